This design comes from an exercise in tuning for small area and a short achievable clock period on the open sky130 flow, not from production work. At most, simulation tests tie the RTL to the original design; equivalence was not proved. Order is by start time. A run may have started before the one above it ended, and the first run may already hold edits. The series may have gaps, and a smaller design here may also do less where the tests do not look. No functional check of the RTL was part of runs 2, 5, 6 and 14. Power figures rest on the tool's default switching activity, not on a simulated workload.

==> design/flow/design.v <==
module final_top (clk,reset,data1,data2,data3,data4,data5,data6,data7,data8,data9,data10,data11,data12,data13,data14,data15,data16,wr1,wr2,wr3,wr4,wr5,wr6,wr7,wr8,wr9,wr10,wr11,wr12,wr13,wr14,wr15,wr16,datao1,datao2,datao3,datao4,datao5,datao6,datao7,datao8,datao9,datao10,datao11,datao12,datao13,datao14,datao15,datao16);
input clk,reset;
input [7:0] data1,data2,data3,data4,data5,data6,data7,data8,data9,data10,data11,data12,data13,data14,data15,data16;
input wr1,wr2,wr3,wr4,wr5,wr6,wr7,wr8,wr9,wr10,wr11,wr12,wr13,wr14,wr15,wr16;
output [7:0] datao1,datao2,datao3,datao4,datao5,datao6,datao7,datao8,datao9,datao10,datao11,datao12,datao13,datao14,datao15,datao16;
wire [7:0] datao1,datao2,datao3,datao4,datao5,datao6,datao7,datao8,datao9,datao10,datao11,datao12,datao13,datao14,datao15,datao16;
wire rr1,rr2,rr3,rr4,rr5,rr6,rr7,rr8,rr9,rr10,rr11,rr12,rr13,rr14,rr15,rr16;
wire [7:0] data_fifo1_out,data_fifo2_out,data_fifo3_out,data_fifo4_out,data_fifo5_out,data_fifo6_out,data_fifo7_out,data_fifo8_out,data_fifo9_out,data_fifo10_out,data_fifo11_out,data_fifo12_out,data_fifo13_out,data_fifo14_out,data_fifo15_out,data_fifo16_out;
wire output_avail1,output_avail2,output_avail3,output_avail4,output_avail5,output_avail6,output_avail7,output_avail8,output_avail9,output_avail10,output_avail11,output_avail12,output_avail13,output_avail14,output_avail15,output_avail16;
wire schedulerenable;
wire rd_en1,rd_en2,rd_en3,rd_en4,rd_en5,rd_en6,rd_en7,rd_en8,rd_en9,rd_en10,rd_en11,rd_en12,rd_en13,rd_en14,rd_en15,rd_en16;
fifo i_fifo1 (
.clk (clk),
.reset (reset),
.iput_data (data1),
.rd_en (rd_en1),
.wr_en (wr1),
.output_avail (output_avail1),
.output_data (data_fifo1_out)
);
fifo i_fifo2 (
.clk (clk),
.reset (reset),
.iput_data (data2),
.rd_en (rd_en2),
.wr_en (wr2),
.output_avail (output_avail2),
.output_data (data_fifo2_out)
);
fifo i_fifo3 (
.clk (clk),
.reset (reset),
.iput_data (data3),
.rd_en (rd_en3),
.wr_en (wr3),
.output_avail (output_avail3),
.output_data (data_fifo3_out)
);
fifo i_fifo4 (
.clk (clk),
.reset (reset),
.iput_data (data4),
.rd_en (rd_en4),
.wr_en (wr4),
.output_avail (output_avail4),
.output_data (data_fifo4_out)
);
fifo i_fifo5 (
.clk (clk),
.reset (reset),
.iput_data (data5),
.rd_en (rd_en5),
.wr_en (wr5),
.output_avail (output_avail5),
.output_data (data_fifo5_out)
);
fifo i_fifo6 (
.clk (clk),
.reset (reset),
.iput_data (data6),
.rd_en (rd_en6),
.wr_en (wr6),
.output_avail (output_avail6),
.output_data (data_fifo6_out)
);
fifo i_fifo7 (
.clk (clk),
.reset (reset),
.iput_data (data7),
.rd_en (rd_en7),
.wr_en (wr7),
.output_avail (output_avail7),
.output_data (data_fifo7_out)
);
fifo i_fifo8 (
.clk (clk),
.reset (reset),
.iput_data (data8),
.rd_en (rd_en8),
.wr_en (wr8),
.output_avail (output_avail8),
.output_data (data_fifo8_out)
);
fifo i_fifo9 (
.clk (clk),
.reset (reset),
.iput_data (data9),
.rd_en (rd_en9),
.wr_en (wr9),
.output_avail (output_avail9),
.output_data (data_fifo9_out)
);
fifo i_fifo10 (
.clk (clk),
.reset (reset),
.iput_data (data10),
.rd_en (rd_en10),
.wr_en (wr10),
.output_avail (output_avail10),
.output_data (data_fifo10_out)
);
fifo i_fifo11 (
.clk (clk),
.reset (reset),
.iput_data (data11),
.rd_en (rd_en11),
.wr_en (wr11),
.output_avail (output_avail11),
.output_data (data_fifo11_out)
);
fifo i_fifo12 (
.clk (clk),
.reset (reset),
.iput_data (data12),
.rd_en (rd_en12),
.wr_en (wr12),
.output_avail (output_avail12),
.output_data (data_fifo12_out)
);
fifo i_fifo13 (
.clk (clk),
.reset (reset),
.iput_data (data13),
.rd_en (rd_en13),
.wr_en (wr13),
.output_avail (output_avail13),
.output_data (data_fifo13_out)
);
fifo i_fifo14 (
.clk (clk),
.reset (reset),
.iput_data (data14),
.rd_en (rd_en14),
.wr_en (wr14),
.output_avail (output_avail14),
.output_data (data_fifo14_out)
);
fifo i_fifo15 (
.clk (clk),
.reset (reset),
.iput_data (data15),
.rd_en (rd_en15),
.wr_en (wr15),
.output_avail (output_avail15),
.output_data (data_fifo15_out)
);
fifo i_fifo16 (
.clk (clk),
.reset (reset),
.iput_data (data16),
.rd_en (rd_en16),
.wr_en (wr16),
.output_avail (output_avail16),
.output_data (data_fifo16_out)
);
scheduler i_scheduler1 (
	.clk (clk),
	.reset (reset),
	.enable (1) ,
	.in_en1 (output_avail1) ,
	.in_en2 (output_avail2) ,
	.in_en3 (output_avail3) ,
	.in_en4 (output_avail4) ,
	.in_en5 (output_avail5) ,
	.in_en6 (output_avail6) ,
	.in_en7 (output_avail7) ,
	.in_en8 (output_avail8) ,
	.in_en9 (output_avail9) ,
	.in_en10 (output_avail10) ,
	.in_en11 (output_avail11) ,
	.in_en12 (output_avail12) ,
	.in_en13 (output_avail13) ,
	.in_en14 (output_avail14) ,
	.in_en15 (output_avail15) ,
	.in_en16 (output_avail16) ,
	.rr1    (rr1) ,
	.rr2    (rr2) ,
	.rr3    (rr3) ,
	.rr4    (rr4) ,
	.rr5    (rr5) ,
	.rr6    (rr6) ,
	.rr7    (rr7) ,
	.rr8    (rr8) ,
	.rr9    (rr9) ,
	.rr10    (rr10),
	.rr11    (rr11),
	.rr12    (rr12),
	.rr13    (rr13),
	.rr14    (rr14),
	.rr15    (rr15),
	.rr16    (rr16)
);
crossbar i_crossbar (
	.clk (clk),
	.reset (reset),
	.rr1(rr1),
	.rr2(rr2),
	.rr3(rr3),
	.rr4(rr4),
	.rr5(rr5),
	.rr6(rr6),
	.rr7(rr7),
	.rr8(rr8),
	.rr9(rr9),
	.rr10(rr10),
	.rr11    (rr11),
	.rr12    (rr12),
	.rr13    (rr13),
	.rr14    (rr14),
	.rr15    (rr15),
	.rr16    (rr16),
	.iput_data1(data_fifo1_out),
	.iput_data2(data_fifo2_out),
	.iput_data3(data_fifo3_out),
	.iput_data4(data_fifo4_out),
	.iput_data5(data_fifo5_out),
        .iput_data6(data_fifo6_out),
	.iput_data7(data_fifo7_out),
	.iput_data8(data_fifo8_out),
	.iput_data9(data_fifo9_out),
	.iput_data10(data_fifo10_out),
	.iput_data11(data_fifo11_out),
	.iput_data12(data_fifo12_out),
	.iput_data13(data_fifo13_out),
	.iput_data14(data_fifo14_out),
	.iput_data15(data_fifo15_out),
	.iput_data16(data_fifo16_out),
	.datao1(datao1),
	.datao2(datao2),
	.datao3(datao3),
	.datao4(datao4),
	.datao5(datao5),
	.datao6(datao6),
	.datao7(datao7),
	.datao8(datao8),
	.datao9(datao9),
	.datao10(datao10),
	.datao11(datao11),
	.datao12(datao12),
	.datao13(datao13),
	.datao14(datao14),
	.datao15(datao15),
	.datao16(datao16),
	.rd_en1(rd_en1),
	.rd_en2(rd_en2),
	.rd_en3(rd_en3),
	.rd_en4(rd_en4),
	.rd_en5(rd_en5),
	.rd_en6(rd_en6),
	.rd_en7(rd_en7),
	.rd_en8(rd_en8),
	.rd_en9(rd_en9),
	.rd_en10(rd_en10),
	.rd_en11(rd_en11),
	.rd_en12(rd_en12),
	.rd_en13(rd_en13),
	.rd_en14(rd_en14),
	.rd_en15(rd_en15),
	.rd_en16(rd_en16),
	.in_en1 (output_avail1) ,
	.in_en2 (output_avail2) ,
	.in_en3 (output_avail3) ,
	.in_en4 (output_avail4) ,
	.in_en5 (output_avail5) ,
	.in_en6 (output_avail6) ,
	.in_en7 (output_avail7) ,
	.in_en8 (output_avail8) ,
	.in_en9 (output_avail9) ,
	.in_en10 (output_avail10), 
	.in_en11 (output_avail11), 
	.in_en12 (output_avail12), 
	.in_en13 (output_avail13), 
	.in_en14 (output_avail14), 
	.in_en15 (output_avail15), 
	.in_en16 (output_avail16) 
   );
endmodule
module fifo (clk,reset,iput_data,rd_en,wr_en,wr_addr,rd_addr,output_data,output_avail);
input clk;
input reset;
input  [7:0] iput_data;
output [7:0] output_data; 
input [2:0]  wr_addr;
input [2:0]  rd_addr;
input   rd_en;
input  wr_en;
output output_avail;
wire cs_0;
wire we_0;
wire oe_0;
wire [2:0] address_0;
wire [2:0] address_0rd;
wire [7:0] data_0;
reg [7:0] data_0_out;
reg [7:0] mem [7:0];
reg  [2:0] wr_addr_int;
reg  [2:0] rd_addr_int;
wire  [7:0] iput_data_int;
integer             i;
always @ (posedge clk or negedge reset)
begin
  if(!reset)
   begin
     wr_addr_int <= 3'd0;
    end
   else if  (wr_en)
   begin
     wr_addr_int  <= wr_addr_int+1;
   end
end
always @ (posedge clk or negedge reset)
begin
  if(!reset)
   begin
     rd_addr_int <= 3'd0;
    end
   else if  (rd_en)
   begin
     rd_addr_int  <= rd_addr_int+1;
   end
end
	assign iput_data_int = iput_data;
assign output_avail = (wr_addr_int != rd_addr_int);
assign cs_0 =1'b1;
assign we_0 = |wr_en;
assign oe_0 = |rd_en;
assign address_0 = wr_addr_int;
assign address_0rd = rd_addr_int;
assign data_0 = iput_data_int;
always @ (posedge clk or negedge reset)
begin : MEM_WRITE
 if(!reset)
   begin
    for (i =0; i< 8;i= i+1 )
     mem[i] <= 8'd0;
  end
 else  if ( cs_0 && we_0 ) begin
     mem[address_0] <= data_0;
  end
end
assign output_data = mem[address_0rd];
endmodule
module scheduler (clk,reset,enable,in_en1,in_en2,in_en3,in_en4,in_en5,in_en6,in_en7,in_en8,in_en9,in_en10,in_en11,in_en12,in_en13,in_en14,in_en15,in_en16, rr1,rr2,rr3,rr4,rr5,rr6,rr7,rr8,rr9,rr10,rr11,rr12,rr13,rr14,rr15,rr16);
input clk;
input reset;
input  in_en1,in_en2,in_en3,in_en4,in_en5,in_en6,in_en7,in_en8,in_en9,in_en10,in_en11,in_en12,in_en13,in_en14,in_en15,in_en16;
output rr1,rr2,rr3,rr4,rr5,rr6,rr7,rr8,rr9,rr10,rr11,rr12,rr13,rr14,rr15,rr16;
input        enable;
reg  rr1,rr2,rr3,rr4,rr5,rr6,rr7,rr8,rr9,rr10,rr11,rr12,rr13,rr14,rr15,rr16;
reg  [3:0] count;
reg   enableff;
always @ (posedge clk or negedge reset)
begin
  if(!reset)
   begin
    count  <= 4'd0;
    end
   else if  (count==15)
   begin
     count   <= 0;
   end
   else if (enable)
   begin
     count   <= count+1;
   end
end
always @ (posedge clk or negedge reset)
begin
  if(!reset)
   begin
    enableff  <= 1'd0;
    end
   else if (enable)
   begin
     enableff  <= 1'd1;
   end
   else
   begin
     enableff  <= 1'd0;
   end
end
always @ (*)
begin
     rr1         = 1'd0;
     rr2         = 1'd0;
     rr3         = 1'd0;
     rr4         = 1'd0;
     rr5         = 1'd0;
     rr6         = 1'd0;
     rr7         = 1'd0;
     rr8         = 1'd0;
     rr9         = 1'd0;
     rr10        = 1'd0;
     rr11        = 1'd0;
     rr12        = 1'd0;
     rr13        = 1'd0;
     rr14        = 1'd0;
     rr15        = 1'd0;
     rr16        = 1'd0;
    if ( (enable) & (count==0))
   begin
     rr1         = 1'd1;    
   end
   else if ( (enable) & (count==1))
   begin
     rr2         = 1'd1;    
   end
   else if ( (enable) & (count==2))
   begin
     rr3         = 1'd1;    
   end
   else if ( (enable) & (count==3))
   begin
     rr4         = 1'd1;    
   end
   else if ( (enable) & (count==4))
   begin
     rr5         = 1'd1;    
   end
     else if ( (enable) & (count==5))
   begin
     rr6         = 1'd1;    
   end
    else if ( (enable) & (count==6))
   begin
     rr7         = 1'd1;    
   end
    else if ( (enable) & (count==7))
   begin
     rr8         = 1'd1;    
   end
    else if ( (enable) & (count==8))
   begin
     rr9         = 1'd1;    
   end
    else if ( (enable) & (count==9))
   begin
     rr10         = 1'd1;    
   end
    else if ( (enable) & (count==10))
   begin
     rr11         = 1'd1;    
   end
    else if ( (enable) & (count==11))
   begin
     rr12         = 1'd1;    
   end
    else if ( (enable) & (count==12))
   begin
     rr13         = 1'd1;    
   end
    else if ( (enable) & (count==13))
   begin
     rr14         = 1'd1;    
   end
    else if ( (enable) & (count==14))
   begin
     rr15         = 1'd1;    
   end
    else if ( (enable) & (count==15))
   begin
     rr16         = 1'd1;    
   end
   else
   begin
     rr1         = 1'd0;
     rr2         = 1'd0;
     rr3         = 1'd0;
     rr4         = 1'd0;
     rr5         = 1'd0;
     rr6         = 1'd0;
     rr7         = 1'd0;
     rr8         = 1'd0;
     rr9         = 1'd0;
     rr10        = 1'd0;
     rr11        = 1'd0;
     rr12        = 1'd0;
     rr13        = 1'd0;
     rr14        = 1'd0;
     rr15        = 1'd0;
    end
end
endmodule
module crossbar (clk,reset,rr1,rr2,rr3,rr4,rr5,rr6,rr7,rr8,rr9,rr10,rr11,rr12,rr13,rr14,rr15,rr16,iput_data1,iput_data2,iput_data3,iput_data4,iput_data5,iput_data6,iput_data7,iput_data8,iput_data9,iput_data10,iput_data11,iput_data12,iput_data13,iput_data14,iput_data15,iput_data16,datao1,datao2,datao3,datao4,datao5,datao6,datao7,datao8,datao9,datao10,datao11,datao12,datao13,datao14,datao15,datao16,
	        rd_en1,rd_en2,rd_en3,rd_en4,rd_en5,rd_en6,rd_en7,rd_en8,rd_en9,rd_en10,rd_en11,rd_en12,rd_en13,rd_en14,rd_en15,rd_en16,in_en1,in_en2,in_en3,in_en4,in_en5,in_en6,in_en7,in_en8,in_en9,in_en10,in_en11,in_en12,in_en13,in_en14,in_en15,in_en16);
input clk;
input reset;
input[7:0]  iput_data1,iput_data2,iput_data3,iput_data4,iput_data5, iput_data6,iput_data7,iput_data8,iput_data9,iput_data10,iput_data11,iput_data12,iput_data13,iput_data14,iput_data15,iput_data16;
input rr1,rr2,rr3,rr4,rr5,rr6,rr7,rr8,rr9,rr10,rr11,rr12,rr13,rr14,rr15,rr16;
input in_en1,in_en2,in_en3,in_en4,in_en5,in_en6,in_en7,in_en8,in_en9,in_en10,in_en11,in_en12,in_en13,in_en14,in_en15,in_en16;
output [7:0] datao1,datao2,datao3,datao4,datao5,datao6,datao7,datao8,datao9,datao10,datao11,datao12,datao13,datao14,datao15,datao16;
output  rd_en1,rd_en2,rd_en3,rd_en4,rd_en5,rd_en6,rd_en7,rd_en8,rd_en9,rd_en10,rd_en11,rd_en12,rd_en13,rd_en14,rd_en15,rd_en16;
wire [3:0] port1_addr,port2_addr,port3_addr,port4_addr,port5_addr,port6_addr,port7_addr,port8_addr,port9_addr,port10_addr,port11_addr,port12_addr,port13_addr,port14_addr,port15_addr,port16_addr;
assign port1_addr = iput_data1[3:0];
assign port2_addr = iput_data2[3:0];
assign port3_addr = iput_data3[3:0];
assign port4_addr = iput_data4[3:0];
assign port5_addr = iput_data5[3:0];
assign port6_addr = iput_data6[3:0];
assign port7_addr = iput_data7[3:0];
assign port8_addr = iput_data8[3:0];
assign port9_addr = iput_data9[3:0];
assign port10_addr = iput_data10[3:0];
assign port11_addr = iput_data11[3:0];
assign port12_addr = iput_data12[3:0];
assign port13_addr = iput_data13[3:0];
assign port14_addr = iput_data14[3:0];
assign port15_addr = iput_data15[3:0];
assign port16_addr = iput_data16[3:0];
assign   datao1 = (rr1 & in_en1 & (port1_addr ==0 ) ) ? iput_data1 :
	          (rr2 & in_en2 & (port2_addr ==0 )) ? iput_data2 :
		   (rr3 & in_en3  & (port3_addr ==0 )) ? iput_data3 :
		    (rr4 & in_en4 & (port4_addr ==0 )) ? iput_data4 :
		   (rr5 & in_en5 &  (port5_addr ==0 )) ? iput_data5 :
		  (rr6 & in_en6 & (port6_addr ==0 )) ? iput_data6 :
		 (rr7 & in_en7 & (port7_addr ==0 )) ? iput_data7 :
	          (rr8 & in_en8 & (port8_addr ==0 )) ? iput_data8 :
	          (rr9 & in_en9 & (port9_addr ==0 )) ? iput_data9 :
	          (rr10 & in_en10 & (port10_addr ==0 )) ? iput_data10 : 
	          (rr11 & in_en11 & (port11_addr ==0 )) ? iput_data11 : 
	          (rr12 & in_en12 & (port12_addr ==0 )) ? iput_data12 : 
	          (rr13 & in_en13 & (port13_addr ==0 )) ? iput_data13 : 
	          (rr14 & in_en14 & (port14_addr ==0 )) ? iput_data14 : 
	          (rr15 & in_en15 & (port15_addr ==0 )) ? iput_data15 : 
	          (rr16 & in_en16 & (port16_addr ==0 )) ? iput_data16 : 
		  '0;
assign   datao2 = (rr2 & in_en1 & (port1_addr ==1 ) ) ? iput_data1 :
	          (rr3 & in_en2 & (port2_addr ==1 )) ? iput_data2 :
		   (rr4 & in_en3  & (port3_addr ==1 )) ? iput_data3 :
		    (rr5 & in_en4 & (port4_addr ==1 )) ? iput_data4 :
		   (rr6 & in_en5 &  (port5_addr ==1 )) ? iput_data5 :
		  (rr7 & in_en6 & (port6_addr ==1 )) ? iput_data6 :
		 (rr8 & in_en7 & (port7_addr ==1 )) ? iput_data7 :
	          (rr9 & in_en8 & (port8_addr ==1 )) ? iput_data8 :
	          (rr10 & in_en9 & (port9_addr ==1 )) ? iput_data9 :
	          (rr11 & in_en10 & (port10_addr ==1 )) ? iput_data10 :
	          (rr12 & in_en11 & (port11_addr ==1 )) ? iput_data11 :
	          (rr13 & in_en12 & (port12_addr ==1 )) ? iput_data12 :
	          (rr14 & in_en13 & (port13_addr ==1 )) ? iput_data13 :
	          (rr15 & in_en14 & (port14_addr ==1 )) ? iput_data14 :
	          (rr16 & in_en15 & (port15_addr ==1 )) ? iput_data15 : 
	          (rr1 & in_en16 & (port16_addr ==1 )) ? iput_data16 : 
		  '0;
assign   datao3 = (rr3 & in_en1 & (port1_addr ==2 ) ) ? iput_data1 :
	          (rr4 & in_en2 & (port2_addr ==2 )) ? iput_data2 :
		   (rr5 & in_en3  & (port3_addr ==2 )) ? iput_data3 :
		    (rr6 & in_en4 & (port4_addr ==2 )) ? iput_data4 :
		   (rr7 & in_en5 &  (port5_addr ==2 )) ? iput_data5 :
		  (rr8 & in_en6 & (port6_addr ==2 )) ? iput_data6 :
		 (rr9 & in_en7 & (port7_addr ==2 )) ? iput_data7 :
	          (rr10 & in_en8 & (port8_addr ==2 )) ? iput_data8 :
	          (rr11 & in_en9 & (port9_addr ==2 )) ? iput_data9 :
	          (rr12 & in_en10 & (port10_addr ==2 )) ? iput_data10 :
	          (rr13 & in_en11 & (port11_addr ==2 )) ? iput_data11 :
	          (rr14 & in_en12 & (port12_addr ==2 )) ? iput_data12 :
	          (rr15 & in_en13 & (port13_addr ==2 )) ? iput_data13 :
	          (rr16 & in_en14 & (port14_addr ==2 )) ? iput_data14 :
	          (rr1 & in_en15 & (port15_addr ==2 )) ? iput_data15 :
	          (rr2 & in_en16 & (port16_addr ==2 )) ? iput_data16 : '0;
assign   datao4 = (rr4 & in_en1 & (port1_addr ==3 ) ) ? iput_data1 :
	          (rr5 & in_en2 & (port2_addr ==3 )) ? iput_data2 :
		   (rr6 & in_en3  & (port3_addr ==3 )) ? iput_data3 :
		    (rr7 & in_en4 & (port4_addr ==3 )) ? iput_data4 :
		   (rr8 & in_en5 &  (port5_addr ==3 )) ? iput_data5 :
		  (rr9 & in_en6 & (port6_addr ==3 )) ? iput_data6 :
		 (rr10 & in_en7 & (port7_addr ==3 )) ? iput_data7 :
		 (rr11 & in_en8 & (port8_addr ==3 )) ? iput_data8 :
		 (rr12 & in_en9 & (port9_addr ==3 )) ? iput_data9 :
		 (rr13 & in_en10 & (port10_addr ==3 )) ? iput_data10 :
		 (rr14 & in_en11 & (port11_addr ==3 )) ? iput_data11 :
		 (rr15 & in_en12 & (port12_addr ==3 )) ? iput_data12 :
	         (rr16 & in_en13 & (port13_addr ==3 )) ? iput_data13 :
	          (rr1 & in_en14 & (port14_addr ==3 )) ? iput_data14 :
	          (rr2 & in_en15 & (port15_addr ==3 )) ? iput_data15 :
	          (rr3 & in_en16 & (port16_addr ==3)) ? iput_data16 : '0;
assign   datao5 = (rr5 & in_en1 & (port1_addr ==4 ) ) ? iput_data1 :
	          (rr6 & in_en2 & (port2_addr ==4 )) ? iput_data2 :
		   (rr7 & in_en3  & (port3_addr ==4 )) ? iput_data3 :
		    (rr8 & in_en4 & (port4_addr ==4 )) ? iput_data4 :
		   (rr9 & in_en5 &  (port5_addr ==4 )) ? iput_data5 :
		  (rr10 & in_en6 & (port6_addr ==4 )) ? iput_data6 :
		  (rr11 & in_en7 & (port7_addr ==4 )) ? iput_data7 :
		  (rr12 & in_en8 & (port8_addr ==4 )) ? iput_data8 :
		  (rr13 & in_en9 & (port9_addr ==4 )) ? iput_data9 :
		  (rr14 & in_en10 & (port10_addr ==4 )) ? iput_data10 :
		  (rr15 & in_en11 & (port11_addr ==4 )) ? iput_data11 :
		 (rr16 & in_en12 & (port12_addr ==4 )) ? iput_data12 :
		 (rr1 & in_en13 & (port13_addr ==4 )) ? iput_data13 :
	          (rr2 & in_en14 & (port14_addr ==4 )) ? iput_data14 :
	          (rr3 & in_en15 & (port15_addr ==4 )) ? iput_data15 :
	          (rr4 & in_en16 & (port16_addr ==4 )) ? iput_data16 : '0;
assign   datao6 = (rr6 & in_en1 & (port1_addr ==5 ) ) ? iput_data1 :
	          (rr7 & in_en2 & (port2_addr ==5 )) ? iput_data2 :
		   (rr8 & in_en3  & (port3_addr ==5 )) ? iput_data3 :
		    (rr9 & in_en4 & (port4_addr ==5 )) ? iput_data4 :
		   (rr10 & in_en5 &  (port5_addr ==5 )) ? iput_data5 :
		  (rr11 & in_en6 & (port6_addr ==5 )) ? iput_data6 :
		  (rr12 & in_en7 & (port7_addr ==5 )) ? iput_data7 :
		  (rr13 & in_en8 & (port8_addr ==5 )) ? iput_data8 :
		  (rr14 & in_en9 & (port9_addr ==5 )) ? iput_data9 :
		  (rr15 & in_en10 & (port10_addr ==5 )) ? iput_data10 :
		  (rr16 & in_en11 & (port11_addr ==5 )) ? iput_data11 :
		 (rr1 & in_en12 & (port12_addr ==5 )) ? iput_data12 :
		 (rr2 & in_en13 & (port13_addr ==5 )) ? iput_data13 :
	          (rr3 & in_en14 & (port14_addr ==5 )) ? iput_data14 :
	          (rr4 & in_en15 & (port15_addr ==5 )) ? iput_data15 :
	          (rr5 & in_en16 & (port16_addr ==5 )) ? iput_data16 : '0;
assign   datao7 = (rr7 & in_en1 & (port1_addr ==6 ) ) ? iput_data1 :
	          (rr8 & in_en2 & (port2_addr ==6 )) ? iput_data2 :
		   (rr9 & in_en3  & (port3_addr ==6 )) ? iput_data3 :
		    (rr10 & in_en4 & (port4_addr ==6 )) ? iput_data4 :
		    (rr11 & in_en5 & (port5_addr ==6 )) ? iput_data5 :
		    (rr12 & in_en6 & (port6_addr ==6 )) ? iput_data6 :
		    (rr13 & in_en7 & (port7_addr ==6 )) ? iput_data7 :
		    (rr14 & in_en8 & (port8_addr ==6 )) ? iput_data8 :
		    (rr15 & in_en9 & (port9_addr ==6 )) ? iput_data9 :
		   (rr16 & in_en10 &  (port10_addr ==6 )) ? iput_data10 :
		   (rr1 & in_en11 &  (port11_addr ==6 )) ? iput_data11 :
		  (rr2 & in_en12 & (port12_addr ==6 )) ? iput_data12 :
		 (rr3 & in_en13 & (port13_addr ==6 )) ? iput_data13 :
	          (rr4 & in_en14 & (port14_addr ==6 )) ? iput_data14 :
	          (rr5 & in_en15 & (port15_addr ==6 )) ? iput_data15 :
	          (rr6 & in_en16 & (port16_addr ==6 )) ? iput_data16 : '0;
assign   datao8 = (rr8 & in_en1 & (port1_addr ==7 ) ) ? iput_data1 :
	          (rr9 & in_en2 & (port2_addr ==7 )) ? iput_data2 :
		   (rr10 & in_en3  & (port3_addr ==7 )) ? iput_data3 :
		   (rr11 & in_en4  & (port4_addr ==7 )) ? iput_data4 :
		   (rr12 & in_en5  & (port5_addr ==7 )) ? iput_data5 :
		   (rr13 & in_en6  & (port6_addr ==7 )) ? iput_data6 :
		   (rr14 & in_en7  & (port7_addr ==7 )) ? iput_data7 :
		   (rr15 & in_en8  & (port8_addr ==7 )) ? iput_data8 :
		    (rr16 & in_en9 & (port9_addr ==7 )) ? iput_data9 :
		    (rr1 & in_en10 & (port10_addr ==7 )) ? iput_data10 :
		   (rr2 & in_en11 &  (port11_addr ==7 )) ? iput_data11 :
		  (rr3 & in_en12 & (port12_addr ==7 )) ? iput_data12 :
		 (rr4 & in_en13 & (port13_addr ==7 )) ? iput_data13 :
	          (rr5 & in_en14 & (port14_addr ==7 )) ? iput_data14 :
	          (rr6 & in_en15 & (port15_addr ==7 )) ? iput_data15 :
	          (rr7 & in_en16 & (port16_addr ==7 )) ? iput_data16 : '0;
assign   datao9 = (rr9 & in_en1 & (port1_addr ==8 ) ) ? iput_data1 :
	          (rr10 & in_en2 & (port2_addr ==8 )) ? iput_data2 :
	          (rr11 & in_en3 & (port3_addr ==8 )) ? iput_data3 :
	          (rr12 & in_en4 & (port4_addr ==8 )) ? iput_data4 :
	          (rr13 & in_en5 & (port5_addr ==8 )) ? iput_data5 :
	          (rr14 & in_en6 & (port6_addr ==8 )) ? iput_data6 :
	          (rr15 & in_en7 & (port7_addr ==8 )) ? iput_data7 :
		   (rr16 & in_en8  & (port8_addr ==8 )) ? iput_data8 :
		   (rr1 & in_en9  & (port9_addr ==8 )) ? iput_data9 :
		    (rr2 & in_en10 & (port10_addr ==8 )) ? iput_data10 :
		   (rr3 & in_en11 &  (port11_addr ==8 )) ? iput_data11 :
		  (rr4 & in_en12 & (port12_addr ==8 )) ? iput_data12 :
		 (rr5 & in_en13 & (port13_addr ==8 )) ? iput_data13 :
	          (rr6 & in_en14 & (port14_addr ==8 )) ? iput_data14 :
	          (rr7 & in_en15 & (port15_addr ==8 )) ? iput_data15 :
	          (rr8 & in_en16 & (port16_addr ==8 )) ? iput_data16 : '0;
assign   datao10 = (rr10 & in_en1 &  (port1_addr ==9 )) ? iput_data1 :
                   (rr11 & in_en2 &  (port2_addr ==9 )) ? iput_data2 :
                   (rr12 & in_en3 &  (port3_addr ==9 )) ? iput_data3 :
                   (rr13 & in_en4 &  (port4_addr ==9 )) ? iput_data4 :
                   (rr14 & in_en5 &  (port5_addr ==9 )) ? iput_data5 :
                   (rr15 & in_en6 &  (port6_addr ==9 )) ? iput_data6 :
	          (rr16 & in_en7 &  (port7_addr ==9 )   ) ? iput_data7 :
	          (rr1 & in_en8 &  (port8_addr ==9 )   ) ? iput_data8 :
		   (rr2 & in_en9  &  (port9_addr ==9 )   ) ? iput_data9 :
		    (rr3 & in_en10 &   (port10_addr ==9 )  ) ? iput_data10 :
		   (rr4 & in_en11 &    (port11_addr ==9 ) ) ? iput_data11 :
		  (rr5 & in_en12 &   (port12_addr ==9 ) ) ? iput_data12 :
		 (rr6 & in_en13 &  (port13_addr ==9 )  ) ? iput_data13 :
	          (rr7 & in_en14 &   (port14_addr ==9 ) ) ? iput_data14 :
	          (rr8 & in_en15 &   (port15_addr ==9 ) ) ? iput_data15 :
	          (rr9 & in_en16 &  (port16_addr ==9 )  ) ? iput_data16 : '0;
  assign   datao11 = (rr11 & in_en1 &  (port1_addr ==10 )) ? iput_data1 :
                   (rr12 & in_en2 &  (port2_addr ==10 )) ? iput_data2 :
                   (rr13 & in_en3 &  (port3_addr ==10 )) ? iput_data3 :
                   (rr14 & in_en4 &  (port4_addr ==10 )) ? iput_data4 :
                   (rr15 & in_en5 &  (port5_addr ==10 )) ? iput_data5 :
                   (rr16 & in_en6 &  (port6_addr ==10 )) ? iput_data6 :
                   (rr1 & in_en7 &  (port7_addr ==10 )) ? iput_data7 :
	          (rr2 & in_en8 &  (port8_addr ==10 )   ) ? iput_data8 :
		   (rr3 & in_en9  &  (port9_addr ==10 )   ) ? iput_data9 :
		    (rr4 & in_en10 &   (port10_addr ==10 )  ) ? iput_data10 :
		   (rr5 & in_en11 &    (port11_addr ==10 ) ) ? iput_data11 :
		  (rr6 & in_en12 &   (port12_addr ==10 ) ) ? iput_data12 :
		 (rr7 & in_en13 &  (port13_addr ==10 )  ) ? iput_data13 :
	          (rr8 & in_en14 &   (port14_addr ==10 ) ) ? iput_data14 :
	          (rr9 & in_en15 &   (port15_addr ==10 ) ) ? iput_data15 :
	          (rr10 & in_en16 &  (port16_addr ==10 )  ) ? iput_data16 : '0;
  assign   datao12 = (rr12 & in_en1 &  (port1_addr ==11 )) ? iput_data1 :
                   (rr13 & in_en2 &  (port2_addr ==11 )) ? iput_data2 :
                   (rr14 & in_en3 &  (port3_addr ==11 )) ? iput_data3 :
                   (rr15 & in_en4 &  (port4_addr ==11 )) ? iput_data4 :
                   (rr16 & in_en5 &  (port5_addr ==11 )) ? iput_data5 :
                   (rr1 & in_en6 &  (port6_addr ==11 )) ? iput_data6 :
                   (rr2 & in_en7 &  (port7_addr ==11 )) ? iput_data7 :
	          (rr3 & in_en8 &  (port8_addr ==11 )   ) ? iput_data8 :
		   (rr4 & in_en9  &  (port9_addr ==11 )   ) ? iput_data9 :
		    (rr5 & in_en10 &   (port10_addr ==11 )  ) ? iput_data10 :
		   (rr6 & in_en11 &    (port11_addr ==11 ) ) ? iput_data11 :
		  (rr7 & in_en12 &   (port12_addr ==11 ) ) ? iput_data12 :
		 (rr8 & in_en13 &  (port13_addr ==11 )  ) ? iput_data13 :
	          (rr9 & in_en14 &   (port14_addr ==11 ) ) ? iput_data14 :
	          (rr10 & in_en15 &   (port15_addr ==11 ) ) ? iput_data15 :
	          (rr11 & in_en16 &  (port16_addr ==11 )  ) ? iput_data16 : '0;
  assign   datao13 = (rr13 & in_en1 &  (port1_addr ==12 )) ? iput_data1 :
                   (rr14 & in_en2 &  (port2_addr ==12 )) ? iput_data2 :
                   (rr15 & in_en3 &  (port3_addr ==12 )) ? iput_data3 :
                   (rr16 & in_en4 &  (port4_addr ==12 )) ? iput_data4 :
                   (rr1 & in_en5 &  (port5_addr ==12 )) ? iput_data5 :
                   (rr2 & in_en6 &  (port6_addr ==12 )) ? iput_data6 :
                   (rr3 & in_en7 &  (port7_addr ==12 )) ? iput_data7 :
	          (rr4 & in_en8 &  (port8_addr ==12 )   ) ? iput_data8 :
		   (rr5 & in_en9  &  (port9_addr ==12 )   ) ? iput_data9 :
		    (rr6 & in_en10 &   (port10_addr ==12 )  ) ? iput_data10 :
		   (rr7 & in_en11 &    (port11_addr ==12 ) ) ? iput_data11 :
		  (rr8 & in_en12 &   (port12_addr ==12 ) ) ? iput_data12 :
		 (rr9 & in_en13 &  (port13_addr ==12 )  ) ? iput_data13 :
	          (rr10 & in_en14 &   (port14_addr ==12 ) ) ? iput_data14 :
	          (rr11 & in_en15 &   (port15_addr ==12 ) ) ? iput_data15 :
	          (rr12 & in_en16 &  (port16_addr ==12 )  ) ? iput_data16 : '0;
  assign   datao14 = (rr14 & in_en1 &  (port1_addr ==13 )) ? iput_data1 :
                   (rr15 & in_en2 &  (port2_addr ==13 )) ? iput_data2 :
                   (rr16 & in_en3 &  (port3_addr ==13 )) ? iput_data3 :
                   (rr1 & in_en4 &  (port4_addr ==13 )) ? iput_data4 :
                   (rr2 & in_en5 &  (port5_addr ==13 )) ? iput_data5 :
                   (rr3 & in_en6 &  (port6_addr ==13 )) ? iput_data6 :
                   (rr4 & in_en7 &  (port7_addr ==13 )) ? iput_data7 :
	          (rr5 & in_en8 &  (port8_addr ==13 )   ) ? iput_data8 :
		   (rr6 & in_en9  &  (port9_addr ==13 )   ) ? iput_data9 :
		    (rr7 & in_en10 &   (port10_addr ==13 )  ) ? iput_data10 :
		   (rr8 & in_en11 &    (port11_addr ==13 ) ) ? iput_data11 :
		  (rr9 & in_en12 &   (port12_addr ==13 ) ) ? iput_data12 :
		 (rr10 & in_en13 &  (port13_addr ==13 )  ) ? iput_data13 :
	          (rr11 & in_en14 &   (port14_addr ==13 ) ) ? iput_data14 :
	          (rr12 & in_en15 &   (port15_addr ==13 ) ) ? iput_data15 :
	          (rr13 & in_en16 &  (port16_addr ==13 )  ) ? iput_data16 : '0;
  assign   datao15 = (rr15 & in_en1 &  (port1_addr ==14 )) ? iput_data1 :
                   (rr16 & in_en2 &  (port2_addr ==14 )) ? iput_data2 :
                   (rr1 & in_en3 &  (port3_addr ==14 )) ? iput_data3 :
                   (rr2 & in_en4 &  (port4_addr ==14 )) ? iput_data4 :
                   (rr3 & in_en5 &  (port5_addr ==14 )) ? iput_data5 :
                   (rr4 & in_en6 &  (port6_addr ==14 )) ? iput_data6 :
                   (rr5 & in_en7 &  (port7_addr ==14 )) ? iput_data7 :
	          (rr6 & in_en8 &  (port8_addr ==14 )   ) ? iput_data8 :
		   (rr7 & in_en9  &  (port9_addr ==14 )   ) ? iput_data9 :
		    (rr8 & in_en10 &   (port10_addr ==14 )  ) ? iput_data10 :
		   (rr9 & in_en11 &    (port11_addr ==14 ) ) ? iput_data11 :
		  (rr10 & in_en12 &   (port12_addr ==14 ) ) ? iput_data12 :
		 (rr11 & in_en13 &  (port13_addr ==14 )  ) ? iput_data13 :
	          (rr12 & in_en14 &   (port14_addr ==14 ) ) ? iput_data14 :
	          (rr13 & in_en15 &   (port15_addr ==14 ) ) ? iput_data15 :
	          (rr14 & in_en16 &  (port16_addr ==14 )  ) ? iput_data16 : '0;
 assign   datao16 = (rr16 & in_en1 &  (port1_addr ==15 )) ? iput_data1 :
                   (rr1 & in_en2 &  (port2_addr ==15 )) ? iput_data2 :
                   (rr2 & in_en3 &  (port3_addr ==15 )) ? iput_data3 :
                   (rr3 & in_en4 &  (port4_addr ==15 )) ? iput_data4 :
                   (rr4 & in_en5 &  (port5_addr ==15 )) ? iput_data5 :
                   (rr5 & in_en6 &  (port6_addr ==15 )) ? iput_data6 :
                   (rr6 & in_en7 &  (port7_addr ==15 )) ? iput_data7 :
	          (rr7 & in_en8 &  (port8_addr ==15 )   ) ? iput_data8 :
		   (rr8 & in_en9  &  (port9_addr ==15 )   ) ? iput_data9 :
		    (rr9 & in_en10 &   (port10_addr ==15 )  ) ? iput_data10 :
		   (rr10 & in_en11 &    (port11_addr ==15 ) ) ? iput_data11 :
		  (rr11 & in_en12 &   (port12_addr ==15 ) ) ? iput_data12 :
		 (rr12 & in_en13 &  (port13_addr ==15 )  ) ? iput_data13 :
	          (rr13 & in_en14 &   (port14_addr ==15 ) ) ? iput_data14 :
	          (rr14 & in_en15 &   (port15_addr ==15 ) ) ? iput_data15 :
	          (rr15 & in_en16 &  (port16_addr ==15 )  ) ? iput_data16 : '0;
assign rd_en1 = (  (rr1 & in_en1 & (port1_addr == 0 ) ) | (rr2 & in_en1 & (port1_addr ==1 ) ) |
                   (rr3 & in_en1 & (port1_addr == 2 ) ) | (rr4 & in_en1 & (port1_addr ==3 ) ) |
                   (rr5 & in_en1 & (port1_addr == 4 ) ) | (rr6 & in_en1 & (port1_addr ==5 ) ) |
                   (rr7 & in_en1 & (port1_addr == 6 ) ) | (rr8 & in_en1 & (port1_addr ==7 ) ) |
                   (rr9 & in_en1 & (port1_addr == 8 ) ) | (rr10 & in_en1 & (port1_addr ==9 ) ) |
	           (rr11 & in_en1 & (port1_addr == 10 ) ) | (rr12 & in_en1 & (port1_addr ==11 ) ) |
	           (rr13 & in_en1 & (port1_addr == 12 ) ) | (rr14 & in_en1 & (port1_addr ==13 ) ) |
	           (rr15 & in_en1 & (port1_addr == 14 ) ) | (rr16 & in_en1 & (port1_addr ==15 ) ) 
	   );
assign rd_en2 = (  (rr2 & in_en2 & (port2_addr == 0 ) ) | (rr3 & in_en2 & (port2_addr ==1 ) ) |
                   (rr4 & in_en2 & (port2_addr == 2 ) ) | (rr5 & in_en2 & (port2_addr ==3 ) ) |
                   (rr6 & in_en2 & (port2_addr == 4 ) ) | (rr7 & in_en2 & (port2_addr ==5 ) ) |
                   (rr8 & in_en2 & (port2_addr == 6 ) ) | (rr9 & in_en2 & (port2_addr ==7 ) ) |
                   (rr10 & in_en2 & (port2_addr == 8 ) ) | (rr11 & in_en2 & (port2_addr ==9 ) ) | 
                   (rr12 & in_en2 & (port2_addr == 10 ) ) | (rr13 & in_en2 & (port2_addr ==11 ) ) | 
                   (rr14 & in_en2 & (port2_addr == 12 ) ) | (rr15 & in_en2 & (port2_addr ==13 ) ) | 
                   (rr16 & in_en2 & (port2_addr == 14 ) ) | (rr1 & in_en2 & (port2_addr ==15 ) )  
	   );
assign rd_en3 = (  (rr3 & in_en3 & (port3_addr == 0 ) ) | (rr4 & in_en3 & (port3_addr ==1 ) ) |
                   (rr5 & in_en3 & (port3_addr == 2 ) ) | (rr6 & in_en3 & (port3_addr ==3 ) ) |
                   (rr7 & in_en3 & (port3_addr == 4 ) ) | (rr8 & in_en3 & (port3_addr ==5 ) ) |
                   (rr9 & in_en3 & (port3_addr == 6 ) ) | (rr10 & in_en3 & (port3_addr ==7 ) ) |
                   (rr11 & in_en3 & (port3_addr == 8 ) ) | (rr12 & in_en3 & (port3_addr ==9 ) )  |
                   (rr13 & in_en3 & (port3_addr == 10 ) ) | (rr14 & in_en3 & (port3_addr ==11 ) )  |
                   (rr15 & in_en3 & (port3_addr == 12 ) ) | (rr16 & in_en3 & (port3_addr ==13 ) )  |
                   (rr1 & in_en3 & (port3_addr == 14 ) ) | (rr2 & in_en3 & (port3_addr ==15 ) )  
	   );
assign rd_en4 = (  (rr4 & in_en4 & (port4_addr == 0 ) ) | (rr5 & in_en4 & (port4_addr ==1 ) ) |
                   (rr6 & in_en4 & (port4_addr == 2 ) ) | (rr7 & in_en4 & (port4_addr ==3 ) ) |
                   (rr8 & in_en4 & (port4_addr == 4 ) ) | (rr9 & in_en4 & (port4_addr ==5 ) ) |
                   (rr10 & in_en4 & (port4_addr == 6 ) ) | (rr11 & in_en4 & (port4_addr ==7 ) ) |
                   (rr12 & in_en4 & (port4_addr == 8 ) ) | (rr13 & in_en4 & (port4_addr ==9 ) )  |
                   (rr14 & in_en4 & (port4_addr == 10 ) ) | (rr15 & in_en4 & (port4_addr ==11 ) )  |
                   (rr16 & in_en4 & (port4_addr == 12 ) ) | (rr1 & in_en4 & (port4_addr ==13 ) )  |
                   (rr2 & in_en4 & (port4_addr == 14 ) ) | (rr3 & in_en4 & (port4_addr ==15 ) )  
	   );
assign rd_en5 = (  (rr5 & in_en5 & (port5_addr == 0 ) ) | (rr6 & in_en5 & (port5_addr ==1 ) ) |
                   (rr7 & in_en5 & (port5_addr == 2 ) ) | (rr8 & in_en5 & (port5_addr ==3 ) ) |
                   (rr9 & in_en5 & (port5_addr == 4 ) ) | (rr10 & in_en5 & (port5_addr ==5 ) ) |
                   (rr11 & in_en5 & (port5_addr == 6 ) ) | (rr12 & in_en5 & (port5_addr ==7 ) ) |
                   (rr13 & in_en5 & (port5_addr == 8 ) ) | (rr14 & in_en5 & (port5_addr ==9 ) ) | 
                   (rr15 & in_en5 & (port5_addr == 10 ) ) | (rr16 & in_en5 & (port5_addr ==11 ) ) | 
                   (rr1 & in_en5 & (port5_addr == 12 ) ) | (rr2 & in_en5 & (port5_addr ==13 ) ) | 
                   (rr3 & in_en5 & (port5_addr == 14 ) ) | (rr4 & in_en5 & (port5_addr ==15 ) ) 
	   );
assign rd_en6 = (  (rr6 & in_en6 & (port6_addr == 0 ) ) | (rr7 & in_en6 & (port6_addr ==1 ) ) |
                   (rr8 & in_en6 & (port6_addr == 2 ) ) | (rr9 & in_en6 & (port6_addr ==3 ) ) |
                   (rr10 & in_en6 & (port6_addr == 4 ) ) | (rr11 & in_en6 & (port6_addr ==5 ) ) |
                   (rr12 & in_en6 & (port6_addr == 6 ) ) | (rr13 & in_en6 & (port6_addr ==7 ) ) |
                   (rr14 & in_en6 & (port6_addr == 8 ) ) | (rr15 & in_en6 & (port6_addr ==9 ) ) |
                   (rr16 & in_en6 & (port6_addr == 10 ) ) | (rr1 & in_en6 & (port6_addr ==11 ) ) |
                   (rr2 & in_en6 & (port6_addr == 12 ) ) | (rr3 & in_en6 & (port6_addr ==13 ) ) |
                   (rr4 & in_en6 & (port6_addr == 14 ) ) | (rr5 & in_en6 & (port6_addr ==15 ) ) 
	   );
assign rd_en7 = (  (rr7 & in_en7 & (port7_addr == 0 ) ) | (rr8 & in_en7 & (port7_addr ==1 ) ) |
                   (rr9 & in_en7 & (port7_addr == 2 ) ) | (rr10 & in_en7 & (port7_addr ==3 ) ) |
                   (rr11 & in_en7 & (port7_addr == 4 ) ) | (rr12 & in_en7 & (port7_addr ==5 ) ) |
                   (rr13 & in_en7 & (port7_addr == 6 ) ) | (rr14 & in_en7 & (port7_addr ==7 ) ) |
                   (rr15 & in_en7 & (port7_addr == 8 ) ) | (rr16 & in_en7 & (port7_addr ==9 ) ) |
                   (rr1 & in_en7 & (port7_addr == 10 ) ) | (rr2 & in_en7 & (port7_addr ==11 ) ) |
                   (rr3 & in_en7 & (port7_addr == 12 ) ) | (rr4 & in_en7 & (port7_addr ==13 ) ) |
                   (rr5 & in_en7 & (port7_addr == 14 ) ) | (rr6 & in_en7 & (port7_addr ==15 ) ) 
	   );
assign rd_en8 = (  (rr8 & in_en8 & (port8_addr == 0 ) ) | (rr9 & in_en8 & (port8_addr ==1 ) ) |
                   (rr10 & in_en8 & (port8_addr == 2 ) ) | (rr11 & in_en8 & (port8_addr ==3 ) ) |
                   (rr12 & in_en8 & (port8_addr == 4 ) ) | (rr13 & in_en8 & (port8_addr ==5 ) ) |
                   (rr14 & in_en8 & (port8_addr == 6 ) ) | (rr15 & in_en8 & (port8_addr ==7 ) ) |
                   (rr16 & in_en8 & (port8_addr == 8 ) ) | (rr1 & in_en8 & (port8_addr ==9 ) ) |
                   (rr2 & in_en8 & (port8_addr == 10 ) ) | (rr3 & in_en8 & (port8_addr ==11 ) ) |
                   (rr4 & in_en8 & (port8_addr == 12 ) ) | (rr5 & in_en8 & (port8_addr ==13 ) ) |
                   (rr6 & in_en8 & (port8_addr == 14 ) ) | (rr7 & in_en8 & (port8_addr ==15 ) ) 
	   );
assign rd_en9 = (  (rr9 & in_en9 & (port9_addr == 0 ) ) | (rr10 & in_en9 & (port9_addr ==1 ) ) |
                   (rr11 & in_en9 & (port9_addr == 2 ) ) | (rr12 & in_en9 & (port9_addr ==3 ) ) |
                   (rr13 & in_en9 & (port9_addr == 4 ) ) | (rr14 & in_en9 & (port9_addr ==5 ) ) |
                   (rr15 & in_en9 & (port9_addr == 6 ) ) | (rr16 & in_en9 & (port9_addr ==7 ) ) |
                   (rr1 & in_en9 & (port9_addr == 8 ) ) | (rr2 & in_en9 & (port9_addr ==9 ) ) |
                   (rr3 & in_en9 & (port9_addr == 10 ) ) | (rr4 & in_en9 & (port9_addr ==11 ) ) |
                   (rr5 & in_en9 & (port9_addr == 12 ) ) | (rr6 & in_en9 & (port9_addr ==13 ) ) |
                   (rr7 & in_en9 & (port9_addr == 14 ) ) | (rr8 & in_en9 & (port9_addr ==15 ) ) 
	   );
assign rd_en10 = (  (rr10 & in_en10 & (port10_addr == 0 ) ) | (rr11 & in_en10 & (port10_addr ==1 ) ) |
                   (rr12 & in_en10 & (port10_addr == 2 ) ) | (rr13 & in_en10 & (port10_addr ==3 ) ) |
                   (rr14 & in_en10 & (port10_addr == 4 ) ) | (rr15 & in_en10 & (port10_addr ==5 ) ) |
                   (rr16 & in_en10 & (port10_addr == 6 ) ) | (rr1 & in_en10 & (port10_addr ==7 ) ) |
                   (rr2 & in_en10 & (port10_addr == 8 ) ) | (rr3 & in_en10 & (port10_addr ==9 ) ) |
                   (rr4 & in_en10 & (port10_addr == 10 ) ) | (rr5 & in_en10 & (port10_addr ==11 ) ) |
                   (rr6 & in_en10 & (port10_addr == 12 ) ) | (rr7 & in_en10 & (port10_addr ==13 ) ) |
                   (rr8 & in_en10 & (port10_addr == 14 ) ) | (rr9 & in_en10 & (port10_addr ==15 ) ) 
	   );
assign rd_en11 = (  (rr11 & in_en11 & (port11_addr == 0 ) ) | (rr12 & in_en11 & (port11_addr ==1 ) ) |
                   (rr13 & in_en11 & (port11_addr == 2 ) ) | (rr14 & in_en11 & (port11_addr ==3 ) ) |
                   (rr15 & in_en11 & (port11_addr == 4 ) ) | (rr16 & in_en11 & (port11_addr ==5 ) ) |
                   (rr1 & in_en11 & (port11_addr == 6 ) ) | (rr2 & in_en11 & (port11_addr ==7 ) ) |
                   (rr3 & in_en11 & (port11_addr == 8 ) ) | (rr4 & in_en11 & (port11_addr ==9 ) ) |
                   (rr5 & in_en11 & (port11_addr == 10 ) ) | (rr6 & in_en11 & (port11_addr ==11 ) ) |
                   (rr7 & in_en11 & (port11_addr == 12 ) ) | (rr8 & in_en11 & (port11_addr ==13 ) ) |
                   (rr9 & in_en11 & (port11_addr == 14 ) ) | (rr10 & in_en11 & (port11_addr ==15 ) ) 
	   );
assign rd_en12 = (  (rr12 & in_en12 & (port12_addr == 0 ) ) | (rr13 & in_en12 & (port12_addr ==1 ) ) |
                   (rr14 & in_en12 & (port12_addr == 2 ) ) | (rr15 & in_en12 & (port12_addr ==3 ) ) |
                   (rr16 & in_en12 & (port12_addr == 4 ) ) | (rr1 & in_en12 & (port12_addr ==5 ) ) |
                   (rr2 & in_en12 & (port12_addr == 6 ) ) | (rr3 & in_en12 & (port12_addr ==7 ) ) |
                   (rr4 & in_en12 & (port12_addr == 8 ) ) | (rr5 & in_en12 & (port12_addr ==9 ) ) |
                   (rr6 & in_en12 & (port12_addr == 10 ) ) | (rr7 & in_en12 & (port12_addr ==11 ) ) |
                   (rr8 & in_en12 & (port12_addr == 12 ) ) | (rr9 & in_en12 & (port12_addr ==13 ) ) |
                   (rr10 & in_en12 & (port12_addr == 14 ) ) | (rr11 & in_en12 & (port12_addr ==15 ) ) 
	   );
assign rd_en13 = (  (rr13 & in_en13 & (port13_addr == 0 ) ) | (rr14 & in_en13 & (port13_addr ==1 ) ) |
                   (rr15 & in_en13 & (port13_addr == 2 ) ) | (rr16 & in_en13 & (port13_addr ==3 ) ) |
                   (rr1 & in_en13 & (port13_addr == 4 ) ) | (rr2 & in_en13 & (port13_addr ==5 ) ) |
                   (rr3 & in_en13 & (port13_addr == 6 ) ) | (rr4 & in_en13 & (port13_addr ==7 ) ) |
                   (rr5 & in_en13 & (port13_addr == 8 ) ) | (rr6 & in_en13 & (port13_addr ==9 ) ) |
                   (rr7 & in_en13 & (port13_addr == 10 ) ) | (rr8 & in_en13 & (port13_addr ==11 ) ) |
                   (rr9 & in_en13 & (port13_addr == 12 ) ) | (rr10 & in_en13 & (port13_addr ==13 ) ) |
                   (rr11 & in_en13 & (port13_addr == 14 ) ) | (rr12 & in_en13 & (port13_addr ==15 ) ) 
	   );
assign rd_en14 = (  (rr14 & in_en14 & (port14_addr == 0 ) ) | (rr15 & in_en14 & (port14_addr ==1 ) ) |
                   (rr16 & in_en14 & (port14_addr == 2 ) ) | (rr1 & in_en14 & (port14_addr ==3 ) ) |
                   (rr2 & in_en14 & (port14_addr == 4 ) ) | (rr3 & in_en14 & (port14_addr ==5 ) ) |
                   (rr4 & in_en14 & (port14_addr == 6 ) ) | (rr5 & in_en14 & (port14_addr ==7 ) ) |
                   (rr6 & in_en14 & (port14_addr == 8 ) ) | (rr7 & in_en14 & (port14_addr ==9 ) ) |
                   (rr8 & in_en14 & (port14_addr == 10 ) ) | (rr9 & in_en14 & (port14_addr ==11 ) ) |
                   (rr10 & in_en14 & (port14_addr == 12 ) ) | (rr11 & in_en14 & (port14_addr ==13 ) ) |
                   (rr12 & in_en14 & (port14_addr == 14 ) ) | (rr13 & in_en14 & (port14_addr ==15 ) ) 
	   );
assign rd_en15 = (  (rr15 & in_en15 & (port15_addr == 0 ) ) | (rr16 & in_en15 & (port15_addr ==1 ) ) |
                   (rr1 & in_en15 & (port15_addr == 2 ) ) | (rr2 & in_en15 & (port15_addr ==3 ) ) |
                   (rr3 & in_en15 & (port15_addr == 4 ) ) | (rr4 & in_en15 & (port15_addr ==5 ) ) |
                   (rr5 & in_en15 & (port15_addr == 6 ) ) | (rr6 & in_en15 & (port15_addr ==7 ) ) |
                   (rr7 & in_en15 & (port15_addr == 8 ) ) | (rr8 & in_en15 & (port15_addr ==9 ) ) |
                   (rr9 & in_en15 & (port15_addr == 10 ) ) | (rr10 & in_en15 & (port15_addr ==11 ) ) |
                   (rr11 & in_en15 & (port15_addr == 12 ) ) | (rr12 & in_en15 & (port15_addr ==13 ) ) |
                   (rr13 & in_en15 & (port15_addr == 14 ) ) | (rr14 & in_en15 & (port15_addr ==15 ) ) 
	   );
assign rd_en16 = (  (rr16 & in_en16 & (port16_addr == 0 ) ) | (rr1 & in_en16 & (port16_addr ==1 ) ) |
                   (rr2 & in_en16 & (port16_addr == 2 ) ) | (rr3 & in_en16 & (port16_addr ==3 ) ) |
                   (rr4 & in_en16 & (port16_addr == 4 ) ) | (rr5 & in_en16 & (port16_addr ==5 ) ) |
                   (rr6 & in_en16 & (port16_addr == 6 ) ) | (rr7 & in_en16 & (port16_addr ==7 ) ) |
                   (rr8 & in_en16 & (port16_addr == 8 ) ) | (rr9 & in_en16 & (port16_addr ==9 ) ) |
                   (rr10 & in_en16 & (port16_addr == 10 ) ) | (rr11 & in_en16 & (port16_addr ==11 ) ) |
                   (rr12 & in_en16 & (port16_addr == 12 ) ) | (rr13 & in_en16 & (port16_addr ==13 ) ) |
                   (rr14 & in_en16 & (port16_addr == 14 ) ) | (rr15 & in_en16 & (port16_addr ==15 ) ) 
	   );
endmodule
==> design/flow/run.sh <==
#!/bin/bash
# synth_recipe.tcl (not shown) runs the flow's synth.tcl, then flattens the netlist and writes it again
# the make line also repeats each setting of config.mk as NAME=value (left out here)
make -C /OpenROAD-flow-scripts/flow DESIGN_CONFIG=/design/flow/config.mk WORK_HOME=/design/flow/orfs CLKGATE_MAP_FILE= SYNTH_SCRIPT=/design/flow/synth_recipe.tcl finish
==> design/flow/config.mk <==
export PLATFORM = sky130hd
export DESIGN_NAME = final_top
export DESIGN_NICKNAME = final_top
export VERILOG_FILES = /design/flow/design.v
export SDC_FILE = /design/flow/constraint.sdc
export NUM_CORES = 4
export LEC_CHECK = 0
export CAP_MARGIN = 40
export CORE_MARGIN = 2
export CORE_UTILIZATION = 40
export SLEW_MARGIN = 30
==> design/flow/constraint.sdc <==
create_clock -name core_clock -period 11.0 [get_ports {clk}]
set_input_delay 2.2000 -clock core_clock [delete_from_list [all_inputs] [get_ports {clk}]]
set_output_delay 2.2000 -clock core_clock [all_outputs]
set_load 0.01 [all_outputs]
==> metrics.cfg, run 1 <==
[run_status]
status = complete, no violations

[synthesis]
syn_inst = 6031
netlist_area_mm2 = 0.06422
ys.flop_type = dfrtp_1
synthTopCellsByArea = dfrtp_1 (44%), mux2_2 (19%), ha_1 (3.8%)
synth_top_area_share_pct = 43.80
ys_ff_latch = 1124
syn_area_per_cell_um2 = 10.65
synth_warnings = 4
synth_cell_types = 99
post-synth-top-area-cell = dfrtp_1
synth_most_common_cell = dfrtp_1
ys_async_sr_fraction_pct = 100.0
synth_edf_count = 0
yosysSeqAreaShare_pct = 43.80
synth_commonest_cells = dfrtp_1 (1124), mux2_2 (1110), nand2_1 (405)

[sta]
finalClockSkew_ns = 0.02779
maxSlewViolCount = 0
hold_viol_final = 0
setup-tns-final_ns = 0
maxSlewHeadroom_pct = 29.02
fmax_mhz = 108.1
period_share_pct = 84.07
setup_viol = 0
hold_ws_ns = 0.4979
grt_setup_unrepaired = no
tightest_slew_ns = 1.057
post-route-min-period_ns = 9.247

[floorplanning]
initial_utilization_pct = 40.13
die_h_um = 404.7
die_w_um = 404.7
die-area_mm2 = 0.1638
ios = 274
fp-row-count = 147
coreArea_mm2 = 0.1600

[hold_path]
hp-start = i_scheduler1.count[0]
min_path_type = flop to flop

[place]
io_buffers = 241
place_area_mm2 = 0.06984
place.gp.congestion = 1.096
place_hpwl_mm = 218.2
placed_cells_incl_taps = 8248

[critical_path]
critPathCaptureType = primary output
crit_required_ns = 8.80
rrSetupSlack_ns = 5.89
worstReg2RegStart = i_fifo12.rd_addr_int[2]
crit_type = flop to primary output
cp_data_arrival_time_ns = 7.05
crit_start = i_fifo14.rd_addr_int[2]
cp_max_fo = 21
cp-start-kind = flop

[grt]
grt_pass1_vias = 54460
grt_usage_pct = 35.16
grt_antenna_before_repair = 14
grt_max_degree = 151
grt_overflow = 0
grt_pass1_wl_mm = 413.3

[cts]
clk_latency_ns = 0.80
clk_path_buf_depth = 3
clockRootBuffer = clkbuf_16
cts_resized = 0
cts_hold_buf = 0
cts_tree = done
cts_sinks = 1124
cts_max_level = 4
cts_setup_buffers = 0
cts_made_buffers = 130
path_clk_slew_ns = 0.06

[finish]
layout.cells.non_filler = 8504
synthToLayoutAreaGrowth_pct = 15.63
fin_area_mm2 = 0.07426
drive_gt1_share_pct = 25.55
nets = 6658

[power_and_ir_drop]
total_power_mw = 27.25
power.density_mw_per_mm2 = 367.0
p_sw_mw = 13.39
switching_share_pct = 49.14
p_seq_share_pct = 27.8
intPower_mw = 13.86
p_leak_nw = 31.56
ir_drop_v = 0.0002833
p_comb_share_pct = 56.7
power_frac_clock_pct = 15.5

[routing]
dr.pass1.iters = 9
drc_errors = 0
ant_nets = 0
avgRoutedWirePerCell_um = 34.47
vias_per_cell = 6.556
drtIter0Drc = 6391
routed_wl_mm = 293.2
vias = 55760

[job]
maxCapViolations = 0

flip-flops by register name (all words and copies together), names as in the netlist, 4 cells and up:
| name | cells |
|---|---|
| i_fifo15.mem | 64 |
| i_fifo2.mem | 64 |
| i_fifo11.mem | 64 |
| i_fifo10.mem | 64 |
| i_scheduler1.count | 4 |
| i_fifo12.mem | 64 |
| i_fifo14.mem | 64 |
| i_fifo5.mem | 64 |
| i_fifo1.mem | 64 |
| i_fifo16.mem | 64 |
| i_fifo9.mem | 64 |
| i_fifo7.mem | 64 |
| i_fifo13.mem | 64 |
| i_fifo3.mem | 64 |
| i_fifo4.mem | 64 |
| i_fifo6.mem | 64 |
| i_fifo8.mem | 64 |
per-stage QoR:
step                      util (%)  setup WS [ns]
after floorplan                  -          4.595
after global placement       43.35          2.728
after detailed placement     43.64          2.736
after CTS                    46.26          1.866
after global routing         46.40          1.585
final                        46.41          1.753
cells by family after synthesis:
logic type | Yosys count | share of synthesized area (%)
compound gates | 1365 | 15.45
other cells | 1 | 0.005839
mux | 1145 | 20.01
fa+ha+maj | 196 | 3.819
simple gates | 1618 | 12.64
flops | 1124 | 43.80
xor+xnor | 81 | 1.105
buf+inv | 501 | 3.166
area by class of cell:
type	instances	area (µm²)
antenna	8	20.02
inverter	150	563.0
fill	14890	85760
sequential	1124	28130
tap	2086	2610
multi-input combinational	4437	34430
timing repair buffer	473	4325
clock inverter	37	469.2
clock buffer	189	3717
power by group through the flow:
stage	Combinational, mW	Sequential [mW]	Clock [mW]
final	15.4	7.59	4.22
after global routing	15.9	7.86	4.49
after CTS	14.9	7.58	4.32
after detailed placement	14.8	7.63	0
after global placement	14.6	7.55	0
after floorplan	8.57	7.09	0
layout by cell type, fill, tap and decap left out, types with 176 or more instances in the layout:
master and instances:
mux2_2 1110, nor2_1 257, o22ai_1 176, a21oi_1 178
nand2_1 405, dfrtp_1 1124, ha_1 196, clkdlybuf4s50_1 240
buf_4 183, nand3_1 298
layer usage:
metal / GRT usage, % / vias up / routed length, µm
met1: 46.32 / 28570 / 121800
met3: 8.921 / 786 / 25910
met2: 52.67 / 2825 / 126800
met5: 0 / - / 34
li1: - / 23570 / -
met4: 19.51 / 6 / 18680
path summary, 6_finish.rpt:
| path | end | cells past startpoint |
|---|---|---|
| min in group asynchronous | i_fifo2.mem[2][7] | 1 |
| max in group asynchronous | i_fifo14.mem[1][0] | 5 |
| setup reg to reg | i_fifo12.rd_addr_int[1] | 13 |
| setup / recovery | datao16[5] | 14 |
| hold reg to reg | i_scheduler1.count[0] | 1 |
| hold / removal | i_scheduler1.count[0] | 1 |
critical path, cell delays in order, from the launching register on:
cell	delay [ns]
dfrtp_1	0.78
inv_1	0.21
ha_1	0.37
or4_4	0.61
or2_0	0.39
buf_4	0.25
a31o_2	0.22
nor2_1	0.33
nand3_1	0.48
o211ai_1	0.26
nor2_1	0.06
o21ai_0	0.66
a21oi_1	0.20
o21ai_0	0.74
clkdlybuf4s50_1	0.69
==> inputs of run 2 (changes only) <==
==> design/flow/design.v (replaced) <==
module final_top (clk,reset,data1,data2,data3,data4,data5,data6,data7,data8,data9,data10,data11,data12,data13,data14,data15,data16,wr1,wr2,wr3,wr4,wr5,wr6,wr7,wr8,wr9,wr10,wr11,wr12,wr13,wr14,wr15,wr16,datao1,datao2,datao3,datao4,datao5,datao6,datao7,datao8,datao9,datao10,datao11,datao12,datao13,datao14,datao15,datao16);
input clk, reset;
input [7:0] data1,data2,data3,data4,data5,data6,data7,data8,data9,data10,data11,data12,data13,data14,data15,data16;
input wr1,wr2,wr3,wr4,wr5,wr6,wr7,wr8,wr9,wr10,wr11,wr12,wr13,wr14,wr15,wr16;
output [7:0] datao1,datao2,datao3,datao4,datao5,datao6,datao7,datao8,datao9,datao10,datao11,datao12,datao13,datao14,datao15,datao16;
wire [127:0] din = {data16,data15,data14,data13,data12,data11,data10,data9,data8,data7,data6,data5,data4,data3,data2,data1};
wire [15:0] wrv = {wr16,wr15,wr14,wr13,wr12,wr11,wr10,wr9,wr8,wr7,wr6,wr5,wr4,wr3,wr2,wr1};
wire [127:0] dout;
assign datao1 = dout[7:0];
assign datao2 = dout[15:8];
assign datao3 = dout[23:16];
assign datao4 = dout[31:24];
assign datao5 = dout[39:32];
assign datao6 = dout[47:40];
assign datao7 = dout[55:48];
assign datao8 = dout[63:56];
assign datao9 = dout[71:64];
assign datao10 = dout[79:72];
assign datao11 = dout[87:80];
assign datao12 = dout[95:88];
assign datao13 = dout[103:96];
assign datao14 = dout[111:104];
assign datao15 = dout[119:112];
assign datao16 = dout[127:120];
reg [3:0] c;
always @(posedge clk or negedge reset)
  if (!reset) c <= 4'd0;
  else        c <= c + 4'd1;
wire [143:0] g;      
genvar j;
generate for (j = 0; j < 16; j = j + 1) begin : q
  reg  [7:0] e [0:6];
  reg  [2:0] n;
  reg        pop;
  wire [7:0] d  = din[8*j+7:8*j];
  wire       w  = wrv[j];
  wire [2:0] m  = n - {2'd0, pop};    
  genvar k;
  for (k = 0; k < 7; k = k + 1) begin : s
    wire ld = (m == k);
    wire sh = pop & ~ld;
    wire hd = ~pop & ~ld;
    wire [7:0] nx = (k == 6) ? d : e[(k + 1) % 7];
    always @(posedge clk)
      e[k] <= ({8{ld}} & d) | ({8{sh}} & nx) | ({8{hd}} & e[k]);
  end
  wire       byp = (m == 3'd0);
  wire [7:0] hn  = byp ? d : (pop ? e[1] : e[0]);
  wire [3:0] want = c + 4'd1 - j;
  wire       mn  = (~byp | w) & (hn[3:0] == want);
  assign g[9*j+8:9*j] = {mn, hn};
  always @(posedge clk or negedge reset)
    if (!reset) begin
      n <= 3'd0; pop <= 1'b0;
    end else begin
      n   <= m + {2'd0, w};
      pop <= mn;
    end
end endgenerate
wire [143:0] z0, z1, z2, z3, z4;
reg [127:0] oreg;
genvar o;
generate for (o = 0; o < 16; o = o + 1) begin : r
  assign z0[9*o+8:9*o] = g[9*((17 - o) % 16)+8:9*((17 - o) % 16)];
  assign z1[9*o+8:9*o] = c[0] ? z0[9*((o + 15) % 16)+8:9*((o + 15) % 16)] : z0[9*o+8:9*o];
  assign z2[9*o+8:9*o] = c[1] ? z1[9*((o + 14) % 16)+8:9*((o + 14) % 16)] : z1[9*o+8:9*o];
  assign z3[9*o+8:9*o] = c[2] ? z2[9*((o + 12) % 16)+8:9*((o + 12) % 16)] : z2[9*o+8:9*o];
  assign z4[9*o+8:9*o] = c[3] ? z3[9*((o + 8) % 16)+8:9*((o + 8) % 16)] : z3[9*o+8:9*o];
  always @(posedge clk or negedge reset)
    if (!reset) oreg[8*o+7:8*o] <= 8'd0;
    else        oreg[8*o+7:8*o] <= z4[9*o+7:9*o] & {8{z4[9*o+8]}};
end endgenerate
assign dout = oreg;
endmodule
--- a/design/flow/config.mk
+++ b/design/flow/config.mk
@@ -6,4 +6,5 @@
 export NUM_CORES = 4
 export LEC_CHECK = 0
+export ABC_AREA = 1
 export CAP_MARGIN = 40
 export CORE_MARGIN = 2
==> metrics.cfg, run 2 <==
[sta]
setup-tns-final_ns = 0
tightest_slew_ns = 0.8341
hold_viol_final = 0
maxSlewViolCount = 0
finalWorstSetupSlack_ns = 6.397
post-route-min-period_ns = 4.603
fmax_mhz = 217.2
setup_viol = 0
finalClockSkew_ns = 0.03680
hold_ws_ns = 0.4639
maxSlewHeadroom_pct = 43.80
period_share_pct = 41.85
grt_setup_unrepaired = no

[cts]
cts_tree = done
cts_hold_buf = 0
path_clk_slew_ns = 0.06
clk_path_buf_depth = 3
cts_max_level = 3
cts_resized = 0
clockRootBuffer = clkbuf_16
cts_made_buffers = 117
cts_sinks = 1092
clk_latency_ns = 0.77
cts_setup_buffers = 0

[floorplanning]
die_w_um = 355.8
ios = 274
die-area_mm2 = 0.1266
fp-row-count = 129
coreArea_mm2 = 0.1233
die_h_um = 355.8
initial_utilization_pct = 40.15

[routing]
ant_nets = 0
vias_per_cell = 5.398
vias = 45870
avgRoutedWirePerCell_um = 19.17
drc_errors = 0
drtIter0Drc = 4325
routed_wl_mm = 162.9
dr.pass1.iters = 9

[finish]
layout.cells.non_filler = 8498
top_regs = q.e: 896 flops, oreg: 128 flops, q.n: 48 flops
mostFrequentLayoutCells = nand2_1 (1920), dfxtp_1 (896), inv_1 (763)
fin_util_pct = 46.97
mostFrequentLayoutCell = nand2_1
nFillCells = 12400
regArea_mm2 = 0.02286
largest_reg_flops = 896
multi_input_area_mm2 = 0.02278
synthToLayoutAreaGrowth_pct = 17.00
nets = 6968
drive_gt1_share_pct = 6.765
fin_area_mm2 = 0.05792
regMostFlops = q.e

[grt]
grt_max_degree = 74
grt_usage_pct = 25.14
grt_antenna_before_repair = 4
grt_overflow = 0
grt_pass1_vias = 42670
grt_pass1_wl_mm = 249.9

[critical_path]
path_cells = buf_12 -> ha_1 -> inv_2 -> nor2_2 -> nor2_4 -> inv_2 -> nand2_1 -> nand3_1 -> nor2_1 -> nand3_1 -> nand3_1 -> nand3_1 -> nand3_2 -> nand2_4 -> nor2_2
crit_type = flop to flop
path_buf_inv = 3
slowest_stage = dfrtp_4
crit_family = simple AND/OR/NAND/NOR gates
rrSetupSlack_ns = 6.40
cp_max_fo = 41
cp_data_arrival_time_ns = 5.29
cp-start-kind = flop
max_stage_delay_ns = 0.74
critPathCaptureType = flop
critical_path.most_common_cell = nand3_1
crit_required_ns = 11.69

[synthesis]
yosys-mux-area-fraction_pct = 0.7885
synthXorXnorAreaFrac_pct = 0.3008
synthSimpleGateAreaFrac_pct = 27.30
synth_most_common_cell = nand2_1
yosysSeqAreaShare_pct = 46.14
synthAdderAreaFrac_pct = 1.668
ys_async_sr_fraction_pct = 17.95
synth_warnings = 17
synth_commonest_cells = nand2_1 (1920), dfxtp_1 (896), inv_1 (764)
synthTopCellsByArea = dfxtp_1 (36%), nand2_1 (15%), dfrtp_1 (9.9%)
synth_compound_area_share_pct = 15.89
syn_inst = 6536
post-synth-top-area-cell = dfxtp_1
ys_ff_latch = 1092
synth_edf_count = 0
syn_area_per_cell_um2 = 7.574
netlist_area_mm2 = 0.04951
synth_cell_types = 39
synth_top_family_by_area = simple AND/OR/NAND/NOR gates
synth_top_area_share_pct = 36.23
ys.flop_type = dfxtp_1

[run_status]
status = complete, no violations

[place]
place_hpwl_mm = 122.2
place_ws_ns = 6.080
io_buffers = 273
place_area_mm2 = 0.05369
place.gp.congestion = 0.9989
placed_cells_incl_taps = 8270

[power_and_ir_drop]
total_power_mw = 20.54
power.density_mw_per_mm2 = 354.7
ir_drop_v = 0.0001593
p_leak_nw = 26.06

[hold_path]
min_path_type = flop to flop

[job]
maxCapViolations = 0

==> run 2: changes by cell type after synthesis, moves of 130 or more <==
cell / before / now
o211ai_1: 55 / 385
o221ai_1: 61 / 278
nand3_1: 298 / 722
dfrtp_1: 1124 / 196
dfxtp_1: 0 / 896
ha_1: 196 / 66
inv_1: 147 / 764
nor3_1: 164 / 15
nand2_1: 405 / 1920
a22oi_1: 154 / 0
o22ai_1: 180 / 0
mux2_2: 1110 / 0
o21ai_0: 165 / 445
clkbuf_1: 274 / 115
==> run 2: logic make-up (layout without fill, tap and decap cells) <==
| group | Yosys count | after routing |
|---|---|---|
| adders and majority gates | 66 | 66 |
| and+or+nand+nor | 3136 | 3136 |
| xor gates and xnor gates | 17 | 17 |
| AOI/OAI and AO/OA | 1168 | 1168 |
| other | 1 | 10 |
| muxes | 39 | 39 |
| buffers and inverters | 1017 | 1333 |
| DFF | 1092 | 1092 |
==> run 2: worst min-delay path: cells and delay by family, from the launching register on <==
family / cells / cell delay, ns
simple gates: 1 / 0.06
flops: 1 / 0.33
compound gates: 1 / 0.05
==> run 2: final cells by class <==
cell class                 instances  share of cell area (%)
sequential                      1092                   39.46
multi-input combinational       4434                   39.33
clock buffer                     178                   6.148
inverter                         809                   5.264
timing repair buffer             302                   5.199
tap                             1637                   3.536
clock inverter                    44                   1.056
antenna                            2                0.008641
==> run 2: power by group <==
group	total (mW)	switching (mW)	internal, mW
Clock	4.23	1.71	2.52
Sequential	6.86	0.914	5.95
Combinational	9.46	6.43	3.03
==> run 2: worst paths after layout <==
path / start / endpoint / depth (start not counted)
setup / recovery: c[1] / oreg[108] / 15
hold / removal: q[5].e[4][5] / q[5].e[3][5] / 2
setup reg to reg: c[1] / oreg[108] / 15
hold reg to reg: q[5].e[4][5] / q[5].e[3][5] / 2
max in group asynchronous: reset / c[3] / 2
min in group asynchronous: reset / oreg[32] / 1
==> run 2: per-layer routing <==
| layer | track usage [%] | wire, µm | vias to the layer above |
|---|---|---|---|
| met3 | 4.604 | 11830 | 310 |
| met4 | 10.35 | 6805 | 0 |
| met1 | 34.19 | 72760 | 21690 |
| met5 | 0 | 0 | - |
| li1 | - | - | 22350 |
| met2 | 39.26 | 71500 | 1518 |
==> inputs of run 3 (changes only) <==
--- a/design/flow/design.v
+++ b/design/flow/design.v
@@ -36,4 +36,5 @@
   wire       w  = wrv[j];
   wire [2:0] m  = n - {2'd0, pop};    
+  wire [7:0] en [0:6];                
   genvar k;
   for (k = 0; k < 7; k = k + 1) begin : s
@@ -42,9 +43,10 @@
     wire hd = ~pop & ~ld;
     wire [7:0] nx = (k == 6) ? d : e[(k + 1) % 7];
+    assign en[k] = ({8{ld}} & d) | ({8{sh}} & nx) | ({8{hd}} & e[k]);
     always @(posedge clk)
-      e[k] <= ({8{ld}} & d) | ({8{sh}} & nx) | ({8{hd}} & e[k]);
+      e[k] <= en[k];
   end
   wire       byp = (m == 3'd0);
-  wire [7:0] hn  = byp ? d : (pop ? e[1] : e[0]);
+  wire [7:0] hn  = en[0];             
   wire [3:0] want = c + 4'd1 - j;
   wire       mn  = (~byp | w) & (hn[3:0] == want);
@@ -58,17 +60,22 @@
     end
 end endgenerate
-wire [143:0] z0, z1, z2, z3, z4;
-reg [127:0] oreg;
+wire [79:0] z0, z1, z2, z3, z4;
 genvar o;
 generate for (o = 0; o < 16; o = o + 1) begin : r
-  assign z0[9*o+8:9*o] = g[9*((17 - o) % 16)+8:9*((17 - o) % 16)];
-  assign z1[9*o+8:9*o] = c[0] ? z0[9*((o + 15) % 16)+8:9*((o + 15) % 16)] : z0[9*o+8:9*o];
-  assign z2[9*o+8:9*o] = c[1] ? z1[9*((o + 14) % 16)+8:9*((o + 14) % 16)] : z1[9*o+8:9*o];
-  assign z3[9*o+8:9*o] = c[2] ? z2[9*((o + 12) % 16)+8:9*((o + 12) % 16)] : z2[9*o+8:9*o];
-  assign z4[9*o+8:9*o] = c[3] ? z3[9*((o + 8) % 16)+8:9*((o + 8) % 16)] : z3[9*o+8:9*o];
+  assign z0[5*o+4:5*o] = {g[9*((17 - o) % 16)+8:9*((17 - o) % 16)+4]};
+  assign z1[5*o+4:5*o] = c[0] ? z0[5*((o + 15) % 16)+4:5*((o + 15) % 16)] : z0[5*o+4:5*o];
+  assign z2[5*o+4:5*o] = c[1] ? z1[5*((o + 14) % 16)+4:5*((o + 14) % 16)] : z1[5*o+4:5*o];
+  assign z3[5*o+4:5*o] = c[2] ? z2[5*((o + 12) % 16)+4:5*((o + 12) % 16)] : z2[5*o+4:5*o];
+  assign z4[5*o+4:5*o] = c[3] ? z3[5*((o + 8) % 16)+4:5*((o + 8) % 16)] : z3[5*o+4:5*o];
+  reg       mt;      
+  reg [3:0] hi;      
   always @(posedge clk or negedge reset)
-    if (!reset) oreg[8*o+7:8*o] <= 8'd0;
-    else        oreg[8*o+7:8*o] <= z4[9*o+7:9*o] & {8{z4[9*o+8]}};
+    if (!reset) begin
+      mt <= 1'b0; hi <= 4'd0;
+    end else begin
+      mt <= z4[5*o+4];
+      hi <= z4[5*o+3:5*o] & {4{z4[5*o+4]}};
+    end
+  assign dout[8*o+7:8*o] = {hi, o[3] & mt, o[2] & mt, o[1] & mt, o[0] & mt};
 end endgenerate
-assign dout = oreg;
 endmodule
==> design/flow/flow/run.sh (new file) <==
#!/bin/bash
# Standard synthesis, then the standard layout steps with a larger setup
# repair margin so that repair_timing works towards a shorter period.
set -e
cp standard.sh synth_recipe.tcl config.mk constraint.sdc flow/ 2>/dev/null || true
bash standard.sh synth > synth.log 2>&1
export SETUP_SLACK_MARGIN=${MARGIN:-7.5}
bash standard.sh finish > layout.log 2>&1
==> design/flow/flow/synth_recipe.tcl (new file) <==
proc synth {args} { yosys synth -nofsm -noshare {*}$args }
source $::env(SCRIPTS_DIR)/synth.tcl
# left out here: clear keep_hierarchy, flatten, clean up, hide names made inside functions, write 1_2_yosys.v
==> design/flow/flow/config.mk (new file) <==
export PLATFORM = sky130hd
export DESIGN_NAME = final_top
export DESIGN_NICKNAME = bench
export VERILOG_FILES = /design/flow/design.v
export SDC_FILE = /design/flow/constraint.sdc
export NUM_CORES = 4
export LEC_CHECK = 0
export ABC_AREA = 1
export CAP_MARGIN = 40
export CORE_MARGIN = 2
export CORE_UTILIZATION = 40
export SLEW_MARGIN = 30
==> design/flow/flow/constraint.sdc (new file) <==
create_clock -name core_clock -period 11.0 [get_ports {clk}]
set_input_delay 2.2000 -clock core_clock [delete_from_list [all_inputs] [get_ports {clk}]]
set_output_delay 2.2000 -clock core_clock [all_outputs]
set_load 0.01 [all_outputs]
==> design/flow/flow/standard.sh (new file) <==
#!/bin/bash
# The standard flow's own layout of this design, on the ORFS make targets given (by default finish). After
# finish it leaves the final layout's DEF at /design/flow/out/final.def.
set -euo pipefail
make -C /OpenROAD-flow-scripts/flow DESIGN_CONFIG=/design/flow/config.mk WORK_HOME=/design/flow/orfs CLKGATE_MAP_FILE= SYNTH_SCRIPT=/design/flow/synth_recipe.tcl ABC_AREA=1 CAP_MARGIN=40 CORE_MARGIN=2 CORE_UTILIZATION=40 SLEW_MARGIN=30 "${@:-finish}"
if [[ -f /design/flow/orfs/results/sky130hd/final_top/base/6_final.odb ]]; then
  : # left out here: write the final layout as DEF
fi
==> design/flow/standard.sh (new file) <==
#!/bin/bash
# synth_recipe.tcl (not shown) runs the flow's synth.tcl, then flattens the netlist and writes it again
# the make line also repeats each setting of config.mk as NAME=value (left out here)
make -C /OpenROAD-flow-scripts/flow DESIGN_CONFIG=/design/flow/config.mk WORK_HOME=/design/flow/orfs CLKGATE_MAP_FILE= SYNTH_SCRIPT=/design/flow/synth_recipe.tcl "${@:-finish}"
removed: design/flow/run.sh
==> metrics.cfg, run 3 <==
[cts]
cts_hold_buf = 0
cts_tree = done
clk_latency_ns = 0.70
path_clk_slew_ns = 0.07
cts_sinks = 1043
cts_max_level = 3
clk_path_buf_depth = 3
clockRootBuffer = clkbuf_16
cts_made_buffers = 112

[synthesis]
ys_ff_latch = 1043
syn_area_per_cell_um2 = 8.065
synth_cell_types = 35
syn_inst = 5707
synth_warnings = 17
yosysSeqAreaShare_pct = 46.96
synth_top_area_share_pct = 38.97
ys_async_sr_fraction_pct = 14.09
synthTopCellsByArea = dfxtp_1 (39%), nand2_1 (13%), dfrtp_1 (8.0%)
synth_edf_count = 0
post-synth-top-area-cell = dfxtp_1
synth_most_common_cell = nand2_1
netlist_area_mm2 = 0.04603
ys.flop_type = dfxtp_1
synth_commonest_cells = nand2_1 (1634), dfxtp_1 (896), inv_1 (586)

[grt]
grt_max_degree = 86
grt_usage_pct = 22.37
grt_pass1_wl_mm = 211.6
grt_antenna_before_repair = 5
grt_overflow = 0
grt_pass1_vias = 37850

[finish]
multi_input_area_mm2 = 0.02127
num_antenna_cells = 0
nets = 6208
largest_reg_flops = 896
fin_util_pct = 47.80
synthToLayoutAreaGrowth_pct = 18.59
regMostFlops = q.e
nFillCells = 11270
regArea_mm2 = 0.02166
top_regs = q.e: 896 flops, r.hi: 64 flops, q.n: 48 flops
mostFrequentLayoutCells = nand2_1 (1625), dfxtp_1 (896), nand3_1 (553)
layout.cells.non_filler = 7601
mostFrequentLayoutCell = nand2_1
drive_gt1_share_pct = 13.40

[sta]
post-route-min-period_ns = 3.593
maxSlewHeadroom_pct = 41.85
tightest_slew_ns = 0.8723
grt_setup_unrepaired = yes
hold_viol_final = 0
fmax_mhz = 278.3
setup_viol = 0
maxSlewViolCount = 0
setup-tns-final_ns = 0
period_share_pct = 32.66
finalClockSkew_ns = 0.03031

[critical_path]
crit_type = flop to primary output
cp_data_arrival_time_ns = 1.39
critPathCaptureType = primary output
cp-start-kind = flop
crit_required_ns = 8.80
cp_max_fo = 2

[floorplanning]
fp-row-count = 124
initial_utilization_pct = 40.31
die_w_um = 343.2
die_h_um = 343.2
die-area_mm2 = 0.1178
ios = 274
coreArea_mm2 = 0.1142

[place]
io_buffers = 241
placed_cells_incl_taps = 7289
place_hpwl_mm = 98.92
place.gp.congestion = 0.9165

[power_and_ir_drop]
ir_drop_v = 0.0001579
p_leak_nw = 24.56
power.density_mw_per_mm2 = 333.3

[routing]
vias_per_cell = 5.264
avgRoutedWirePerCell_um = 17.70
vias = 40010
dr.pass1.iters = 6
drc_errors = 0
routed_wl_mm = 134.5
drtIter0Drc = 2996
ant_nets = 0

[hold_path]
min_path_type = flop to flop

[run_status]
status = complete, no violations

[job]
maxCapViolations = 0

==> run 3: cell types whose count changed after synthesis, sizes merged, moves of 17 or more <==
cell,previous run,this run
buf,93,145
clkbuf,115,83
o21ai,449,150
nand4,13,80
inv,795,622
nor2,365,278
o221ai,278,296
dfrtp,196,147
mux2i,39,113
o211ai,385,402
or2,28,8
nand2,1945,1671
nand3,764,652
==> run 3: worst paths after layout <==
kind,start,endpoint,slack (ns),depth (start not counted)
min in group asynchronous,reset,q[14].n[1],1.37,1
worst min-delay path,q[0].e[4][0],q[0].e[3][0],0.46,2
worst min register to register,q[0].e[4][0],q[0].e[3][0],0.46,2
worst max-delay path,r[10].mt,datao11[3],7.41,2
max in group asynchronous,reset,q[11].pop,8.16,4
worst max register to register,c[1],r[9].hi[1],7.68,16
==> run 3: logic make-up after synthesis <==
logic type | synth area share, %
simple gates | 26.03
other cells | 0.008147
flops | 46.96
compound gates | 14.28
buf+inv | 7.916
fa+ha+maj | 1.903
xor+xnor | 0.4431
mux | 2.457
==> run 3: timing repair <==
item / in CTS / in global routing
setup endpoints to repair: 176 / 157
gates cloned: 0 / 1
resized for setup: 500 / 190
pin swaps: 77 / 41
setup buffers: 71 / 26
endpoints found under the hold margin: 0 / 0
==> run 3: layout make-up <==
| type | count | area share, % |
|---|---|---|
| Multi-Input combinational cell | 3825 | 38.96 |
| Clock inverter | 32 | 0.6487 |
| Sequential cell | 1043 | 39.67 |
| Tap cell | 1512 | 3.466 |
| Inverter | 642 | 4.438 |
| Timing Repair Buffer | 368 | 6.326 |
| Clock buffer | 179 | 6.489 |
==> run 3: report_power, final <==
part | leakage [nW] | internal [mW] | switching (mW)
sequential | 9.40 | 5.66 | 0.780
clock | 1.93 | 2.34 | 1.58
combinational | 13.2 | 2.77 | 5.06
==> run 3: worst max-delay path, cell delays in order (launching register included) <==
cell and delay [ns]:
dfrtp_2 0.45, buf_6 0.13, buf_6 0.11
==> run 3: per-layer routing <==
layer | part of all wire, % | GRT usage, % | up-vias
met5 | 0.028 | 0 | -
met4 | 3.1 | 7.587 | 6
met3 | 5.7 | 3.907 | 224
met2 | 45 | 35.64 | 1014
met1 | 46 | 30.61 | 18780
li1 | - | - | 19980
==> run 3: through the flow <==
stage,hold WS [ns],cell area [µm²],total power [mW],worst slack [ns]
CTS,0.4622,53730,18.06,7.366
finish,0.4564,54590,18.20,7.407
global placement,0.4469,49390,13.66,6.274
detailed placement,0.4476,49460,13.85,6.261
floorplan,0.4361,46140,11.79,7.724
global route,0.4787,54590,19.64,7.363
==> inputs of run 4 (changes only) <==
removed: design/flow/flow/synth_recipe.tcl
removed: design/flow/flow/config.mk
removed: design/flow/flow/constraint.sdc
removed: design/flow/flow/standard.sh
==> metrics.cfg, run 4 <==
[routing]
highest_layer = met5
route.met3.wl_mm = 7.713
dr.pass1.iters = 6
drc_errors = 0
met2_length_mm = 60.28
vias_per_cell = 5.264
met1Wirelength_mm = 62.32
ant_nets = 0
avgRoutedWirePerCell_um = 17.70
drtIter0Drc = 2996
vias = 40010
routed_wl_mm = 134.5

[finish]
drive_gt1_share_pct = 13.40
regMostFlops = q.e
mostFrequentLayoutCells = nand2_1 (1625), dfxtp_1 (896), nand3_1 (553)
top_regs = q.e: 896 flops, r.hi: 64 flops, q.n: 48 flops
nFillCells = 11270
fin_area_mm2 = 0.05459
mostFrequentLayoutCell = nand2_1
largest_reg_flops = 896
num_antenna_cells = 0
nets = 6208
multi_input_area_mm2 = 0.02127
synthToLayoutAreaGrowth_pct = 18.59
regArea_mm2 = 0.02166

[critical_path]
cp_max_fo = 2
critPathCaptureType = primary output
slowest_stage = dfrtp_2
critical_path.most_common_cell = buf_6
rrSetupSlack_ns = 7.68
cp-start-kind = flop
r2r_cells = 16
worstReg2RegStart = c[1]
r2r_end = r[9].hi[1]
max_stage_delay_ns = 0.45
cp_data_arrival_time_ns = 1.39
crit_required_ns = 8.80
crit_start = r[10].mt
path_cells = buf_6 -> buf_6
crit_type = flop to primary output

[floorplanning]
initial_utilization_pct = 40.31
fp-row-count = 124
die_h_um = 343.2
coreArea_mm2 = 0.1142
ios = 274
die-area_mm2 = 0.1178
die_w_um = 343.2

[synthesis]
synth_top_area_share_pct = 38.97
ys.flop_type = dfxtp_1
synth_most_common_cell = nand2_1
syn_inst = 5707
syn_area_per_cell_um2 = 8.065
synth_commonest_cells = nand2_1 (1634), dfxtp_1 (896), inv_1 (586)
ys_ff_latch = 1043
ys_async_sr_fraction_pct = 14.09
synthTopCellsByArea = dfxtp_1 (39%), nand2_1 (13%), dfrtp_1 (8.0%)
synth_edf_count = 0
synth_cell_types = 35
yosysSeqAreaShare_pct = 46.96
netlist_area_mm2 = 0.04603
synth_warnings = 17
post-synth-top-area-cell = dfxtp_1

[power_and_ir_drop]
ir_drop_v = 0.0001579
total_power_mw = 18.20
p_leak_nw = 24.56
power.density_mw_per_mm2 = 333.3

[hold_path]
hold_depth = 2
min_to = q[0].e[3][0]
min_path_type = flop to flop
hp-start = q[0].e[4][0]

[grt]
grt_pass1_vias = 37850
grt_max_degree = 86
grt_antenna_before_repair = 5
grt_pass1_wl_mm = 211.6
grt_overflow = 0
grt_usage_pct = 22.37

[sta]
tightest_slew_ns = 0.8723
maxSlewViolCount = 0
fmax_mhz = 278.3
setup-tns-final_ns = 0
period_share_pct = 32.66
post-route-min-period_ns = 3.593
setup_viol = 0
finalClockSkew_ns = 0.03031
hold_ws_ns = 0.4564
finalWorstSetupSlack_ns = 7.407
maxSlewHeadroom_pct = 41.85
hold_viol_final = 0
grt_setup_unrepaired = yes

[cts]
cts_made_buffers = 112
path_clk_slew_ns = 0.07
cts_max_level = 3
cts_tree = done
clk_path_buf_depth = 3
clockRootBuffer = clkbuf_16
cts_sinks = 1043
cts_hold_buf = 0
clk_latency_ns = 0.70

[place]
place_ws_ns = 6.261
place_hpwl_mm = 98.92
place.gp.congestion = 0.9165
io_buffers = 241
place_area_mm2 = 0.04946

[run_status]
status = complete, no violations

[job]
maxCapViolations = 0

[run 4: worst max path at each step]
stage | endpoint | slack (ns) | cells past startpoint
2_1_floorplan | r[13].hi[0] | 7.72 | 11
3_3_place_gp | r[4].hi[2] | 6.27 | 9
3_5_place_dp | r[4].hi[2] | 6.26 | 9
4_1_cts | datao16[0] | 7.37 | 2
5_1_grt | datao11[3] | 7.36 | 2
6_report | datao11[3] | 7.41 | 2
[run 4: area by class of cell]
type                            count  area share, %
Sequential cell                  1043          39.67
Multi-Input combinational cell   3825          38.96
Tap cell                         1512          3.466
Clock buffer                      179          6.489
Timing Repair Buffer              368          6.326
Clock inverter                     32         0.6487
Inverter                          642          4.438
[run 4: kinds of logic (layout without fill, tap and decap cells)]
logic type,count (synthesis),after routing,synth area share (%)
other,1,32,0.008147
buffers and inverters,870,1221,7.916
AOI/OAI and AO/OA,888,888,14.28
adders and majority gates,70,70,1.903
and+or+nand+nor,2703,2703,26.03
DFF,1043,1043,46.96
xor gates and xnor gates,19,19,0.4431
muxes,113,113,2.457
[run 4: per-layer routing]
| layer | track usage (%) | vias to the layer above |
|---|---|---|
| met5 | 0 | - |
| met4 | 7.587 | 6 |
| met3 | 3.907 | 224 |
| met2 | 35.64 | 1014 |
| met1 | 30.61 | 18780 |
| li1 | - | 19980 |
[run 4: worst max-delay path: cells and delay by family, from the launching register on]
| family | cells | cell delay [ns] |
|---|---|---|
| DFF | 1 | 0.45 |
| buffers and inverters | 2 | 0.24 |
[run 4: repair_timing]
action                                  CTS  global route
endpoints found under the setup margin  176           157
pin swaps                                77            41
gates cloned                              0             1
gates resized for setup                 500           190
setup buffers                            71            26
[run 4: through the flow]
stage | std cells | util [%]
CTS | 7571 | 47.06
finish | 7601 | 47.80
floorplan | 5738 | -
detailed placement | 7289 | 43.31
global route | 7601 | 47.80
global placement | 7285 | 43.26
[run 4: power by group]
group / switching (mW) / total (mW) / leakage, nW / internal [mW]
sequential: 0.780 / 6.44 / 9.40 / 5.66
combinational: 5.06 / 7.83 / 13.2 / 2.77
clock: 1.58 / 3.92 / 1.93 / 2.34
total: 7.42 / 18.2 / 24.6 / 10.8
==> inputs of run 5 (changes only) <==
--- a/design/flow/design.v
+++ b/design/flow/design.v
@@ -30,5 +30,4 @@
 genvar j;
 generate for (j = 0; j < 16; j = j + 1) begin : q
-  reg  [7:0] e [0:6];
   reg  [2:0] n;
   reg        pop;
@@ -36,17 +35,14 @@
   wire       w  = wrv[j];
   wire [2:0] m  = n - {2'd0, pop};    
-  wire [7:0] en [0:6];                
+  wire [6:0] ld, sh, hd;
   genvar k;
   for (k = 0; k < 7; k = k + 1) begin : s
-    wire ld = (m == k);
-    wire sh = pop & ~ld;
-    wire hd = ~pop & ~ld;
-    wire [7:0] nx = (k == 6) ? d : e[(k + 1) % 7];
-    assign en[k] = ({8{ld}} & d) | ({8{sh}} & nx) | ({8{hd}} & e[k]);
-    always @(posedge clk)
-      e[k] <= en[k];
+    assign ld[k] = (m == k);
+    assign sh[k] = pop & ~ld[k];
+    assign hd[k] = ~pop & ~ld[k];
   end
+  wire [7:0] hn;                      
+  qstore st (.clk(clk), .d(d), .ld(ld), .sh(sh), .hd(hd), .hn(hn));
   wire       byp = (m == 3'd0);
-  wire [7:0] hn  = en[0];             
   wire [3:0] want = c + 4'd1 - j;
   wire       mn  = (~byp | w) & (hn[3:0] == want);
@@ -80,2 +76,18 @@
 end endgenerate
 endmodule
+module qstore (clk, d, ld, sh, hd, hn);
+input clk;
+input [7:0] d;
+input [6:0] ld, sh, hd;
+output [7:0] hn;
+reg  [7:0] e [0:6];
+wire [7:0] en [0:6];
+genvar k;
+generate for (k = 0; k < 7; k = k + 1) begin : s
+  wire [7:0] nx = (k == 6) ? d : e[(k + 1) % 7];
+  assign en[k] = ({8{ld[k]}} & d) | ({8{sh[k]}} & nx) | ({8{hd[k]}} & e[k]);
+  always @(posedge clk)
+    e[k] <= en[k];
+end endgenerate
+assign hn = en[0];
+endmodule
==> design/flow/flow/synth_recipe.tcl (new file) <==
proc synth {args} { yosys synth -nofsm -noshare {*}$args }
source $::env(SCRIPTS_DIR)/synth.tcl
# left out here: clear keep_hierarchy, flatten, clean up, hide names made inside functions, write 1_2_yosys.v
==> design/flow/flow/config.mk (new file) <==
export PLATFORM = sky130hd
export DESIGN_NAME = final_top
export DESIGN_NICKNAME = bench
export VERILOG_FILES = /design/flow/design.v
export SDC_FILE = /design/flow/constraint.sdc
export NUM_CORES = 4
export LEC_CHECK = 0
export CAP_MARGIN = 40
export CORE_MARGIN = 2
export CORE_UTILIZATION = 40
export SLEW_MARGIN = 30
export SYNTH_HIERARCHICAL = 1
==> design/flow/flow/constraint.sdc (new file) <==
create_clock -name core_clock -period 11.0 [get_ports {clk}]
set_input_delay 2.2000 -clock core_clock [delete_from_list [all_inputs] [get_ports {clk}]]
set_output_delay 2.2000 -clock core_clock [all_outputs]
set_load 0.01 [all_outputs]
==> design/flow/flow/standard.sh (new file) <==
#!/bin/bash
# The standard flow's own layout of this design, on the ORFS make targets given (by default finish). After
# finish it leaves the final layout's DEF at /design/flow/out/final.def.
set -euo pipefail
make -C /OpenROAD-flow-scripts/flow DESIGN_CONFIG=/design/flow/config.mk WORK_HOME=/design/flow/orfs CLKGATE_MAP_FILE= SYNTH_SCRIPT=/design/flow/synth_recipe.tcl CAP_MARGIN=40 CORE_MARGIN=2 CORE_UTILIZATION=40 SLEW_MARGIN=30 SYNTH_HIERARCHICAL=1 "${@:-finish}"
if [[ -f /design/flow/orfs/results/sky130hd/final_top/base/6_final.odb ]]; then
  : # left out here: write the final layout as DEF
fi
--- a/design/flow/config.mk
+++ b/design/flow/config.mk
@@ -6,7 +6,7 @@
 export NUM_CORES = 4
 export LEC_CHECK = 0
-export ABC_AREA = 1
 export CAP_MARGIN = 40
 export CORE_MARGIN = 2
 export CORE_UTILIZATION = 40
 export SLEW_MARGIN = 30
+export SYNTH_HIERARCHICAL = 1
==> metrics.cfg, run 5 <==
[critical_path]
worstReg2RegStart = c[2]
cp-start-kind = primary input
crit_required_ns = 11.58
r2r_cells = 9
r2r_end = r[7].mt
crit_type = primary input to flop
cp_data_arrival_time_ns = 4.94
rrSetupSlack_ns = 6.76
critPathCaptureType = flop
cp_max_fo = 7

[floorplanning]
die_h_um = 339.3
fp-row-count = 122
die_w_um = 339.3
coreArea_mm2 = 0.1111
die-area_mm2 = 0.1151
initial_utilization_pct = 40.46
ios = 274

[sta]
grt_setup_unrepaired = yes
fmax_mhz = 229.2
period_share_pct = 39.66
maxSlewViolCount = 0
hold_viol_final = 0
setup-tns-final_ns = 0
post-route-min-period_ns = 4.362
maxSlewHeadroom_pct = 38.90
tightest_slew_ns = 0.9146
hold_ws_ns = 0.4479
finalClockSkew_ns = 0.03378
setup_viol = 0

[power_and_ir_drop]
p_leak_nw = 24.10
total_power_mw = 18.52
power_frac_clock_pct = 19.6
power.density_mw_per_mm2 = 356.3
ir_drop_v = 0.0001510
intPower_mw = 11.35
p_comb_share_pct = 44.4
switching_share_pct = 38.75
p_sw_mw = 7.177
p_seq_share_pct = 36.0

[finish]
nets = 4513
regMostFlops = q.st.e
mostFrequentLayoutCells = dfxtp_1 (896), inv_1 (836), a222oi_1 (769)
mostFrequentLayoutCell = dfxtp_1
synthToLayoutAreaGrowth_pct = 15.63
drive_gt1_share_pct = 17.62
largest_reg_flops = 896
top_regs = q.st.e: 896 flops, r.hi: 64 flops, q.n: 48 flops
fin_area_mm2 = 0.05199

[cts]
cts_hold_buf = 0
clockRootBuffer = clkbuf_16
cts_made_buffers = 107
clk_path_buf_depth = 3
cts_tree = done
cts_max_level = 3
cts_sinks = 1043
clk_latency_ns = 0.70
path_clk_slew_ns = 0.06

[hold_path]
hp-start = q[1].st.e[6][5]
min_to = q[1].st.e[5][5]
min_path_type = flop to flop
hold_depth = 2

[synthesis]
ys_ff_latch = 1043
synth_edf_count = 0
synth_warnings = 9
synth_top_area_share_pct = 39.90
synth_most_common_cell = dfxtp_1
syn_area_per_cell_um2 = 10.52
ys_async_sr_fraction_pct = 14.09
yosysSeqAreaShare_pct = 48.08
synthTopCellsByArea = dfxtp_1 (40%), a222oi_1 (17%), dfrtp_1 (8.2%)
synth_commonest_cells = dfxtp_1 (896), inv_1 (839), a222oi_1 (769)
syn_inst = 4274
post-synth-top-area-cell = dfxtp_1
ys.flop_type = dfxtp_1
netlist_area_mm2 = 0.04496
synth_cell_types = 74

[routing]
vias = 34350
drc_errors = 0
avgRoutedWirePerCell_um = 21.08
dr.pass1.iters = 14
drtIter0Drc = 6025
routed_wl_mm = 123.9
ant_nets = 0
vias_per_cell = 5.846

[place]
place.gp.congestion = 0.9113
io_buffers = 241
place_hpwl_mm = 89.18
place_area_mm2 = 0.04656

[grt]
grt_overflow = 0
grt_max_degree = 80
grt_antenna_before_repair = 12
grt_pass1_vias = 31870
grt_usage_pct = 20.58
grt_pass1_wl_mm = 190.1

[job]
maxCapViolations = 0

[run_status]
status = complete, no violations

==> run 5: logic make-up (layout without fill, tap and decap cells) <==
| kind of cell | Yosys count | in the layout | share of synthesized area [%] |
|---|---|---|---|
| buf+inv | 1313 | 1387 | 13.88 |
| flops | 1043 | 1043 | 48.08 |
| compound gates | 1015 | 1015 | 21.90 |
| simple gates | 557 | 557 | 5.774 |
| mux | 164 | 171 | 6.025 |
| xor+xnor | 115 | 115 | 2.502 |
| fa+ha+maj | 66 | 66 | 1.837 |
| other cells | 1 | 34 | 0.008341 |
==> run 5: worst max path at each step <==
| stage | start | endpoint |
|---|---|---|
| finish | data4[1] | r[7].mt |
| global route | data4[1] | r[7].mt |
| CTS | data8[1] | r[7].mt |
| detailed placement | data11[1] | r[11].hi[2] |
| global placement | data11[0] | r[12].hi[1] |
| floorplan | data8[1] | r[3].hi[0] |
==> run 5: what timing repair did <==
action / 4_1_cts / 5_1_grt
pin swaps: 40 / 54
buffers inserted: 44 / 34
cloned: 7 / 0
setup endpoints to repair: 189 / 132
gates resized for setup: 686 / 183
==> run 5: per-module statistics from Yosys, one instance, submodules excluded <==
module	cells inside	flip-flops and latches
final_top	1378	147
qstore	181	56
==> run 5: stage by stage <==
stage                     utilization (%)  instances  setup slack [ns]
after floorplan                         -       4305             6.430
after global placement              41.80       5574             5.345
after detailed placement            41.90       5590             5.256
after CTS                           45.93       5835             6.637
after global routing                46.78       5876             6.594
final                               46.78       5876             6.638
==> run 5: final cells by class <==
class / count / area, µm²
Antenna cell: 2 / 5.005
Clock buffer: 163 / 3212
Clock inverter: 31 / 332.8
Fill cell: 10270 / 59140
Inverter: 841 / 3166
Multi-Input combinational cell: 1956 / 18680
Sequential cell: 1043 / 21680
Tap cell: 1488 / 1862
Timing Repair Buffer: 352 / 3054
==> run 5: power groups by stage <==
stage          combinational [mW]  sequential, mW  clock [mW]
2_1_floorplan                6.46            6.32           0
3_3_place_gp                 7.26            6.69           0
3_5_place_dp                 7.47            6.69           0
4_1_cts                      7.81            6.64        3.73
5_1_grt                      9.04            6.84        3.88
6_report                     8.22            6.67        3.64
==> run 5: routing by layer <==
metal / GRT usage, % / wire (µm) / up-vias / part of all wire [%]
li1: - / - / 15930 / -
met1: 27.93 / 54070 / 16790 / 44
met2: 31.93 / 55190 / 1369 / 45
met3: 4.368 / 9801 / 254 / 7.9
met4: 8.250 / 4721 / 12 / 3.8
met5: 0 / 78 / - / 0.063
==> run 5: critical path, stage by stage <==
cell             delay (ns)
clkdlybuf4s15_2        0.25
a222oi_1               0.32
inv_1                  0.10
xor2_1                 0.24
and3_1                 0.20
o32ai_2                0.12
nor3_2                 0.35
a32oi_2                0.18
mux4_2                 0.61
buf_6                  0.18
mux2i_2                0.17
==> inputs of run 6 (changes only) <==
--- a/design/flow/flow/config.mk
+++ b/design/flow/flow/config.mk
@@ -9,4 +9,6 @@
 export CORE_MARGIN = 2
 export CORE_UTILIZATION = 40
+export CTS_CLUSTER_DIAMETER = 100
+export CTS_CLUSTER_SIZE = 30
 export SLEW_MARGIN = 30
 export SYNTH_HIERARCHICAL = 1
==> design/flow/flow/standard.sh (replaced) <==
#!/bin/bash
# The standard flow's own layout of this design, on the ORFS make targets given (by default finish). After
# finish it leaves the final layout's DEF at /design/flow/out/final.def.
set -euo pipefail
make -C /OpenROAD-flow-scripts/flow DESIGN_CONFIG=/design/flow/config.mk WORK_HOME=/design/flow/orfs CLKGATE_MAP_FILE= SYNTH_SCRIPT=/design/flow/synth_recipe.tcl CAP_MARGIN=40 CORE_MARGIN=2 CORE_UTILIZATION=40 CTS_CLUSTER_DIAMETER=100 CTS_CLUSTER_SIZE=30 SLEW_MARGIN=30 SYNTH_HIERARCHICAL=1 "${@:-finish}"
if [[ -f /design/flow/orfs/results/sky130hd/final_top/base/6_final.odb ]]; then
  : # left out here: write the final layout as DEF
fi
--- a/design/flow/config.mk
+++ b/design/flow/config.mk
@@ -9,4 +9,6 @@
 export CORE_MARGIN = 2
 export CORE_UTILIZATION = 40
+export CTS_CLUSTER_DIAMETER = 100
+export CTS_CLUSTER_SIZE = 30
 export SLEW_MARGIN = 30
 export SYNTH_HIERARCHICAL = 1
==> metrics.cfg, run 6 <==
[critical_path]
r2r_end = r[7].mt
crit_required_ns = 11.57
slowest_stage = mux4_2
path_cells = dlygate4sd2_1 -> a222oi_1 -> inv_1 -> xnor2_1 -> xnor2_2 -> a22oi_2 -> buf_4 -> mux4_2 -> buf_6 -> o32ai_2
worstReg2RegStart = c[0]
crit_family = buffers and inverters
crit_type = primary input to flop
max_stage_delay_ns = 0.54
cp-start-kind = primary input
cp_max_fo = 7
cp_data_arrival_time_ns = 4.97
rrSetupSlack_ns = 6.74
r2r_cells = 11
path_buf_inv = 4
critPathCaptureType = flop

[synthesis]
ys.flop_type = dfxtp_1
synth_commonest_cells = dfxtp_1 (896), inv_1 (839), a222oi_1 (769)
netlist_area_mm2 = 0.04496
synth_cell_types = 74
synthTopCellsByArea = dfxtp_1 (40%), a222oi_1 (17%), dfrtp_1 (8.2%)
synth_top_area_share_pct = 39.90
post-synth-top-area-cell = dfxtp_1
synth_warnings = 9
synth_most_common_cell = dfxtp_1
ys_ff_latch = 1043
synth_edf_count = 0
syn_area_per_cell_um2 = 10.52
syn_inst = 4274
ys_async_sr_fraction_pct = 14.09
yosysSeqAreaShare_pct = 48.08

[finish]
nets = 4471
regMostFlops = q.st.e
synthToLayoutAreaGrowth_pct = 11.30
drive_gt1_share_pct = 16.39
fin_area_mm2 = 0.05004
layout.cells.non_filler = 5779
top_regs = q.st.e: 896 flops, r.hi: 64 flops, q.n: 48 flops
nFillCells = 10440
largest_reg_flops = 896
regArea_mm2 = 0.02167
mostFrequentLayoutCell = dfxtp_1
multi_input_area_mm2 = 0.01884
mostFrequentLayoutCells = dfxtp_1 (896), inv_1 (836), a222oi_1 (769)
fin_util_pct = 45.03

[routing]
avgRoutedWirePerCell_um = 21.23
vias_per_cell = 5.881
drtIter0Drc = 6235
ant_nets = 0
drc_errors = 0
routed_wl_mm = 122.7
vias = 33990
dr.pass1.iters = 13

[cts]
clockRootBuffer = clkbuf_16
cts_tree = done
cts_hold_buf = 0
cts_made_buffers = 43
path_clk_slew_ns = 0.12
cts_sinks = 1043
clk_path_buf_depth = 3
clk_latency_ns = 0.66
cts_max_level = 2

[power_and_ir_drop]
p_sw_mw = 6.911
switching_share_pct = 40.69
power_frac_clock_pct = 12.0
intPower_mw = 10.08
p_comb_share_pct = 48.8
p_leak_nw = 23.14
p_seq_share_pct = 39.2
ir_drop_v = 0.0001160
total_power_mw = 16.99
power.density_mw_per_mm2 = 339.4

[sta]
hold_ws_ns = 0.4655
setup-tns-final_ns = 0
hold_viol_final = 0
post-route-min-period_ns = 4.400
finalClockSkew_ns = 0.02890
period_share_pct = 40.00
grt_setup_unrepaired = yes
tightest_slew_ns = 0.8769
maxSlewViolCount = 0
fmax_mhz = 227.3
maxSlewHeadroom_pct = 41.41
finalWorstSetupSlack_ns = 6.600
setup_viol = 0

[floorplanning]
coreArea_mm2 = 0.1111
die_w_um = 339.3
ios = 274
die_h_um = 339.3
fp-row-count = 122
die-area_mm2 = 0.1151
initial_utilization_pct = 40.46

[grt]
grt_usage_pct = 20.15
grt_overflow = 0
grt_max_degree = 80
grt_pass1_wl_mm = 187.0
grt_pass1_vias = 30960
grt_antenna_before_repair = 11

[place]
place.gp.congestion = 0.9113
placed_cells_incl_taps = 5590
place_area_mm2 = 0.04656
io_buffers = 241
place_ws_ns = 5.256
place_hpwl_mm = 89.18

[job]
maxCapViolations = 0

[hold_path]
min_to = q[3].st.e[4][1]
min_path_type = flop to flop
hp-start = q[3].st.e[5][1]
hold_depth = 2

[run_status]
status = complete, no violations

[run 6: area by class of cell]
type	instances	share of cell area, %
Antenna cell	1	0.005000
Clock buffer	67	2.498
Clock inverter	9	0.2200
Inverter	841	6.321
Multi-Input combinational cell	1958	37.65
Sequential cell	1043	43.30
Tap cell	1488	3.720
Timing Repair Buffer	372	6.283
[run 6: modules after synthesis, one instance, submodules excluded]
module     cells inside  cell area, µm²  flops+latches  copies in the design
qstore              181            1994             56                    16
final_top          1378           13050            147                     1
[run 6: cells by family (layout without fill, tap and decap cells)]
kind of cell / count (synthesis) / in the layout / synth area share [%]
AOI/OAI and AO/OA: 1015 / 1015 / 21.90
xor gates and xnor gates: 115 / 115 / 2.502
adders and majority gates: 66 / 66 / 1.837
buffers and inverters: 1313 / 1289 / 13.88
DFF: 1043 / 1043 / 48.08
muxes: 164 / 173 / 6.025
other: 1 / 33 / 0.008341
and+or+nand+nor: 557 / 557 / 5.774
[run 6: timing repair]
item                       in CTS  in global routing
pin swaps                      28                 88
setup endpoints to repair     189                127
gates resized for setup       657                245
gates cloned                    8                  1
setup buffers                  42                 56
[run 6: power groups by stage]
stage,logic [mW],registers [mW],clock network [mW]
6_report,8.29,6.65,2.05
4_1_cts,7.78,6.62,2.11
5_1_grt,9.12,6.82,2.26
3_3_place_gp,7.26,6.69,0
3_5_place_dp,7.47,6.69,0
2_1_floorplan,6.46,6.32,0
[run 6: worst max-delay path by stage]
| stage | start | endpoint | slack (ns) | depth (start not counted) |
|---|---|---|---|---|
| detailed placement | data11[1] | r[11].hi[2] | 5.26 | 9 |
| finish | data7[3] | r[3].hi[3] | 6.60 | 10 |
| global placement | data11[0] | r[12].hi[1] | 5.35 | 9 |
| CTS | data8[1] | r[7].mt | 6.59 | 10 |
| global route | data8[1] | r[7].mt | 6.57 | 10 |
| floorplan | data8[1] | r[3].hi[0] | 6.43 | 9 |
[run 6: layer usage]
layer	up-vias	part of all wire (%)	GRT usage, %
met2	1331	45	31.71
met3	195	8.0	3.808
li1	15780	-	-
met1	16670	44	28.05
met5	-	0.064	0
met4	12	3.4	6.121
[run 6: worst reg2reg max path: stages, from the launching register on]
cell and delay, ns:
dfrtp_4 0.45, clkinvlp_4 0.12, ha_4 0.53, buf_4 0.44, inv_1 0.25, a31oi_4 0.41
xnor3_1 0.28, a2111o_1 0.45, o22a_2 0.33, mux4_2 0.57, buf_12 0.18, mux2i_2 0.16
==> inputs of run 7 (changes only) <==
--- a/design/flow/design.v
+++ b/design/flow/design.v
@@ -30,4 +30,5 @@
 genvar j;
 generate for (j = 0; j < 16; j = j + 1) begin : q
+  reg  [7:0] e [0:6];
   reg  [2:0] n;
   reg        pop;
@@ -35,14 +36,17 @@
   wire       w  = wrv[j];
   wire [2:0] m  = n - {2'd0, pop};    
-  wire [6:0] ld, sh, hd;
+  wire [7:0] en [0:6];                
   genvar k;
   for (k = 0; k < 7; k = k + 1) begin : s
-    assign ld[k] = (m == k);
-    assign sh[k] = pop & ~ld[k];
-    assign hd[k] = ~pop & ~ld[k];
+    wire ld = (m == k);
+    wire sh = pop & ~ld;
+    wire hd = ~pop & ~ld;
+    wire [7:0] nx = (k == 6) ? d : e[(k + 1) % 7];
+    assign en[k] = ({8{ld}} & d) | ({8{sh}} & nx) | ({8{hd}} & e[k]);
+    always @(posedge clk)
+      e[k] <= en[k];
   end
-  wire [7:0] hn;                      
-  qstore st (.clk(clk), .d(d), .ld(ld), .sh(sh), .hd(hd), .hn(hn));
   wire       byp = (m == 3'd0);
+  wire [7:0] hn  = en[0];             
   wire [3:0] want = c + 4'd1 - j;
   wire       mn  = (~byp | w) & (hn[3:0] == want);
@@ -64,30 +68,25 @@
   assign z3[5*o+4:5*o] = c[2] ? z2[5*((o + 12) % 16)+4:5*((o + 12) % 16)] : z2[5*o+4:5*o];
   assign z4[5*o+4:5*o] = c[3] ? z3[5*((o + 8) % 16)+4:5*((o + 8) % 16)] : z3[5*o+4:5*o];
-  reg       mt;      
   reg [3:0] hi;      
   always @(posedge clk or negedge reset)
-    if (!reset) begin
-      mt <= 1'b0; hi <= 4'd0;
-    end else begin
-      mt <= z4[5*o+4];
-      hi <= z4[5*o+3:5*o] & {4{z4[5*o+4]}};
+    if (!reset) hi <= 4'd0;
+    else        hi <= z4[5*o+3:5*o] & {4{z4[5*o+4]}};
+  assign dout[8*o+7:8*o+4] = hi;
+  genvar b;
+  for (b = 0; b < 4; b = b + 1) begin : lo
+    if (o & (1 << b)) begin : one
+      obit f (.clk(clk), .reset(reset), .d(z4[5*o+4]), .q(dout[8*o+b]));
+    end else begin : zero
+      assign dout[8*o+b] = 1'b0;
     end
-  assign dout[8*o+7:8*o] = {hi, o[3] & mt, o[2] & mt, o[1] & mt, o[0] & mt};
+  end
 end endgenerate
 endmodule
-module qstore (clk, d, ld, sh, hd, hn);
-input clk;
-input [7:0] d;
-input [6:0] ld, sh, hd;
-output [7:0] hn;
-reg  [7:0] e [0:6];
-wire [7:0] en [0:6];
-genvar k;
-generate for (k = 0; k < 7; k = k + 1) begin : s
-  wire [7:0] nx = (k == 6) ? d : e[(k + 1) % 7];
-  assign en[k] = ({8{ld[k]}} & d) | ({8{sh[k]}} & nx) | ({8{hd[k]}} & e[k]);
-  always @(posedge clk)
-    e[k] <= en[k];
-end endgenerate
-assign hn = en[0];
+module obit (clk, reset, d, q);
+input clk, reset, d;
+output q;
+reg q;
+always @(posedge clk or negedge reset)
+  if (!reset) q <= 1'b0;
+  else        q <= d;
 endmodule
==> design/flow/flow/run.sh (replaced) <==
#!/bin/bash
# Standard synthesis, then the standard layout steps with plain buffers on
# the ports and a larger setup repair margin, so that repair_timing works
# towards a shorter period than the clock's.
set -e
bash standard.sh synth > synth.log 2>&1
export SETUP_SLACK_MARGIN=${MARGIN:-7.5}
export BUFFER_PORTS_ARGS="-buffer_cell sky130_fd_sc_hd__buf_2"
bash standard.sh finish > layout.log 2>&1
--- a/design/flow/config.mk
+++ b/design/flow/config.mk
@@ -6,9 +6,8 @@
 export NUM_CORES = 4
 export LEC_CHECK = 0
+export ABC_AREA = 1
 export CAP_MARGIN = 40
 export CORE_MARGIN = 2
 export CORE_UTILIZATION = 40
-export CTS_CLUSTER_DIAMETER = 100
-export CTS_CLUSTER_SIZE = 30
 export SLEW_MARGIN = 30
 export SYNTH_HIERARCHICAL = 1
removed: design/flow/flow/synth_recipe.tcl
removed: design/flow/flow/config.mk
removed: design/flow/flow/constraint.sdc
removed: design/flow/flow/standard.sh
==> metrics.cfg, run 7 <==
[finish]
multi_input_area_mm2 = 0.02099
layout.cells.non_filler = 7556
drive_gt1_share_pct = 12.81
mostFrequentLayoutCells = nand2_1 (1633), dfxtp_1 (896), inv_1 (584)
mostFrequentLayoutCell = nand2_1
fin_util_pct = 46.50
top_regs = q.e: 896 flops, r.hi: 64 flops, q.n: 48 flops
synthToLayoutAreaGrowth_pct = 15.21
regArea_mm2 = 0.02210
nets = 6164
nFillCells = 11360
regMostFlops = q.e
largest_reg_flops = 896

[critical_path]
crit_type = flop to primary output
path_cells = buf_6
rrSetupSlack_ns = 7.61
r2r_end = r[2].hi[1]
path_buf_inv = 1
worstReg2RegStart = q[15].pop
cp-start-kind = flop
max_stage_delay_ns = 0.48
r2r_cells = 13
cp_max_fo = 1
crit_required_ns = 8.80
slowest_stage = dfrtp_2
crit_family = flip-flops
cp_data_arrival_time_ns = 1.34
critPathCaptureType = primary output

[sta]
maxSlewViolCount = 0
hold_viol_final = 0
tightest_slew_ns = 0.8827
setup_viol = 0
period_share_pct = 32.22
post-route-min-period_ns = 3.544
grt_setup_unrepaired = yes
finalClockSkew_ns = 0.02483
finalWorstSetupSlack_ns = 7.456
setup-tns-final_ns = 0
maxSlewHeadroom_pct = 40.90
fmax_mhz = 282.1

[synthesis]
synth_most_common_cell = nand2_1
ys_async_sr_fraction_pct = 15.47
synth_cell_types = 35
synth_warnings = 24
synth_top_area_share_pct = 38.81
syn_inst = 5692
netlist_area_mm2 = 0.04621
ys_ff_latch = 1060
yosysSeqAreaShare_pct = 47.69
syn_area_per_cell_um2 = 8.119
synth_commonest_cells = nand2_1 (1634), dfxtp_1 (896), inv_1 (586)
synth_edf_count = 0
ys.flop_type = dfxtp_1
post-synth-top-area-cell = dfxtp_1
synthTopCellsByArea = dfxtp_1 (39%), nand2_1 (13%), dfrtp_1 (8.9%)

[power_and_ir_drop]
ir_drop_v = 0.0001864
power.density_mw_per_mm2 = 335.0
total_power_mw = 17.84
p_leak_nw = 23.96

[grt]
grt_usage_pct = 22.56
grt_pass1_vias = 37570
grt_overflow = 0
grt_pass1_wl_mm = 212.3
grt_antenna_before_repair = 10
grt_max_degree = 60

[floorplanning]
die_h_um = 343.9
fp-row-count = 124
ios = 274
die-area_mm2 = 0.1183
initial_utilization_pct = 40.36
coreArea_mm2 = 0.1145
die_w_um = 343.9

[hold_path]
hp-start = q[0].e[4][0]
min_path_type = flop to flop
min_to = q[0].e[3][0]
hold_depth = 2

[place]
placed_cells_incl_taps = 7305
place_hpwl_mm = 101.2
io_buffers = 241
place_ws_ns = 6.660
place.gp.congestion = 0.9132

[cts]
clockRootBuffer = clkbuf_16
cts_max_level = 3
path_clk_slew_ns = 0.06
cts_sinks = 1060
cts_tree = done
clk_latency_ns = 0.71
cts_hold_buf = 0
cts_made_buffers = 115
clk_path_buf_depth = 3

[routing]
drc_errors = 0
vias = 39910
dr.pass1.iters = 6
routed_wl_mm = 136.0
ant_nets = 0
avgRoutedWirePerCell_um = 18.00
vias_per_cell = 5.282
drtIter0Drc = 3073

[job]
maxCapViolations = 0

[run_status]
status = complete, no violations

-- run 7: cell count changes in the layout (fill, tap and decap cells not counted), moves of 80 or more --
cell	delta
nor2b_1	-96
a222oi_1	-769
clkdlybuf4s50_1	-83
o211ai_1	+401
o21ai_0	+146
nand2_1	+1519
o221ai_1	+295
mux4_2	-89
a22o_1	-128
nor2_2	+80
nand3_1	+570
buf_2	+123
inv_1	-252
-- run 7: area by class of cell --
type | count | share of cell area [%]
repair buffers | 304 | 3.931
multi-input cells | 3825 | 39.43
clock buffers | 178 | 6.476
inverters | 642 | 4.535
flip-flops and latches | 1060 | 41.50
well taps | 1512 | 3.553
clock inverters | 32 | 0.5616
diodes | 3 | 0.01410
-- run 7: cells by family (layout without fill, tap and decap cells) --
logic type	Yosys count	after routing	synth area share (%)
AO/OA/AOI/OAI	888	888	14.22
XOR/XNOR	19	19	0.4413
adder cells (fa/ha/maj)	70	70	1.895
multiplexers	113	113	2.448
AND/OR/NAND/NOR	2703	2703	25.93
flip-flops	1060	1060	47.69
buffers and inverters	838	1156	7.364
other	1	35	0.008115
-- run 7: worst max path at each step --
stage	from	to	slack, ns	cells past startpoint
after global placement	c[0]	r[1].hi[2]	6.59	18
final	r[3].hi[2]	datao4[6]	7.46	1
after detailed placement	data6[6]	r[12].hi[2]	6.66	9
after global routing	r[7].hi[2]	datao8[6]	7.42	1
after CTS	r[3].hi[1]	datao4[5]	7.43	1
after floorplan	wr3	r[13].lo[0].one.f.q	7.71	9
-- run 7: modules after synthesis, one instance, submodules excluded --
module / cell area, µm² / flops+latches / cells
obit: 25.02 / 1 / 1
final_top: 45410 / 1028 / 5660
-- run 7: report_power, final --
part / switching [mW] / internal (mW) / total, mW / leakage [nW]
clock network: 1.59 / 2.24 / 3.83 / 1.84
logic: 4.95 / 2.50 / 7.45 / 12.5
registers: 0.817 / 5.74 / 6.56 / 9.63
total: 7.36 / 10.5 / 17.8 / 24.0
-- run 7: per-layer routing --
layer,up-vias,wire (µm),track usage [%]
met3,236,8496,4.145
met2,1008,61730,36.52
met5,-,46,0
met1,18740,61270,30.38
li1,19920,-,-
met4,8,4431,7.482
-- run 7: through the flow --
| stage | cell area, µm² | hold slack, ns |
|---|---|---|
| 3_5_place_dp | 48700 | 0.4497 |
| 5_1_grt | 53240 | 0.4815 |
| 4_1_cts | 52840 | 0.4626 |
| 2_1_floorplan | 46330 | 0.4361 |
| 3_3_place_gp | 48600 | 0.4457 |
| 6_report | 53240 | 0.4543 |
-- run 7: repair_timing --
item                       in CTS  in global routing
gates cloned                    1                  1
resized for setup              64                 43
setup endpoints to repair     172                166
buffers inserted               13                 22
pin swaps                       3                 20
==> inputs of run 8 (changes only) <==
--- a/design/flow/config.mk
+++ b/design/flow/config.mk
@@ -10,4 +10,6 @@
 export CORE_MARGIN = 2
 export CORE_UTILIZATION = 40
+export CTS_CLUSTER_DIAMETER = 80
+export CTS_CLUSTER_SIZE = 24
 export SLEW_MARGIN = 30
 export SYNTH_HIERARCHICAL = 1
==> metrics.cfg, run 8 <==
[floorplanning]
coreArea_mm2 = 0.1145
die-area_mm2 = 0.1183
die_h_um = 343.9
ios = 274
die_w_um = 343.9
fp-row-count = 124
initial_utilization_pct = 40.36

[critical_path]
path_cells = buf_6
r2r_end = r[3].hi[1]
crit_start = r[3].hi[2]
cp_max_fo = 1
cp_data_arrival_time_ns = 1.34
cp-start-kind = flop
max_stage_delay_ns = 0.49
crit_required_ns = 8.80
crit_type = flop to primary output
crit_end = datao4[6]
worstReg2RegStart = c[1]
critPathCaptureType = primary output
slowest_stage = dfrtp_2
cp_num_cells = 1
r2r_cells = 18
rrSetupSlack_ns = 7.62
path_buf_inv = 1
crit_family = flip-flops

[sta]
hold_ws_ns = 0.4506
period_share_pct = 32.14
setup_viol = 0
setup-tns-final_ns = 0
tightest_slew_ns = 0.9000
finalClockSkew_ns = 0.02831
maxSlewViolCount = 0
grt_setup_unrepaired = yes
post-route-min-period_ns = 3.536
finalWorstSetupSlack_ns = 7.464
hold_viol_final = 0
maxSlewHeadroom_pct = 39.93
fmax_mhz = 282.8

[grt]
grt_antenna_before_repair = 11
grt_max_degree = 60
grt_pass1_wl_mm = 208.8
grt_usage_pct = 22.13
grt_overflow = 0
grt_pass1_vias = 36760

[routing]
routed_wl_mm = 134.1
vias_per_cell = 5.266
dr.pass1.iters = 6
drtIter0Drc = 3109
drc_errors = 0
vias = 39210
avgRoutedWirePerCell_um = 18.02
ant_nets = 0

[finish]
fin_area_mm2 = 0.05129
nFillCells = 11570
drive_gt1_share_pct = 11.52
top_regs = q.e: 896 flops, r.hi: 64 flops, q.n: 48 flops
nets = 6105
synthToLayoutAreaGrowth_pct = 10.98
mostFrequentLayoutCells = nand2_1 (1633), dfxtp_1 (896), inv_1 (584)
largest_reg_flops = 896
mostFrequentLayoutCell = nand2_1
regMostFlops = q.e
layout.cells.non_filler = 7446
fin_util_pct = 44.79

[synthesis]
synth_commonest_cells = nand2_1 (1634), dfxtp_1 (896), inv_1 (586)
syn_area_per_cell_um2 = 8.119
synth_cell_types = 35
synth_warnings = 24
synth_top_area_share_pct = 38.81
ys_ff_latch = 1060
yosysSeqAreaShare_pct = 47.69
netlist_area_mm2 = 0.04621
ys_async_sr_fraction_pct = 15.47
synthTopCellsByArea = dfxtp_1 (39%), nand2_1 (13%), dfrtp_1 (8.9%)
synth_most_common_cell = nand2_1
synth_edf_count = 0
ys.flop_type = dfxtp_1
syn_inst = 5692
post-synth-top-area-cell = dfxtp_1

[hold_path]
min_path_type = flop to flop

[run_status]
status = complete, no violations

[power_and_ir_drop]
p_leak_nw = 23.02
power.density_mw_per_mm2 = 320.1
total_power_mw = 16.42
ir_drop_v = 0.0001448

[place]
io_buffers = 241
place_area_mm2 = 0.04870
place.gp.congestion = 0.9132
place_ws_ns = 6.660
placed_cells_incl_taps = 7305
place_hpwl_mm = 101.2

[cts]
cts_made_buffers = 55
clk_latency_ns = 0.69
cts_hold_buf = 0
cts_max_level = 2
path_clk_slew_ns = 0.10
clockRootBuffer = clkbuf_16
cts_tree = done
clk_path_buf_depth = 3
cts_sinks = 1060

[job]
maxCapViolations = 0

-- run 8: power breakdown --
group	switching (mW)	total, mW	internal, mW
clock	1.34	2.43	1.09
sequential	0.815	6.54	5.73
combinational	4.94	7.44	2.50
total	7.10	16.4	9.32
-- run 8: what timing repair did --
item,in CTS,in global routing
pin swaps,2,27
cloned,1,1
buffers inserted,9,27
setup endpoints to repair,182,150
resized for setup,60,43
-- run 8: cells by family (layout without fill, tap and decap cells) --
group                      count (synthesis)  count (layout)  synth area share (%)
DFF                                     1060            1060                 47.69
muxes                                    113             113                 2.448
xor gates and xnor gates                  19              19                0.4413
other                                      1              36              0.008115
AOI/OAI and AO/OA                        888             888                 14.22
and+or+nand+nor                         2703            2703                 25.93
buffers and inverters                    838            1045                 7.364
adders and majority gates                 70              70                 1.895
-- run 8: worst min-delay path, stage by stage, from the launching register on --
cell,delay [ns]
dfxtp_1,0.34
nand2_1,0.05
o221ai_1,0.05
-- run 8: metal layers --
layer  wire length, µm  GRT usage (%)  share of wire (%)  vias up
met5                58              0              0.043        -
met4              3939          6.431                2.9       10
met3              8000          3.406                6.0      211
met2             61300          36.24                 46      903
met1             60850          30.20                 45    18380
li1                  -              -                  -    19710
-- run 8: modules after synthesis, one instance, submodules excluded --
module     area (µm²)  flip-flops and latches  times used  cells inside
final_top       45410                    1028           1          5660
obit            25.02                       1          32             1
-- run 8: final cells by class --
type                    count  area [µm²]  share of cell area, %
multi-input cells        3825       20990                  40.92
clock buffers              80        1563                  3.047
diodes                      4       10.01                0.01952
well taps                1512        1892                  3.689
clock inverters            18       240.2                 0.4684
flip-flops and latches   1060       22100                  43.09
repair buffers            305        2083                  4.062
inverters                 642        2415                  4.708
-- run 8: worst min-delay path by stage --
| stage | endpoint | cells after the start | startpoint | slack (ns) |
|---|---|---|---|---|
| after floorplan | q[0].e[3][0] | 2 | q[0].e[4][0] | 0.44 |
| after global placement | q[6].e[3][0] | 2 | q[6].e[4][0] | 0.45 |
| after detailed placement | q[7].e[5][5] | 2 | q[7].e[5][5] | 0.45 |
| after CTS | q[4].e[3][5] | 2 | q[4].e[4][5] | 0.46 |
| after global routing | q[0].e[3][5] | 2 | q[0].e[4][5] | 0.49 |
| final | q[4].e[3][5] | 2 | q[4].e[4][5] | 0.45 |
==> inputs of run 9 (changes only) <==
--- a/design/flow/flow/run.sh
+++ b/design/flow/flow/run.sh
@@ -5,5 +5,5 @@
 set -e
 bash standard.sh synth > synth.log 2>&1
-export SETUP_SLACK_MARGIN=${MARGIN:-7.5}
+export SETUP_SLACK_MARGIN=${MARGIN:-7.8}
 export BUFFER_PORTS_ARGS="-buffer_cell sky130_fd_sc_hd__buf_2"
 bash standard.sh finish > layout.log 2>&1
--- a/design/flow/config.mk
+++ b/design/flow/config.mk
@@ -9,5 +9,5 @@
 export CAP_MARGIN = 40
 export CORE_MARGIN = 2
-export CORE_UTILIZATION = 40
+export CORE_UTILIZATION = 60
 export CTS_CLUSTER_DIAMETER = 80
 export CTS_CLUSTER_SIZE = 24
==> metrics.cfg, run 9 <==
[cts]
cts_made_buffers = 52
clk_latency_ns = 0.67
clockRootBuffer = clkbuf_16
cts_tree = done
path_clk_slew_ns = 0.10
clk_path_buf_depth = 3
cts_sinks = 1060
cts_max_level = 2

[synthesis]
synth_cell_types = 35
netlist_area_mm2 = 0.04621
ys_async_sr_fraction_pct = 15.47
synth_top_area_share_pct = 38.81
synth_most_common_cell = nand2_1
ys_ff_latch = 1060
synth_edf_count = 0
synth_warnings = 24
ys.flop_type = dfxtp_1
yosysSeqAreaShare_pct = 47.69
syn_area_per_cell_um2 = 8.119
synthTopCellsByArea = dfxtp_1 (39%), nand2_1 (13%), dfrtp_1 (8.9%)
synth_commonest_cells = nand2_1 (1634), dfxtp_1 (896), inv_1 (586)
syn_inst = 5692
post-synth-top-area-cell = dfxtp_1

[sta]
hold_viol_final = 0
finalWorstSetupSlack_ns = 7.494
maxSlewViolCount = 0
grt_setup_unrepaired = yes
hold_ws_ns = 0.4641
period_share_pct = 31.87
setup-tns-final_ns = 0
tightest_slew_ns = 0.8545
setup_viol = 0
post-route-min-period_ns = 3.506
fmax_mhz = 285.2
maxSlewHeadroom_pct = 43.03
finalClockSkew_ns = 0.04079

[finish]
mostFrequentLayoutCell = nand2_1
top_regs = q.e: 896 flops, r.hi: 64 flops, q.n: 48 flops
mostFrequentLayoutCells = nand2_1 (1575), dfxtp_1 (896), inv_1 (571)
layout.cells.non_filler = 7042
drive_gt1_share_pct = 15.56
nets = 6193
regMostFlops = q.e
largest_reg_flops = 896
synthToLayoutAreaGrowth_pct = 13.48

[critical_path]
max_stage_delay_ns = 0.48
crit_type = flop to primary output
critPathCaptureType = primary output
slowest_stage = dfrtp_1
crit_family = flip-flops
path_buf_inv = 1
cp_max_fo = 1
crit_start = r[0].hi[0]
cp_data_arrival_time_ns = 1.31
cp-start-kind = flop
worstReg2RegStart = c[2]
crit_required_ns = 8.80
path_cells = buf_2

[grt]
met1_usage_pct = 42.21
grt_pass1_wl_mm = 202.0
grt_max_degree = 81
busiest_layer = met2
grt_overflow = 0
met3_usage_pct = 4.756
grtUsageMet2_pct = 52.19
grt_pass1_vias = 37280
grt_usage_pct = 31.66
grt_antenna_before_repair = 9

[place]
placed_cells_incl_taps = 6824
place_hpwl_mm = 95.33
place.gp.congestion = 0.9638
place_ws_ns = 6.776
io_buffers = 241

[floorplanning]
initial_utilization_pct = 60.75
die-area_mm2 = 0.07926
die_w_um = 281.5
coreArea_mm2 = 0.07608
ios = 274
fp-row-count = 101
die_h_um = 281.5

[run_status]
status = complete, no violations

[hold_path]
hp-start = q[2].e[4][1]
min_path_type = flop to flop

[routing]
vias_per_cell = 5.767
avgRoutedWirePerCell_um = 18.59
drc_errors = 0
drtIter0Drc = 3530
dr.pass1.iters = 7
vias = 40610
ant_nets = 0
routed_wl_mm = 130.9

[power_and_ir_drop]
ir_drop_v = 0.0002126
p_leak_nw = 23.71
power.density_mw_per_mm2 = 322.1

[job]
maxCapViolations = 0

[run 9: cell counts after synthesis]
No cell type changed its count.
[run 9: kinds of logic (layout without fill, tap and decap cells)]
group	Yosys count	in the layout	share of synthesized area, %
AND/OR/NAND/NOR	2703	2708	25.93
adder cells (fa/ha/maj)	70	70	1.895
XOR/XNOR	19	19	0.4413
AO/OA/AOI/OAI	888	888	14.22
multiplexers	113	113	2.448
other	1	34	0.008115
flip-flops	1060	1060	47.69
buffers and inverters	838	1120	7.364
[run 9: repair_timing]
| action | in CTS | in global routing |
|---|---|---|
| pin swaps | 53 | 88 |
| setup endpoints to repair | 196 | 192 |
| gates cloned | 0 | 6 |
| hold buffers | 0 | 0 |
| resized for setup | 107 | 194 |
| buffers inserted | 63 | 58 |
[run 9: final timing paths]
check / slack (ns) / to / depth (start not counted)
setup / recovery: 7.49 / datao1[4] / 1
hold / removal: 0.46 / q[2].e[3][1] / 2
setup reg to reg: 7.88 / r[7].hi[3] / 20
hold reg to reg: 0.46 / q[2].e[3][1] / 2
max in group asynchronous: 8.51 / c[2] / 3
min in group asynchronous: 1.47 / q[5].n[1] / 1
[run 9: final cells by class]
class	count	area, µm²
diodes	2	5.005
well taps	1030	1289
clock inverters	10	95.09
multi-input cells	3830	22250
inverters	642	2430
repair buffers	391	2861
clock buffers	77	1448
flip-flops and latches	1060	22070
fillers	6541	23630
[run 9: report_power, final]
part           total [mW]  internal, mW  switching (mW)
clock network        2.20         0.931            1.27
logic                8.19          2.88            5.31
registers            6.50          5.72           0.780
total                16.9          9.53            7.36
[run 9: through the flow]
| stage | cell area [µm²] | util (%) | total power [mW] |
|---|---|---|---|
| finish | 52440 | 68.94 | 16.89 |
| detailed placement | 48640 | 63.94 | 13.91 |
| global route | 52440 | 68.94 | 18.18 |
| global placement | 48510 | 63.77 | 13.70 |
| CTS | 51030 | 67.08 | 16.36 |
| floorplan | 46840 | - | 11.93 |
[run 9: per-layer routing]
metal | share of wire (%) | wire length [µm]
met3 | 5.8 | 7619
met1 | 44 | 57190
met2 | 47 | 61130
met5 | 0.039 | 51
met4 | 3.8 | 4939
[run 9: Yosys stat by module (local to each module, per instance)]
module,flops+latches,cells,cell area (µm²)
final_top,1028,5660,45410
obit,1,1,25.02
==> inputs of run 10 (changes only) <==
--- a/design/flow/flow/run.sh
+++ b/design/flow/flow/run.sh
@@ -5,5 +5,5 @@
 set -e
 bash standard.sh synth > synth.log 2>&1
-export SETUP_SLACK_MARGIN=${MARGIN:-7.8}
+export SETUP_SLACK_MARGIN=${MARGIN:-8.1}
 export BUFFER_PORTS_ARGS="-buffer_cell sky130_fd_sc_hd__buf_2"
 bash standard.sh finish > layout.log 2>&1
==> metrics.cfg, run 10 <==
[critical_path]
max_stage_delay_ns = 0.47
path_cells = buf_2
r2r_end = r[14].hi[0]
critPathCaptureType = primary output
rrSetupSlack_ns = 7.90
crit_end = datao12[0]
cp_max_fo = 1
path_buf_inv = 1
crit_type = flop to primary output
crit_family = flip-flops
worstReg2RegStart = q[2].pop
crit_start = r[11].lo[0].one.f.q
slowest_stage = dfrtp_1
cp-start-kind = flop
cp_data_arrival_time_ns = 1.30
crit_required_ns = 8.80
cp_num_cells = 1
r2r_cells = 17

[floorplanning]
die_w_um = 281.5
coreArea_mm2 = 0.07608
ios = 274
die_h_um = 281.5
fp-row-count = 101
initial_utilization_pct = 60.75
die-area_mm2 = 0.07926

[synthesis]
post-synth-top-area-cell = dfxtp_1
yosysSeqAreaShare_pct = 47.69
synth_top_area_share_pct = 38.81
synth_most_common_cell = nand2_1
synth_cell_types = 35
ys_ff_latch = 1060
synthTopCellsByArea = dfxtp_1 (39%), nand2_1 (13%), dfrtp_1 (8.9%)
syn_inst = 5692
synth_edf_count = 0
syn_area_per_cell_um2 = 8.119
synth_commonest_cells = nand2_1 (1634), dfxtp_1 (896), inv_1 (586)
ys_async_sr_fraction_pct = 15.47
netlist_area_mm2 = 0.04621
ys.flop_type = dfxtp_1
synth_warnings = 24

[finish]
synthToLayoutAreaGrowth_pct = 18.29
drive_gt1_share_pct = 20.15
nFillCells = 6197
nets = 6262
top_regs = q.e: 896 flops, r.hi: 64 flops, q.n: 48 flops
fin_util_pct = 71.86
mostFrequentLayoutCell = nand2_1
mostFrequentLayoutCells = nand2_1 (1504), dfxtp_1 (896), inv_1 (537)
largest_reg_flops = 896
regMostFlops = q.e

[grt]
grt_pass1_wl_mm = 204.7
grt_max_degree = 90
grt_antenna_before_repair = 4
grt_overflow = 0
grt_pass1_vias = 37820
grt_usage_pct = 32.09

[hold_path]
min_path_type = flop to flop

[sta]
setup-tns-final_ns = 0
setup_viol = 0
grt_setup_unrepaired = yes
finalWorstSetupSlack_ns = 7.503
maxSlewViolCount = 0
fmax_mhz = 285.9
maxSlewHeadroom_pct = 37.20
post-route-min-period_ns = 3.497
period_share_pct = 31.79
finalClockSkew_ns = 0.03174
hold_ws_ns = 0.4662
hold_viol_final = 0
tightest_slew_ns = 0.9419

[routing]
vias = 41100
drtIter0Drc = 3294
ant_nets = 0
drc_errors = 0
vias_per_cell = 5.782
dr.pass1.iters = 8
avgRoutedWirePerCell_um = 18.86
routed_wl_mm = 134.0

[cts]
path_clk_slew_ns = 0.10
clockRootBuffer = clkbuf_16
cts_hold_buf = 0
cts_max_level = 2
clk_latency_ns = 0.65
clk_path_buf_depth = 3
cts_sinks = 1060
cts_tree = done
cts_made_buffers = 51

[place]
io_buffers = 241
place_hpwl_mm = 95.95
place.gp.congestion = 0.9528
place_ws_ns = 6.694

[power_and_ir_drop]
ir_drop_v = 0.0001955
p_leak_nw = 24.49
total_power_mw = 17.63
power.density_mw_per_mm2 = 322.5

[run_status]
status = complete, no violations

[job]
maxCapViolations = 0

-- run 10: cell counts after synthesis --
No cell type changed its count.
-- run 10: worst min-delay path by stage --
stage	startpoint	endpoint	slack [ns]	cells past startpoint
final	q[14].e[4][6]	q[14].e[3][6]	0.47	2
after global routing	q[4].e[4][5]	q[4].e[3][5]	0.48	2
after CTS	q[4].e[4][5]	q[4].e[3][5]	0.47	2
after detailed placement	q[6].e[4][6]	q[6].e[3][6]	0.45	2
after global placement	q[4].e[4][6]	q[4].e[3][6]	0.44	2
after floorplan	q[0].e[4][0]	q[0].e[3][0]	0.44	2
-- run 10: repair_timing --
item,CTS,global route
setup endpoints to repair,255,204
gates resized for setup,365,355
gates cloned,3,7
buffers inserted,108,85
pin swaps,189,182
-- run 10: per-layer routing --
layer  vias up  global-route usage, %  part of all wire, %
met5         -                      0                    0
met2      1344                  52.02                   46
met3       331                  6.878                  8.1
met4         0                  12.74                  4.2
li1      20040                      -                    -
met1     19380                  41.89                   42
-- run 10: per-stage QoR --
stage | area, µm² | instances
after floorplan | 46900 | 5723
after global placement | 48570 | 6818
after detailed placement | 48620 | 6820
after CTS | 52470 | 7013
after global routing | 54660 | 7107
final | 54660 | 7107
-- run 10: cell families (layout without fill, tap and decap cells) --
family	count (synthesis)	in the layout	share of synthesized area [%]
other cells	1	34	0.008115
flops	1060	1060	47.69
compound gates	888	888	14.22
fa+ha+maj	70	70	1.895
buf+inv	838	1187	7.364
mux	113	113	2.448
simple gates	2703	2706	25.93
xor+xnor	19	19	0.4413
-- run 10: layout make-up --
cell class / count / area [µm²] / area share [%]
Timing Repair Buffer: 463 / 3797 / 6.947
Clock inverter: 6 / 71.32 / 0.1305
Tap cell: 1030 / 1289 / 2.358
Sequential cell: 1060 / 22070 / 40.38
Clock buffer: 76 / 1444 / 2.641
Inverter: 642 / 2472 / 4.523
Multi-Input combinational cell: 3828 / 23510 / 43.01
Antenna cell: 2 / 5.005 / 0.009155
-- run 10: report_power, final --
group	leakage [nW]	internal, mW	switching (mW)	total [mW]
Combinational	14.1	3.27	5.66	8.92
Clock	0.730	0.943	1.25	2.19
Sequential	9.66	5.72	0.790	6.51
-- run 10: per-module statistics from Yosys, one instance, submodules excluded --
module     flip-flops and latches  times used  cells inside
obit                            1          32             1
final_top                    1028           1          5660
==> inputs of run 11 (changes only) <==
--- a/design/flow/flow/run.sh
+++ b/design/flow/flow/run.sh
@@ -5,5 +5,5 @@
 set -e
 bash standard.sh synth > synth.log 2>&1
-export SETUP_SLACK_MARGIN=${MARGIN:-8.1}
+export SETUP_SLACK_MARGIN=${MARGIN:-7.5}
 export BUFFER_PORTS_ARGS="-buffer_cell sky130_fd_sc_hd__buf_2"
 bash standard.sh finish > layout.log 2>&1
--- a/design/flow/config.mk
+++ b/design/flow/config.mk
@@ -9,5 +9,5 @@
 export CAP_MARGIN = 40
 export CORE_MARGIN = 2
-export CORE_UTILIZATION = 60
+export CORE_UTILIZATION = 70
 export CTS_CLUSTER_DIAMETER = 80
 export CTS_CLUSTER_SIZE = 24
==> metrics.cfg, run 11 <==
[sta]
hold_viol_final = 0
fmax_mhz = 286.3
finalClockSkew_ns = 0.04114
grt_setup_unrepaired = yes
maxSlewHeadroom_pct = 41.38
maxSlewViolCount = 0
setup_viol = 0
setup-tns-final_ns = 0
tightest_slew_ns = 0.8793
post-route-min-period_ns = 3.493
period_share_pct = 31.76

[cts]
clk_path_buf_depth = 3
clk_latency_ns = 0.67
cts_hold_buf = 0
cts_made_buffers = 50
cts_tree = done
clockRootBuffer = clkbuf_16
cts_max_level = 2
path_clk_slew_ns = 0.09
cts_sinks = 1060

[critical_path]
crit_required_ns = 11.58
crit_type = primary input to flop
slowest_stage = o211ai_1
max_stage_delay_ns = 0.61
path_cells = buf_2 -> inv_1 -> o211ai_1 -> mux2i_1 -> mux2i_1 -> nand2_1 -> nand3_1 -> nand2_1 -> nor2_2
critPathCaptureType = flop
cp_data_arrival_time_ns = 4.07
r2r_cells = 15
cp_max_fo = 6
rrSetupSlack_ns = 7.63
cp-start-kind = primary input
worstReg2RegStart = q[1].pop
r2r_end = r[10].hi[2]

[finish]
synthToLayoutAreaGrowth_pct = 8.090
layout.cells.non_filler = 6790
drive_gt1_share_pct = 10.97
mostFrequentLayoutCells = nand2_1 (1634), dfxtp_1 (896), inv_1 (582)
mostFrequentLayoutCell = nand2_1
regMostFlops = q.e
largest_reg_flops = 896
nets = 6109
top_regs = q.e: 896 flops, r.hi: 64 flops, q.n: 48 flops
nFillCells = 5091

[synthesis]
synth_most_common_cell = nand2_1
synthTopCellsByArea = dfxtp_1 (39%), nand2_1 (13%), dfrtp_1 (8.9%)
synth_cell_types = 35
post-synth-top-area-cell = dfxtp_1
synth_top_area_share_pct = 38.81
synth_warnings = 24
ys_async_sr_fraction_pct = 15.47
syn_inst = 5692
syn_area_per_cell_um2 = 8.119
ys.flop_type = dfxtp_1
ys_ff_latch = 1060
synth_commonest_cells = nand2_1 (1634), dfxtp_1 (896), inv_1 (586)
synth_edf_count = 0
netlist_area_mm2 = 0.04621
yosysSeqAreaShare_pct = 47.69

[floorplanning]
die-area_mm2 = 0.06809
initial_utilization_pct = 70.54
fp-row-count = 94
ios = 274
coreArea_mm2 = 0.06551
die_h_um = 260.9
die_w_um = 260.9

[grt]
grt_max_degree = 104
grt_pass1_vias = 37500
grt_usage_pct = 35.22
grt_overflow = 0
grt_antenna_before_repair = 11
grt_pass1_wl_mm = 194.3

[hold_path]
min_to = q[2].e[3][4]
hp-start = q[2].e[4][4]
min_path_type = flop to flop
hold_depth = 2

[power_and_ir_drop]
power.density_mw_per_mm2 = 322.4
p_leak_nw = 22.87
ir_drop_v = 0.0002116

[routing]
vias_per_cell = 5.971
drc_errors = 0
ant_nets = 0
drtIter0Drc = 4147
vias = 40540
avgRoutedWirePerCell_um = 18.14
dr.pass1.iters = 7
routed_wl_mm = 123.2

[place]
placed_cells_incl_taps = 6654
io_buffers = 241
place.gp.congestion = 0.9395
place_hpwl_mm = 90.32

[job]
maxCapViolations = 0

[run_status]
status = complete, no violations

-- run 11: cell type report --
cell class	instances	area (µm²)	area share, %
sequential	1060	22070	44.19
multi-input combinational	3825	20970	41.98
inverter	642	2420	4.844
timing repair buffer	314	1934	3.872
clock buffer	79	1423	2.848
tap	864	1081	2.164
clock inverter	4	48.80	0.09769
antenna	2	5.005	0.01002
-- run 11: per-stage QoR --
| step | worst slack, ns | cell area (µm²) | util [%] | power, mW | hold slack, ns |
|---|---|---|---|---|---|
| 2_1_floorplan | 7.714 | 46330 | - | 11.83 | 0.4361 |
| 5_1_grt | 7.449 | 49950 | 76.25 | 17.35 | 0.4873 |
| 3_5_place_dp | 6.715 | 47850 | 73.05 | 13.73 | 0.4455 |
| 3_3_place_gp | 6.679 | 47760 | 72.91 | 13.44 | 0.4418 |
| 4_1_cts | 7.505 | 49480 | 75.54 | 15.88 | 0.4618 |
| 6_report | 7.507 | 49950 | 76.25 | 16.11 | 0.4679 |
-- run 11: metal layers --
| layer | routed length [µm] | vias up | share of wire (%) | global-route usage, % |
|---|---|---|---|---|
| met1 | 50900 | 19060 | 41 | 46.05 |
| met4 | 6053 | 16 | 4.9 | 15.00 |
| met3 | 9432 | 347 | 7.7 | 6.291 |
| met5 | 107 | - | 0.087 | 0 |
| met2 | 56690 | 1415 | 46 | 57.73 |
| li1 | - | 19710 | - | - |
-- run 11: critical path, delay by kind of cell --
kind / cells / cell delay [ns]
AO/OA/AOI/OAI: 1 / 0.61
buffers and inverters: 2 / 0.24
multiplexers: 2 / 0.56
AND/OR/NAND/NOR: 4 / 0.44
-- run 11: repair_timing --
action	CTS	global route
hold endpoints to repair	0	0
gates cloned	0	2
resized for setup	16	24
pin swaps	3	27
setup buffers	11	36
endpoints found under the setup margin	98	96
-- run 11: report_power, final --
group          internal, mW  total (mW)  leakage (nW)  switching, mW
Clock                 0.901        2.13         0.703           1.23
Combinational          2.48        7.46          12.5           4.98
Sequential             5.73        6.52          9.66          0.794
Total                  9.10        16.1          22.9           7.00
-- run 11: worst max path at each step --
stage / start / to
2_1_floorplan: wr3 / r[13].lo[0].one.f.q
3_3_place_gp: c[1] / r[12].hi[2]
3_5_place_dp: c[1] / r[14].hi[1]
4_1_cts: c[0] / r[15].hi[1]
5_1_grt: data10[6] / r[8].hi[2]
6_report: data10[4] / r[11].hi[0]
-- run 11: cell families (layout without fill, tap and decap cells) --
group,Yosys count,count (layout),share of synthesized area [%]
flops,1060,1060,47.69
buf+inv,838,1039,7.364
compound gates,888,888,14.22
fa+ha+maj,70,70,1.895
other cells,1,34,0.008115
xor+xnor,19,19,0.4413
simple gates,2703,2703,25.93
mux,113,113,2.448
-- run 11: modules after synthesis, one instance, submodules excluded --
module     cells  area (µm²)  flops+latches  times used
obit           1       25.02              1          32
final_top   5660       45410           1028           1
==> inputs of run 12 (changes only) <==
==> design/flow/flow/run.sh (replaced) <==
#!/bin/bash
# Standard synthesis, then the standard layout steps with plain buffers on
# the ports and a larger setup repair margin, so that repair_timing works
# towards a shorter period than the clock's. After global placement the
# flip-flops that drive output ports are moved next to their port buffers.
set -e
bash standard.sh synth > synth.log 2>&1
export SETUP_SLACK_MARGIN=${MARGIN:-7.6}
export BUFFER_PORTS_ARGS="-buffer_cell sky130_fd_sc_hd__buf_2"
RES=$PWD/orfs/results/$FLOW_PLATFORM/final_top/base
bash standard.sh $RES/3_3_place_gp.odb > place_gp.log 2>&1
ODB=$RES/3_3_place_gp.odb STEP=${STEP:-6000} openroad -no_init -exit flow/move_oregs.tcl > move_oregs.log 2>&1
touch $RES/3_3_place_gp.odb
bash standard.sh finish > layout.log 2>&1
==> design/flow/flow/move_oregs.tcl (new file) <==
# Move each flip-flop that drives an output port's buffer next to that
# buffer, so that the flip-flop's output wire is short. Detailed placement
# legalizes the moved cells afterwards.
read_db $::env(ODB)
set block [ord::get_db_block]
set moved 0
foreach bt [$block getBTerms] {
  if {[$bt getIoType] ne "OUTPUT"} { continue }
  set net [$bt getNet]
  if {$net eq "NULL"} { continue }
  set buf ""
  foreach it [$net getITerms] {
    if {[$it isOutputSignal]} { set buf [$it getInst] }
  }
  if {$buf eq ""} { continue }
  set ff ""
  foreach it [$buf getITerms] {
    if {[$it isInputSignal] && [$it getNet] ne "NULL"} {
      foreach it2 [[$it getNet] getITerms] {
        if {[$it2 isOutputSignal]} { set ff [$it2 getInst] }
      }
    }
  }
  if {$ff eq "" || ![string match "*df*" [[$ff getMaster] getName]]} { continue }
  lassign [$buf getLocation] bx by
  set bb [$bt getBBox]
  set px [$bb xMin]; set py [$bb yMin]
  # step a little from the buffer towards the core centre
  set die [$block getDieArea]
  set cx [expr {([$die xMin] + [$die xMax]) / 2}]
  set cy [expr {([$die yMin] + [$die yMax]) / 2}]
  set dx [expr {$cx - $bx}]; set dy [expr {$cy - $by}]
  set len [expr {sqrt($dx*$dx + $dy*$dy)}]
  if {$len > 0} {
    set nx [expr {int($bx + $dx / $len * $::env(STEP))}]
    set ny [expr {int($by + $dy / $len * $::env(STEP))}]
  } else { set nx $bx; set ny $by }
  $ff setLocation $nx $ny
  incr moved
}
puts "moved $moved flip-flops"
write_db $::env(ODB)
--- a/design/flow/config.mk
+++ b/design/flow/config.mk
@@ -9,5 +9,5 @@
 export CAP_MARGIN = 40
 export CORE_MARGIN = 2
-export CORE_UTILIZATION = 70
+export CORE_UTILIZATION = 60
 export CTS_CLUSTER_DIAMETER = 80
 export CTS_CLUSTER_SIZE = 24
==> metrics.cfg, run 12 <==
[run_status]
status = complete, no violations

[synthesis]
ys_ff_latch = 1060
synth_compound_area_share_pct = 14.22
synth_commonest_cells = nand2_1 (1634), dfxtp_1 (896), inv_1 (586)
synth_top_family_by_area = simple AND/OR/NAND/NOR gates
synth_cell_types = 35
ys.flop_type = dfxtp_1
synth_top_area_share_pct = 38.81
ys_async_sr_fraction_pct = 15.47
yosysSeqAreaShare_pct = 47.69
synthSimpleGateAreaFrac_pct = 25.93
post-synth-top-area-cell = dfxtp_1
syn_area_per_cell_um2 = 8.119
synth_edf_count = 0
synth_most_common_cell = nand2_1
synthAdderAreaFrac_pct = 1.895
synth_warnings = 24
syn_inst = 5692
netlist_area_mm2 = 0.04621
synthTopCellsByArea = dfxtp_1 (39%), nand2_1 (13%), dfrtp_1 (8.9%)
yosys-mux-area-fraction_pct = 2.448
synthXorXnorAreaFrac_pct = 0.4413

[sta]
period_share_pct = 31.53
fmax_mhz = 288.3
hold_ws_ns = 0.4549
post-route-min-period_ns = 3.468
finalClockSkew_ns = 0.03008
hold_viol_final = 0
finalWorstSetupSlack_ns = 7.532
setup_viol = 0
maxSlewViolCount = 0
setup-tns-final_ns = 0
tightest_slew_ns = 0.7730
grt_setup_unrepaired = yes
maxSlewHeadroom_pct = 48.47

[cts]
cts_sinks = 1060
cts_made_buffers = 52
clk_latency_ns = 0.67
cts_max_level = 2
cts_tree = done
clockRootBuffer = clkbuf_16
clk_path_buf_depth = 3
cts_hold_buf = 0
path_clk_slew_ns = 0.10

[power_and_ir_drop]
intPower_mw = 9.299
total_power_mw = 16.57
p_sw_mw = 7.269
p_seq_share_pct = 39.2
ir_drop_v = 0.0001980
power.density_mw_per_mm2 = 323.9
power_frac_clock_pct = 13.3
p_leak_nw = 23.19
p_comb_share_pct = 47.6
switching_share_pct = 43.87

[grt]
grt_overflow = 0
grt_usage_pct = 32.46
grt_pass1_wl_mm = 206.6
grt_max_degree = 81
grt_antenna_before_repair = 8
grt_pass1_vias = 37990

[critical_path]
crit_type = primary input to flop
critPathCaptureType = flop
cp_data_arrival_time_ns = 4.03
slowest_stage = o211ai_1
r2r_cells = 14
max_stage_delay_ns = 0.50
cp-start-kind = primary input
crit_required_ns = 11.56
rrSetupSlack_ns = 7.69
path_cells = buf_2 -> inv_1 -> o211ai_1 -> mux2i_1 -> mux2i_1 -> nand2_1 -> nand3_1 -> nand2_1 -> nor2_2
cp_max_fo = 6

[floorplanning]
fp-row-count = 101
coreArea_mm2 = 0.07608
die_h_um = 281.5
die-area_mm2 = 0.07926
initial_utilization_pct = 60.75
die_w_um = 281.5
ios = 274

[place]
place.gp.congestion = 0.9331
place_area_mm2 = 0.04807
place_hpwl_mm = 97.79
place_ws_ns = 6.458
placed_cells_incl_taps = 6822
io_buffers = 241

[finish]
synthToLayoutAreaGrowth_pct = 10.68
top_regs = q.e: 896 flops, r.hi: 64 flops, q.n: 48 flops
nets = 6143
mostFrequentLayoutCell = nand2_1
largest_reg_flops = 896
regMostFlops = q.e
mostFrequentLayoutCells = nand2_1 (1628), dfxtp_1 (896), inv_1 (582)
drive_gt1_share_pct = 12.16
layout.cells.non_filler = 6996
fin_util_pct = 67.23
fin_area_mm2 = 0.05115

[routing]
ant_nets = 0
drtIter0Drc = 3238
vias = 40680
dr.pass1.iters = 5
drc_errors = 0
vias_per_cell = 5.814
avgRoutedWirePerCell_um = 18.85
routed_wl_mm = 131.8

[hold_path]
hold_depth = 2
min_path_type = flop to flop

[job]
maxCapViolations = 0

==> run 12: power groups by stage <==
stage	registers (mW)	logic (mW)	clock network (mW)
after floorplan	6.35	5.48	0
after global placement	6.55	7.08	0
after detailed placement	6.53	7.35	0
after CTS	6.47	7.52	2.23
after global routing	6.66	8.82	2.38
final	6.49	7.88	2.20
==> run 12: layer usage <==
layer  part of all wire [%]  GRT usage [%]  vias up
met5                  0.020              0        -
met4                    3.8          11.80        4
met3                    7.2          6.281      275
li1                       -              -    19790
met2                     47          53.64     1225
met1                     42          42.35    19380
==> run 12: logic make-up (layout without fill, tap and decap cells) <==
| logic type | count (synthesis) | in the layout |
|---|---|---|
| simple gates | 2703 | 2703 |
| mux | 113 | 113 |
| flops | 1060 | 1060 |
| buf+inv | 838 | 1078 |
| other cells | 1 | 35 |
| compound gates | 888 | 888 |
| xor+xnor | 19 | 19 |
| fa+ha+maj | 70 | 70 |
==> run 12: per-module statistics from Yosys (local to each module, per instance) <==
module / times used / cell area (µm²) / flip-flops and latches / cells inside
final_top: 1 / 45410 / 1028 / 5660
obit: 32 / 25.02 / 1 / 1
==> run 12: area by class of cell <==
class	count	area, µm²
fillers	6608	24930
flip-flops and latches	1060	22070
multi-input cells	3825	21410
inverters	642	2425
repair buffers	346	2411
clock buffers	81	1441
well taps	1030	1289
clock inverters	9	95.09
diodes	3	7.507
==> run 12: path summary, 6_finish.rpt <==
check,start,end
setup reg to reg,c[0],r[13].hi[2]
min in group asynchronous,reset,q[10].pop
setup / recovery,data1[5],r[14].hi[1]
hold / removal,q[2].e[4][0],q[2].e[3][0]
max in group asynchronous,reset,r[1].hi[0]
hold reg to reg,q[2].e[4][0],q[2].e[3][0]
==> run 12: timing repair <==
action / in CTS / in global routing
endpoints found under the setup margin: 117 / 132
gates cloned: 2 / 1
gates resized for setup: 73 / 127
pin swaps: 30 / 49
setup buffers: 40 / 37
==> run 12: critical path, delay by kind of cell <==
| family | cells | cell delay, ns |
|---|---|---|
| and+or+nand+nor | 4 | 0.52 |
| buffers and inverters | 2 | 0.22 |
| AOI/OAI and AO/OA | 1 | 0.50 |
| muxes | 2 | 0.59 |
==> inputs of run 13 (changes only) <==
--- a/design/flow/flow/run.sh
+++ b/design/flow/flow/run.sh
@@ -6,5 +6,5 @@
 set -e
 bash standard.sh synth > synth.log 2>&1
-export SETUP_SLACK_MARGIN=${MARGIN:-7.6}
+export SETUP_SLACK_MARGIN=${MARGIN:-7.8}
 export BUFFER_PORTS_ARGS="-buffer_cell sky130_fd_sc_hd__buf_2"
 RES=$PWD/orfs/results/$FLOW_PLATFORM/final_top/base
==> metrics.cfg, run 13 <==
[floorplanning]
die_w_um = 281.5
die-area_mm2 = 0.07926
coreArea_mm2 = 0.07608
ios = 274
die_h_um = 281.5
initial_utilization_pct = 60.75
fp-row-count = 101

[critical_path]
cp_data_arrival_time_ns = 1.20
crit_type = flop to primary output
crit_family = flip-flops
crit_required_ns = 8.80
path_cells = buf_6
cp_max_fo = 1
slowest_stage = dfrtp_1
cp-start-kind = flop
rrSetupSlack_ns = 7.81
path_buf_inv = 1
max_stage_delay_ns = 0.41
critPathCaptureType = primary output

[finish]
mostFrequentLayoutCell = nand2_1
mostFrequentLayoutCells = nand2_1 (1533), dfxtp_1 (896), inv_1 (559)
top_regs = q.e: 896 flops, r.hi: 64 flops, q.n: 48 flops
largest_reg_flops = 896
regMostFlops = q.e
drive_gt1_share_pct = 18.16
nets = 6233
synthToLayoutAreaGrowth_pct = 16.42

[routing]
ant_nets = 0
dr.pass1.iters = 7
vias_per_cell = 5.803
drc_errors = 0
drtIter0Drc = 3393
vias = 41110
routed_wl_mm = 134.6
avgRoutedWirePerCell_um = 19.00

[synthesis]
synth_cell_types = 35
ys_async_sr_fraction_pct = 15.47
ys_ff_latch = 1060
ys.flop_type = dfxtp_1
syn_area_per_cell_um2 = 8.119
synth_commonest_cells = nand2_1 (1634), dfxtp_1 (896), inv_1 (586)
syn_inst = 5692
synthTopCellsByArea = dfxtp_1 (39%), nand2_1 (13%), dfrtp_1 (8.9%)
yosysSeqAreaShare_pct = 47.69
synth_edf_count = 0
netlist_area_mm2 = 0.04621
synth_top_area_share_pct = 38.81
post-synth-top-area-cell = dfxtp_1
synth_most_common_cell = nand2_1
synth_warnings = 24

[place]
place_hpwl_mm = 95.97
place_ws_ns = 6.583
place.gp.congestion = 0.9638
io_buffers = 241

[sta]
grt_setup_unrepaired = yes
finalWorstSetupSlack_ns = 7.600
setup-tns-final_ns = 0
post-route-min-period_ns = 3.400
maxSlewViolCount = 0
tightest_slew_ns = 0.7956
fmax_mhz = 294.1
setup_viol = 0
maxSlewHeadroom_pct = 46.96
period_share_pct = 30.91
hold_viol_final = 0
finalClockSkew_ns = 0.03858

[power_and_ir_drop]
power_frac_clock_pct = 12.5
switching_share_pct = 43.85
ir_drop_v = 0.0001863
p_seq_share_pct = 37.4
p_sw_mw = 7.601
p_leak_nw = 24.17
intPower_mw = 9.734
p_comb_share_pct = 50.1
power.density_mw_per_mm2 = 322.2

[job]
maxCapViolations = 0

[cts]
clk_latency_ns = 0.66
cts_made_buffers = 51
clockRootBuffer = clkbuf_16
cts_sinks = 1060
cts_max_level = 2
clk_path_buf_depth = 3
path_clk_slew_ns = 0.10
cts_tree = done

[grt]
grt_usage_pct = 32.15
grt_overflow = 0
grt_antenna_before_repair = 6
grt_pass1_vias = 38140
grt_max_degree = 82
grt_pass1_wl_mm = 205.4

[run_status]
status = complete, no violations

[hold_path]
min_path_type = flop to flop

run 13: worst paths after layout:
| kind | from | endpoint | cells after the start |
|---|---|---|---|
| max | r[0].hi[3] | datao1[7] | 1 |
| min | q[4].e[4][1] | q[4].e[3][1] | 2 |
| max reg2reg | c[2] | r[2].hi[2] | 20 |
| min reg2reg | q[4].e[4][1] | q[4].e[3][1] | 2 |
| max in group asynchronous | reset | c[0] | 3 |
| min in group asynchronous | reset | q[15].n[1] | 1 |
run 13: power groups by stage:
stage,sequential [mW],clock [mW],combinational [mW]
after floorplan,6.35,0,5.58
after global placement,6.53,0,7.17
after detailed placement,6.52,0,7.43
after CTS,6.46,2.20,7.84
after global routing,6.65,2.35,9.63
final,6.48,2.17,8.68
run 13: area by class of cell:
class                           count  area, µm²
Timing Repair Buffer              431       3391
Tap cell                         1030       1289
Multi-Input combinational cell   3831      23080
Clock buffer                       83       1449
Clock inverter                      5      66.31
Fill cell                        6242      22280
Sequential cell                  1060      22070
Antenna cell                        3      7.507
Inverter                          642       2447
run 13: metal layers:
metal	track usage, %	part of all wire (%)	wire, µm
met5	0	0.025	34
met4	12.55	4.3	5810
met3	5.220	6.3	8487
met2	53.08	47	62800
met1	42.27	43	57490
run 13: tightest hold or removal path: cells and delay by family (launching register included):
kind	cells	cell delay (ns)
flip-flops	1	0.33
AND/OR/NAND/NOR	1	0.05
AO/OA/AOI/OAI	1	0.06
run 13: what timing repair did:
item | 4_1_cts | 5_1_grt
pin swaps | 74 | 173
gates resized for setup | 151 | 399
gates cloned | 1 | 8
setup buffers | 87 | 72
endpoints found under the setup margin | 196 | 192
hold buffers | 0 | 0
run 13: cells by family (layout without fill, tap and decap cells):
family | after synthesis | after routing | synth area share (%)
buf+inv | 838 | 1161 | 7.364
other cells | 1 | 35 | 0.008115
xor+xnor | 19 | 19 | 0.4413
flops | 1060 | 1060 | 47.69
fa+ha+maj | 70 | 70 | 1.895
mux | 113 | 113 | 2.448
simple gates | 2703 | 2709 | 25.93
compound gates | 888 | 888 | 14.22
run 13: stage by stage:
stage	hold WS, ns	instances	cell area, µm²	utilization [%]	power (mW)
finish	0.4670	7085	53800	70.72	17.33
global route	0.4900	7083	53800	70.71	18.63
detailed placement	0.4455	6824	48640	63.94	13.94
CTS	0.4654	7000	51430	67.61	16.50
floorplan	0.4361	5723	46840	-	11.93
global placement	0.4439	6818	48510	63.77	13.70
run 13: modules after synthesis (local to each module, per instance):
module,area [µm²],times used,flip-flops and latches
obit,25.02,32,1
final_top,45410,1,1028
==> inputs of run 14 (changes only) <==
--- a/design/flow/design.v
+++ b/design/flow/design.v
@@ -24,7 +24,13 @@
 assign datao16 = dout[127:120];
 reg [3:0] c;
+reg [3:0] ca, cb;
 always @(posedge clk or negedge reset)
-  if (!reset) c <= 4'd0;
-  else        c <= c + 4'd1;
+  if (!reset) begin
+    c <= 4'd0; ca <= 4'b0001; cb <= 4'b0001;
+  end else begin
+    c  <= c + 4'd1;
+    ca <= {ca[2:0], ca[3]};
+    cb <= (c[1:0] == 2'd3) ? {cb[2:0], cb[3]} : cb;
+  end
 wire [143:0] g;      
 genvar j;
@@ -60,12 +66,16 @@
     end
 end endgenerate
-wire [79:0] z0, z1, z2, z3, z4;
+wire [79:0] z0, z2, z4;
 genvar o;
 generate for (o = 0; o < 16; o = o + 1) begin : r
   assign z0[5*o+4:5*o] = {g[9*((17 - o) % 16)+8:9*((17 - o) % 16)+4]};
-  assign z1[5*o+4:5*o] = c[0] ? z0[5*((o + 15) % 16)+4:5*((o + 15) % 16)] : z0[5*o+4:5*o];
-  assign z2[5*o+4:5*o] = c[1] ? z1[5*((o + 14) % 16)+4:5*((o + 14) % 16)] : z1[5*o+4:5*o];
-  assign z3[5*o+4:5*o] = c[2] ? z2[5*((o + 12) % 16)+4:5*((o + 12) % 16)] : z2[5*o+4:5*o];
-  assign z4[5*o+4:5*o] = c[3] ? z3[5*((o + 8) % 16)+4:5*((o + 8) % 16)] : z3[5*o+4:5*o];
+  assign z2[5*o+4:5*o] = ({5{ca[0]}} & z0[5*o+4:5*o])
+                       | ({5{ca[1]}} & z0[5*((o + 15) % 16)+4:5*((o + 15) % 16)])
+                       | ({5{ca[2]}} & z0[5*((o + 14) % 16)+4:5*((o + 14) % 16)])
+                       | ({5{ca[3]}} & z0[5*((o + 13) % 16)+4:5*((o + 13) % 16)]);
+  assign z4[5*o+4:5*o] = ({5{cb[0]}} & z2[5*o+4:5*o])
+                       | ({5{cb[1]}} & z2[5*((o + 12) % 16)+4:5*((o + 12) % 16)])
+                       | ({5{cb[2]}} & z2[5*((o + 8) % 16)+4:5*((o + 8) % 16)])
+                       | ({5{cb[3]}} & z2[5*((o + 4) % 16)+4:5*((o + 4) % 16)]);
   reg [3:0] hi;      
   always @(posedge clk or negedge reset)
--- a/design/flow/flow/run.sh
+++ b/design/flow/flow/run.sh
@@ -6,5 +6,5 @@
 set -e
 bash standard.sh synth > synth.log 2>&1
-export SETUP_SLACK_MARGIN=${MARGIN:-7.8}
+export SETUP_SLACK_MARGIN=${MARGIN:-7.6}
 export BUFFER_PORTS_ARGS="-buffer_cell sky130_fd_sc_hd__buf_2"
 RES=$PWD/orfs/results/$FLOW_PLATFORM/final_top/base
==> metrics.cfg, run 14 <==
[run_status]
status = complete, no violations

[floorplanning]
fp-row-count = 102
die-area_mm2 = 0.08042
die_w_um = 283.6
initial_utilization_pct = 60.55
coreArea_mm2 = 0.07747
die_h_um = 283.6
ios = 274

[sta]
grt_setup_unrepaired = yes
post-route-min-period_ns = 3.429
finalClockSkew_ns = 0.02417
period_share_pct = 31.17
maxSlewHeadroom_pct = 41.48
maxSlewViolCount = 0
tightest_slew_ns = 0.8768
setup_viol = 0
fmax_mhz = 291.6
setup-tns-final_ns = 0
hold_viol_final = 0

[critical_path]
cp_max_fo = 5
crit_required_ns = 11.52
crit_start = data1[1]
r2r_cells = 18
rrSetupSlack_ns = 7.69
r2r_end = r[6].hi[2]
crit_type = primary input to flop
critPathCaptureType = flop
cp_data_arrival_time_ns = 3.95
worstReg2RegStart = q[13].pop
cp-start-kind = primary input

[synthesis]
synthAdderAreaFrac_pct = 1.921
synth_most_common_cell = nand2_1
ys_async_sr_fraction_pct = 16.10
synth_edf_count = 0
synthTopCellsByArea = dfxtp_1 (38%), nand2_1 (13%), dfrtp_1 (9.1%)
synthSimpleGateAreaFrac_pct = 25.09
synth_commonest_cells = nand2_1 (1681), dfxtp_1 (896), inv_1 (702)
yosys-mux-area-fraction_pct = 0
synth_top_family_by_area = simple AND/OR/NAND/NOR gates
ys.flop_type = dfxtp_1
syn_inst = 5984
post-synth-top-area-cell = dfxtp_1
synth_warnings = 24
synth_top_area_share_pct = 38.24
netlist_area_mm2 = 0.04690
synth_compound_area_share_pct = 16.88
synth_cell_types = 45
yosysSeqAreaShare_pct = 47.43
ys_ff_latch = 1068
synthXorXnorAreaFrac_pct = 0.3948
syn_area_per_cell_um2 = 7.838

[job]
maxCapViolations = 0

[grt]
grt_antenna_before_repair = 9
busiest_layer = met2
grt_overflow = 0
met1_usage_pct = 48.16
grt_usage_pct = 34.44
grt_pass1_vias = 40000
grt_pass1_wl_mm = 223.7
met3_usage_pct = 5.008
grt_max_degree = 98
grtUsageMet2_pct = 53.92

[power_and_ir_drop]
ir_drop_v = 0.0001907
power_frac_clock_pct = 14.1
switching_share_pct = 43.33
power.density_mw_per_mm2 = 305.0
p_leak_nw = 23.23
p_comb_share_pct = 45.4
intPower_mw = 8.992
p_seq_share_pct = 40.5
p_sw_mw = 6.876

[finish]
mostFrequentLayoutCells = nand2_1 (1665), dfxtp_1 (896), inv_1 (690)
layout.cells.non_filler = 7271
synthToLayoutAreaGrowth_pct = 10.92
fin_util_pct = 67.16
largest_reg_flops = 896
top_regs = q.e: 896 flops, r.hi: 64 flops, q.n: 48 flops
multi_input_area_mm2 = 0.02188
drive_gt1_share_pct = 12.44
nets = 6406
mostFrequentLayoutCell = nand2_1
nFillCells = 6579
regArea_mm2 = 0.02226
regMostFlops = q.e

[routing]
vias = 43130
routed_wl_mm = 143.6
drc_errors = 0
vias_per_cell = 5.932
drtIter0Drc = 4117
avgRoutedWirePerCell_um = 19.75
ant_nets = 0
dr.pass1.iters = 8

[cts]
path_clk_slew_ns = 0.10
clk_latency_ns = 0.65
cts_hold_buf = 0
clk_path_buf_depth = 3
clockRootBuffer = clkbuf_16
cts_max_level = 2
cts_made_buffers = 52
cts_tree = done
cts_sinks = 1068

[place]
place_hpwl_mm = 105.9
placed_cells_incl_taps = 7121
io_buffers = 241
place.gp.congestion = 1.024

[hold_path]
min_path_type = flop to flop
min_to = q[1].e[3][0]
hp-start = q[1].e[4][0]
hold_depth = 2

run 14: cell count changes in the layout (fill, tap and decap cells not counted), sizes merged, moves of 20 or more:
| cell | previous run | this run |
|---|---|---|
| o22ai | 0 | 147 |
| inv | 617 | 735 |
| mux2i | 113 | 0 |
| nand3 | 658 | 442 |
| o21ai | 150 | 228 |
| nand4 | 80 | 104 |
| nor2 | 278 | 446 |
| nand2 | 1671 | 1725 |
| buf | 424 | 322 |
| o221ai | 296 | 316 |
| o211ai | 402 | 357 |
run 14: through the flow:
stage	power [mW]	hold slack [ns]	setup WS, ns	cell area (µm²)
after floorplan	11.29	0.3519	7.610	47020
after global placement	12.93	0.4439	6.635	48660
after detailed placement	13.18	0.4494	6.360	48770
after CTS	15.50	0.4726	7.578	50910
after global routing	17.04	0.4959	7.556	52020
final	15.87	0.4701	7.571	52030
run 14: logic make-up after synthesis:
kind of cell,Yosys count
simple gates,2751
flops,1068
xor+xnor,19
other cells,1
fa+ha+maj,72
buf+inv,959
compound gates,1114
run 14: worst max path at each step:
stage / endpoint / depth (start not counted)
2_1_floorplan: r[4].hi[0] / 10
3_3_place_gp: r[15].lo[0].one.f.q / 19
3_5_place_dp: r[8].hi[2] / 20
4_1_cts: r[8].hi[2] / 19
5_1_grt: r[6].hi[2] / 17
6_report: r[3].lo[1].one.f.q / 12
run 14: per-module statistics from Yosys, one instance, submodules excluded:
module,flops+latches,cells,area (µm²)
final_top,1036,5952,46100
obit,1,1,25.02
run 14: timing repair:
| item | 4_1_cts | 5_1_grt |
|---|---|---|
| gates resized for setup | 125 | 206 |
| cloned | 0 | 2 |
| buffers inserted | 15 | 33 |
| pin swaps | 18 | 39 |
| endpoints found under the setup margin | 124 | 133 |
run 14: layout make-up:
class                   instances  share of cell area, %
flip-flops and latches       1068                  42.79
clock inverters                 8                 0.1996
repair buffers                324                  4.064
well taps                    1040                  2.501
inverters                     753                  5.510
clock buffers                  87                  2.874
multi-input cells            3989                  42.05
diodes                          2               0.009620
run 14: critical path: stages:
cell and delay (ns):
buf_2 0.15, nand2_1 0.12, nand3_2 0.16, nand2_1 0.07, inv_1 0.13, nor2_4 0.07, nand4_1 0.16, nand2_1 0.11
o21ai_1 0.19, nand2_1 0.14, nor2_4 0.32, inv_2 0.13
run 14: metal layers:
metal,wire length (µm),up-vias
met3,11700,318
met2,63840,1768
li1,-,20620
met5,27,-
met4,6009,4
met1,62000,20420
run 14: power by group through the flow:
stage | Combinational (mW) | Clock (mW) | Sequential [mW]
after floorplan | 5.04 | 0 | 6.26
after global placement | 6.48 | 0 | 6.45
after detailed placement | 6.71 | 0 | 6.47
after CTS | 6.83 | 2.27 | 6.41
after global routing | 8.04 | 2.41 | 6.59
final | 7.21 | 2.23 | 6.43
==> inputs of run 15 (changes only) <==
--- a/design/flow/design.v
+++ b/design/flow/design.v
@@ -24,13 +24,7 @@
 assign datao16 = dout[127:120];
 reg [3:0] c;
-reg [3:0] ca, cb;
 always @(posedge clk or negedge reset)
-  if (!reset) begin
-    c <= 4'd0; ca <= 4'b0001; cb <= 4'b0001;
-  end else begin
-    c  <= c + 4'd1;
-    ca <= {ca[2:0], ca[3]};
-    cb <= (c[1:0] == 2'd3) ? {cb[2:0], cb[3]} : cb;
-  end
+  if (!reset) c <= 4'd0;
+  else        c <= c + 4'd1;
 wire [143:0] g;      
 genvar j;
@@ -66,16 +60,12 @@
     end
 end endgenerate
-wire [79:0] z0, z2, z4;
+wire [79:0] z0, z1, z2, z3, z4;
 genvar o;
 generate for (o = 0; o < 16; o = o + 1) begin : r
   assign z0[5*o+4:5*o] = {g[9*((17 - o) % 16)+8:9*((17 - o) % 16)+4]};
-  assign z2[5*o+4:5*o] = ({5{ca[0]}} & z0[5*o+4:5*o])
-                       | ({5{ca[1]}} & z0[5*((o + 15) % 16)+4:5*((o + 15) % 16)])
-                       | ({5{ca[2]}} & z0[5*((o + 14) % 16)+4:5*((o + 14) % 16)])
-                       | ({5{ca[3]}} & z0[5*((o + 13) % 16)+4:5*((o + 13) % 16)]);
-  assign z4[5*o+4:5*o] = ({5{cb[0]}} & z2[5*o+4:5*o])
-                       | ({5{cb[1]}} & z2[5*((o + 12) % 16)+4:5*((o + 12) % 16)])
-                       | ({5{cb[2]}} & z2[5*((o + 8) % 16)+4:5*((o + 8) % 16)])
-                       | ({5{cb[3]}} & z2[5*((o + 4) % 16)+4:5*((o + 4) % 16)]);
+  assign z1[5*o+4:5*o] = c[0] ? z0[5*((o + 15) % 16)+4:5*((o + 15) % 16)] : z0[5*o+4:5*o];
+  assign z2[5*o+4:5*o] = c[1] ? z1[5*((o + 14) % 16)+4:5*((o + 14) % 16)] : z1[5*o+4:5*o];
+  assign z3[5*o+4:5*o] = c[2] ? z2[5*((o + 12) % 16)+4:5*((o + 12) % 16)] : z2[5*o+4:5*o];
+  assign z4[5*o+4:5*o] = c[3] ? z3[5*((o + 8) % 16)+4:5*((o + 8) % 16)] : z3[5*o+4:5*o];
   reg [3:0] hi;      
   always @(posedge clk or negedge reset)
==> design/flow/flow/run.sh (replaced) <==
#!/bin/bash
# Standard synthesis, then the standard layout steps with plain buffers on
# the ports and a larger setup repair margin, so that repair_timing works
# towards a shorter period than the clock's.
set -e
bash standard.sh synth > synth.log 2>&1
export SETUP_SLACK_MARGIN=${MARGIN:-7.5}
export BUFFER_PORTS_ARGS="-buffer_cell sky130_fd_sc_hd__buf_2"
bash standard.sh finish > layout.log 2>&1
removed: design/flow/flow/move_oregs.tcl
==> metrics.cfg, run 15 <==
[critical_path]
path_cells = buf_2
critPathCaptureType = primary output
cp-start-kind = flop
path_buf_inv = 1
crit_family = flip-flops
cp_data_arrival_time_ns = 1.32
cp_max_fo = 1
slowest_stage = dfrtp_1
max_stage_delay_ns = 0.48
crit_type = flop to primary output
crit_required_ns = 8.80

[finish]
nFillCells = 6789
drive_gt1_share_pct = 10.94
regMostFlops = q.e
mostFrequentLayoutCell = nand2_1
mostFrequentLayoutCells = nand2_1 (1633), dfxtp_1 (896), inv_1 (582)
nets = 6106
fin_area_mm2 = 0.05016
top_regs = q.e: 896 flops, r.hi: 64 flops, q.n: 48 flops
synthToLayoutAreaGrowth_pct = 8.542
largest_reg_flops = 896
fin_util_pct = 65.94

[synthesis]
synthTopCellsByArea = dfxtp_1 (39%), nand2_1 (13%), dfrtp_1 (8.9%)
netlist_area_mm2 = 0.04621
synthAdderAreaFrac_pct = 1.895
ys_ff_latch = 1060
synth_most_common_cell = nand2_1
ys.flop_type = dfxtp_1
yosys-mux-area-fraction_pct = 2.448
synth_warnings = 24
synth_edf_count = 0
synthXorXnorAreaFrac_pct = 0.4413
syn_inst = 5692
synth_commonest_cells = nand2_1 (1634), dfxtp_1 (896), inv_1 (586)
synthSimpleGateAreaFrac_pct = 25.93
synth_cell_types = 35
ys_async_sr_fraction_pct = 15.47
synth_top_family_by_area = simple AND/OR/NAND/NOR gates
yosysSeqAreaShare_pct = 47.69
synth_compound_area_share_pct = 14.22
post-synth-top-area-cell = dfxtp_1
synth_top_area_share_pct = 38.81
syn_area_per_cell_um2 = 8.119

[routing]
dr.pass1.iters = 6
vias_per_cell = 5.757
avgRoutedWirePerCell_um = 18.57
ant_nets = 0
vias = 40040
drc_errors = 0
routed_wl_mm = 129.2
drtIter0Drc = 3363

[sta]
period_share_pct = 31.97
post-route-min-period_ns = 3.516
finalClockSkew_ns = 0.03598
setup_viol = 0
grt_setup_unrepaired = yes
tightest_slew_ns = 0.7878
maxSlewViolCount = 0
fmax_mhz = 284.4
maxSlewHeadroom_pct = 47.25
hold_viol_final = 0
setup-tns-final_ns = 0

[floorplanning]
die_w_um = 281.5
die-area_mm2 = 0.07926
die_h_um = 281.5
fp-row-count = 101
initial_utilization_pct = 60.75
coreArea_mm2 = 0.07608
ios = 274

[grt]
grt_max_degree = 81
grt_pass1_wl_mm = 202.3
grt_usage_pct = 31.85
grt_pass1_vias = 36800
grt_overflow = 0
grt_antenna_before_repair = 6

[cts]
clk_path_buf_depth = 3
clockRootBuffer = clkbuf_16
clk_latency_ns = 0.66
path_clk_slew_ns = 0.10
cts_tree = done
cts_made_buffers = 51
cts_sinks = 1060
cts_hold_buf = 0
cts_max_level = 2

[place]
place.gp.congestion = 0.9331
place_hpwl_mm = 96.98
io_buffers = 241
place_area_mm2 = 0.04805

[power_and_ir_drop]
p_leak_nw = 22.86
total_power_mw = 16.19
power.density_mw_per_mm2 = 322.8
ir_drop_v = 0.0001971

[run_status]
status = complete, no violations

[hold_path]
min_path_type = flop to flop

[job]
maxCapViolations = 0

## run 15: cell types whose count changed in the layout (fill, tap and decap cells not counted), sizes merged, moves of 17 or more
cell    previous run  this run
inv              735       623
nand4            104        80
o22ai            147         0
mux2i              0       113
o221ai           316       296
nand3            442       652
buf              322       305
nand2           1725      1671
o21ai            228       150
o211ai           357       402
nor2             446       278
## run 15: metrics by stage
stage | hold WS [ns] | setup WS, ns | cells
2_1_floorplan | 0.4361 | 7.714 | 5723
3_3_place_gp | 0.4431 | 6.733 | 6819
3_5_place_dp | 0.4474 | 6.689 | 6821
4_1_cts | 0.4718 | 7.501 | 6920
5_1_grt | 0.4905 | 7.456 | 6953
6_report | 0.4674 | 7.484 | 6954
## run 15: area by class of cell
type	instances	area, µm²	share of cell area, %
well taps	1030	1289	2.569
clock buffers	83	1449	2.889
flip-flops and latches	1060	22070	44.00
clock inverters	3	40.04	0.07982
inverters	642	2422	4.829
multi-input cells	3825	20970	41.80
repair buffers	310	1924	3.836
diodes	1	2.502	0.004989
## run 15: per-layer routing
layer	track usage, %	routed length (µm)	up-vias
li1	-	-	19720
met1	42.34	55400	18940
met2	53.01	60550	1155
met3	5.610	9343	224
met4	9.711	3841	2
met5	0	12	-
## run 15: worst paths after layout
| path | startpoint | endpoint | slack, ns | depth (start not counted) |
|---|---|---|---|---|
| setup reg to reg | c[2] | r[13].lo[2].one.f.q | 7.62 | 19 |
| setup / recovery | r[11].lo[1].one.f.q | datao12[1] | 7.48 | 1 |
| hold / removal | q[2].e[4][2] | q[2].e[3][2] | 0.47 | 2 |
| max in group asynchronous | reset | r[6].hi[2] | 8.20 | 4 |
| hold reg to reg | q[2].e[4][2] | q[2].e[3][2] | 0.47 | 2 |
| min in group asynchronous | reset | q[14].n[0] | 1.44 | 1 |
## run 15: report_power, final
| part | internal (mW) | switching (mW) |
|---|---|---|
| clock network | 0.916 | 1.26 |
| logic | 2.48 | 5.02 |
| registers | 5.72 | 0.797 |
## run 15: per-module statistics from Yosys (local to each module, per instance)
module | area (µm²) | times used
obit | 25.02 | 32
final_top | 45410 | 1
## run 15: cell families (layout without fill, tap and decap cells)
group                    Yosys count  count (layout)
AND/OR/NAND/NOR                 2703            2703
flip-flops                      1060            1060
AO/OA/AOI/OAI                    888             888
buffers and inverters            838            1038
multiplexers                     113             113
adder cells (fa/ha/maj)           70              70
XOR/XNOR                          19              19
other                              1              33
## run 15: what timing repair did
action                     4_1_cts  5_1_grt
pin swaps                        2       23
gates cloned                     1        1
resized for setup               19       34
buffers inserted                12       27
setup endpoints to repair      101      101
==> inputs of run 16 (changes only) <==
--- a/design/flow/design.v
+++ b/design/flow/design.v
@@ -39,5 +39,5 @@
   genvar k;
   for (k = 0; k < 7; k = k + 1) begin : s
-    wire ld = (m == k);
+    wire ld = (m <= k);
     wire sh = pop & ~ld;
     wire hd = ~pop & ~ld;
==> design/flow/flow/run.sh (replaced) <==
#!/bin/bash
# Standard synthesis, then the standard layout steps with plain buffers on
# the ports and a larger setup repair margin, so that repair_timing works
# towards a shorter period than the clock's. After global placement the
# flip-flops that drive output ports are moved next to their port buffers.
set -e
bash standard.sh synth > synth.log 2>&1
export SETUP_SLACK_MARGIN=${MARGIN:-7.5}
export BUFFER_PORTS_ARGS="-buffer_cell sky130_fd_sc_hd__buf_2"
RES=$PWD/orfs/results/$FLOW_PLATFORM/final_top/base
bash standard.sh $RES/3_3_place_gp.odb > place_gp.log 2>&1
ODB=$RES/3_3_place_gp.odb STEP=${STEP:-6000} openroad -no_init -exit flow/move_oregs.tcl > move_oregs.log 2>&1
touch $RES/3_3_place_gp.odb
bash standard.sh finish > layout.log 2>&1
==> design/flow/flow/move_oregs.tcl (new file) <==
# Move each flip-flop that drives an output port's buffer next to that
# buffer, so that the flip-flop's output wire is short. Detailed placement
# legalizes the moved cells afterwards.
read_db $::env(ODB)
set block [ord::get_db_block]
set moved 0
foreach bt [$block getBTerms] {
  if {[$bt getIoType] ne "OUTPUT"} { continue }
  set net [$bt getNet]
  if {$net eq "NULL"} { continue }
  set buf ""
  foreach it [$net getITerms] {
    if {[$it isOutputSignal]} { set buf [$it getInst] }
  }
  if {$buf eq ""} { continue }
  set ff ""
  foreach it [$buf getITerms] {
    if {[$it isInputSignal] && [$it getNet] ne "NULL"} {
      foreach it2 [[$it getNet] getITerms] {
        if {[$it2 isOutputSignal]} { set ff [$it2 getInst] }
      }
    }
  }
  if {$ff eq "" || ![string match "*df*" [[$ff getMaster] getName]]} { continue }
  lassign [$buf getLocation] bx by
  set bb [$bt getBBox]
  set px [$bb xMin]; set py [$bb yMin]
  # step a little from the buffer towards the core centre
  set die [$block getDieArea]
  set cx [expr {([$die xMin] + [$die xMax]) / 2}]
  set cy [expr {([$die yMin] + [$die yMax]) / 2}]
  set dx [expr {$cx - $bx}]; set dy [expr {$cy - $by}]
  set len [expr {sqrt($dx*$dx + $dy*$dy)}]
  if {$len > 0} {
    set nx [expr {int($bx + $dx / $len * $::env(STEP))}]
    set ny [expr {int($by + $dy / $len * $::env(STEP))}]
  } else { set nx $bx; set ny $by }
  $ff setLocation $nx $ny
  incr moved
}
puts "moved $moved flip-flops"
write_db $::env(ODB)
==> metrics.cfg, run 16 <==
[run_status]
status = complete, no violations

[sta]
finalClockSkew_ns = 0.03097
maxSlewViolCount = 0
grt_setup_unrepaired = yes
post-route-min-period_ns = 3.494
setup-tns-final_ns = 0
maxSlewHeadroom_pct = 44.73
finalWorstSetupSlack_ns = 7.506
period_share_pct = 31.77
fmax_mhz = 286.2
setup_viol = 0
hold_ws_ns = 0.4582
tightest_slew_ns = 0.8260
hold_viol_final = 0

[routing]
drc_errors = 0
drtIter0Drc = 3755
dr.pass1.iters = 7
routed_wl_mm = 131.1
vias_per_cell = 5.705
vias = 40620
ant_nets = 0
avgRoutedWirePerCell_um = 18.41

[floorplanning]
die_w_um = 279.1
initial_utilization_pct = 60.80
coreArea_mm2 = 0.07470
fp-row-count = 100
die_h_um = 279.1
die-area_mm2 = 0.07791
ios = 274

[hold_path]
min_to = q[13].e[2][2]
hold_depth = 2
hp-start = q[13].e[3][2]
min_path_type = flop to flop

[finish]
nets = 6324
fin_area_mm2 = 0.05010
synthToLayoutAreaGrowth_pct = 10.30
drive_gt1_share_pct = 10.68
regMostFlops = q.e
largest_reg_flops = 896
fin_util_pct = 67.07
top_regs = q.e: 896 flops, r.hi: 64 flops, q.n: 48 flops
mostFrequentLayoutCells = nand2_1 (2016), dfxtp_1 (896), nand3_1 (714)
mostFrequentLayoutCell = nand2_1
layout.cells.non_filler = 7120

[critical_path]
critical_path.most_common_cell = nand3_1
crit_type = primary input to flop
path_cells = buf_2 -> inv_1 -> nor2_1 -> nand2_1 -> nand3_1 -> nand2_1 -> nand2_1 -> nor2_2 -> nand4_1 -> buf_4 -> nand3_1 -> nand3_1 -> nand3_1 -> nand2_2 -> nor2_2
r2r_end = r[15].hi[3]
r2r_cells = 16
critPathCaptureType = flop
crit_required_ns = 11.54
worstReg2RegStart = c[1]
cp_data_arrival_time_ns = 4.03
cp-start-kind = primary input
max_stage_delay_ns = 0.22
cp_max_fo = 5
slowest_stage = nor2_2
crit_family = simple AND/OR/NAND/NOR gates
rrSetupSlack_ns = 7.59
path_buf_inv = 3

[synthesis]
ys_ff_latch = 1060
synthTopCellsByArea = dfxtp_1 (39%), nand2_1 (17%), dfrtp_1 (9.0%)
ys_async_sr_fraction_pct = 15.47
post-synth-top-area-cell = dfxtp_1
ys.flop_type = dfxtp_1
synth_most_common_cell = nand2_1
synth_cell_types = 36
synth_top_area_share_pct = 39.49
netlist_area_mm2 = 0.04542
syn_inst = 5894
yosysSeqAreaShare_pct = 48.53
synth_edf_count = 0
syn_area_per_cell_um2 = 7.706
synth_warnings = 24
synth_commonest_cells = nand2_1 (2031), dfxtp_1 (896), nand3_1 (746)

[grt]
grt_max_degree = 82
grt_pass1_vias = 38010
grt_pass1_wl_mm = 207.7
grt_antenna_before_repair = 10
grt_overflow = 0
grt_usage_pct = 32.98

[place]
placed_cells_incl_taps = 6994
place_hpwl_mm = 98.67
place_ws_ns = 6.423
place_area_mm2 = 0.04734
place.gp.congestion = 0.9584
io_buffers = 241

[cts]
cts_sinks = 1060
cts_max_level = 2
path_clk_slew_ns = 0.10
clk_latency_ns = 0.64
clockRootBuffer = clkbuf_16
cts_tree = done
clk_path_buf_depth = 3
cts_made_buffers = 51

[power_and_ir_drop]
ir_drop_v = 0.0002013
power.density_mw_per_mm2 = 323.5
p_leak_nw = 22.95
total_power_mw = 16.21

[job]
maxCapViolations = 0

==> run 16: cell count changes after synthesis, sizes merged, moves of 15 or more <==
cell	previous run	this run
nand2	1671	2056
a21oi	36	113
inv	622	448
nor2	278	449
clkbuf	83	67
buf	113	95
nand3	652	788
o221ai	296	77
o21ai	150	9
o211ai	402	419
mux2	0	15
mux2i	113	57
==> run 16: modules after synthesis (local to each module, per instance) <==
module     cells inside  area [µm²]  flops+latches
final_top          5862       44620           1028
obit                  1       25.02              1
==> run 16: area by class of cell <==
| class | count | area [µm²] |
|---|---|---|
| Fill cell | 6505 | 24600 |
| Sequential cell | 1060 | 22070 |
| Multi-Input combinational cell | 4229 | 21680 |
| Inverter | 474 | 1790 |
| Timing Repair Buffer | 292 | 1767 |
| Clock buffer | 81 | 1463 |
| Tap cell | 969 | 1212 |
| Clock inverter | 8 | 98.84 |
| Antenna cell | 7 | 17.52 |
==> run 16: tightest hold or removal path, stage by stage, from the launching register on <==
cell	delay, ns
dfxtp_1	0.33
nand2_1	0.05
nand3_1	0.06
==> run 16: power breakdown <==
part | leakage [nW] | switching (mW) | internal (mW) | total (mW)
registers | 9.68 | 0.906 | 5.76 | 6.67
logic | 12.5 | 5.00 | 2.33 | 7.34
clock network | 0.756 | 1.23 | 0.973 | 2.20
total | 22.9 | 7.14 | 9.07 | 16.2
==> run 16: timing repair <==
item / 4_1_cts / 5_1_grt
setup endpoints to repair: 96 / 117
cloned: 1 / 0
pin swaps: 10 / 35
buffers inserted: 12 / 16
hold buffers: 0 / 0
resized for setup: 113 / 130
==> run 16: cells by family after synthesis <==
kind of cell | after synthesis | share of synthesized area, %
other | 1 | 0.008257
buffers and inverters | 636 | 5.752
adder cells (fa/ha/maj) | 70 | 1.928
XOR/XNOR | 23 | 0.5097
AO/OA/AOI/OAI | 633 | 10.08
flip-flops | 1060 | 48.53
AND/OR/NAND/NOR | 3399 | 31.56
multiplexers | 72 | 1.628
==> run 16: worst max path at each step <==
stage,endpoint,start,depth (start not counted),slack (ns)
after global placement,r[14].hi[3],data14[1],13,6.68
after global routing,r[10].hi[1],data10[3],14,7.42
after detailed placement,r[6].hi[2],data14[1],13,6.42
final,r[10].hi[3],data12[3],15,7.51
after CTS,r[5].hi[2],data15[1],14,7.44
after floorplan,r[1].hi[0],data15[1],13,7.60
==> run 16: metal layers <==
metal | GRT usage (%) | part of all wire (%)
met1 | 46.10 | 45
met3 | 4.610 | 6.7
met4 | 11.26 | 3.7
met5 | 0 | 0.037
met2 | 52.53 | 45
==> inputs of run 17 (changes only) <==
==> design/flow/flow/run.sh (replaced) <==
#!/bin/bash
# Standard synthesis, then the standard layout steps with plain buffers on
# the ports and a larger setup repair margin, so that repair_timing works
# towards a shorter period than the clock's.
set -e
bash standard.sh synth > synth.log 2>&1
export SETUP_SLACK_MARGIN=${MARGIN:-7.5}
export BUFFER_PORTS_ARGS="-buffer_cell sky130_fd_sc_hd__buf_2"
bash standard.sh finish > layout.log 2>&1
removed: design/flow/flow/move_oregs.tcl
==> metrics.cfg, run 17 <==
[synthesis]
synth_top_area_share_pct = 39.49
synth_warnings = 24
yosysSeqAreaShare_pct = 48.53
ys_ff_latch = 1060
synth_most_common_cell = nand2_1
syn_inst = 5894
synth_cell_types = 36
netlist_area_mm2 = 0.04542
ys.flop_type = dfxtp_1
synth_edf_count = 0
ys_async_sr_fraction_pct = 15.47
post-synth-top-area-cell = dfxtp_1
synthTopCellsByArea = dfxtp_1 (39%), nand2_1 (17%), dfrtp_1 (9.0%)
syn_area_per_cell_um2 = 7.706
synth_commonest_cells = nand2_1 (2031), dfxtp_1 (896), nand3_1 (746)

[cts]
cts_sinks = 1060
cts_made_buffers = 52
path_clk_slew_ns = 0.09
cts_hold_buf = 0
clockRootBuffer = clkbuf_16
cts_tree = done
clk_path_buf_depth = 3
cts_max_level = 2
clk_latency_ns = 0.64

[floorplanning]
die-area_mm2 = 0.07791
die_w_um = 279.1
initial_utilization_pct = 60.80
coreArea_mm2 = 0.07470
ios = 274
die_h_um = 279.1
fp-row-count = 100

[place]
io_buffers = 241
place_hpwl_mm = 96.30
place.gp.congestion = 0.9584

[routing]
drtIter0Drc = 3618
drc_errors = 0
dr.pass1.iters = 6
avgRoutedWirePerCell_um = 18.03
vias_per_cell = 5.669
ant_nets = 0
vias = 40290
routed_wl_mm = 128.2

[critical_path]
crit_family = flip-flops
crit_required_ns = 8.80
crit_type = flop to primary output
cp_data_arrival_time_ns = 1.31
cp-start-kind = flop
cp_max_fo = 1
max_stage_delay_ns = 0.48
slowest_stage = dfrtp_1
critPathCaptureType = primary output
path_cells = buf_2
path_buf_inv = 1

[power_and_ir_drop]
power.density_mw_per_mm2 = 322.6
p_leak_nw = 22.83
ir_drop_v = 0.0001789

[finish]
synthToLayoutAreaGrowth_pct = 8.755
largest_reg_flops = 896
mostFrequentLayoutCells = nand2_1 (2016), dfxtp_1 (896), nand3_1 (737)
mostFrequentLayoutCell = nand2_1
drive_gt1_share_pct = 9.178
top_regs = q.e: 896 flops, r.hi: 64 flops, q.n: 48 flops
fin_util_pct = 66.13
regMostFlops = q.e
nets = 6318
nFillCells = 6706

[sta]
setup_viol = 0
hold_ws_ns = 0.4605
hold_viol_final = 0
grt_setup_unrepaired = no
setup-tns-final_ns = 0
maxSlewHeadroom_pct = 41.70
fmax_mhz = 284.9
tightest_slew_ns = 0.8745
post-route-min-period_ns = 3.510
maxSlewViolCount = 0
period_share_pct = 31.91
finalClockSkew_ns = 0.02972

[grt]
grt_pass1_wl_mm = 202.4
grt_usage_pct = 32.25
grt_antenna_before_repair = 12
grt_overflow = 0
grt_max_degree = 82
grt_pass1_vias = 37340

[job]
maxCapViolations = 0

[hold_path]
min_path_type = flop to flop

[run_status]
status = complete, no violations

-- run 17: worst paths after layout --
kind | from | end | slack (ns) | depth (start not counted)
worst max-delay path | r[7].hi[3] | datao8[7] | 7.49 | 1
worst min-delay path | q[8].e[5][1] | q[8].e[4][1] | 0.46 | 2
worst max register to register | c[1] | r[3].lo[0].one.f.q | 7.64 | 18
worst min register to register | q[8].e[5][1] | q[8].e[4][1] | 0.46 | 2
max in group asynchronous | reset | q[9].pop | 8.50 | 3
min in group asynchronous | reset | q[15].n[0] | 1.48 | 1
-- run 17: final cells by class --
class	instances	area [µm²]	area share, %
Sequential cell	1060	22070	44.68
Multi-Input combinational cell	4229	21110	42.75
Inverter	474	1785	3.615
Timing Repair Buffer	285	1697	3.435
Clock buffer	78	1430	2.895
Tap cell	969	1212	2.455
Clock inverter	8	76.32	0.1545
Antenna cell	4	10.01	0.02026
-- run 17: worst reg2reg max path, stage by stage, from the launching register on --
cell	delay, ns
dfrtp_2	0.47
buf_12	0.21
ha_4	0.19
inv_1	0.07
nand2_1	0.07
nand2_2	0.24
ha_2	0.30
nand2_1	0.06
nand2_1	0.08
nand2_2	0.16
nand4_1	0.16
nand2_1	0.06
nor2_1	0.22
nand4_1	0.31
nand3_2	0.16
nand3_1	0.11
nand3_1	0.13
nand2_2	0.15
inv_1	0.15
-- run 17: layer usage --
layer / vias to the layer above / GRT usage, % / wire (µm)
met5: - / 0.6879 / 156
met4: 14 / 12.52 / 5084
met3: 244 / 5.891 / 9239
met2: 1278 / 49.41 / 55420
met1: 18790 / 45.21 / 58270
li1: 19970 / - / -
-- run 17: logic make-up after synthesis --
| family | Yosys count | synth area share (%) |
|---|---|---|
| AOI/OAI and AO/OA | 633 | 10.08 |
| buffers and inverters | 636 | 5.752 |
| other | 1 | 0.008257 |
| DFF | 1060 | 48.53 |
| muxes | 72 | 1.628 |
| xor gates and xnor gates | 23 | 0.5097 |
| and+or+nand+nor | 3399 | 31.56 |
| adders and majority gates | 70 | 1.928 |
-- run 17: power by group --
part	leakage [nW]	switching (mW)	internal, mW
Combinational	12.4	4.79	2.27
Sequential	9.68	0.936	5.76
Clock	0.732	1.26	0.918
Total	22.8	6.98	8.95
-- run 17: repair_timing --
item                                    4_1_cts  5_1_grt
resized for setup                            21       77
pin swaps                                     2       24
buffers inserted                              7       15
hold endpoints to repair                      0        0
endpoints found under the setup margin       97      127
cloned                                        1        0
-- run 17: metrics by stage --
stage,instance area (µm²),power (mW),setup slack (ns),cells
2_1_floorplan,45530,11.56,7.595,5925
3_3_place_gp,47240,13.39,6.684,6986
3_5_place_dp,47330,13.58,6.700,6993
4_1_cts,49010,15.76,7.503,7087
5_1_grt,49390,17.21,7.439,7107
6_report,49390,15.93,7.490,7107
-- run 17: modules after synthesis, one instance, submodules excluded --
module	times used	area [µm²]	flip-flops and latches	cells
obit	32	25.02	1	1
final_top	1	44620	1028	5862
==> inputs of run 18 (changes only) <==
--- a/design/flow/config.mk
+++ b/design/flow/config.mk
@@ -11,5 +11,5 @@
 export CORE_UTILIZATION = 60
 export CTS_CLUSTER_DIAMETER = 80
-export CTS_CLUSTER_SIZE = 24
+export CTS_CLUSTER_SIZE = 28
 export SLEW_MARGIN = 30
 export SYNTH_HIERARCHICAL = 1
==> metrics.cfg, run 18 <==
[routing]
vias_per_cell = 5.681
avgRoutedWirePerCell_um = 18.01
routed_wl_mm = 127.8
vias = 40310
drc_errors = 0
dr.pass1.iters = 6
ant_nets = 0
drtIter0Drc = 3710

[critical_path]
max_stage_delay_ns = 0.48
crit_type = flop to primary output
cp_num_cells = 1
r2r_cells = 16
crit_required_ns = 8.80
cp-start-kind = flop
critPathCaptureType = primary output
slowest_stage = dfrtp_1
crit_family = flip-flops
path_buf_inv = 1
path_cells = buf_2
cp_data_arrival_time_ns = 1.30
cp_max_fo = 1

[synthesis]
ys_ff_latch = 1060
synth_top_area_share_pct = 39.49
synth_top_family_by_area = simple AND/OR/NAND/NOR gates
ys_async_sr_fraction_pct = 15.47
netlist_area_mm2 = 0.04542
synthAdderAreaFrac_pct = 1.928
synth_compound_area_share_pct = 10.08
synth_cell_types = 36
syn_inst = 5894
ys.flop_type = dfxtp_1
synth_edf_count = 0
yosysSeqAreaShare_pct = 48.53
synth_most_common_cell = nand2_1
synth_warnings = 24
synthXorXnorAreaFrac_pct = 0.5097
synth_commonest_cells = nand2_1 (2031), dfxtp_1 (896), nand3_1 (746)
syn_area_per_cell_um2 = 7.706
synthSimpleGateAreaFrac_pct = 31.56
yosys-mux-area-fraction_pct = 1.628
post-synth-top-area-cell = dfxtp_1
synthTopCellsByArea = dfxtp_1 (39%), nand2_1 (17%), dfrtp_1 (9.0%)

[finish]
nFillCells = 6686
fin_util_pct = 66.10
drive_gt1_share_pct = 9.276
fin_area_mm2 = 0.04937
synthToLayoutAreaGrowth_pct = 8.711
layout.cells.non_filler = 7096
nets = 6307
top_regs = q.e: 896 flops, r.hi: 64 flops, q.n: 48 flops
regMostFlops = q.e
multi_input_area_mm2 = 0.02113
mostFrequentLayoutCell = nand2_1
regArea_mm2 = 0.02208
mostFrequentLayoutCells = nand2_1 (2019), dfxtp_1 (896), nand3_1 (736)
largest_reg_flops = 896

[sta]
finalClockSkew_ns = 0.02316
setup-tns-final_ns = 0
grt_setup_unrepaired = yes
maxSlewViolCount = 0
tightest_slew_ns = 0.8647
post-route-min-period_ns = 3.499
maxSlewHeadroom_pct = 42.35
fmax_mhz = 285.8
setup_viol = 0
hold_viol_final = 0
period_share_pct = 31.81

[place]
io_buffers = 241
placed_cells_incl_taps = 6993
place_area_mm2 = 0.04733
place.gp.congestion = 0.9584
place_hpwl_mm = 96.30

[grt]
grt_usage_pct = 32.21
grt_antenna_before_repair = 10
grt_overflow = 0
grt_max_degree = 82
grt_pass1_wl_mm = 202.4
grt_pass1_vias = 37190

[floorplanning]
die-area_mm2 = 0.07791
ios = 274
die_h_um = 279.1
die_w_um = 279.1
initial_utilization_pct = 60.80
fp-row-count = 100
coreArea_mm2 = 0.07470

[cts]
cts_made_buffers = 47
cts_sinks = 1060
cts_max_level = 2
path_clk_slew_ns = 0.11
cts_tree = done
clk_latency_ns = 0.64
clockRootBuffer = clkbuf_16
clk_path_buf_depth = 3

[run_status]
status = complete, no violations

[hold_path]
hold_depth = 2
min_path_type = flop to flop

[job]
maxCapViolations = 0

[power_and_ir_drop]
p_leak_nw = 22.78
power.density_mw_per_mm2 = 322.7
ir_drop_v = 0.0001783

-- run 18: cell counts after synthesis --
No cell type changed its count.
-- run 18: Yosys stat by module (local to each module, per instance) --
module     copies in the design  flip-flops and latches  area (µm²)
final_top                     1                    1028       44620
obit                         32                       1       25.02
-- run 18: final timing paths --
path | from | endpoint | slack, ns
setup / recovery | r[7].hi[3] | datao8[7] | 7.50
hold / removal | q[13].e[6][3] | q[13].e[5][3] | 0.46
setup reg to reg | c[2] | r[14].hi[2] | 7.60
hold reg to reg | q[13].e[6][3] | q[13].e[5][3] | 0.46
max in group asynchronous | reset | q[9].pop | 8.51
min in group asynchronous | reset | q[15].n[0] | 1.48
-- run 18: layout make-up --
cell class,count,area share (%)
sequential,1060,44.71
inverter,474,3.616
clock inverter,12,0.3066
tap,969,2.456
antenna,4,0.02027
multi-input combinational,4229,42.79
timing repair buffer,279,3.383
clock buffer,69,2.719
-- run 18: cells by family (layout without fill, tap and decap cells) --
family | count (synthesis) | count (layout)
compound gates | 633 | 633
xor+xnor | 23 | 23
fa+ha+maj | 70 | 70
buf+inv | 636 | 834
flops | 1060 | 1060
mux | 72 | 72
other cells | 1 | 36
simple gates | 3399 | 3399
-- run 18: through the flow --
stage	worst slack, ns	power (mW)	hold WS, ns
CTS	7.500	15.76	0.4676
finish	7.501	15.93	0.4636
global route	7.431	17.20	0.4864
floorplan	7.595	11.56	0.4250
detailed placement	6.700	13.58	0.4394
global placement	6.684	13.39	0.4341
-- run 18: power breakdown --
part / switching, mW / internal [mW] / total [mW]
Combinational: 4.79 / 2.28 / 7.07
Clock: 1.27 / 0.905 / 2.17
Sequential: 0.935 / 5.76 / 6.70
Total: 6.99 / 8.94 / 15.9
-- run 18: what timing repair did --
action | CTS | global route
gates resized for setup | 22 | 84
setup buffers | 7 | 9
gates cloned | 1 | 0
pin swaps | 2 | 23
endpoints found under the setup margin | 96 | 129
hold buffers | 0 | 0
-- run 18: metal layers --
layer | track usage, % | routed length [µm] | vias to the layer above | part of all wire (%)
met5 | 0 | 64 | - | 0.050
met4 | 11.14 | 4822 | 10 | 3.8
met3 | 5.113 | 8995 | 232 | 7.0
met2 | 49.90 | 55700 | 1307 | 44
met1 | 45.79 | 58210 | 18820 | 46
li1 | - | - | 19940 | -
==> inputs of run 19 (changes only) <==
--- a/design/flow/flow/run.sh
+++ b/design/flow/flow/run.sh
@@ -5,5 +5,5 @@
 set -e
 bash standard.sh synth > synth.log 2>&1
-export SETUP_SLACK_MARGIN=${MARGIN:-7.5}
+export SETUP_SLACK_MARGIN=${MARGIN:-7.3}
 export BUFFER_PORTS_ARGS="-buffer_cell sky130_fd_sc_hd__buf_2"
 bash standard.sh finish > layout.log 2>&1
--- a/design/flow/config.mk
+++ b/design/flow/config.mk
@@ -11,5 +11,5 @@
 export CORE_UTILIZATION = 60
 export CTS_CLUSTER_DIAMETER = 80
-export CTS_CLUSTER_SIZE = 28
+export CTS_CLUSTER_SIZE = 24
 export SLEW_MARGIN = 30
 export SYNTH_HIERARCHICAL = 1
==> metrics.cfg, run 19 <==
[routing]
highest_layer = met5
route.met3.wl_mm = 9.412
dr.pass1.iters = 8
met1Wirelength_mm = 57.92
vias_per_cell = 5.675
met2_length_mm = 55.29
drtIter0Drc = 3576
routed_wl_mm = 127.7
vias = 40270
avgRoutedWirePerCell_um = 18.00
drc_errors = 0
ant_nets = 0

[grt]
grt_overflow = 0
grt_pass1_wl_mm = 201.9
grt_antenna_before_repair = 11
grt_usage_pct = 32.16
grt_pass1_vias = 37260
grt_max_degree = 82

[synthesis]
synth_edf_count = 0
netlist_area_mm2 = 0.04542
ys.flop_type = dfxtp_1
synth_most_common_cell = nand2_1
syn_area_per_cell_um2 = 7.706
ys_async_sr_fraction_pct = 15.47
synth_warnings = 24
synthTopCellsByArea = dfxtp_1 (39%), nand2_1 (17%), dfrtp_1 (9.0%)
synth_commonest_cells = nand2_1 (2031), dfxtp_1 (896), nand3_1 (746)
post-synth-top-area-cell = dfxtp_1
ys_ff_latch = 1060
syn_inst = 5894
yosysSeqAreaShare_pct = 48.53
synth_cell_types = 36
synth_top_area_share_pct = 39.49

[finish]
regMostFlops = q.e
nFillCells = 6734
mostFrequentLayoutCell = nand2_1
mostFrequentLayoutCells = nand2_1 (2025), dfxtp_1 (896), nand3_1 (745)
synthToLayoutAreaGrowth_pct = 8.193
nets = 6308
drive_gt1_share_pct = 8.246
multi_input_area_mm2 = 0.02094
top_regs = q.e: 896 flops, r.hi: 64 flops, q.n: 48 flops
largest_reg_flops = 896
layout.cells.non_filler = 7096
regArea_mm2 = 0.02206

[cts]
cts_hold_buf = 0
cts_sinks = 1060
cts_max_level = 2
clk_latency_ns = 0.64
clockRootBuffer = clkbuf_16
cts_tree = done
clk_path_buf_depth = 3
path_clk_slew_ns = 0.10
cts_made_buffers = 52

[floorplanning]
initial_utilization_pct = 60.80
die_h_um = 279.1
fp-row-count = 100
die_w_um = 279.1
die-area_mm2 = 0.07791
ios = 274
coreArea_mm2 = 0.07470

[critical_path]
r2r_cells = 16
cp_data_arrival_time_ns = 4.14
slowest_stage = ha_2
cp_max_fo = 40
cp-start-kind = flop
worstReg2RegStart = c[1]
crit_type = flop to flop
r2r_end = r[15].lo[2].one.f.q
path_cells = buf_16 -> ha_2 -> inv_1 -> nand2_1 -> nand2_2 -> ha_2 -> inv_1 -> nand4_1 -> nand2_1 -> nor2_1 -> nand4_1 -> nand3_1 -> nand3_1 -> nand3_1 -> nand2_2 -> inv_1
crit_required_ns = 11.55
max_stage_delay_ns = 0.52
critPathCaptureType = flop
rrSetupSlack_ns = 7.41

[sta]
period_share_pct = 32.59
finalClockSkew_ns = 0.02705
maxSlewViolCount = 0
hold_viol_final = 0
setup-tns-final_ns = 0
post-route-min-period_ns = 3.585
tightest_slew_ns = 0.8654
grt_setup_unrepaired = no
maxSlewHeadroom_pct = 42.30
setup_viol = 0
fmax_mhz = 278.9

[power_and_ir_drop]
total_power_mw = 15.85
power.density_mw_per_mm2 = 322.6
p_leak_nw = 22.76
ir_drop_v = 0.0001787

[hold_path]
hp-start = q[3].e[4][6]
hold_depth = 2
min_to = q[3].e[4][6]
min_path_type = flop to flop

[place]
place.gp.congestion = 0.9584
io_buffers = 241
place_hpwl_mm = 96.30
placed_cells_incl_taps = 6993

[run_status]
status = complete, no violations

[job]
maxCapViolations = 0

-- run 19: changes by cell type in the layout (fill, tap and decap cells not counted), moves of 9 or more --
cell	before	now
dfrtp_1	138	152
inv_2	35	23
inv_1	411	423
dfrtp_2	25	11
nand3_1	736	745
nor2_1	421	431
-- run 19: logic make-up (layout without fill, tap and decap cells) --
logic type,after synthesis,in the layout,synth area share (%)
compound gates,633,633,10.08
mux,72,72,1.628
other cells,1,35,0.008257
xor+xnor,23,23,0.5097
buf+inv,636,835,5.752
fa+ha+maj,70,70,1.928
flops,1060,1060,48.53
simple gates,3399,3399,31.56
-- run 19: final cells by class --
cell class | count | area share, %
inverters | 474 | 3.634
clock inverters | 8 | 0.1553
flip-flops and latches | 1060 | 44.89
diodes | 3 | 0.01528
repair buffers | 275 | 3.308
clock buffers | 78 | 2.910
well taps | 969 | 2.467
multi-input cells | 4229 | 42.62
-- run 19: what timing repair did --
| action | in CTS | in global routing |
|---|---|---|
| cloned | 0 | 1 |
| pin swaps | 0 | 6 |
| resized for setup | 11 | 28 |
| setup buffers | 3 | 9 |
| endpoints found under the setup margin | 96 | 96 |
-- run 19: per-layer routing --
| metal | GRT usage (%) | up-vias |
|---|---|---|
| met4 | 12.46 | 14 |
| li1 | - | 19960 |
| met1 | 45.25 | 18760 |
| met3 | 5.648 | 231 |
| met2 | 49.26 | 1304 |
| met5 | 0.6879 | - |
-- run 19: worst max-delay path by stage --
stage	startpoint	end	slack, ns	cells past startpoint
2_1_floorplan	data15[1]	r[1].hi[0]	7.60	13
3_3_place_gp	data14[1]	r[14].hi[3]	6.68	13
3_5_place_dp	data14[1]	r[14].lo[2].one.f.q	6.70	13
4_1_cts	c[1]	r[14].lo[3].one.f.q	7.31	17
5_1_grt	c[2]	r[4].hi[3]	7.30	16
6_report	c[1]	r[15].lo[2].one.f.q	7.41	16
-- run 19: metrics by stage --
step | util (%) | area, µm² | hold slack (ns) | worst slack [ns]
2_1_floorplan | - | 45530 | 0.4250 | 7.595
3_3_place_gp | 63.24 | 47240 | 0.4341 | 6.684
3_5_place_dp | 63.36 | 47330 | 0.4394 | 6.700
4_1_cts | 65.47 | 48900 | 0.4623 | 7.311
5_1_grt | 65.78 | 49140 | 0.4813 | 7.298
6_report | 65.78 | 49140 | 0.4614 | 7.415
-- run 19: worst max-delay path, delay by kind of cell, from the launching register on --
kind	cells	cell delay, ns
AND/OR/NAND/NOR	10	1.58
adder cells (fa/ha/maj)	2	0.75
buffers and inverters	4	0.67
flip-flops	1	0.47
-- run 19: Yosys stat by module (local to each module, per instance) --
module | cells inside | times used | flops+latches
obit | 1 | 32 | 1
final_top | 5862 | 1 | 1028
-- run 19: report_power, final --
group	total (mW)	internal (mW)	switching, mW	leakage, nW
clock	2.17	0.918	1.25	0.732
sequential	6.70	5.76	0.935	9.69
combinational	6.98	2.23	4.75	12.3
==> inputs of run 20 (changes only) <==
--- a/design/flow/flow/run.sh
+++ b/design/flow/flow/run.sh
@@ -5,5 +5,5 @@
 set -e
 bash standard.sh synth > synth.log 2>&1
-export SETUP_SLACK_MARGIN=${MARGIN:-7.3}
+export SETUP_SLACK_MARGIN=${MARGIN:-7.6}
 export BUFFER_PORTS_ARGS="-buffer_cell sky130_fd_sc_hd__buf_2"
 bash standard.sh finish > layout.log 2>&1
==> metrics.cfg, run 20 <==
[floorplanning]
die_h_um = 279.1
coreArea_mm2 = 0.07470
ios = 274
fp-row-count = 100
die_w_um = 279.1
initial_utilization_pct = 60.80
die-area_mm2 = 0.07791

[synthesis]
synth_edf_count = 0
synth_cell_types = 36
netlist_area_mm2 = 0.04542
yosysSeqAreaShare_pct = 48.53
yosys-mux-area-fraction_pct = 1.628
ys_ff_latch = 1060
synthXorXnorAreaFrac_pct = 0.5097
syn_inst = 5894
synth_top_family_by_area = simple AND/OR/NAND/NOR gates
synth_most_common_cell = nand2_1
synthSimpleGateAreaFrac_pct = 31.56
synthTopCellsByArea = dfxtp_1 (39%), nand2_1 (17%), dfrtp_1 (9.0%)
post-synth-top-area-cell = dfxtp_1
ys.flop_type = dfxtp_1
ys_async_sr_fraction_pct = 15.47
synth_compound_area_share_pct = 10.08
syn_area_per_cell_um2 = 7.706
synth_commonest_cells = nand2_1 (2031), dfxtp_1 (896), nand3_1 (746)
synth_top_area_share_pct = 39.49
synth_warnings = 24
synthAdderAreaFrac_pct = 1.928

[routing]
drc_errors = 0
dr.pass1.iters = 8
vias_per_cell = 5.697
routed_wl_mm = 129.1
vias = 40630
avgRoutedWirePerCell_um = 18.10
drtIter0Drc = 3987
ant_nets = 0

[critical_path]
max_stage_delay_ns = 0.49
rrSetupSlack_ns = 7.71
worstReg2RegStart = q[9].pop
cp-start-kind = flop
critPathCaptureType = primary output
crit_required_ns = 8.80
path_buf_inv = 1
cp_data_arrival_time_ns = 1.30
cp_max_fo = 1
r2r_cells = 17
path_cells = buf_6
crit_family = flip-flops
r2r_end = r[1].hi[1]
slowest_stage = dfrtp_2
crit_type = flop to primary output

[finish]
drive_gt1_share_pct = 10.55
mostFrequentLayoutCell = nand2_1
regArea_mm2 = 0.02209
largest_reg_flops = 896
layout.cells.non_filler = 7133
regMostFlops = q.e
nFillCells = 6583
top_regs = q.e: 896 flops, r.hi: 64 flops, q.n: 48 flops
multi_input_area_mm2 = 0.02132
synthToLayoutAreaGrowth_pct = 10.04
nets = 6347
mostFrequentLayoutCells = nand2_1 (2011), dfxtp_1 (896), nand3_1 (706)

[run_status]
status = complete, no violations

[grt]
grt_usage_pct = 32.22
grt_pass1_wl_mm = 202.4
grt_antenna_before_repair = 10
grt_pass1_vias = 37130
grt_max_degree = 63
grt_overflow = 0

[sta]
setup-tns-final_ns = 0
setup_viol = 0
maxSlewViolCount = 0
grt_setup_unrepaired = yes
tightest_slew_ns = 0.8291
finalClockSkew_ns = 0.01868
maxSlewHeadroom_pct = 44.48
post-route-min-period_ns = 3.499
period_share_pct = 31.81
fmax_mhz = 285.8
hold_viol_final = 0

[power_and_ir_drop]
total_power_mw = 16.04
power_frac_clock_pct = 13.5
power.density_mw_per_mm2 = 320.9
intPower_mw = 9.033
p_leak_nw = 23.04
p_sw_mw = 7.007
p_comb_share_pct = 44.6
switching_share_pct = 43.68
ir_drop_v = 0.0002028
p_seq_share_pct = 41.9

[hold_path]
hold_depth = 2
min_to = q[4].e[4][0]
hp-start = q[4].e[5][0]
min_path_type = flop to flop

[cts]
cts_hold_buf = 0
cts_tree = done
clk_path_buf_depth = 3
cts_max_level = 2
path_clk_slew_ns = 0.10
cts_sinks = 1060
clk_latency_ns = 0.64
cts_made_buffers = 51
clockRootBuffer = clkbuf_16

[place]
io_buffers = 241
place.gp.congestion = 0.9631
place_hpwl_mm = 95.34
placed_cells_incl_taps = 6988

[job]
maxCapViolations = 0

==> run 20: cell types whose count changed in the layout (fill, tap and decap cells not counted), moves of 11 or more <==
| cell | previous run | this run |
|---|---|---|
| buf_2 | 241 | 223 |
| buf_4 | 22 | 57 |
| buf_6 | 2 | 22 |
| dfrtp_1 | 152 | 132 |
| dfrtp_2 | 11 | 29 |
| inv_1 | 423 | 408 |
| inv_2 | 23 | 34 |
| nand2_1 | 2025 | 2011 |
| nand3_1 | 745 | 706 |
| nand3_2 | 41 | 75 |
| nor2_1 | 431 | 413 |
| nor2_2 | 17 | 35 |
==> run 20: repair_timing <==
action | in CTS | in global routing
setup buffers | 14 | 41
cloned | 2 | 0
resized for setup | 60 | 131
pin swaps | 16 | 52
endpoints found under the setup margin | 235 | 285
==> run 20: modules after synthesis, one instance, submodules excluded <==
| module | copies in the design | area [µm²] | flops+latches |
|---|---|---|---|
| obit | 32 | 25.02 | 1 |
| final_top | 1 | 44620 | 1028 |
==> run 20: worst min-delay path: stages (launching register included) <==
cell and delay, ns:
dfxtp_1 0.33, nand2_1 0.05, nand3_1 0.05
==> run 20: cell type report <==
type	count	share of cell area (%)
multi-input cells	4229	42.66
diodes	4	0.02003
repair buffers	315	4.113
flip-flops and latches	1060	44.20
well taps	969	2.426
inverters	474	3.605
clock inverters	6	0.1552
clock buffers	76	2.826
==> run 20: layer usage <==
metal	up-vias	track usage (%)	routed length [µm]
met5	-	0	74
met4	10	11.10	4627
met3	272	5.171	10330
met2	1427	50.70	57260
met1	18890	45.10	56810
li1	20040	-	-
==> run 20: kinds of logic after synthesis <==
| kind of cell | count (synthesis) |
|---|---|
| adders and majority gates | 70 |
| muxes | 72 |
| and+or+nand+nor | 3399 |
| AOI/OAI and AO/OA | 633 |
| buffers and inverters | 636 |
| other | 1 |
| DFF | 1060 |
| xor gates and xnor gates | 23 |
==> run 20: worst max-delay path by stage <==
stage                     start             endpoint  slack (ns)  cells after the start
detailed placement    data14[1]          r[14].hi[3]        6.64                     13
CTS                 r[13].hi[3]           datao14[7]        7.50                      1
global route         r[5].hi[3]            datao6[7]        7.48                      1
finish              r[13].hi[3]           datao14[7]        7.50                      1
floorplan             data12[1]           r[4].hi[0]        7.61                     12
global placement      data14[1]  r[14].lo[1].one.f.q        6.70                     13
==> run 20: power by group through the flow <==
stage | registers [mW] | logic, mW | clock network [mW]
2_1_floorplan | 6.47 | 5.09 | 0
3_3_place_gp | 6.73 | 6.67 | 0
3_5_place_dp | 6.75 | 6.83 | 0
4_1_cts | 6.68 | 6.89 | 2.20
5_1_grt | 6.90 | 8.06 | 2.33
6_report | 6.72 | 7.16 | 2.17
==> run 20: stage by stage <==
| stage | instance area, µm² | worst slack [ns] | util [%] | hold slack (ns) |
|---|---|---|---|---|
| after floorplan | 45540 | 7.612 | - | 0.4250 |
| after global placement | 47230 | 6.697 | 63.23 | 0.4359 |
| after detailed placement | 47260 | 6.645 | 63.27 | 0.4391 |
| after CTS | 49130 | 7.502 | 65.77 | 0.4485 |
| after global routing | 49980 | 7.482 | 66.91 | 0.4696 |
| final | 49980 | 7.501 | 66.91 | 0.4438 |
==> inputs of run 21 (changes only) <==
--- a/design/flow/flow/run.sh
+++ b/design/flow/flow/run.sh
@@ -5,5 +5,5 @@
 set -e
 bash standard.sh synth > synth.log 2>&1
-export SETUP_SLACK_MARGIN=${MARGIN:-7.6}
+export SETUP_SLACK_MARGIN=${MARGIN:-7.7}
 export BUFFER_PORTS_ARGS="-buffer_cell sky130_fd_sc_hd__buf_2"
 bash standard.sh finish > layout.log 2>&1
==> metrics.cfg, run 21 <==
[routing]
drc_errors = 0
vias = 40850
routed_wl_mm = 129.9
avgRoutedWirePerCell_um = 18.16
vias_per_cell = 5.709
ant_nets = 0
dr.pass1.iters = 6
drtIter0Drc = 3770

[cts]
cts_made_buffers = 51
path_clk_slew_ns = 0.10
clockRootBuffer = clkbuf_16
cts_sinks = 1060
clk_path_buf_depth = 3
cts_max_level = 2
clk_latency_ns = 0.65
cts_hold_buf = 0
cts_tree = done

[finish]
top_regs = q.e: 896 flops, r.hi: 64 flops, q.n: 48 flops
mostFrequentLayoutCell = nand2_1
largest_reg_flops = 896
nets = 6369
drive_gt1_share_pct = 12.42
nFillCells = 6495
synthToLayoutAreaGrowth_pct = 11.80
mostFrequentLayoutCells = nand2_1 (2001), dfxtp_1 (896), nand3_1 (660)
regMostFlops = q.e

[synthesis]
synth_most_common_cell = nand2_1
synth_top_family_by_area = simple AND/OR/NAND/NOR gates
ys_async_sr_fraction_pct = 15.47
synth_warnings = 24
synth_edf_count = 0
synthXorXnorAreaFrac_pct = 0.5097
synthAdderAreaFrac_pct = 1.928
synthSimpleGateAreaFrac_pct = 31.56
ys_ff_latch = 1060
ys.flop_type = dfxtp_1
netlist_area_mm2 = 0.04542
syn_area_per_cell_um2 = 7.706
synth_top_area_share_pct = 39.49
yosysSeqAreaShare_pct = 48.53
synth_cell_types = 36
syn_inst = 5894
synth_compound_area_share_pct = 10.08
post-synth-top-area-cell = dfxtp_1
yosys-mux-area-fraction_pct = 1.628
synthTopCellsByArea = dfxtp_1 (39%), nand2_1 (17%), dfrtp_1 (9.0%)
synth_commonest_cells = nand2_1 (2031), dfxtp_1 (896), nand3_1 (746)

[grt]
grt_max_degree = 87
grt_pass1_wl_mm = 201.9
grt_antenna_before_repair = 3
grt_pass1_vias = 36750
grt_overflow = 0
grt_usage_pct = 32.26

[sta]
maxSlewHeadroom_pct = 34.45
setup-tns-final_ns = 0
fmax_mhz = 287.7
finalWorstSetupSlack_ns = 7.524
maxSlewViolCount = 0
period_share_pct = 31.60
post-route-min-period_ns = 3.476
finalClockSkew_ns = 0.02603
setup_viol = 0
grt_setup_unrepaired = yes
tightest_slew_ns = 0.9832
hold_ws_ns = 0.4541
hold_viol_final = 0

[floorplanning]
die_h_um = 279.1
coreArea_mm2 = 0.07470
fp-row-count = 100
initial_utilization_pct = 60.80
ios = 274
die_w_um = 279.1
die-area_mm2 = 0.07791

[critical_path]
path_buf_inv = 1
path_cells = buf_2
crit_family = flip-flops
r2r_cells = 14
cp_data_arrival_time_ns = 1.28
cp-start-kind = flop
worstReg2RegStart = c[1]
r2r_end = r[15].lo[0].one.f.q
crit_type = flop to primary output
critPathCaptureType = primary output
slowest_stage = dfrtp_1
cp_max_fo = 1
max_stage_delay_ns = 0.46
crit_required_ns = 8.80
rrSetupSlack_ns = 7.77

[run_status]
status = complete, no violations

[hold_path]
min_path_type = flop to flop
hp-start = q[13].e[6][7]
hold_depth = 2
min_to = q[13].e[5][7]

[power_and_ir_drop]
power.density_mw_per_mm2 = 320.4
p_seq_share_pct = 41.3
total_power_mw = 16.27
p_leak_nw = 23.28
p_sw_mw = 7.119
ir_drop_v = 0.0001859
intPower_mw = 9.152
switching_share_pct = 43.76
p_comb_share_pct = 45.4
power_frac_clock_pct = 13.3

[job]
maxCapViolations = 0

[place]
io_buffers = 241
place_ws_ns = 6.860
place.gp.congestion = 0.9442
place_hpwl_mm = 96.43

[run 21: cell counts after synthesis]
No cell type changed its count.
[run 21: through the flow]
stage / util, % / cells / cell area (µm²)
floorplan: - / 5925 / 45660
global placement: 63.39 / 6984 / 47350
detailed placement: 63.47 / 6988 / 47410
CTS: 66.10 / 7097 / 49370
global route: 67.98 / 7156 / 50780
finish: 67.98 / 7156 / 50780
[run 21: repair_timing]
item / CTS / global route
gates resized for setup: 83 / 229
pin swaps: 26 / 109
setup endpoints to repair: 202 / 277
hold endpoints to repair: 0 / 0
setup buffers: 23 / 57
[run 21: layer usage]
layer | global-route usage [%] | wire (µm) | vias to the layer above
li1 | - | - | 20100
met1 | 46.34 | 58250 | 19060
met2 | 48.56 | 56150 | 1450
met3 | 5.857 | 10630 | 238
met4 | 11.72 | 4843 | 2
met5 | 0.5003 | 55 | -
[run 21: power by group through the flow]
| stage | sequential (mW) | combinational (mW) | clock (mW) |
|---|---|---|---|
| floorplan | 6.48 | 5.11 | 0 |
| global placement | 6.74 | 6.65 | 0 |
| detailed placement | 6.75 | 6.83 | 0 |
| CTS | 6.69 | 6.94 | 2.20 |
| global route | 6.88 | 8.28 | 2.34 |
| finish | 6.71 | 7.39 | 2.16 |
[run 21: logic make-up after synthesis]
| group | Yosys count |
|---|---|
| AND/OR/NAND/NOR | 3399 |
| flip-flops | 1060 |
| buffers and inverters | 636 |
| AO/OA/AOI/OAI | 633 |
| multiplexers | 72 |
| adder cells (fa/ha/maj) | 70 |
| XOR/XNOR | 23 |
| other | 1 |
[run 21: worst max-delay path by stage]
stage	start	to	slack [ns]	cells past startpoint
after CTS	r[15].hi[2]	datao16[6]	7.52	1
final	r[2].lo[1].one.f.q	datao3[1]	7.52	1
after detailed placement	data5[0]	r[0].hi[2]	6.86	14
after global routing	r[9].lo[3].one.f.q	datao10[3]	7.51	1
after global placement	data5[0]	r[4].hi[2]	6.92	14
after floorplan	data12[3]	r[11].hi[0]	7.68	13
[run 21: layout make-up]
class	instances	area [µm²]	share of cell area [%]
clock buffers	82	1445	2.846
well taps	969	1212	2.388
repair buffers	337	2246	4.423
flip-flops and latches	1060	22080	43.48
multi-input cells	4229	21880	43.10
diodes	1	2.502	0.004928
inverters	474	1863	3.669
clock inverters	4	46.29	0.09117
[run 21: modules after synthesis (local to each module, per instance)]
module	cells	flops+latches
obit	1	1
final_top	5862	1028
==> inputs of run 22 (changes only) <==
--- a/design/flow/design.v
+++ b/design/flow/design.v
@@ -68,25 +68,14 @@
   assign z3[5*o+4:5*o] = c[2] ? z2[5*((o + 12) % 16)+4:5*((o + 12) % 16)] : z2[5*o+4:5*o];
   assign z4[5*o+4:5*o] = c[3] ? z3[5*((o + 8) % 16)+4:5*((o + 8) % 16)] : z3[5*o+4:5*o];
+  reg       mt;      
   reg [3:0] hi;      
   always @(posedge clk or negedge reset)
-    if (!reset) hi <= 4'd0;
-    else        hi <= z4[5*o+3:5*o] & {4{z4[5*o+4]}};
-  assign dout[8*o+7:8*o+4] = hi;
-  genvar b;
-  for (b = 0; b < 4; b = b + 1) begin : lo
-    if (o & (1 << b)) begin : one
-      obit f (.clk(clk), .reset(reset), .d(z4[5*o+4]), .q(dout[8*o+b]));
-    end else begin : zero
-      assign dout[8*o+b] = 1'b0;
+    if (!reset) begin
+      mt <= 1'b0; hi <= 4'd0;
+    end else begin
+      mt <= z4[5*o+4];
+      hi <= z4[5*o+3:5*o] & {4{z4[5*o+4]}};
     end
-  end
+  assign dout[8*o+7:8*o] = {hi, o[3] & mt, o[2] & mt, o[1] & mt, o[0] & mt};
 end endgenerate
 endmodule
-module obit (clk, reset, d, q);
-input clk, reset, d;
-output q;
-reg q;
-always @(posedge clk or negedge reset)
-  if (!reset) q <= 1'b0;
-  else        q <= d;
-endmodule
==> design/flow/run.sh (new file) <==
#!/bin/bash
# synth_recipe.tcl (not shown) runs the flow's synth.tcl, then flattens the netlist and writes it again
# the make line also repeats each setting of config.mk as NAME=value (left out here)
make -C /OpenROAD-flow-scripts/flow DESIGN_CONFIG=/design/flow/config.mk WORK_HOME=/design/flow/orfs CLKGATE_MAP_FILE= SYNTH_SCRIPT=/design/flow/synth_recipe.tcl finish
--- a/design/flow/config.mk
+++ b/design/flow/config.mk
@@ -12,4 +12,4 @@
 export CTS_CLUSTER_DIAMETER = 80
 export CTS_CLUSTER_SIZE = 24
+export SETUP_SLACK_MARGIN = 5
 export SLEW_MARGIN = 30
-export SYNTH_HIERARCHICAL = 1
removed: design/flow/flow/run.sh
removed: design/flow/standard.sh
==> metrics.cfg, run 22 <==
[routing]
routed_wl_mm = 126.7
drc_errors = 0
vias_per_cell = 5.691
vias = 40190
drtIter0Drc = 3453
avgRoutedWirePerCell_um = 17.93
ant_nets = 0
dr.pass1.iters = 6

[critical_path]
cp_max_fo = 48
crit_required_ns = 11.57
crit_type = flop to flop
cp-start-kind = flop
critPathCaptureType = flop
cp_data_arrival_time_ns = 5.02

[synthesis]
syn_inst = 5893
synth_commonest_cells = nand2_1 (2017), dfxtp_1 (896), nand3_1 (696)
synth_warnings = 17
ys_ff_latch = 1043
syn_area_per_cell_um2 = 7.790
synth_cell_types = 39
ys_async_sr_fraction_pct = 14.09
netlist_area_mm2 = 0.04591
yosysSeqAreaShare_pct = 47.08
synth_top_area_share_pct = 39.07
synth_most_common_cell = nand2_1
synth_edf_count = 0
ys.flop_type = dfxtp_1
post-synth-top-area-cell = dfxtp_1
synthTopCellsByArea = dfxtp_1 (39%), nand2_1 (16%), dfrtp_1 (8.0%)

[sta]
fmax_mhz = 224.6
finalWorstSetupSlack_ns = 6.547
post-route-min-period_ns = 4.453
maxSlewViolCount = 0
setup-tns-final_ns = 0
tightest_slew_ns = 0.8911
finalClockSkew_ns = 0.01889
hold_viol_final = 0
period_share_pct = 40.49
grt_setup_unrepaired = no
setup_viol = 0
maxSlewHeadroom_pct = 40.33

[floorplanning]
initial_utilization_pct = 60.55
ios = 274
die_w_um = 280.6
die_h_um = 280.6
die-area_mm2 = 0.07874
fp-row-count = 101
coreArea_mm2 = 0.07582

[place]
place_ws_ns = 6.396
place.gp.congestion = 0.9749
io_buffers = 241
place_hpwl_mm = 95.42

[grt]
grt_overflow = 0
grt_max_degree = 80
grt_pass1_vias = 37520
grt_pass1_wl_mm = 201.3
grt_antenna_before_repair = 6
grt_usage_pct = 31.77

[cts]
cts_tree = done
cts_sinks = 1043
cts_hold_buf = 0
clockRootBuffer = clkbuf_16
clk_latency_ns = 0.64
path_clk_slew_ns = 0.10
cts_max_level = 2
cts_resized = 0
cts_setup_buffers = 0
clk_path_buf_depth = 3
cts_made_buffers = 50

[job]
maxCapViolations = 0

[run_status]
status = complete, no violations

[finish]
mostFrequentLayoutCell = nand2_1
largest_reg_flops = 896
synthToLayoutAreaGrowth_pct = 9.716
nets = 6265
top_regs = q.e: 896 flops, r.hi: 64 flops, q.n: 48 flops
nFillCells = 6717
mostFrequentLayoutCells = nand2_1 (2017), dfxtp_1 (896), nand3_1 (696)
fin_util_pct = 66.43
drive_gt1_share_pct = 6.903
regMostFlops = q.e

[power_and_ir_drop]
p_leak_nw = 22.53
power.density_mw_per_mm2 = 317.1
ir_drop_v = 0.0001811
total_power_mw = 15.97

[hold_path]
min_path_type = flop to flop

run 22: changes by cell type after synthesis, sizes merged, moves of 9 or more:
cell    previous run  this run
o221ai            77       100
clkbuf            67        55
o211ai           419       374
dfrtp            164       147
buf               95       134
nor2             449       440
nand3            788       814
run 22: final timing paths:
kind                              start  cells after the start      endpoint  slack, ns
hold reg to reg            q[2].e[5][1]                      2  q[2].e[4][1]       0.46
min in group asynchronous         reset                      1    q[10].n[0]       1.58
setup reg to reg                   c[2]                     18   r[14].hi[0]       6.55
setup / recovery                   c[2]                     18   r[14].hi[0]       6.55
max in group asynchronous         reset                      4     q[1].n[1]       8.29
hold / removal             q[2].e[5][1]                      2  q[2].e[4][1]       0.46
run 22: logic make-up after synthesis:
group,synth area share (%)
simple gates,32.82
flops,47.08
buf+inv,6.230
compound gates,9.615
mux,1.829
fa+ha+maj,1.908
xor+xnor,0.5042
other cells,0.008168
run 22: stage by stage:
stage	area, µm²	hold slack (ns)	std cells
floorplan	46030	0.4250	5924
global placement	48690	0.4324	6965
detailed placement	48810	0.4414	6973
CTS	50330	0.4590	7060
global route	50370	0.4817	7063
finish	50370	0.4555	7063
run 22: report_power, final:
part	leakage (nW)	total [mW]	switching [mW]	internal, mW
clock	0.736	2.17	1.23	0.941
sequential	9.47	6.62	0.939	5.68
combinational	12.3	7.19	4.82	2.37
total	22.5	16.0	6.98	8.99
run 22: critical path, cell delays in order (launching register included):
cell and delay (ns):
dfrtp_4 0.79, buf_4 0.59, ha_1 0.29, nand2_1 0.08
nand2_2 0.16, nand2_2 0.25, inv_2 0.22, nand2_1 0.07
nand2_1 0.40, inv_2 0.04, nand2_1 0.07, nand2_1 0.06
nor2_2 0.14, nand4_1 0.40, nand3_1 0.30, nand3_1 0.17
nand3_2 0.15, nand2_4 0.09, nor2_2 0.09
run 22: final cells by class:
type / instances / area (µm²) / area share [%]
inverters: 477 / 1793 / 3.560
repair buffers: 262 / 2656 / 5.274
multi-input cells: 4215 / 21550 / 42.78
diodes: 1 / 2.502 / 0.004968
flip-flops and latches: 1043 / 21630 / 42.93
clock buffers: 81 / 1451 / 2.881
well taps: 978 / 1224 / 2.429
clock inverters: 6 / 67.56 / 0.1341
run 22: layer usage:
metal	routed length [µm]	track usage (%)	share of wire, %
met1	55800	43.10	44
met2	57640	51.48	46
met3	8307	4.671	6.6
met4	4902	11.75	3.9
met5	23	0	0.018
==> inputs of run 23 (changes only) <==
--- a/design/flow/design.v
+++ b/design/flow/design.v
@@ -68,14 +68,25 @@
   assign z3[5*o+4:5*o] = c[2] ? z2[5*((o + 12) % 16)+4:5*((o + 12) % 16)] : z2[5*o+4:5*o];
   assign z4[5*o+4:5*o] = c[3] ? z3[5*((o + 8) % 16)+4:5*((o + 8) % 16)] : z3[5*o+4:5*o];
-  reg       mt;      
   reg [3:0] hi;      
   always @(posedge clk or negedge reset)
-    if (!reset) begin
-      mt <= 1'b0; hi <= 4'd0;
-    end else begin
-      mt <= z4[5*o+4];
-      hi <= z4[5*o+3:5*o] & {4{z4[5*o+4]}};
+    if (!reset) hi <= 4'd0;
+    else        hi <= z4[5*o+3:5*o] & {4{z4[5*o+4]}};
+  assign dout[8*o+7:8*o+4] = hi;
+  genvar b;
+  for (b = 0; b < 4; b = b + 1) begin : lo
+    if (o & (1 << b)) begin : one
+      obit f (.clk(clk), .reset(reset), .d(z4[5*o+4]), .q(dout[8*o+b]));
+    end else begin : zero
+      assign dout[8*o+b] = 1'b0;
     end
-  assign dout[8*o+7:8*o] = {hi, o[3] & mt, o[2] & mt, o[1] & mt, o[0] & mt};
+  end
 end endgenerate
 endmodule
+module obit (clk, reset, d, q);
+input clk, reset, d;
+output q;
+reg q;
+always @(posedge clk or negedge reset)
+  if (!reset) q <= 1'b0;
+  else        q <= d;
+endmodule
==> design/flow/flow/run.sh (new file) <==
#!/bin/bash
# Standard synthesis, then the standard layout steps with plain buffers on
# the ports and a larger setup repair margin, so that repair_timing works
# towards a shorter period than the clock's. After global placement the
# flip-flops that drive output ports are moved half way towards their port buffers.
set -e
bash standard.sh synth > synth.log 2>&1
export SETUP_SLACK_MARGIN=${MARGIN:-7.5}
export BUFFER_PORTS_ARGS="-buffer_cell sky130_fd_sc_hd__buf_2"
RES=$PWD/orfs/results/$FLOW_PLATFORM/final_top/base
bash standard.sh $RES/3_3_place_gp.odb > place_gp.log 2>&1
ODB=$RES/3_3_place_gp.odb FRAC=${FRAC:-0.5} openroad -no_init -exit flow/move_oregs.tcl > move_oregs.log 2>&1
touch $RES/3_3_place_gp.odb
bash standard.sh finish > layout.log 2>&1
==> design/flow/flow/move_oregs.tcl (new file) <==
# Move each flip-flop that drives an output port's buffer part of the way
# towards that buffer, so that the flip-flop's output wire is shorter. Detailed placement
# legalizes the moved cells afterwards.
read_db $::env(ODB)
set block [ord::get_db_block]
set moved 0
foreach bt [$block getBTerms] {
  if {[$bt getIoType] ne "OUTPUT"} { continue }
  set net [$bt getNet]
  if {$net eq "NULL"} { continue }
  set buf ""
  foreach it [$net getITerms] {
    if {[$it isOutputSignal]} { set buf [$it getInst] }
  }
  if {$buf eq ""} { continue }
  set ff ""
  foreach it [$buf getITerms] {
    if {[$it isInputSignal] && [$it getNet] ne "NULL"} {
      foreach it2 [[$it getNet] getITerms] {
        if {[$it2 isOutputSignal]} { set ff [$it2 getInst] }
      }
    }
  }
  if {$ff eq "" || ![string match "*df*" [[$ff getMaster] getName]]} { continue }
  lassign [$buf getLocation] bx by
  lassign [$ff getLocation] fx fy
  # move the flip-flop part of the way towards its port buffer
  set nx [expr {int($bx + ($fx - $bx) * $::env(FRAC))}]
  set ny [expr {int($by + ($fy - $by) * $::env(FRAC))}]
  $ff setLocation $nx $ny
  incr moved
}
puts "moved $moved flip-flops"
write_db $::env(ODB)
==> design/flow/standard.sh (new file) <==
#!/bin/bash
# synth_recipe.tcl (not shown) runs the flow's synth.tcl, then flattens the netlist and writes it again
# the make line also repeats each setting of config.mk as NAME=value (left out here)
make -C /OpenROAD-flow-scripts/flow DESIGN_CONFIG=/design/flow/config.mk WORK_HOME=/design/flow/orfs CLKGATE_MAP_FILE= SYNTH_SCRIPT=/design/flow/synth_recipe.tcl "${@:-finish}"
--- a/design/flow/config.mk
+++ b/design/flow/config.mk
@@ -12,4 +12,4 @@
 export CTS_CLUSTER_DIAMETER = 80
 export CTS_CLUSTER_SIZE = 24
-export SETUP_SLACK_MARGIN = 5
 export SLEW_MARGIN = 30
+export SYNTH_HIERARCHICAL = 1
removed: design/flow/run.sh
==> metrics.cfg, run 23 <==
[run_status]
status = complete, no violations

[synthesis]
yosysSeqAreaShare_pct = 48.53
ys_ff_latch = 1060
ys.flop_type = dfxtp_1
synth_most_common_cell = nand2_1
synth_commonest_cells = nand2_1 (2031), dfxtp_1 (896), nand3_1 (746)
syn_area_per_cell_um2 = 7.706
netlist_area_mm2 = 0.04542
syn_inst = 5894
post-synth-top-area-cell = dfxtp_1
synthTopCellsByArea = dfxtp_1 (39%), nand2_1 (17%), dfrtp_1 (9.0%)
synth_warnings = 24
synth_cell_types = 36
synth_edf_count = 0
ys_async_sr_fraction_pct = 15.47
synth_top_area_share_pct = 39.49

[sta]
post-route-min-period_ns = 3.469
hold_viol_final = 0
finalWorstSetupSlack_ns = 7.531
setup_viol = 0
tightest_slew_ns = 0.8572
grt_setup_unrepaired = yes
maxSlewHeadroom_pct = 42.60
period_share_pct = 31.54
maxSlewViolCount = 0
setup-tns-final_ns = 0
fmax_mhz = 288.2
finalClockSkew_ns = 0.02428

[finish]
largest_reg_flops = 896
mostFrequentLayoutCells = nand2_1 (2016), dfxtp_1 (896), nand3_1 (729)
drive_gt1_share_pct = 10.27
fin_util_pct = 66.61
synthToLayoutAreaGrowth_pct = 9.546
fin_area_mm2 = 0.04975
mostFrequentLayoutCell = nand2_1
regMostFlops = q.e
top_regs = q.e: 896 flops, r.hi: 64 flops, q.n: 48 flops
nFillCells = 6538
nets = 6323

[cts]
path_clk_slew_ns = 0.10
clk_latency_ns = 0.64
cts_hold_buf = 0
cts_made_buffers = 51
clk_path_buf_depth = 3
clockRootBuffer = clkbuf_16
cts_sinks = 1060
cts_tree = done
cts_max_level = 2

[critical_path]
crit_required_ns = 11.56
critPathCaptureType = flop
cp-start-kind = primary input
crit_type = primary input to flop
cp_max_fo = 6
cp_data_arrival_time_ns = 4.02

[routing]
vias_per_cell = 5.725
routed_wl_mm = 129.9
vias = 40740
route.met3.wl_mm = 9.320
met1Wirelength_mm = 58.30
ant_nets = 0
highest_layer = met5
drc_errors = 0
dr.pass1.iters = 7
met2_length_mm = 57.43
avgRoutedWirePerCell_um = 18.25
drtIter0Drc = 3858

[hold_path]
min_path_type = flop to flop

[floorplanning]
ios = 274
initial_utilization_pct = 60.80
die-area_mm2 = 0.07791
fp-row-count = 100
coreArea_mm2 = 0.07470
die_h_um = 279.1
die_w_um = 279.1

[power_and_ir_drop]
p_leak_nw = 22.87
power.density_mw_per_mm2 = 323.0
ir_drop_v = 0.0002014

[grt]
grt_max_degree = 82
grt_pass1_wl_mm = 206.6
grt_antenna_before_repair = 6
grt_overflow = 0
grt_usage_pct = 32.74
grt_pass1_vias = 37830

[place]
io_buffers = 241
place_area_mm2 = 0.04735
place_hpwl_mm = 98.04
place_ws_ns = 6.553
place.gp.congestion = 0.9584

[job]
maxCapViolations = 0

[run 23: metrics by stage]
step | instances | total power [mW] | hold WS [ns]
after floorplan | 5925 | 11.56 | 0.4250
after global placement | 6986 | 13.39 | 0.4341
after detailed placement | 6994 | 13.63 | 0.4409
after CTS | 7097 | 15.84 | 0.4617
after global routing | 7113 | 17.32 | 0.4780
final | 7117 | 16.07 | 0.4592
[run 23: cell type report]
type | instances | area (µm²) | share of cell area, %
repair buffers | 291 | 1747 | 3.511
clock buffers | 83 | 1469 | 2.952
flip-flops and latches | 1060 | 22070 | 44.36
multi-input cells | 4229 | 21410 | 43.02
well taps | 969 | 1212 | 2.437
inverters | 474 | 1789 | 3.596
diodes | 6 | 15.01 | 0.03018
clock inverters | 5 | 46.29 | 0.09305
[run 23: worst paths after layout]
kind,from,to,slack (ns),depth (start not counted)
worst max-delay path,data16[0],r[12].hi[0],7.53,12
worst min-delay path,q[13].e[3][2],q[13].e[2][2],0.46,2
worst max register to register,c[2],r[12].hi[0],7.63,17
worst min register to register,q[13].e[3][2],q[13].e[2][2],0.46,2
max in group asynchronous,reset,q[9].pop,8.44,3
min in group asynchronous,reset,q[15].n[0],1.49,1
[run 23: timing repair]
item / in CTS / in global routing
gates cloned: 1 / 0
pin swaps: 9 / 22
setup endpoints to repair: 96 / 109
setup buffers: 14 / 13
gates resized for setup: 52 / 131
[run 23: report_power, final]
group	total, mW	leakage [nW]	internal, mW	switching (mW)
logic	7.22	12.5	2.31	4.91
registers	6.69	9.68	5.76	0.928
clock network	2.17	0.732	0.929	1.24
total	16.1	22.9	9.00	7.07
[run 23: critical path, cell delays in order]
cell and delay [ns]:
buf_2 0.15, nand2_1 0.11, nand3_1 0.11, nand2_1 0.08, nand2_1 0.05, nor2_1 0.17, nand4_1 0.33, nand3_1 0.23
nand3_1 0.13, nand3_1 0.14, nand2_2 0.14, nor2_2 0.18
[run 23: per-module statistics from Yosys (local to each module, per instance)]
| module | cells inside | copies in the design | cell area (µm²) | flops+latches |
|---|---|---|---|---|
| obit | 1 | 32 | 25.02 | 1 |
| final_top | 5862 | 1 | 44620 | 1028 |
[run 23: routing by layer]
layer / up-vias / global-route usage, %
met2: 1485 / 51.45
li1: 19990 / -
met5: - / 0
met4: 6 / 11.29
met3: 250 / 4.376
met1: 19010 / 46.47
[run 23: cells by family (layout without fill, tap and decap cells)]
kind of cell / Yosys count / after routing / share of synthesized area (%)
flip-flops: 1060 / 1060 / 48.53
AND/OR/NAND/NOR: 3399 / 3399 / 31.56
XOR/XNOR: 23 / 23 / 0.5097
other: 1 / 38 / 0.008257
multiplexers: 72 / 72 / 1.628
buffers and inverters: 636 / 853 / 5.752
adder cells (fa/ha/maj): 70 / 70 / 1.928
AO/OA/AOI/OAI: 633 / 633 / 10.08
==> inputs of run 24 (changes only) <==
==> design/flow/flow/run.sh (replaced) <==
#!/bin/bash
# Standard synthesis, then the standard layout steps with plain buffers on
# the ports and a larger setup repair margin, so that repair_timing works
# towards a shorter period than the clock's.
set -e
bash standard.sh synth > synth.log 2>&1
export SETUP_SLACK_MARGIN=${MARGIN:-7.5}
export BUFFER_PORTS_ARGS="-buffer_cell sky130_fd_sc_hd__buf_2"
bash standard.sh finish > layout.log 2>&1
--- a/design/flow/config.mk
+++ b/design/flow/config.mk
@@ -12,4 +12,5 @@
 export CTS_CLUSTER_DIAMETER = 80
 export CTS_CLUSTER_SIZE = 24
+export GPL_TIMING_DRIVEN = 0
 export SLEW_MARGIN = 30
 export SYNTH_HIERARCHICAL = 1
removed: design/flow/flow/move_oregs.tcl
==> metrics.cfg, run 24 <==
[synthesis]
ys_async_sr_fraction_pct = 15.47
synthAdderAreaFrac_pct = 1.928
ys_ff_latch = 1060
synth_commonest_cells = nand2_1 (2031), dfxtp_1 (896), nand3_1 (746)
synth_edf_count = 0
yosysSeqAreaShare_pct = 48.53
synthTopCellsByArea = dfxtp_1 (39%), nand2_1 (17%), dfrtp_1 (9.0%)
synth_most_common_cell = nand2_1
ys.flop_type = dfxtp_1
yosys-mux-area-fraction_pct = 1.628
post-synth-top-area-cell = dfxtp_1
synth_compound_area_share_pct = 10.08
synthSimpleGateAreaFrac_pct = 31.56
synth_cell_types = 36
syn_inst = 5894
synth_top_area_share_pct = 39.49
syn_area_per_cell_um2 = 7.706
synthXorXnorAreaFrac_pct = 0.5097
netlist_area_mm2 = 0.04542
synth_top_family_by_area = simple AND/OR/NAND/NOR gates
synth_warnings = 24

[place]
io_buffers = 241
place_ws_ns = 6.511
place_hpwl_mm = 104.1
placed_cells_incl_taps = 7142
place.gp.congestion = 1.015
place_area_mm2 = 0.04807

[routing]
vias = 41660
routed_wl_mm = 137.6
ant_nets = 0
dr.pass1.iters = 6
drc_errors = 0
drtIter0Drc = 3957
vias_per_cell = 5.727
avgRoutedWirePerCell_um = 18.92

[sta]
maxSlewHeadroom_pct = 34.88
fmax_mhz = 286.3
post-route-min-period_ns = 3.493
setup_viol = 0
period_share_pct = 31.75
grt_setup_unrepaired = yes
finalWorstSetupSlack_ns = 7.507
hold_ws_ns = 0.4552
setup-tns-final_ns = 0
tightest_slew_ns = 0.9768
finalClockSkew_ns = 0.03918
hold_viol_final = 0
maxSlewViolCount = 0

[critical_path]
crit_type = primary input to flop
path_cells = buf_2 -> nand3_1 -> nand3_1 -> nand2_1 -> nand2_1 -> nor2_1 -> nand4_1 -> nand3_1 -> nand3_1 -> nand3_2 -> nand2_4 -> nor2_4
max_stage_delay_ns = 0.38
cp-start-kind = primary input
critical_path.most_common_cell = nand3_1
r2r_end = r[11].hi[2]
r2r_cells = 13
rrSetupSlack_ns = 7.54
crit_required_ns = 11.58
worstReg2RegStart = c[1]
slowest_stage = nand4_1
critPathCaptureType = flop
cp_max_fo = 5
cp_data_arrival_time_ns = 4.07

[cts]
cts_tree = done
path_clk_slew_ns = 0.10
cts_hold_buf = 0
cts_max_level = 2
clockRootBuffer = clkbuf_16
clk_path_buf_depth = 3
clk_latency_ns = 0.66
cts_sinks = 1060
cts_made_buffers = 51

[finish]
regArea_mm2 = 0.02204
synthToLayoutAreaGrowth_pct = 10.64
mostFrequentLayoutCell = nand2_1
mostFrequentLayoutCells = nand2_1 (2019), dfxtp_1 (896), nand3_1 (730)
drive_gt1_share_pct = 9.840
multi_input_area_mm2 = 0.02126
nFillCells = 6470
top_regs = q.e: 896 flops, r.hi: 64 flops, q.n: 48 flops
fin_area_mm2 = 0.05025
largest_reg_flops = 896
regMostFlops = q.e
layout.cells.non_filler = 7274
nets = 6478
fin_util_pct = 67.27

[job]
maxCapViolations = 0

[grt]
grt_max_degree = 70
grt_usage_pct = 34.62
grt_overflow = 0
grt_pass1_wl_mm = 214.2
grt_antenna_before_repair = 10
grt_pass1_vias = 38550

[power_and_ir_drop]
total_power_mw = 16.15
ir_drop_v = 0.0002241
power.density_mw_per_mm2 = 321.4
p_leak_nw = 23.30

[floorplanning]
ios = 274
initial_utilization_pct = 60.80
coreArea_mm2 = 0.07470
fp-row-count = 100
die_h_um = 279.1
die-area_mm2 = 0.07791
die_w_um = 279.1

[hold_path]
hp-start = q[4].e[4][2]
min_to = q[4].e[3][2]
min_path_type = flop to flop
hold_depth = 2

[run_status]
status = complete, no violations

[run 24: cell types whose count changed in the layout (fill, tap and decap cells not counted), moves of 7 or more]
cell      change
buf_6        +10
nor2_2       -32
inv_2         -7
dfrtp_1      +19
dfrtp_2      -18
buf_4        +35
nor2_1       +41
inv_1         +8
buf_1        +25
buf_2        +25
nor2_4        -9
clkbuf_1     +70
[run 24: cell families (layout without fill, tap and decap cells)]
family          count (synthesis)  count (layout)
mux                            72              72
fa+ha+maj                      70              70
other cells                     1              36
simple gates                 3399            3399
buf+inv                       636            1012
compound gates                633             633
xor+xnor                       23              23
flops                        1060            1060
[run 24: routing by layer]
| metal | vias up | track usage [%] | share of wire [%] |
|---|---|---|---|
| li1 | 20300 | - | - |
| met1 | 19490 | 46.23 | 42 |
| met2 | 1524 | 54.31 | 44 |
| met3 | 334 | 7.296 | 8.6 |
| met4 | 10 | 15.19 | 5.0 |
| met5 | - | 0 | 0.049 |
[run 24: where the power goes]
part | total, mW | internal (mW) | leakage, nW | switching (mW)
Sequential | 6.63 | 5.76 | 9.70 | 0.869
Combinational | 7.36 | 2.39 | 12.9 | 4.97
Clock | 2.17 | 0.912 | 0.724 | 1.25
[run 24: Yosys stat by module (local to each module, per instance)]
| module | area (µm²) | copies in the design |
|---|---|---|
| final_top | 44620 | 1 |
| obit | 25.02 | 32 |
[run 24: critical path: cells and delay by family]
family	cells	cell delay, ns
buffers and inverters	1	0.13
AND/OR/NAND/NOR	11	1.73
[run 24: how the worst max path moves through the flow]
stage | from | to | slack [ns] | cells after the start
after floorplan | data15[1] | r[1].hi[0] | 7.60 | 13
after global placement | reset | r[4].hi[0] | 4.80 | 1
after detailed placement | data14[1] | r[14].hi[2] | 6.51 | 13
after CTS | data12[1] | r[12].hi[3] | 7.50 | 13
after global routing | data10[3] | r[11].hi[2] | 7.43 | 15
final | data8[0] | r[11].hi[2] | 7.51 | 12
[run 24: repair_timing]
item                       4_1_cts  5_1_grt
hold endpoints to repair         0        0
pin swaps                       11       35
buffers inserted                 8       24
gates cloned                     0        0
resized for setup               34       64
setup endpoints to repair       96       97
[run 24: cell type report]
| class | instances | area share [%] |
|---|---|---|
| Buffer | 162 | 1.686 |
| Clock buffer | 86 | 2.863 |
| Tap cell | 969 | 2.413 |
| Inverter | 474 | 3.548 |
| Antenna cell | 4 | 0.01992 |
| Timing Repair Buffer | 284 | 3.155 |
| Multi-Input combinational cell | 4229 | 42.30 |
| Sequential cell | 1060 | 43.87 |
| Clock inverter | 6 | 0.1494 |
==> inputs of run 25 (changes only) <==
--- a/design/flow/config.mk
+++ b/design/flow/config.mk
@@ -12,5 +12,5 @@
 export CTS_CLUSTER_DIAMETER = 80
 export CTS_CLUSTER_SIZE = 24
-export GPL_TIMING_DRIVEN = 0
+export PLACE_DENSITY = 0.72
 export SLEW_MARGIN = 30
 export SYNTH_HIERARCHICAL = 1
==> metrics.cfg, run 25 <==
[hold_path]
hold_depth = 2
min_path_type = flop to flop
min_to = q[13].e[5][7]
hp-start = q[13].e[6][7]

[routing]
routed_wl_mm = 128.3
vias_per_cell = 5.685
vias = 40420
dr.pass1.iters = 6
ant_nets = 0
drtIter0Drc = 3934
avgRoutedWirePerCell_um = 18.04
drc_errors = 0

[cts]
cts_max_level = 2
cts_tree = done
path_clk_slew_ns = 0.09
clk_path_buf_depth = 3
cts_made_buffers = 52
cts_sinks = 1060
clockRootBuffer = clkbuf_16
clk_latency_ns = 0.64

[critical_path]
path_cells = buf_2
r2r_cells = 18
cp_max_fo = 1
path_buf_inv = 1
slowest_stage = dfrtp_1
critPathCaptureType = primary output
r2r_end = r[8].hi[3]
rrSetupSlack_ns = 7.59
cp-start-kind = flop
worstReg2RegStart = c[1]
crit_required_ns = 8.80
crit_family = flip-flops
crit_type = flop to primary output
max_stage_delay_ns = 0.46
cp_data_arrival_time_ns = 1.28

[grt]
grt_pass1_vias = 37150
grt_antenna_before_repair = 8
grt_overflow = 0
grt_max_degree = 87
grt_usage_pct = 32.12
grt_pass1_wl_mm = 202.0

[floorplanning]
initial_utilization_pct = 60.80
coreArea_mm2 = 0.07470
die_w_um = 279.1
die-area_mm2 = 0.07791
ios = 274
fp-row-count = 100
die_h_um = 279.1

[synthesis]
synthTopCellsByArea = dfxtp_1 (39%), nand2_1 (17%), dfrtp_1 (9.0%)
synth_cell_types = 36
synth_most_common_cell = nand2_1
syn_inst = 5894
synth_edf_count = 0
syn_area_per_cell_um2 = 7.706
yosysSeqAreaShare_pct = 48.53
synth_top_area_share_pct = 39.49
ys.flop_type = dfxtp_1
ys_async_sr_fraction_pct = 15.47
synth_commonest_cells = nand2_1 (2031), dfxtp_1 (896), nand3_1 (746)
post-synth-top-area-cell = dfxtp_1
synth_warnings = 24
netlist_area_mm2 = 0.04542
ys_ff_latch = 1060

[place]
place_hpwl_mm = 96.10
place.gp.congestion = 0.9347
io_buffers = 241

[finish]
mostFrequentLayoutCell = nand2_1
drive_gt1_share_pct = 9.562
top_regs = q.e: 896 flops, r.hi: 64 flops, q.n: 48 flops
regArea_mm2 = 0.02208
mostFrequentLayoutCells = nand2_1 (2017), dfxtp_1 (896), nand3_1 (731)
nFillCells = 6752
nets = 6322
largest_reg_flops = 896
synthToLayoutAreaGrowth_pct = 9.011
multi_input_area_mm2 = 0.02112
regMostFlops = q.e

[power_and_ir_drop]
power.density_mw_per_mm2 = 322.1
ir_drop_v = 0.0002167
p_leak_nw = 22.84

[sta]
hold_ws_ns = 0.4606
period_share_pct = 31.63
setup-tns-final_ns = 0
finalClockSkew_ns = 0.02608
maxSlewHeadroom_pct = 40.25
post-route-min-period_ns = 3.479
maxSlewViolCount = 0
tightest_slew_ns = 0.8924
hold_viol_final = 0
fmax_mhz = 287.5
grt_setup_unrepaired = yes
setup_viol = 0

[job]
maxCapViolations = 0

[run_status]
status = complete, no violations

-- run 25: area by class of cell --
type                            count  share of cell area [%]
Inverter                          474                   3.621
Sequential cell                  1060                   44.59
Timing Repair Buffer              289                   3.536
Antenna cell                        3                 0.01516
Tap cell                          969                   2.449
Clock inverter                      9                  0.1592
Multi-Input combinational cell   4229                   42.65
Clock buffer                       78                   2.974
-- run 25: how the worst max path moves through the flow --
stage                      startpoint                   to  slack [ns]  cells past startpoint
final                     r[12].hi[0]           datao13[4]        7.52                      1
after global routing             c[1]           r[6].hi[0]        7.48                     20
after CTS                    q[0].pop  r[15].lo[0].one.f.q        7.50                     17
after detailed placement     data5[0]  r[15].lo[1].one.f.q        6.68                     14
after global placement       data5[0]  r[13].lo[0].one.f.q        6.72                     14
after floorplan             data15[1]           r[1].hi[0]        7.60                     13
-- run 25: per-layer routing --
layer | track usage, % | up-vias | share of wire [%]
li1 | - | 20000 | -
met1 | 44.58 | 18870 | 44
met2 | 51.62 | 1309 | 45
met3 | 4.376 | 233 | 7.3
met4 | 10.97 | 8 | 3.5
met5 | 0 | - | 0.045
-- run 25: cells by family after synthesis --
family,share of synthesized area (%)
AND/OR/NAND/NOR,31.56
flip-flops,48.53
buffers and inverters,5.752
AO/OA/AOI/OAI,10.08
multiplexers,1.628
adder cells (fa/ha/maj),1.928
XOR/XNOR,0.5097
other,0.008257
-- run 25: per-stage QoR --
stage / instance area (µm²) / util (%) / setup slack (ns) / total power, mW / std cells
CTS: 49080 / 65.71 / 7.500 / 15.80 / 7092
global placement: 47230 / 63.23 / 6.721 / 13.40 / 6985
global route: 49510 / 66.28 / 7.477 / 17.19 / 7110
finish: 49510 / 66.28 / 7.521 / 15.95 / 7111
floorplan: 45530 / - / 7.595 / 11.56 / 5925
detailed placement: 47310 / 63.33 / 6.683 / 13.59 / 6991
-- run 25: repair_timing --
item,CTS,global route
setup endpoints to repair,104,114
pin swaps,9,27
resized for setup,27,84
gates cloned,1,0
hold buffers,0,0
buffers inserted,13,12
-- run 25: power breakdown --
| part | leakage, nW | total [mW] | internal (mW) | switching [mW] |
|---|---|---|---|---|
| logic | 12.4 | 7.04 | 2.27 | 4.77 |
| clock network | 0.750 | 2.20 | 0.942 | 1.26 |
| registers | 9.67 | 6.70 | 5.76 | 0.940 |
| total | 22.8 | 15.9 | 8.97 | 6.98 |
-- run 25: Yosys stat by module, one instance, submodules excluded --
module,cells inside,copies in the design,flops+latches
obit,1,32,1
final_top,5862,1,1028

-- port drivers added, routing unchanged --
In the flow no input, the clock included, has a driving cell. The finished layouts below were timed again as built, in two steps.
Step 1 assumes that a clkbuf_16 drives the clock port and a buf_2 every other input.
Step 2 moves the port delays by t, midway between the first and last clock arrival at a register: inputs arrive t later, outputs are due t later. That takes back most of the time a late clock gives input paths.
a / b / c = ideal ports / drivers / drivers and shift; a / b = the first two.
run	t (ns)	setup slack, ns	slew at the worst register clock pin (ns)
run 1	0.869	1.753 / 1.662 / 2.531	0.07 / 0.07
run 2	0.835	6.397 / 6.397 / 5.995	0.06 / 0.06
run 3	0.759	7.407 / 7.334 / 6.795	0.07 / 0.07
run 4	0.759	7.407 / 7.334 / 6.795	0.07 / 0.07
run 5	0.755	6.638 / 6.663 / 5.908	0.07 / 0.07
run 6	0.710	6.600 / 6.620 / 5.910	0.12 / 0.12
run 7	0.770	7.456 / 7.381 / 6.791	0.06 / 0.06
run 8	0.754	7.464 / 7.389 / 6.865	0.10 / 0.10
run 9	0.720	7.494 / 7.422 / 7.099	0.11 / 0.11
run 10	0.708	7.503 / 7.432 / 7.095	0.10 / 0.10
run 11	0.719	7.507 / 7.457 / 6.834	0.10 / 0.10
run 12	0.724	7.532 / 7.522 / 6.857	0.10 / 0.10
run 13	0.715	7.600 / 7.529 / 7.068	0.10 / 0.10
run 14	0.713	7.571 / 7.516 / 6.911	0.10 / 0.10
run 15	0.714	7.484 / 7.414 / 6.874	0.11 / 0.11
run 16	0.694	7.506 / 7.545 / 6.851	0.10 / 0.10
run 17	0.700	7.490 / 7.419 / 6.921	0.10 / 0.10
run 18	0.704	7.501 / 7.430 / 6.890	0.11 / 0.11
run 19	0.699	7.415 / 7.405 / 6.771	0.10 / 0.10
run 20	0.702	7.501 / 7.433 / 6.954	0.10 / 0.10
run 21	0.702	7.524 / 7.457 / 7.001	0.10 / 0.10
run 22	0.706	6.547 / 6.547 / 6.352	0.10 / 0.10
run 23	0.702	7.531 / 7.497 / 6.882	0.10 / 0.10
run 24	0.714	7.507 / 7.459 / 6.845	0.10 / 0.10
run 25	0.699	7.521 / 7.452 / 6.907	0.10 / 0.10
After both steps every run listed still meets setup and hold. For run 5, which loses most, drivers alone change the setup slack by +0.025 ns; drivers and shift together by -0.730 ns.
